Background: an optimization exercise with open tools, aiming at a short achievable clock period and few clock cycles. Do not read the settings as production practice. At most, simulation tests tie the RTL to the original design; equivalence was not proved. The runs stand in the order in which they began. Some may have run side by side, so a run need not build on the results above it, and the first need not be the original design. Some runs may be left out. An edit can pass the tests and still lose a function that they never use. No functional check of the RTL was part of runs 2, 3 and 5 to 18. No driver is modelled on the clock port, so clocking that relies on it looks cheaper here than on a real chip. Power is estimated from default activity; no workload was simulated.

$ cat flow/config.mk
export PLATFORM = sky130hd
export DESIGN_NAME = Simple_Single_CPU
export DESIGN_NICKNAME = Simple_Single_CPU
export VERILOG_FILES = /design/flow/design.v
export SDC_FILE = /design/flow/constraint.sdc
export NUM_CORES = 8
export LEC_CHECK = 0
export ABC_CLOCK_PERIOD_IN_PS = 5000
export CAP_MARGIN = 20
export CORE_MARGIN = 2
export CORE_UTILIZATION = 25
export PLACE_DENSITY = 0.45
export SETUP_SLACK_MARGIN = 5
export SLEW_MARGIN = 20
$ cat flow/constraint.sdc
create_clock -name core_clock -period 11.0 [get_ports {clk_i}]
set_input_delay 2.2000 -clock core_clock [delete_from_list [all_inputs] [get_ports {clk_i}]]
set_output_delay 2.2000 -clock core_clock [all_outputs]
set_load 0.01 [all_outputs]
$ cat flow/run.sh
#!/bin/bash
# synth_recipe.tcl (not shown) runs the flow's synth.tcl, then flattens the netlist and writes it again
# the make line also repeats each setting of config.mk as NAME=value (left out here)
make -C /OpenROAD-flow-scripts/flow DESIGN_CONFIG=/design/flow/config.mk WORK_HOME=/design/flow/orfs CLKGATE_MAP_FILE= SYNTH_SCRIPT=/design/flow/synth_recipe.tcl finish
$ cat flow/design.v
module ALU
(
    srcA_i,
    srcB_i,
    ALUctrl_i,
    ALUresult_o,
    NZCV_o
);
    input  [32-1:0] srcA_i;       
    input  [32-1:0] srcB_i;       
    input  [ 4-1:0] ALUctrl_i;    
    output [32-1:0] ALUresult_o;  
    output [ 4-1:0] NZCV_o;       
    reg    [33-1:0] result;  
    assign ALUresult_o = result[31:0];  
    assign NZCV_o[3]   = result[31];  
    assign NZCV_o[2]   = ~|result[31:0];  
    assign NZCV_o[1]   = (ALUctrl_i == 4'b0010 || ALUctrl_i == 4'b0110) ? result[32] : 1'b0;  
    assign NZCV_o[0]   = (srcA_i[31] ^ (srcA_i[31] + srcB_i[31])) & (srcB_i[31] ^ (srcA_i[31] + srcB_i[31]));  
    always @(*)
    begin
        case(ALUctrl_i) 
            4'b0000: result = srcA_i & srcB_i;                                    
            4'b0001: result = srcA_i | srcB_i;                                    
            4'b0010: result = srcA_i + srcB_i;                  
            4'b0110: result = srcA_i -{1'b1, srcB_i};                  
            4'b0111: result = ($signed(srcA_i) < $signed(srcB_i)) ? 33'd1:33'd0 ;  
            4'b1100: result = ~(srcA_i | srcB_i);                                    
            4'b1101: result = ~(srcA_i & srcB_i);                                    
            default: result = 33'd0;                               
        endcase
    end
endmodule
module ALU_Conrtoller
(
    funct_i,
    ALUop_i,
    ALUctrl_o
);
    input  [3:0] funct_i;    
    input  [1:0] ALUop_i;    
    output [3:0] ALUctrl_o;  
    reg    [2:0] ALUopcode;  
    assign ALUctrl_o = {1'b0 , ALUopcode};  
    always @(*)
    begin
        case(ALUop_i)  
            2'b00  : ALUopcode = 3'b010;  
            2'b01  : ALUopcode = 3'b110;  
            2'b10  :  
                begin
                    case(funct_i[2:0])
                        3'b000:  ALUopcode = (funct_i[3]) ? 3'b110 : 3'b010;  
                        3'b010:  ALUopcode = 3'b111;  
                        3'b110:  ALUopcode = 3'b001;  
                        3'b111:  ALUopcode = 3'b000;  
                        default: ALUopcode = 3'b000;  
                    endcase
                end
            2'b11  : ALUopcode = 3'b000;        
            default: ALUopcode = 3'b000;  
        endcase
    end
endmodule
module Controller
(
    instr_op_i,
    ALUop_o,
    RegWrite_o,
    MemWrite_o,
    MemtoReg_o,
    MemRead_o,
    ALUSrc_o,
    Branch_o,
    Jal_o,
    Jalr_o
);
    localparam OPC_OP     = 5'b01100;  
    localparam OPC_OP_IMM = 5'b00100;  
    localparam OPC_LOAD   = 5'b00000;  
    localparam OPC_STORE  = 5'b01000;  
    localparam OPC_BRANCH = 5'b11000;  
    localparam OPC_JAL    = 5'b11011;  
    localparam OPC_JALR   = 5'b11001;  
    localparam OPC_LUI    = 5'b01101;  
    localparam OPC_AUIPC  = 5'b00101;  
    localparam F3_ADDSUB = 3'b000;  
    localparam F3_SLT    = 3'b010;  
    localparam F3_SLTU   = 3'b011;  
    localparam F3_XOR    = 3'b100;  
    localparam F3_OR     = 3'b110;  
    localparam F3_AND    = 3'b111;  
    localparam F3_SLL    = 3'b001;  
    localparam F3_SR     = 3'b101;  
    input  wire [7-1:0] instr_op_i;  
    output  reg [2-1:0] ALUop_o;     
    output  reg         RegWrite_o;  
    output  reg         MemWrite_o;  
    output  reg [2-1:0] MemtoReg_o;  
    output  reg         MemRead_o;   
    output  reg         ALUSrc_o;    
    output  reg         Branch_o;    
    output  reg         Jal_o;       
    output  reg         Jalr_o;      
    always @(*)
    begin
        case (instr_op_i[6:2])  
            OPC_LOAD:  
                begin
                    RegWrite_o = 1'b1;
                    ALUSrc_o   = 1'b1;
                    MemWrite_o = 1'b0;
                    MemtoReg_o = 2'b01;
                    MemRead_o  = 1'b1;
                    Branch_o   = 1'b0;
                    Jal_o      = 1'b0;
                    Jalr_o     = 1'b0;
                    ALUop_o    = 2'b00;
                end
            OPC_STORE:  
                begin
                    RegWrite_o = 1'b0;
                    ALUSrc_o   = 1'b1;
                    MemWrite_o = 1'b1;
                    MemtoReg_o = 2'b00;
                    MemRead_o  = 1'b0;
                    Branch_o   = 1'b0;
                    Jal_o      = 1'b0;
                    Jalr_o     = 1'b0;
                    ALUop_o    = 2'b00;
                end
            OPC_BRANCH:  
                begin
                    RegWrite_o = 1'b0;
                    ALUSrc_o   = 1'b0;
                    MemWrite_o = 1'b0;
                    MemtoReg_o = 2'b00;
                    MemRead_o  = 1'b0;
                    Branch_o   = 1'b1;
                    Jal_o      = 1'b0;
                    Jalr_o     = 1'b0;
                    ALUop_o    = 2'b01;
                end
            OPC_OP:  
                begin
                    RegWrite_o = 1'b1;
                    ALUSrc_o   = 1'b0;
                    MemWrite_o = 1'b0;
                    MemtoReg_o = 2'b00;
                    MemRead_o  = 1'b0;
                    Branch_o   = 1'b0;
                    Jal_o      = 1'b0;
                    Jalr_o     = 1'b0;
                    ALUop_o    = 2'b10;
                end
            OPC_OP_IMM:  
                begin
                    RegWrite_o = 1'b1;
                    ALUSrc_o   = 1'b1;
                    MemWrite_o = 1'b0;
                    MemtoReg_o = 2'b00;
                    MemRead_o  = 1'b0;
                    Branch_o   = 1'b0;
                    Jal_o      = 1'b0;
                    Jalr_o     = 1'b0;
                    ALUop_o    = 2'b10;
                end
            OPC_JAL:  
                begin
                    RegWrite_o = 1'b1;
                    ALUSrc_o   = 1'b0;
                    MemWrite_o = 1'b0;
                    MemtoReg_o = 2'b10;
                    MemRead_o  = 1'b0;
                    Branch_o   = 1'b0;
                    Jal_o      = 1'b1;
                    Jalr_o     = 1'b0;
                    ALUop_o    = 2'b00;
                end
            OPC_JALR:  
                begin
                    RegWrite_o = 1'b1;
                    ALUSrc_o   = 1'b0;
                    MemWrite_o = 1'b0;
                    MemtoReg_o = 2'b10;
                    MemRead_o  = 1'b0;
                    Branch_o   = 1'b0;
                    Jal_o      = 1'b0;
                    Jalr_o     = 1'b1;
                    ALUop_o    = 2'b00;
                end
            OPC_AUIPC:  
                begin
                    RegWrite_o = 1'b1;
                    ALUSrc_o   = 1'b0;
                    MemWrite_o = 1'b0;
                    MemtoReg_o = 2'b11;
                    MemRead_o  = 1'b0;
                    Branch_o   = 1'b0;
                    Jal_o      = 1'b0;
                    Jalr_o     = 1'b0;
                    ALUop_o    = 2'b00;
                end
            default:  
                begin
                    RegWrite_o = 1'b0;
                    ALUSrc_o   = 1'b0;
                    MemWrite_o = 1'b0;
                    MemtoReg_o = 2'b00;
                    MemRead_o  = 1'b0;
                    Branch_o   = 1'b0;
                    Jal_o      = 1'b0;
                    Jalr_o     = 1'b0;
                    ALUop_o    = 2'b00;
                end
        endcase
    end
endmodule
module Imm_Gen
(
    instr_data_i,  
    imm_data_o     
);
    localparam OPC_OP_IMM = 5'b00100;  
    localparam OPC_LOAD   = 5'b00000;  
    localparam OPC_STORE  = 5'b01000;  
    localparam OPC_BRANCH = 5'b11000;  
    localparam OPC_JAL    = 5'b11011;  
    localparam OPC_JALR   = 5'b11001;  
    localparam OPC_LUI    = 5'b01101;  
    localparam OPC_AUIPC  = 5'b00101;  
    input      [32-1:0] instr_data_i;  
    output reg [32-1:0] imm_data_o;    
    always @(*)
    begin
        case (instr_data_i[6:2])  
            OPC_LOAD, OPC_OP_IMM, OPC_JALR:  
                imm_data_o = {{20{instr_data_i[31]}}, instr_data_i[31:20]};
            OPC_STORE:  
                imm_data_o = {{20{instr_data_i[31]}}, instr_data_i[31:25], instr_data_i[11:7]};
            OPC_BRANCH:  
                imm_data_o = {{19{instr_data_i[31]}}, instr_data_i[31], instr_data_i[7],
                              instr_data_i[30:25], instr_data_i[11:8], 1'b0};
            OPC_JAL:  
                imm_data_o = {{11{instr_data_i[31]}}, instr_data_i[31], instr_data_i[19:12],
                              instr_data_i[20], instr_data_i[30:21], 1'b0};
            OPC_LUI, OPC_AUIPC:  
                imm_data_o = {instr_data_i[31:12], 12'd0};
            default:  
                imm_data_o = 32'd0;
        endcase
    end
endmodule
module MUX_2to1
(
    select_i,  
    data0_i,   
    data1_i,   
    data_o     
);
    input           select_i;  
    input  [32-1:0] data0_i;   
    input  [32-1:0] data1_i;   
    output [32-1:0] data_o;    
    assign data_o = (select_i) ? data1_i: data0_i;
endmodule
module MUX_4to1
(
    select_i,
    data0_i,
    data1_i,
    data2_i,
    data3_i,
    data_o
);
    input  wire [ 2-1:0] select_i;  
    input  wire [32-1:0] data0_i;   
    input  wire [32-1:0] data1_i;   
    input  wire [32-1:0] data2_i;   
    input  wire [32-1:0] data3_i;   
    output reg  [32-1:0] data_o;    
    always @(*)
    begin
        case (select_i)
            2'b00:   data_o = data0_i;
            2'b01:   data_o = data1_i;
            2'b10:   data_o = data2_i;
            2'b11:   data_o = data3_i;
            default: data_o = 32'd0;  
        endcase 
    end
endmodule
module ProgramCounter
(
    clk_i,   
    rst_n,   
    load_i,  
    count_o  
);
    input  wire          clk_i;    
    input  wire          rst_n;    
    input  wire [32-1:0] load_i;   
    output reg  [32-1:0] count_o;  
    always @(posedge clk_i or negedge rst_n) 
    begin
        if(~rst_n)
            count_o <= 0;
        else
            count_o <= load_i;
    end
endmodule
module Reg_File
(
    clk_i,
    rst_n,
    RegWrite_i,
    rs1_addr_i,
    rs2_addr_i,
    rd_addr_i,
    rd_data_i,
    rs1_data_o,
    rs2_data_o
);
    input           clk_i;       
    input           rst_n;       
    input           RegWrite_i;  
    input  [ 5-1:0] rs1_addr_i;  
    input  [ 5-1:0] rs2_addr_i;  
    input  [ 5-1:0] rd_addr_i;   
    input  [32-1:0] rd_data_i;   
    output [32-1:0] rs1_data_o;  
    output [32-1:0] rs2_data_o;  
    reg signed [31:0] register [0:31];  
    assign rs1_data_o = register[rs1_addr_i];
    assign rs2_data_o = register[rs2_addr_i];
    always @(negedge rst_n or posedge clk_i) 
    begin
        if (~rst_n)  
        begin  
            register[ 0] <= 0; register[ 1] <= 0; register[ 2] <= 0; register[ 3] <= 0;
            register[ 4] <= 0; register[ 5] <= 0; register[ 6] <= 0; register[ 7] <= 0;
            register[ 8] <= 0; register[ 9] <= 0; register[10] <= 0; register[11] <= 0;
            register[12] <= 0; register[13] <= 0; register[14] <= 0; register[15] <= 0;
            register[16] <= 0; register[17] <= 0; register[18] <= 0; register[19] <= 0;
            register[20] <= 0; register[21] <= 0; register[22] <= 0; register[23] <= 0;
            register[24] <= 0; register[25] <= 0; register[26] <= 0; register[27] <= 0;
            register[28] <= 0; register[29] <= 128; register[30] <= 0; register[31] <= 0;
        end
        else
        begin
            if (RegWrite_i)  
            begin
                if(rd_addr_i != 5'd0)  
                    register[rd_addr_i] <= rd_data_i;
            end
            else 
                register[rd_addr_i] <= register[rd_addr_i];
        end
    end
endmodule
module adder
(
    srcA_i,  
    srcB_i,  
    sum_o    
);
    input  [32-1:0] srcA_i;
    input  [32-1:0] srcB_i;
    output [32-1:0] sum_o;
    assign sum_o = srcA_i + srcB_i;
endmodule
module Simple_Single_CPU
(
    clk_i,
    rst_n,
    imem_addr_o,
    imem_rdata_i,
    dmem_addr_o,
    dmem_wdata_o,
    dmem_we_o,
    dmem_re_o,
    dmem_rdata_i
);
    input         clk_i;          
    input         rst_n;          
    output [32-1:0] imem_addr_o;    
    input  [32-1:0] imem_rdata_i;   
    output [32-1:0] dmem_addr_o;    
    output [32-1:0] dmem_wdata_o;   
    output          dmem_we_o;      
    output          dmem_re_o;      
    input  [32-1:0] dmem_rdata_i;   
    wire [32-1:0] PC_next;        
    wire [32-1:0] PC_pres;        
    wire [32-1:0] instr;          
    wire [32-1:0] imm_out;        
    wire [   3:0] funct;          
    wire [   6:0] opcode;         
    wire [ 2-1:0] ALUop;          
    wire          RegWrite;       
    wire          MemWrite;       
    wire [ 2-1:0] MemtoReg;       
    wire          MemRead;        
    wire          ALUSrc;         
    wire          Branch;         
    wire          Jal;            
    wire          Jalr;           
    wire [ 5-1:0] rs1_addr;       
    wire [ 5-1:0] rs2_addr;       
    wire [ 5-1:0] rd_addr;        
    wire [32-1:0] rs1_data;       
    wire [32-1:0] rs2_data;       
    wire [32-1:0] rd_data;        
    wire [32-1:0] ALUsrcA;        
    wire [32-1:0] ALUsrcB;        
    wire [32-1:0] ALUresult;      
    wire [ 4-1:0] NZCV;           
    wire [32-1:0] PC_plusfour;    
    wire [32-1:0] PC_branch;      
    wire [32-1:0] PC_jump;        
    wire [ 4-1:0] ALUctrl;        
    wire [32-1:0] mem_data_wr;    
    wire [32-1:0] mem_data_rd;    
    wire [32-1:0] PC_target;      
    wire          target_sel;     
    ProgramCounter PC
    (
        .clk_i(clk_i),
        .rst_n(rst_n),
        .load_i(PC_next),          
        .count_o(PC_pres)          
    );
    assign imem_addr_o = PC_pres;       
    assign instr       = imem_rdata_i;  
    Imm_Gen ImmGen
    (
        .instr_data_i(instr),    
        .imm_data_o(imm_out)       
    );
    assign opcode = instr[6:0];
    Controller Control
    (
        .instr_op_i(opcode),     
        .ALUop_o(ALUop),        
        .RegWrite_o(RegWrite),     
        .MemWrite_o(MemWrite),     
        .MemtoReg_o(MemtoReg),     
        .MemRead_o(MemRead),      
        .ALUSrc_o(ALUSrc),       
        .Branch_o(Branch),       
        .Jal_o(Jal),          
        .Jalr_o(Jalr)          
    );
    assign rs1_addr = instr[19:15];
    assign rs2_addr = instr[24:20];
    assign rd_addr  = instr[11: 7];
    Reg_File RF
    (
        .clk_i(clk_i),
        .rst_n(rst_n),
        .RegWrite_i(RegWrite),     
        .rs1_addr_i(rs1_addr),     
        .rs2_addr_i(rs2_addr),     
        .rd_addr_i(rd_addr),      
        .rd_data_i(rd_data),      
        .rs1_data_o(rs1_data),     
        .rs2_data_o(rs2_data)      
    );
    MUX_2to1 MUX_ALUSrc
    (
        .data0_i(rs2_data),        
        .data1_i(imm_out),        
        .select_i(ALUSrc),      
        .data_o(ALUsrcB)          
    );
    assign ALUsrcA = rs1_data;
    ALU ALU
    (
        .srcA_i(ALUsrcA),         
        .srcB_i(ALUsrcB),         
        .ALUctrl_i(ALUctrl),      
        .ALUresult_o(ALUresult),    
        .NZCV_o(NZCV)          
    );
    assign funct = {instr[30], instr[14:12]};
    ALU_Conrtoller ALU_Conrtoller
    (
        .funct_i(funct),       
        .ALUop_i(ALUop),       
        .ALUctrl_o(ALUctrl)      
    );
    adder adder_PC_plusfour
    (
        .srcA_i(PC_pres),        
        .srcB_i(32'd4),
        .sum_o(PC_plusfour)          
    );
    assign mem_data_wr = rs2_data;
    assign dmem_addr_o  = ALUresult;     
    assign dmem_wdata_o = mem_data_wr;   
    assign dmem_re_o    = MemRead;       
    assign dmem_we_o    = MemWrite;      
    assign mem_data_rd  = dmem_rdata_i;  
    adder adder_branch_addr
    (
        .srcA_i(PC_pres),        
        .srcB_i(imm_out),        
        .sum_o(PC_branch)          
    );
    MUX_4to1 MUX_Mem_Reg
    (
        .data0_i(ALUresult),       
        .data1_i(mem_data_rd),       
        .data2_i(PC_plusfour),       
        .data3_i(PC_branch),  
        .select_i(MemtoReg),      
        .data_o(rd_data)         
    );
    assign target_sel = (Branch & NZCV[2]) | Jal;
    MUX_2to1 MUX_PC_Source
    (
        .data0_i(PC_plusfour),       
        .data1_i(PC_branch),       
        .select_i(target_sel),      
        .data_o(PC_target)         
    );
    adder adder_jalr_addr
    (
        .srcA_i(rs1_data),        
        .srcB_i(imm_out),        
        .sum_o(PC_jump)          
    );
    MUX_2to1 MUX_PC_Branch
    (
        .data0_i(PC_target),       
        .data1_i(PC_jump),       
        .select_i(Jalr),      
        .data_o(PC_next)         
    );
endmodule
==> results of run 1 <==
## critical path, delay by kind of cell
| kind | cells | cell delay, ns |
|---|---|---|
| AO/OA/AOI/OAI | 8 | 2.10 |
| adder cells (fa/ha/maj) | 1 | 0.23 |
| buffers and inverters | 7 | 0.92 |
| AND/OR/NAND/NOR | 8 | 1.91 |
## path summary, 6_finish.rpt
path | cells past startpoint | start | slack, ns | endpoint
max in group asynchronous | 3 | rst_n | 7.24 | RF.register[26][29]
hold / removal | 0 | RF.register[0][27] | 0.42 | RF.register[0][27]
setup / recovery | 24 | imem_rdata_i[21] | 1.38 | dmem_addr_o[30]
min in group asynchronous | 1 | rst_n | 1.45 | RF.register[28][10]
setup reg to reg | 43 | RF.register[10][1] | 3.54 | PC.count_o[14]
hold reg to reg | 0 | RF.register[0][27] | 0.42 | RF.register[0][27]
## registers in the layout, indices dropped and copies added, names as in the netlist
| signal | cells |
|---|---|
| PC.count_o | 32 |
| RF.register | 1024 |
## report_power, final
group,internal (mW),switching (mW),total [mW]
combinational,3.51,4.29,7.80
sequential,4.64,1.26,5.90
clock,2.52,2.02,4.54
## final cells by class
class,instances,area [um^2],share of cell area
inverters,157,617,0.00628
clock buffers,176,3640,0.0370
multi-input cells,5993,42900,0.437
flip-flops and latches,1056,26400,0.269
diodes,59,148,0.00150
repair buffers,1657,19500,0.198
well taps,3515,4400,0.0447
clock inverters,56,658,0.00670
## placed cells by master, fill, tap and decap left out, types with 45 or more instances in the layout
cell type	netlist	layout
clkbuf_16	0	146
nand2_1	1421	1359
nand2_4	0	46
buf_12	0	286
o21ai_0	1155	492
buf_6	4	351
a221oi_1	302	211
ha_1	159	121
inv_1	156	131
a21oi_1	280	189
a221oi_2	3	86
a22oi_1	840	813
buf_4	3	792
nor3_1	99	54
a21oi_4	0	46
diode_2	0	59
buf_16	0	61
a21oi_2	1	48
nor2_1	330	204
clkdlybuf4s50_1	0	79
nor2_4	0	117
a22o_1	304	304
dfrtp_1	1055	1055
o21ai_2	1	364
buf_8	2	45
o21ai_1	4	285
nand4_1	176	176
nand3_1	121	110
## cells by family (layout without fill, tap and decap cells)
family                   count (synthesis)  after routing  synth area share
AND/OR/NAND/NOR                       2400           2402             0.160
buffers and inverters                  908           2046            0.0531
AO/OA/AOI/OAI                         3310           3319             0.339
adder cells (fa/ha/maj)                163            163            0.0314
flip-flops                            1056           1056             0.401
multiplexers                            32             32           0.00512
other                                    0             59                 0
XOR/XNOR                                77             77            0.0102
## through the flow
| step | hold slack [ns] | power (mW) | instance area, um^2 | util | setup slack (ns) |
|---|---|---|---|---|---|
| floorplan | 0.462 | 8.16 | 68200 | - | 2.69 |
| global placement | 0.402 | 11.0 | 78500 | 0.299 | 0.173 |
| detailed placement | 0.409 | 11.0 | 78500 | 0.299 | 0.139 |
| CTS | 0.424 | 17.2 | 94200 | 0.359 | 1.63 |
| global route | 0.440 | 18.7 | 98100 | 0.374 | 1.42 |
| finish | 0.422 | 18.2 | 98300 | 0.375 | 1.38 |
## per-layer routing
metal | global-route usage | up-vias | share of wire | wire length, um
met2 | 0.535 | 8407 | 0.39 | 215000
met3 | 0.185 | 3057 | 0.15 | 79700
met4 | 0.301 | 30 | 0.10 | 55100
met5 | 0.00693 | - | 0.00075 | 407
met1 | 0.455 | 42114 | 0.36 | 196000
li1 | - | 32205 | - | -
## repair_timing
| action | CTS | global route |
|---|---|---|
| gates cloned | 78 | 16 |
| buffers inserted | 485 | 136 |
| gates resized for setup | 1553 | 733 |
| endpoints found under the setup margin | 1090 | 1089 |
| pin swaps | 350 | 234 |
==> results.ini, run 1 <==
[pwr]
leakage_nw=41.7
peakVddDrop_mv=0.185
power_density_nw_per_um2=186

[placement]
dp.cells=11663
port_buffers=161
gp_congestion=1.04
hpwlAfterDp_um=332000

[finish]
fillCellCount=26267
final_cell_count_no_fill=12669
final_nets=9225
drive_above_1_share=0.323
syn_to_final_growth_pct=49.1

[critical_path]
critPathRequiredTime_ns=8.80
crit_type=input pin to output port
critPathLaunchType=input pin
crit_fanout=5
critPathCaptureType=output port
cp_cell_sequence=buf_12 > buf_12 > or3b_4 > nor2_4 > buf_12 > buf_8 > a22o_1 > a221oi_2 > nand3_2 > nor3_4 > a21oi_2 > o21a_4 > ha_4 > or4b_4 > nor2b_4 > o2111a_2 > nor3_4 > o31a_1 > buf_4 > buf_6 > o211ai_1 > nand3_1 > a32o_2 > buf_6
cpMaxStageDelayCell=or4b_4
crit_top_cell=buf_12
cpPeakStageDelay_ns=0.54
arrival_ns=7.42

[yosys]
synth.area.top_cells=dfrtp_1 (40%), a22oi_1 (9.6%), o21ai_0 (8.8%)
yosysTopAreaCell=dfrtp_1
postSynthCellCount=7946
ys.flop_type=dfrtp_1
yosysTopAreaCellShare=0.400
yosys-top-cells-count=nand2_1 (1421), o21ai_0 (1155), dfrtp_1 (1055)
synth_area_per_cell_um2=8.30
synth-edff-count=0
synth_seq_cells=1056
async_flop_share=1.00
synth.most_common_cell=nand2_1
ys_types=100
syn_area_um2=65900
yosysSeqAreaShare=0.401
yosysWarnings=8

[timing]
clock-skew-final_ns=0.0485
fmax_ghz=0.104
fin_setup_tns_ns=0
hold_viol=0
worst_slew_pin_slew_ns=1.23
rsz0062_at_grt=yes
slew_viol_final=0
period_share=0.875
finalSetupViolations=0
maxSlewHeadroom=0.177
min_period_ns=9.62

[die]
io_pins=164
die_y_um=518
row_count=188
dieArea_um2=268000
start_util=0.251
core_um2=262000
dieWidth_um=518

[drt]
ant_nets=0
drt_iter0_markers=14721
route.detailed.drc=0
num_vias=85813
via_per_inst=6.77
avgRoutedWirePerCell_um=43.1
drt_first_pass_iters=15
drt-total-wl_um=546000

[clock_tree]
clk_latency_ns=0.86
htree_levels=4
path_clk_slew_ns=0.06
cts_buffers=131
cts-root-buf=clkbuf_16
cts.sinks=1056
cts_hold_buf=0
tritoncts=done
cts.path.max_buffers=3

[global_routing]
grt_pass1_wl_um=714000
grt_start_max_net_pins=152
grt_pass1_vias=77364
antenna_found_initial=47
grt.overflow.total=0
track_usage=0.387

[min_path]
min_path_type=flop to flop

[status]
status=finished clean

[run]
drv_cap=0

Testbench counts, summed over its fixed seeds: cycles 30,188.
==> inputs of run 2 (changes only) <==
==> flow/design.v (replaced) <==
module Simple_Single_CPU
(
    input         clk_i,
    input         rst_n,
    output [31:0] imem_addr_o,
    input  [31:0] imem_rdata_i,
    output [31:0] dmem_addr_o,
    output [31:0] dmem_wdata_o,
    output        dmem_we_o,
    output        dmem_re_o,
    input  [31:0] dmem_rdata_i
);
    localparam NB = 4;    
    reg  [31:0] pcF;
    reg         fwE;      
    reg         ldE;      
    reg         rdmE;     
    reg         stE;      
    reg         brE, jalE, jalrE;
    reg         predE;    
    reg         rpE;      
    reg  [NB-1:0] hitE;
    reg  [4:0]  rdE;
    reg  [31:0] A, B, R2, IMM, pcE, pc4E;
    reg         subE, sltE, orE, andE, auiE, lnkE;
    reg         wM, ldM, weM, reM;
    reg  [4:0]  rdM;
    reg  [31:0] resM, sdM;
    reg  [31:0] rf [0:31];
    reg  [31:1] rfv;
    reg  [NB-1:0] bv;
    reg  [31:0] btag [0:NB-1];
    reg  [31:0] btgt [0:NB-1];
    reg  [1:0]  bptr;
    assign imem_addr_o = pcF;
    wire [31:0] I   = imem_rdata_i;
    wire [4:0]  op  = I[6:2];
    wire [4:0]  rd  = I[11:7];
    wire [4:0]  rs1 = I[19:15];
    wire [4:0]  rs2 = I[24:20];
    wire [2:0]  f3  = I[14:12];
    wire dOP   = (op == 5'b01100);
    wire dIMM  = (op == 5'b00100);
    wire dLD   = (op == 5'b00000);
    wire dST   = (op == 5'b01000);
    wire dBR   = (op == 5'b11000);
    wire dJAL  = (op == 5'b11011);
    wire dJALR = (op == 5'b11001);
    wire dAUI  = (op == 5'b00101);
    wire rdnz   = (rd != 5'd0);
    wire dWen   = (dOP | dIMM | dLD | dJAL | dJALR | dAUI) & rdnz;
    wire useRs1 = dOP | dIMM | dLD | dST | dBR | dJALR;
    wire useRs2 = dOP | dST | dBR;
    wire [31:0] immI = {{20{I[31]}}, I[31:20]};
    wire [31:0] immS = {{20{I[31]}}, I[31:25], I[11:7]};
    wire [31:0] immB = {{20{I[31]}}, I[7], I[30:25], I[11:8], 1'b0};
    wire [31:0] immJ = {{12{I[31]}}, I[19:12], I[20], I[30:21], 1'b0};
    wire [31:0] immU = {I[31:12], 12'd0};
    wire arith = dOP | dIMM;
    wire aSub  = arith & (((f3 == 3'b000) & I[30]) | (f3 == 3'b010));
    wire aSlt  = arith & (f3 == 3'b010);
    wire aOr   = arith & (f3 == 3'b110);
    wire aAnd  = arith & ~((f3 == 3'b000) | (f3 == 3'b010) | (f3 == 3'b110));
    wire [31:0] rfe [0:31];
    assign rfe[0] = 32'd0;
    genvar g;
    generate
        for (g = 1; g < 32; g = g + 1) begin : rfeff
            assign rfe[g] = rfv[g] ? rf[g] : ((g == 29) ? 32'd128 : 32'd0);
        end
    endgenerate
    wire [31:0] resE;
    wire [31:0] mval = ldM ? dmem_rdata_i : resM;
    wire fE1 = fwE & (rdE == rs1);
    wire fE2 = fwE & (rdE == rs2);
    wire fM1 = wM & (rdM == rs1);
    wire fM2 = wM & (rdM == rs2);
    wire [31:0] r1v = fE1 ? resE : fM1 ? mval : rfe[rs1];
    wire [31:0] r2v = fE2 ? resE : fM2 ? mval : rfe[rs2];
    wire lduse = ldE & (((rdE == rs1) & useRs1) | ((rdE == rs2) & useRs2));
    wire [NB-1:0] hit;
    reg  [31:0] pTgt;
    integer k;
    generate
        for (g = 0; g < NB; g = g + 1) begin : bl
            assign hit[g] = bv[g] & (btag[g] == pcF);
        end
    endgenerate
    always @(*) begin
        pTgt = 32'd0;
        for (k = 0; k < NB; k = k + 1)
            pTgt = pTgt | (btgt[k] & {32{hit[k]}});
    end
    wire pHit = |hit;
    wire [31:0] pc4F = pcF + 32'd4;
    wire [31:0] sum  = subE ? (A - B) : (A + B);
    wire        slt  = (A[31] ^ B[31]) ? A[31] : sum[31];
    wire [31:0] alu  = sltE ? {31'd0, slt} : orE ? (A | B) : andE ? (A & B) : sum;
    wire [31:0] pcSum = pcE + IMM;
    assign resE = auiE ? pcSum : lnkE ? pc4E : alu;
    wire eq     = (A == R2);
    wire takenE = jalE | jalrE | (brE & eq);
    wire mispE  = rpE | jalrE | (takenE ^ predE);
    wire [31:0] rtgt = rpE ? pcE : jalrE ? sum : takenE ? pcSum : pc4E;
    wire vF = ~mispE & ~lduse;    
    always @(posedge clk_i or negedge rst_n) begin
        if (!rst_n) begin
            pcF   <= 32'd0;
            fwE   <= 1'b0; ldE <= 1'b0; rdmE <= 1'b0; stE <= 1'b0;
            brE   <= 1'b0; jalE <= 1'b0; jalrE <= 1'b0; predE <= 1'b0; rpE <= 1'b0;
            wM    <= 1'b0; weM <= 1'b0; reM <= 1'b0;
            bv    <= {NB{1'b0}};
            bptr  <= 2'd0;
            rfv   <= 31'd0;
        end else begin
            pcF   <= mispE ? rtgt : pHit ? pTgt : pc4F;
            fwE   <= vF & dWen;
            ldE   <= vF & dLD & rdnz;
            rdmE  <= vF & dLD;
            stE   <= vF & dST;
            brE   <= vF & dBR;
            jalE  <= vF & dJAL;
            jalrE <= vF & dJALR;
            predE <= vF & pHit;
            rpE   <= ~mispE & lduse;
            wM    <= fwE;
            weM   <= stE;
            reM   <= rdmE;
            if (mispE & takenE & ~jalrE) begin
                bv[bptr] <= 1'b1;
                bptr     <= bptr + 2'd1;
            end else if (mispE & predE & ~takenE) begin
                bv <= bv & ~hitE;
            end
            if (wM) rfv[rdM] <= 1'b1;
        end
    end
    always @(posedge clk_i) begin
        rdE  <= rd;
        A    <= r1v;
        B    <= (dIMM | dLD | dJALR) ? immI : dST ? immS : r2v;
        R2   <= r2v;
        IMM  <= dBR ? immB : dJAL ? immJ : immU;
        pcE  <= pcF;
        pc4E <= pc4F;
        hitE <= hit;
        subE <= aSub;
        sltE <= aSlt;
        orE  <= aOr;
        andE <= aAnd;
        auiE <= dAUI;
        lnkE <= dJAL | dJALR;
        ldM  <= rdmE;
        rdM  <= rdE;
        resM <= resE;
        sdM  <= R2;
        if (wM) rf[rdM] <= mval;
        if (mispE & takenE & ~jalrE) begin
            btag[bptr] <= pcE;
            btgt[bptr] <= pcSum;
        end
    end
    assign dmem_addr_o  = resM;
    assign dmem_wdata_o = sdM;
    assign dmem_we_o    = weM;
    assign dmem_re_o    = reM;
endmodule
==> results.ini, run 2 <==
[critical_path]
critPathLaunchType=input pin
critPathCaptureType=flop
critPathRequiredTime_ns=11.77
crit_fanout=15
crit_type=input pin to flop
arrival_ns=7.04

[run]
drv_cap=0

[pwr]
power.share.clock=0.331
power.internal_mw=12.5
p_total_mw=19.6
peakVddDrop_mv=0.114
p_sw_frac=0.362
power_density_nw_per_um2=218
p_seq_frac=0.419
leakage_nw=29.9
p_switching_mw=7.08
power.share.combinational=0.250

[clock_tree]
cts_hold_buf=0
clk_latency_ns=0.92
cts_buffers=194
htree_levels=4
path_clk_slew_ns=0.06
tritoncts=done
cts.path.max_buffers=4
cts-root-buf=clkbuf_16
cts.sinks=1599

[drt]
drt_first_pass_iters=8
avgRoutedWirePerCell_um=42.4
route.detailed.drc=0
drt_iter0_markers=13124
num_vias=71373
via_per_inst=6.37
ant_nets=0
drt-total-wl_um=475000

[placement]
place_ws_ns=3.50
port_buffers=161
hpwlAfterDp_um=305000
gp_congestion=0.999
place_area_um2=83100
dp.cells=10803

[timing]
hold_viol=0
fin_setup_tns_ns=0
finalSetupViolations=0
maxSlewHeadroom=0.108
holdWs_ns=0.355
min_period_ns=6.28
fmax_ghz=0.159
worst_slew_pin_slew_ns=1.33
rsz0062_at_grt=yes
layout_setup_ws_ns=4.72
clock-skew-final_ns=0.101
period_share=0.571
slew_viol_final=0

[yosys]
ys.flop_type=edfxtp_1
synth.area.top_cells=edfxtp_1 (49%), dfxtp_1 (7.3%), nand3_1 (7.3%)
postSynthCellCount=6909
synth_seq_cells=1599
synth_area_per_cell_um2=10.9
syn_area_um2=75600
synth.most_common_cell=edfxtp_1
yosysWarnings=1
yosysTopAreaCellShare=0.494
ys_types=100
synth-edff-count=1244
yosysTopAreaCell=edfxtp_1
yosys-top-cells-count=edfxtp_1 (1244), nand3_1 (1096), nand2_1 (573)
yosysSeqAreaShare=0.594
async_flop_share=0.0507

[finish]
finish.instance_area_um2=89700
final_cell_count_no_fill=11209
final_util=0.299
layout_commonest_cell=edfxtp_1
largest_reg_flops=992
drive_above_1_share=0.122
top_register=rf
final_nets=7198
syn_to_final_growth_pct=18.7
mostFrequentLayoutCells=edfxtp_1 (1244), nand3_1 (1093), nand2_1 (562), buf_4 (305), dfxtp_1 (271)
reg_top3=rf x992, btag x128, btgt x124

[global_routing]
grt_pass1_vias=65923
track_usage=0.298
antenna_found_initial=65
top_usage_layer=met2
grt.met3_usage=0.116
use_met2=0.442
use_met1=0.353
grt_start_max_net_pins=70
grt.overflow.total=0
grt_pass1_wl_um=617000

[min_path]
min_path_type=flop to flop

[die]
start_util=0.252
die_y_um=554
core_um2=300000
dieArea_um2=307000
dieWidth_um=554
io_pins=164
row_count=201

[status]
status=finished clean

==> run 2: cell types whose count changed after synthesis, sizes merged, moves of 255 or more <==
cell,before,now
o21ai,1160,179
dfxtp,0,274
dfrtp,1055,81
edfxtp,0,1244
a22o,304,11
clkbuf,677,422
nand3,121,1096
nand2,1421,573
a221oi,305,14
a22oi,840,79
==> run 2: cells by family (layout without fill, tap and decap cells) <==
kind of cell,count (synthesis),in the layout,share of synthesized area
adder cells (fa/ha/maj),88,88,0.0148
buffers and inverters,634,919,0.0332
other,0,57,0
AO/OA/AOI/OAI,1359,1359,0.123
flip-flops,1599,1599,0.594
AND/OR/NAND/NOR,2853,2853,0.189
XOR/XNOR,292,292,0.0340
multiplexers,84,84,0.0117
==> run 2: final timing paths <==
kind                               end              from  depth (start not counted)  slack [ns]
min reg2reg                        weM               stE                          0        0.35
min                                weM               stE                          0        0.35
min in group asynchronous          weM             rst_n                          1        1.32
max in group asynchronous      rfv[16]             rst_n                          2        8.46
max reg2reg                btgt[2][25]            R2[12]                         13        5.21
max                               B[8]  imem_rdata_i[20]                         12        4.72
==> run 2: power groups by stage <==
stage	clock, mW	combinational, mW	sequential (mW)
global route	6.75	4.96	8.22
floorplan	0	2.38	7.82
CTS	6.51	4.68	8.18
detailed placement	0	4.66	8.30
global placement	0	4.64	8.30
finish	6.48	4.88	8.19
==> run 2: worst max-delay path: stages <==
cell             delay, ns
clkdlybuf4s50_1       0.46
buf_4                 0.33
or3b_1                0.70
nor2_4                0.72
buf_4                 0.55
nand3_1               0.15
nand4_1               0.15
nor4_1                0.08
a31oi_2               0.70
o21ai_1               0.19
o21ai_1               0.40
mux2_2                0.27
==> run 2: what timing repair did <==
item | CTS | global route
pin swaps | 0 | 1
resized for setup | 14 | 5
cloned | 0 | 0
setup buffers | 0 | 1
setup endpoints to repair | 180 | 10
==> run 2: routing by layer <==
layer  wire [um]  part of all wire  vias to the layer above
met5         401           0.00084                        -
met4       39200             0.082                       30
met3       63800              0.13                     1995
met2      201000              0.42                     6760
met1      170000              0.36                    35593
li1            -                 -                    26995
==> run 2: area by class of cell <==
type	instances	area, um^2
Antenna cell	57	143
Clock buffer	251	5370
Clock inverter	95	853
Fill cell	30957	211000
Inverter	101	379
Multi-Input combinational cell	4676	29100
Sequential cell	1599	44900
Tap cell	3958	4950
Timing Repair Buffer	472	4010
==> inputs of run 3 (changes only) <==
==> flow/flow/run.sh (new file) <==
#!/bin/bash
# Standard layout, with timing repair aiming well below the 11 ns clock.
set -euo pipefail
bash standard.sh SETUP_SLACK_MARGIN=7.5 finish > standard_make.log 2>&1
==> flow/standard.sh (new file) <==
#!/bin/bash
# synth_recipe.tcl (not shown) runs the flow's synth.tcl, then flattens the netlist and writes it again
# the make line also repeats each setting of config.mk as NAME=value (left out here)
make -C /OpenROAD-flow-scripts/flow DESIGN_CONFIG=/design/flow/config.mk WORK_HOME=/design/flow/orfs CLKGATE_MAP_FILE= SYNTH_SCRIPT=/design/flow/synth_recipe.tcl "${@:-finish}"
removed: flow/run.sh
==> results.ini, run 3 <==
[drt]
drt_first_pass_iters=9
via_per_inst=6.45
drt_iter0_markers=14540
route.detailed.drc=0
drt-total-wl_um=511000
num_vias=77631
avgRoutedWirePerCell_um=42.4
ant_nets=0

[die]
dieWidth_um=554
core_um2=300000
io_pins=164
dieArea_um2=307000
die_y_um=554
row_count=201
start_util=0.252

[critical_path]
crit_fanout=20
cp_cell_sequence=buf_12 > buf_16 > nand3b_1 > buf_4 > buf_4 > nor2_2 > buf_12 > nand3_1 > nand4_1 > or4_4 > nor4_4 > o221ai_2 > o21a_1
critPathLaunchType=input pin
crit_type=input pin to flop
cpMaxStageDelayCell=nor4_4
critPathRequiredTime_ns=11.73
endpoint=A[25]
rr_endpoint=A[28]
r2r_cells=17
crit_start=imem_rdata_i[16]
r2r-start=B[5]
cpPeakStageDelay_ns=0.66
rrSetupSlack_ns=6.77
critPathCaptureType=flop
arrival_ns=5.08

[pwr]
p_sw_frac=0.368
p_seq_frac=0.393
power.internal_mw=13.2
power.share.combinational=0.296
peakVddDrop_mv=0.127
power_density_nw_per_um2=197
p_switching_mw=7.70
power.share.clock=0.311
leakage_nw=36.9

[timing]
rsz0062_at_grt=yes
fin_setup_tns_ns=0
slew_viol_final=0
min_period_ns=4.34
maxSlewHeadroom=0.0961
finalSetupViolations=0
hold_viol=0
fmax_ghz=0.230
clock-skew-final_ns=0.118
worst_slew_pin_slew_ns=1.36
period_share=0.395

[yosys]
ys_types=100
postSynthCellCount=6909
async_flop_share=0.0507
yosysWarnings=1
synth.area.top_cells=edfxtp_1 (49%), dfxtp_1 (7.3%), nand3_1 (7.3%)
synth.most_common_cell=edfxtp_1
yosysSeqAreaShare=0.594
syn_area_um2=75600
yosysTopAreaCellShare=0.494
ys.flop_type=edfxtp_1
synth-edff-count=1244
synth_seq_cells=1599
synth_area_per_cell_um2=10.9
yosys-top-cells-count=edfxtp_1 (1244), nand3_1 (1096), nand2_1 (573)
yosysTopAreaCell=edfxtp_1

[min_path]
min_path_type=flop to flop

[finish]
final_util=0.354
syn_to_final_growth_pct=40.5
final_nets=8016
reg_top3=rf x992, btag x128, btgt x124
mostFrequentLayoutCells=edfxtp_1 (1244), nand3_1 (1013), buf_4 (658), nand2_1 (521), buf_6 (260)
top_register=rf
largest_reg_flops=992
drive_above_1_share=0.324
layout_commonest_cell=edfxtp_1

[status]
status=finished clean

[global_routing]
antenna_found_initial=67
grt_pass1_wl_um=652000
grt_start_max_net_pins=60
track_usage=0.316
grt.overflow.total=0
grt_pass1_vias=69098

[clock_tree]
cts_hold_buf=0
htree_levels=4
tritoncts=done
cts_buffers=189
cts.path.max_buffers=4
cts.sinks=1599
clk_latency_ns=0.96
path_clk_slew_ns=0.06
cts-root-buf=clkbuf_16

[placement]
gp_congestion=0.994
port_buffers=161
hpwlAfterDp_um=298000

[run]
drv_cap=0

run 3: cell count changes in the layout (fill, tap and decap cells not counted), moves of 40 or more:
cell | before | now
buf_4 | 305 | 658
nand3_2 | 3 | 70
clkdlybuf4s50_1 | 159 | 52
buf_6 | 2 | 260
o21ai_0 | 122 | 80
a21oi_1 | 170 | 130
dfxtp_1 | 271 | 175
nand2_1 | 562 | 521
dfxtp_2 | 3 | 69
nor4_1 | 110 | 67
nand3_1 | 1093 | 1013
o22ai_1 | 245 | 204
buf_12 | 3 | 214
run 3: area by class of cell:
| cell class | count | area, um^2 |
|---|---|---|
| timing repair inverter | 8 | 55.1 |
| fill | 29593 | 194000 |
| multi-input combinational | 4680 | 34500 |
| clock buffer | 228 | 5000 |
| timing repair buffer | 1283 | 14700 |
| tap | 3958 | 4950 |
| clock inverter | 114 | 1180 |
| sequential | 1599 | 45200 |
| inverter | 101 | 418 |
| antenna | 72 | 180 |
run 3: metrics by stage:
step / hold WS (ns) / area [um^2] / total power, mW / setup WS [ns] / std cells
2_1_floorplan: 0.331 / 77100 / 10.3 / 6.73 / 6909
3_3_place_gp: 0.356 / 83500 / 13.0 / 3.46 / 10790
3_5_place_dp: 0.354 / 83600 / 13.0 / 3.88 / 10790
4_1_cts: 0.354 / 101000 / 20.3 / 6.83 / 11721
5_1_grt: 0.366 / 106000 / 21.2 / 6.67 / 11978
6_report: 0.354 / 106000 / 20.9 / 6.66 / 12043
run 3: timing repair:
action                                  4_1_cts  5_1_grt
endpoints found under the setup margin      987      695
gates resized for setup                    1868      469
setup buffers                               558      228
pin swaps                                   353      293
cloned                                       31       19
run 3: kinds of logic after synthesis:
family / Yosys count / synth area share
AO/OA/AOI/OAI: 1359 / 0.123
XOR/XNOR: 292 / 0.0340
adder cells (fa/ha/maj): 88 / 0.0148
buffers and inverters: 634 / 0.0332
flip-flops: 1599 / 0.594
AND/OR/NAND/NOR: 2853 / 0.189
multiplexers: 84 / 0.0117
run 3: power groups by stage:
stage               sequential (mW)  clock, mW  combinational (mW)
global placement               8.38          0                4.61
floorplan                      7.82          0                2.45
detailed placement             8.37          0                4.62
finish                         8.22       6.51                6.20
CTS                            8.17       6.51                5.58
global route                   8.20       6.74                6.28
run 3: how the worst min path moves through the flow:
stage | from | to | slack [ns] | cells past startpoint
after CTS | R2[14] | sdM[14] | 0.35 | 0
after global routing | R2[14] | sdM[14] | 0.37 | 0
after floorplan | stE | weM | 0.33 | 0
after detailed placement | R2[14] | sdM[14] | 0.35 | 0
final | R2[14] | sdM[14] | 0.35 | 0
after global placement | R2[11] | sdM[11] | 0.36 | 0
run 3: metal layers:
layer  part of all wire  routed length, um  GRT usage  vias to the layer above
li1                   -                  -          -                    28680
met2               0.40             207000      0.447                     8035
met4               0.10              52900      0.248                       38
met3               0.15              76200      0.149                     2668
met5             0.0022               1140    0.00969                        -
met1               0.34             174000      0.363                    38210
run 3: critical path, delay by kind of cell:
family                 cells  cell delay, ns
AND/OR/NAND/NOR            6            1.74
AO/OA/AOI/OAI              2            0.33
buffers and inverters      5            0.73
==> inputs of run 4 (changes only) <==
==> flow/design.v (replaced) <==
module Simple_Single_CPU
(
    input         clk_i,
    input         rst_n,
    output [31:0] imem_addr_o,
    input  [31:0] imem_rdata_i,
    output [31:0] dmem_addr_o,
    output [31:0] dmem_wdata_o,
    output        dmem_we_o,
    output        dmem_re_o,
    input  [31:0] dmem_rdata_i
);
    reg  [31:0] pcF;
    reg         fwE;      
    reg         fastE;    
    reg         lateE;    
    reg         rdmE;     
    reg         stE;      
    reg         brE;      
    reg         jalrE;    
    reg         auiE;     
    reg         x1E;      
    reg  [4:0]  rdE;
    reg  [31:0] A, B, R2, pcE, tgtE, valE;
    reg         mSum, mOr, mAnd, mVal, slowE, sltE;
    reg         wM, ldM, weM, reM;
    reg         x1M;      
    reg  [4:0]  rdM;
    reg  [31:0] resM, sdM;
    reg  [31:0] baseJ;
    reg  [31:0] rf [0:31];
    reg  [31:1] rfv;
    reg  [31:1] zf;
    assign imem_addr_o = pcF;
    wire [31:0] I   = imem_rdata_i;
    wire [4:0]  op  = I[6:2];
    wire [4:0]  rd  = I[11:7];
    wire [4:0]  rs1 = I[19:15];
    wire [4:0]  rs2 = I[24:20];
    wire [2:0]  f3  = I[14:12];
    wire dOP   = (op == 5'b01100);
    wire dIMM  = (op == 5'b00100);
    wire dLD   = (op == 5'b00000);
    wire dST   = (op == 5'b01000);
    wire dBR   = (op == 5'b11000);
    wire dJAL  = (op == 5'b11011);
    wire dJALR = (op == 5'b11001);
    wire dAUI  = (op == 5'b00101);
    wire rdnz   = (rd != 5'd0);
    wire dWen   = (dOP | dIMM | dLD | dJAL | dJALR | dAUI) & rdnz;
    wire useRs1 = dOP | dIMM | dLD | dST | dBR | dJALR;
    wire useRs2 = dOP | dST | dBR;
    wire useImm = dIMM | dLD | dST | dJALR;
    wire [31:0] immI = {{20{I[31]}}, I[31:20]};
    wire [31:0] immS = {{20{I[31]}}, I[31:25], I[11:7]};
    wire [31:0] immB = {{20{I[31]}}, I[7], I[30:25], I[11:8], 1'b0};
    wire [31:0] immJ = {{12{I[31]}}, I[19:12], I[20], I[30:21], 1'b0};
    wire arith = dOP | dIMM;
    wire aSub  = arith & (f3 == 3'b000) & I[30];
    wire aSlt  = arith & (f3 == 3'b010);
    wire aOr   = arith & (f3 == 3'b110);
    wire aAnd  = arith & ~(f3 == 3'b000) & ~(f3 == 3'b010) & ~(f3 == 3'b110);
    wire aSlow = aSub | aSlt;
    wire dVal  = dAUI | dJAL | dJALR;
    wire [1023:0] rfflat;
    wire [31:0]   zfe;
    assign rfflat[31:0] = 32'd0;
    assign zfe[0] = 1'b1;
    genvar g;
    generate
        for (g = 1; g < 32; g = g + 1) begin : rfeff
            assign rfflat[32*g +: 32] = rfv[g] ? rf[g] : ((g == 29) ? 32'd128 : 32'd0);
            assign zfe[g] = zf[g];
        end
    endgenerate
    wire [31:0] oh1, oh2, rf1, rf2;
    cpu_dec5   u_oh1 (.a(rs1), .y(oh1));
    cpu_dec5   u_oh2 (.a(rs2), .y(oh2));
    cpu_rfread u_rd1 (.regs(rfflat), .oh(oh1), .y(rf1));
    cpu_rfread u_rd2 (.regs(rfflat), .oh(oh2), .y(rf2));
    wire [31:0] resE;
    wire [31:0] mval;
    cpu_mux2 #(32) u_mval (.s(ldM), .a(dmem_rdata_i), .b(resM), .y(mval));
    wire fE1 = fastE & (rdE == rs1);
    wire fE2 = fastE & (rdE == rs2);
    wire fM1 = wM & (rdM == rs1);
    wire fM2 = wM & (rdM == rs2);
    wire [31:0] r1o, r2o, r1v, r2v, b0, Bn;
    cpu_mux2 #(32) u_r1o (.s(fM1), .a(mval), .b(rf1), .y(r1o));
    cpu_mux2 #(32) u_r2o (.s(fM2), .a(mval), .b(rf2), .y(r2o));
    cpu_mux2 #(32) u_r1v (.s(fE1), .a(resE), .b(r1o), .y(r1v));
    cpu_mux2 #(32) u_r2v (.s(fE2), .a(resE), .b(r2o), .y(r2v));
    cpu_mux2 #(32) u_b0  (.s(useImm), .a(dST ? immS : immI), .b(r2o), .y(b0));
    cpu_mux2 #(32) u_bn  (.s(fE2 & ~useImm), .a(resE), .b(b0), .y(Bn));
    wire lduse = lateE & (((rdE == rs1) & useRs1) | ((rdE == rs2) & useRs2));
    wire zr1, zr2;
    cpu_zsel u_zs1 (.oh(oh1), .z(zfe), .y(zr1));
    cpu_zsel u_zs2 (.oh(oh2), .z(zfe), .y(zr2));
    wire kz = ~(fwE & ((rdE == rs1) | (rdE == rs2))) &
              ~(wM & ((rdM == rs1) | (rdM == rs2)));
    wire off4   = (immB == 32'd4);
    wire sameBR = (rs1 == rs2);
    wire brT    = dBR & ~off4 & (sameBR | (kz & zr1 & zr2));     
    wire brN    = dBR & (off4 | (~sameBR & kz & (zr1 ^ zr2)));   
    wire [31:0] pc4F;
    wire [18:0] pcH13p, pcH13m, tB0, tB1;
    wire [10:0] pcH21p, pcH21m, tJ0, tJ1;
    wire [19:0] bjHp, bjHm, tR0, tR1;
    cpu_inc4 u_pc4 (.a(pcF), .y(pc4F));
    cpu_incdec #(19) u_h13 (.a(pcF[31:13]), .p(pcH13p), .m(pcH13m));
    cpu_incdec #(11) u_h21 (.a(pcF[31:21]), .p(pcH21p), .m(pcH21m));
    cpu_incdec #(20) u_bjh (.a(baseJ[31:12]), .p(bjHp), .m(bjHm));
    cpu_hipre #(19) u_pb (.sg(I[31]), .h(pcF[31:13]), .hp(pcH13p), .hm(pcH13m), .y0(tB0), .y1(tB1));
    cpu_hipre #(11) u_pj (.sg(I[31]), .h(pcF[31:21]), .hp(pcH21p), .hm(pcH21m), .y0(tJ0), .y1(tJ1));
    cpu_hipre #(20) u_pr (.sg(I[31]), .h(baseJ[31:12]), .hp(bjHp), .hm(bjHm), .y0(tR0), .y1(tR1));
    wire [12:0] tBl; wire cB;
    wire [20:0] tJl; wire cJ;
    wire [11:0] tRl; wire cR;
    cpu_add #(13) u_tbl (.a(pcF[12:0]), .b(immB[12:0]), .s(tBl), .co(cB));
    cpu_add #(21) u_tjl (.a(pcF[20:0]), .b(immJ[20:0]), .s(tJl), .co(cJ));
    cpu_add #(12) u_trl (.a(baseJ[11:0]), .b(I[31:20]), .s(tRl), .co(cR));
    wire [18:0] tBh;
    wire [10:0] tJh;
    wire [19:0] tRh;
    cpu_mux2 #(19) u_tbh (.s(cB), .a(tB1), .b(tB0), .y(tBh));
    cpu_mux2 #(11) u_tjh (.s(cJ), .a(tJ1), .b(tJ0), .y(tJh));
    cpu_mux2 #(20) u_trh (.s(cR), .a(tR1), .b(tR0), .y(tRh));
    wire [31:0] tB = {tBh, tBl};
    wire [31:0] tJ = {tJh, tJl};
    wire [31:0] tR = {tRh, tRl};
    wire [19:0] auiH; wire auiC;
    cpu_add #(20) u_aui (.a(pcF[31:12]), .b(I[31:12]), .s(auiH), .co(auiC));
    wire [31:0] auiF = {auiH, pcF[11:0]};
    wire jalrF = auiE ? (rs1 == rdE) : ((rs1 == 5'd1) & ~x1E & ~(x1M & ldM));
    wire jmpF  = dJAL | (dJALR & jalrF);
    wire [31:0] sum; wire sumc;
    cpu_add #(32) u_sum (.a(A), .b(B), .s(sum), .co(sumc));
    cpu_ressel u_res (.a(A), .b(B), .sum(sum), .val(valE),
                      .mSum(mSum), .mOr(mOr), .mAnd(mAnd), .mVal(mVal), .y(resE));
    wire [31:0] dif = A - B;
    wire        slt = (A[31] ^ B[31]) ? A[31] : dif[31];
    wire [31:0] resMn = slowE ? (sltE ? {31'd0, slt} : dif) : resE;
    wire eq;
    cpu_eq u_eq (.a(A), .b(R2), .eq(eq));
    wire mispE  = jalrE | (brE & eq);
    wire [31:0] rtgt = jalrE ? sum : tgtE;
    wire go = ~mispE & ~lduse;
    wire [31:0] pcN;
    cpu_pcnext u_pcn (
        .sE(mispE), .sR(go & dJALR & jalrF), .sJ(go & dJAL), .sB(go & brT),
        .s4(go & ~jmpF & ~brT), .sH(~mispE & lduse),
        .e(rtgt), .r(tR), .j(tJ), .b(tB), .p4(pc4F), .h(pcF), .y(pcN));
    wire vF = go;    
    wire        x1w  = wM & x1M;
    wire [31:0] x1M1 = x1w ? mval : rfflat[63:32];
    wire [31:0] x1n  = x1E ? resMn : x1M1;
    always @(posedge clk_i or negedge rst_n) begin
        if (!rst_n) begin
            pcF   <= 32'd0;
            fwE   <= 1'b0; fastE <= 1'b0; lateE <= 1'b0; rdmE <= 1'b0; stE <= 1'b0;
            brE   <= 1'b0; jalrE <= 1'b0; auiE <= 1'b0; x1E <= 1'b0;
            wM    <= 1'b0; weM <= 1'b0; reM <= 1'b0;
            rfv   <= 31'd0;
            zf    <= ~(31'd1 << 28);    
        end else begin
            pcF   <= pcN;
            fwE   <= vF & dWen;
            fastE <= vF & dWen & ~dLD & ~aSlow;
            lateE <= vF & dWen & (dLD | aSlow);
            rdmE  <= vF & dLD;
            stE   <= vF & dST;
            brE   <= vF & dBR & ~brT & ~brN;
            jalrE <= vF & dJALR & ~jalrF;
            auiE  <= vF & dAUI & rdnz;
            x1E   <= vF & dWen & (rd == 5'd1);
            wM    <= fwE;
            weM   <= stE;
            reM   <= rdmE;
            if (wM) begin
                rfv[rdM] <= 1'b1;
                zf[rdM]  <= (mval == 32'd0);
            end
        end
    end
    always @(posedge clk_i) begin
        rdE   <= rd;
        A     <= r1v;
        B     <= Bn;
        R2    <= r2v;
        pcE   <= pcF;
        tgtE  <= tB;
        valE  <= dAUI ? auiF : pc4F;
        mVal  <= dVal;
        mOr   <= aOr;
        mAnd  <= aAnd;
        mSum  <= ~dVal & ~aOr & ~aAnd;
        slowE <= aSlow;
        sltE  <= aSlt;
        baseJ <= (vF & dAUI & rdnz) ? auiF : x1n;
        ldM   <= rdmE;
        x1M   <= x1E;
        rdM   <= rdE;
        resM  <= resMn;
        sdM   <= R2;
        if (wM) rf[rdM] <= mval;
    end
    assign dmem_addr_o  = resM;
    assign dmem_wdata_o = sdM;
    assign dmem_we_o    = weM;
    assign dmem_re_o    = reM;
endmodule
module cpu_add #(parameter W = 32)
(
    input  [W-1:0] a,
    input  [W-1:0] b,
    output [W-1:0] s,
    output         co
);
    localparam L = (W > 16) ? 5 : (W > 8) ? 4 : (W > 4) ? 3 : (W > 2) ? 2 : 1;
    wire [W-1:0] gg [0:L];
    wire [W-1:0] pp [0:L];
    assign gg[0] = a & b;
    assign pp[0] = a ^ b;
    genvar k, i;
    generate
        for (k = 0; k < L; k = k + 1) begin : lvl
            for (i = 0; i < W; i = i + 1) begin : bit_
                if (i >= (1 << k)) begin : comb
                    assign gg[k+1][i] = gg[k][i] | (pp[k][i] & gg[k][i - (1 << k)]);
                    assign pp[k+1][i] = pp[k][i] & pp[k][i - (1 << k)];
                end else begin : pass
                    assign gg[k+1][i] = gg[k][i];
                    assign pp[k+1][i] = pp[k][i];
                end
            end
        end
    endgenerate
    assign s  = pp[0] ^ {gg[L][W-2:0], 1'b0};
    assign co = gg[L][W-1];
endmodule
module cpu_incdec #(parameter W = 20)
(
    input  [W-1:0] a,
    output [W-1:0] p,
    output [W-1:0] m
);
    assign p = a + 1'b1;
    assign m = a - 1'b1;
endmodule
module cpu_inc4
(
    input  [31:0] a,
    output [31:0] y
);
    assign y = a + 32'd4;
endmodule
module cpu_hipre #(parameter W = 20)
(
    input          sg,
    input  [W-1:0] h,
    input  [W-1:0] hp,
    input  [W-1:0] hm,
    output [W-1:0] y0,
    output [W-1:0] y1
);
    assign y0 = sg ? hm : h;
    assign y1 = sg ? h : hp;
endmodule
module cpu_mux2 #(parameter W = 32)
(
    input          s,
    input  [W-1:0] a,
    input  [W-1:0] b,
    output [W-1:0] y
);
    assign y = s ? a : b;
endmodule
module cpu_dec5
(
    input  [4:0]  a,
    output [31:0] y
);
    genvar i;
    generate
        for (i = 0; i < 32; i = i + 1) begin : d
            assign y[i] = (a == i);
        end
    endgenerate
endmodule
module cpu_rfread
(
    input  [1023:0] regs,
    input  [31:0]   oh,
    output [31:0]   y
);
    reg [31:0] acc;
    integer i;
    always @(*) begin
        acc = 32'd0;
        for (i = 0; i < 32; i = i + 1)
            acc = acc | (regs[32*i +: 32] & {32{oh[i]}});
    end
    assign y = acc;
endmodule
module cpu_zsel
(
    input  [31:0] oh,
    input  [31:0] z,
    output        y
);
    assign y = |(oh & z);
endmodule
module cpu_eq
(
    input  [31:0] a,
    input  [31:0] b,
    output        eq
);
    assign eq = (a == b);
endmodule
module cpu_ressel
(
    input  [31:0] a,
    input  [31:0] b,
    input  [31:0] sum,
    input  [31:0] val,
    input         mSum,
    input         mOr,
    input         mAnd,
    input         mVal,
    output [31:0] y
);
    assign y = ({32{mSum}} & sum) | ({32{mOr}} & (a | b)) |
               ({32{mAnd}} & (a & b)) | ({32{mVal}} & val);
endmodule
module cpu_pcnext
(
    input         sE,
    input         sR,
    input         sJ,
    input         sB,
    input         s4,
    input         sH,
    input  [31:0] e,
    input  [31:0] r,
    input  [31:0] j,
    input  [31:0] b,
    input  [31:0] p4,
    input  [31:0] h,
    output [31:0] y
);
    assign y = ({32{sE}} & e) | ({32{sR}} & r) | ({32{sJ}} & j) |
               ({32{sB}} & b) | ({32{s4}} & p4) | ({32{sH}} & h);
endmodule
==> flow/flow/run.sh (replaced) <==
#!/bin/bash
# The standard layout (standard.sh, its synthesis unchanged), with two
# changes to how the layout is optimised:
#  - timing repair aims at a slack well above the 11 ns clock's, so that it keeps
#    shortening the critical paths;
#  - the port buffers are buf_8 cells rather than the resizer's default choice.
# make's full output goes to standard_make.log; each ORFS step also keeps its own
# log under orfs/logs/.
set -euo pipefail
bash standard.sh SETUP_SLACK_MARGIN=7.0 \
    "BUFFER_PORTS_ARGS=-buffer_cell sky130_fd_sc_hd__buf_8" \
    finish > standard_make.log 2>&1
--- a/flow/config.mk
+++ b/flow/config.mk
@@ -12,3 +12,4 @@
 export PLACE_DENSITY = 0.45
 export SETUP_SLACK_MARGIN = 5
 export SLEW_MARGIN = 20
+export SYNTH_HIERARCHICAL = 1
==> results.ini, run 4 <==
[critical_path]
critPathLaunchType=input pin
path_delay_family=simple AND/OR/NAND/NOR gates
critPathCaptureType=flop
path_buf_inv=4
cpPeakStageDelay_ns=0.85
crit_top_cell=mux2_4
cp_cell_sequence=buf_16 > nand2b_4 > buf_12 > nor2_4 > buf_12 > buf_6 > a22oi_2 > nand4_1 > or4_4 > mux2_4 > mux2_4 > mux2_4
arrival_ns=5.45
crit_type=input pin to flop
critPathRequiredTime_ns=11.75
crit_fanout=7
cpMaxStageDelayCell=or4_4

[finish]
top_register=rf
mostFrequentLayoutCells=and2_1 (998), edfxtp_1 (992), a22oi_1 (884), buf_4 (362), nand4_1 (312)
final_nets=7698
largest_reg_flops=992
syn_to_final_growth_pct=30.2
drive_above_1_share=0.307
fillCellCount=30744
final_cell_count_no_fill=11751
layout_commonest_cell=and2_1

[timing]
min_period_ns=4.70
clock-skew-final_ns=0.116
maxSlewHeadroom=0.272
worst_slew_pin_slew_ns=1.09
slew_viol_final=0
period_share=0.428
rsz0062_at_grt=yes
hold_viol=0
finalSetupViolations=0
fmax_ghz=0.213
layout_setup_ws_ns=6.30
fin_setup_tns_ns=0

[yosys]
syn_area_um2=77700
postSynthCellCount=6838
synth_area_per_cell_um2=11.4
yosysWarnings=13

[clock_tree]
clk_latency_ns=0.96
cts_hold_buf=0
cts-root-buf=clkbuf_16
cts.path.max_buffers=4
tritoncts=done
cts_buffers=177
cts.sinks=1372
htree_levels=4
path_clk_slew_ns=0.06

[drt]
ant_nets=0
drt-total-wl_um=413000
via_per_inst=5.65
drt_iter0_markers=9448
avgRoutedWirePerCell_um=35.1
drt_first_pass_iters=7
route.detailed.drc=0
num_vias=66443

[pwr]
leakage_nw=36.0
peakVddDrop_mv=0.132
power_density_nw_per_um2=186

[die]
dieArea_um2=315000
die_y_um=561
core_um2=309000
dieWidth_um=561
start_util=0.251
io_pins=164
row_count=204

[global_routing]
grt_start_max_net_pins=66
track_usage=0.249
grt_pass1_vias=62030
grt_pass1_wl_um=544000
antenna_found_initial=41
grt.overflow.total=0

[placement]
hpwlAfterDp_um=236000
dp.cells=10909
gp_congestion=0.953
place_ws_ns=4.51
port_buffers=161

[status]
status=finished clean

[min_path]
min_path_type=flop to flop

[run]
drv_cap=0

run 4: power by group:
group / total, mW / internal, mW / switching [mW]
sequential: 6.89 / 6.24 / 0.655
combinational: 6.13 / 2.41 / 3.73
clock: 5.77 / 3.32 / 2.45
total: 18.8 / 12.0 / 6.83
run 4: layout make-up:
type                    instances  area [um^2]  share of cell area
well taps                    4120         5150              0.0510
diodes                         20         50.0            0.000495
repair buffers                855        11700               0.116
multi-input cells            4966        40200               0.398
flip-flops and latches       1372        38000               0.376
clock inverters                77          648             0.00641
inverters                     105          414             0.00410
clock buffers                 236         4920              0.0487
run 4: final timing paths:
| kind | start | to | slack, ns | cells after the start |
|---|---|---|---|---|
| worst max-delay path | imem_rdata_i[24] | B[27] | 6.30 | 12 |
| worst min-delay path | stE | weM | 0.35 | 0 |
| worst max register to register | A[0] | baseJ[20] | 7.03 | 13 |
| worst min register to register | stE | weM | 0.35 | 0 |
| max in group asynchronous | rst_n | rfv[3] | 8.36 | 2 |
| min in group asynchronous | rst_n | stE | 1.18 | 1 |
run 4: through the flow:
stage	utilization	hold slack (ns)	power (mW)	area [um^2]
after floorplan	-	0.331	9.98	78300
after global placement	0.275	0.340	12.5	84900
after detailed placement	0.275	0.340	12.5	84900
after CTS	0.318	0.353	18.6	98300
after global routing	0.327	0.361	19.4	101000
final	0.327	0.351	18.8	101000
run 4: metal layers:
metal | global-route usage | share of wire | vias to the layer above
li1 | - | - | 27546
met1 | 0.319 | 0.39 | 33710
met2 | 0.382 | 0.43 | 4181
met3 | 0.0549 | 0.10 | 996
met4 | 0.151 | 0.074 | 10
met5 | 0 | 0.00018 | -
run 4: repair_timing:
action / CTS / global route
resized for setup: 727 / 266
endpoints found under the hold margin: 0 / 0
pin swaps: 251 / 250
cloned: 71 / 11
buffers inserted: 291 / 136
setup endpoints to repair: 233 / 209
Testbench counts for the RTL of run 4, summed over its fixed seeds: cycles 30,932.
==> inputs of run 5 (changes only) <==
--- a/flow/design.v
+++ b/flow/design.v
@@ -11,6 +11,7 @@
     input  [31:0] dmem_rdata_i
 );
     reg  [31:0] pcF;
+    reg  [31:0] pcO;      
     reg         fwE;      
     reg         fastE;    
     reg         lateE;    
@@ -18,6 +19,7 @@
     reg         stE;      
     reg         brE;      
     reg         jalrE;    
+    reg         rpE;      
     reg         auiE;     
     reg         x1E;      
     reg  [4:0]  rdE;
@@ -27,11 +29,13 @@
     reg         x1M;      
     reg  [4:0]  rdM;
     reg  [31:0] resM, sdM;
+    reg  [31:0] resMo;    
     reg  [31:0] baseJ;
+    reg         bjBad;
     reg  [31:0] rf [0:31];
     reg  [31:1] rfv;
     reg  [31:1] zf;
-    assign imem_addr_o = pcF;
+    assign imem_addr_o = pcO;
     wire [31:0] I   = imem_rdata_i;
     wire [4:0]  op  = I[6:2];
     wire [4:0]  rd  = I[11:7];
@@ -73,11 +77,12 @@
             assign zfe[g] = zf[g];
         end
     endgenerate
-    wire [31:0] oh1, oh2, rf1, rf2;
+    wire [31:0] oh1, oh2, ohb, ohz1, ohz2;
     cpu_dec5   u_oh1 (.a(rs1), .y(oh1));
     cpu_dec5   u_oh2 (.a(rs2), .y(oh2));
-    cpu_rfread u_rd1 (.regs(rfflat), .oh(oh1), .y(rf1));
-    cpu_rfread u_rd2 (.regs(rfflat), .oh(oh2), .y(rf2));
+    cpu_dec5   u_ohb (.a(rs2), .y(ohb));
+    cpu_dec5   u_oz1 (.a(rs1), .y(ohz1));
+    cpu_dec5   u_oz2 (.a(rs2), .y(ohz2));
     wire [31:0] resE;
     wire [31:0] mval;
     cpu_mux2 #(32) u_mval (.s(ldM), .a(dmem_rdata_i), .b(resM), .y(mval));
@@ -85,23 +90,36 @@
     wire fE2 = fastE & (rdE == rs2);
     wire fM1 = wM & (rdM == rs1);
     wire fM2 = wM & (rdM == rs2);
-    wire [31:0] r1o, r2o, r1v, r2v, b0, Bn;
-    cpu_mux2 #(32) u_r1o (.s(fM1), .a(mval), .b(rf1), .y(r1o));
-    cpu_mux2 #(32) u_r2o (.s(fM2), .a(mval), .b(rf2), .y(r2o));
-    cpu_mux2 #(32) u_r1v (.s(fE1), .a(resE), .b(r1o), .y(r1v));
-    cpu_mux2 #(32) u_r2v (.s(fE2), .a(resE), .b(r2o), .y(r2v));
-    cpu_mux2 #(32) u_b0  (.s(useImm), .a(dST ? immS : immI), .b(r2o), .y(b0));
-    cpu_mux2 #(32) u_bn  (.s(fE2 & ~useImm), .a(resE), .b(b0), .y(Bn));
+    wire fMl1 = fM1 & ldM, fMr1 = fM1 & ~ldM;
+    wire fMl2 = fM2 & ldM, fMr2 = fM2 & ~ldM;
+    wire fEb  = fE2 & ~useImm;
+    wire fMlb = fMl2 & ~useImm, fMrb = fMr2 & ~useImm;
+    wire [31:0] imB = dST ? immS : immI;
+    wire [31:0] pA, qA, pR, qR, pB, qB;
+    cpu_fwd3 u_fwa (.d0(resE), .s0(fE1), .d1(dmem_rdata_i), .s1(fMl1), .d2(resM), .s2(fMr1), .p(pA), .q(qA));
+    cpu_fwd3 u_fwr (.d0(resE), .s0(fE2), .d1(dmem_rdata_i), .s1(fMl2), .d2(resM), .s2(fMr2), .p(pR), .q(qR));
+    cpu_fwd4 u_fwb (.d0(resE), .s0(fEb), .d1(dmem_rdata_i), .s1(fMlb), .d2(resM), .s2(fMrb),
+                    .d3(imB), .s3(useImm), .p(pB), .q(qB));
+    wire [31:0] r1v, r2v, Bn;
+    cpu_rdport u_opa (.regs(rfflat), .oh(oh1), .fw(fE1 | fM1), .p(pA), .q(qA), .y(r1v));
+    cpu_rdport u_opr (.regs(rfflat), .oh(oh2), .fw(fE2 | fM2), .p(pR), .q(qR), .y(r2v));
+    cpu_rdport u_opb (.regs(rfflat), .oh(ohb), .fw(fEb | fMlb | fMrb | useImm), .p(pB), .q(qB), .y(Bn));
     wire lduse = lateE & (((rdE == rs1) & useRs1) | ((rdE == rs2) & useRs2));
-    wire zr1, zr2;
-    cpu_zsel u_zs1 (.oh(oh1), .z(zfe), .y(zr1));
-    cpu_zsel u_zs2 (.oh(oh2), .z(zfe), .y(zr2));
-    wire kz = ~(fwE & ((rdE == rs1) | (rdE == rs2))) &
-              ~(wM & ((rdM == rs1) | (rdM == rs2)));
+    wire [31:0] ohE, ohM;
+    cpu_dec5 u_ohe (.a(rdE), .y(ohE));
+    cpu_dec5 u_ohm (.a(rdM), .y(ohM));
+    wire [31:0] busy = (ohE & {32{fwE}}) | (ohM & {32{wM}});
+    wire [31:0] zfk  = zfe & ~busy;
+    wire [31:0] nzfk = ~zfe & ~busy;
+    wire zk1, zk2, nk1, nk2;
+    cpu_zselg u_zs1 (.oh(ohz1), .z(zfk), .y(zk1));
+    cpu_zselg u_zs2 (.oh(ohz2), .z(zfk), .y(zk2));
+    cpu_zselg u_nz1 (.oh(ohz1), .z(nzfk), .y(nk1));
+    cpu_zselg u_nz2 (.oh(ohz2), .z(nzfk), .y(nk2));
     wire off4   = (immB == 32'd4);
     wire sameBR = (rs1 == rs2);
-    wire brT    = dBR & ~off4 & (sameBR | (kz & zr1 & zr2));     
-    wire brN    = dBR & (off4 | (~sameBR & kz & (zr1 ^ zr2)));   
+    wire brT    = dBR & ~off4 & (sameBR | (zk1 & zk2));                   
+    wire brN    = dBR & (off4 | (~sameBR & ((zk1 & nk2) | (nk1 & zk2))));  
     wire [31:0] pc4F;
     wire [18:0] pcH13p, pcH13m, tB0, tB1;
     wire [10:0] pcH21p, pcH21m, tJ0, tJ1;
@@ -113,25 +131,19 @@
     cpu_hipre #(19) u_pb (.sg(I[31]), .h(pcF[31:13]), .hp(pcH13p), .hm(pcH13m), .y0(tB0), .y1(tB1));
     cpu_hipre #(11) u_pj (.sg(I[31]), .h(pcF[31:21]), .hp(pcH21p), .hm(pcH21m), .y0(tJ0), .y1(tJ1));
     cpu_hipre #(20) u_pr (.sg(I[31]), .h(baseJ[31:12]), .hp(bjHp), .hm(bjHm), .y0(tR0), .y1(tR1));
-    wire [12:0] tBl; wire cB;
+    wire [12:0] tBl; wire cB, cBn;
     wire [20:0] tJl; wire cJ;
     wire [11:0] tRl; wire cR;
-    cpu_add #(13) u_tbl (.a(pcF[12:0]), .b(immB[12:0]), .s(tBl), .co(cB));
-    cpu_add #(21) u_tjl (.a(pcF[20:0]), .b(immJ[20:0]), .s(tJl), .co(cJ));
-    cpu_add #(12) u_trl (.a(baseJ[11:0]), .b(I[31:20]), .s(tRl), .co(cR));
+    cpu_addg #(13) u_tbl (.a(pcF[12:0]), .b(immB[12:0]), .s(tBl), .co(cB), .con(cBn));
+    cpu_addg #(21) u_tjl (.a(pcF[20:0]), .b(immJ[20:0]), .s(tJl), .co(cJ), .con());
+    cpu_addg #(12) u_trl (.a(baseJ[11:0]), .b(I[31:20]), .s(tRl), .co(cR), .con());
     wire [18:0] tBh;
-    wire [10:0] tJh;
-    wire [19:0] tRh;
     cpu_mux2 #(19) u_tbh (.s(cB), .a(tB1), .b(tB0), .y(tBh));
-    cpu_mux2 #(11) u_tjh (.s(cJ), .a(tJ1), .b(tJ0), .y(tJh));
-    cpu_mux2 #(20) u_trh (.s(cR), .a(tR1), .b(tR0), .y(tRh));
-    wire [31:0] tB = {tBh, tBl};
-    wire [31:0] tJ = {tJh, tJl};
-    wire [31:0] tR = {tRh, tRl};
+    wire [31:0] tB = {tBh, tBl};    
     wire [19:0] auiH; wire auiC;
     cpu_add #(20) u_aui (.a(pcF[31:12]), .b(I[31:12]), .s(auiH), .co(auiC));
     wire [31:0] auiF = {auiH, pcF[11:0]};
-    wire jalrF = auiE ? (rs1 == rdE) : ((rs1 == 5'd1) & ~x1E & ~(x1M & ldM));
+    wire jalrF = auiE ? (rs1 == rdE) : ((rs1 == 5'd1) & ~x1E & ~bjBad);
     wire jmpF  = dJAL | (dJALR & jalrF);
     wire [31:0] sum; wire sumc;
     cpu_add #(32) u_sum (.a(A), .b(B), .s(sum), .co(sumc));
@@ -140,30 +152,43 @@
     wire [31:0] dif = A - B;
     wire        slt = (A[31] ^ B[31]) ? A[31] : dif[31];
     wire [31:0] resMn = slowE ? (sltE ? {31'd0, slt} : dif) : resE;
+    wire [31:0] resMno;
+    cpu_pass #(32) u_rmo (.a(resMn), .y(resMno));
     wire eq;
     cpu_eq u_eq (.a(A), .b(R2), .eq(eq));
-    wire mispE  = jalrE | (brE & eq);
-    wire [31:0] rtgt = jalrE ? sum : tgtE;
-    wire go = ~mispE & ~lduse;
-    wire [31:0] pcN;
-    cpu_pcnext u_pcn (
-        .sE(mispE), .sR(go & dJALR & jalrF), .sJ(go & dJAL), .sB(go & brT),
-        .s4(go & ~jmpF & ~brT), .sH(~mispE & lduse),
-        .e(rtgt), .r(tR), .j(tJ), .b(tB), .p4(pc4F), .h(pcF), .y(pcN));
-    wire vF = go;    
+    wire mispE  = rpE | jalrE | (brE & eq);
+    wire [31:0] rtgt = rpE ? pcE : jalrE ? sum : tgtE;
+    wire nm  = ~mispE;
+    wire eJ  = nm & dJAL;
+    wire eR  = nm & dJALR & jalrF;
+    wire eBs = nm & dBR & ~off4 & sameBR;     
+    wire eBz = nm & dBR & ~off4;              
+    wire e4  = nm & ~jmpF & ~eBs;             
+    wire [31:0] pcN, pcNo;
+    cpu_pcsel u_pcn (
+        .sE(mispE), .e4n(~e4), .eBz(eBz), .eBs(eBs), .zk1(zk1), .zk2(zk2),
+        .cB(cB), .cBn(cBn), .eJ(eJ), .cJ(cJ), .eR(eR), .cR(cR),
+        .e(rtgt), .p4(pc4F),
+        .rl(tRl), .r1(tR1), .r0(tR0), .jl(tJl), .j1(tJ1), .j0(tJ0),
+        .bl(tBl), .b1(tB1), .b0(tB0), .y(pcN));
+    cpu_pass #(32) u_pco (.a(pcN), .y(pcNo));
+    wire vF = ~mispE & ~lduse;    
     wire        x1w  = wM & x1M;
     wire [31:0] x1M1 = x1w ? mval : rfflat[63:32];
-    wire [31:0] x1n  = x1E ? resMn : x1M1;
+    wire [31:0] x1n  = x1E ? valE : x1M1;
     always @(posedge clk_i or negedge rst_n) begin
         if (!rst_n) begin
             pcF   <= 32'd0;
+            pcO   <= 32'd0;
             fwE   <= 1'b0; fastE <= 1'b0; lateE <= 1'b0; rdmE <= 1'b0; stE <= 1'b0;
-            brE   <= 1'b0; jalrE <= 1'b0; auiE <= 1'b0; x1E <= 1'b0;
+            brE   <= 1'b0; jalrE <= 1'b0; rpE <= 1'b0; auiE <= 1'b0; x1E <= 1'b0;
+            bjBad <= 1'b0;
             wM    <= 1'b0; weM <= 1'b0; reM <= 1'b0;
             rfv   <= 31'd0;
             zf    <= ~(31'd1 << 28);    
         end else begin
             pcF   <= pcN;
+            pcO   <= pcNo;
             fwE   <= vF & dWen;
             fastE <= vF & dWen & ~dLD & ~aSlow;
             lateE <= vF & dWen & (dLD | aSlow);
@@ -171,8 +196,10 @@
             stE   <= vF & dST;
             brE   <= vF & dBR & ~brT & ~brN;
             jalrE <= vF & dJALR & ~jalrF;
+            rpE   <= ~mispE & lduse;
             auiE  <= vF & dAUI & rdnz;
             x1E   <= vF & dWen & (rd == 5'd1);
+            bjBad <= x1E & ~mVal;
             wM    <= fwE;
             weM   <= stE;
             reM   <= rdmE;
@@ -201,10 +228,11 @@
         x1M   <= x1E;
         rdM   <= rdE;
         resM  <= resMn;
+        resMo <= resMno;
         sdM   <= R2;
         if (wM) rf[rdM] <= mval;
     end
-    assign dmem_addr_o  = resM;
+    assign dmem_addr_o  = resMo;
     assign dmem_wdata_o = sdM;
     assign dmem_we_o    = weM;
     assign dmem_re_o    = reM;
@@ -287,29 +315,6 @@
         end
     endgenerate
 endmodule
-module cpu_rfread
-(
-    input  [1023:0] regs,
-    input  [31:0]   oh,
-    output [31:0]   y
-);
-    reg [31:0] acc;
-    integer i;
-    always @(*) begin
-        acc = 32'd0;
-        for (i = 0; i < 32; i = i + 1)
-            acc = acc | (regs[32*i +: 32] & {32{oh[i]}});
-    end
-    assign y = acc;
-endmodule
-module cpu_zsel
-(
-    input  [31:0] oh,
-    input  [31:0] z,
-    output        y
-);
-    assign y = |(oh & z);
-endmodule
 module cpu_eq
 (
     input  [31:0] a,
@@ -333,22 +338,271 @@
     assign y = ({32{mSum}} & sum) | ({32{mOr}} & (a | b)) |
                ({32{mAnd}} & (a & b)) | ({32{mVal}} & val);
 endmodule
-module cpu_pcnext
+module cpu_rdport
+(
+    input  [1023:0] regs,
+    input  [31:0]   oh,
+    input           fw,
+    input  [31:0]   p,
+    input  [31:0]   q,
+    output [31:0]   y
+);
+    genvar b, j;
+    generate
+        for (b = 0; b < 32; b = b + 1) begin : bit_
+            wire [15:0] t;
+            wire [3:0]  u;
+            wire [1:0]  v;
+            wire        x;
+            for (j = 0; j < 16; j = j + 1) begin : l1
+                g_aoi22 g (.a(oh[2*j]), .b(regs[32*(2*j) + b]), .c(oh[2*j+1]), .d(regs[32*(2*j+1) + b]), .y(t[j]));
+            end
+            for (j = 0; j < 4; j = j + 1) begin : l2
+                g_nand4 g (.a(t[4*j]), .b(t[4*j+1]), .c(t[4*j+2]), .d(t[4*j+3]), .y(u[j]));
+            end
+            g_nor2  g3a (.a(u[0]), .b(u[1]), .y(v[0]));
+            g_nor2  g3b (.a(u[2]), .b(u[3]), .y(v[1]));
+            g_a21o  g4  (.a(v[0]), .b(v[1]), .c(fw), .y(x));
+            g_nand3 g5  (.a(x), .b(p[b]), .c(q[b]), .y(y[b]));
+        end
+    endgenerate
+endmodule
+module cpu_fwd3
 (
-    input         sE,
-    input         sR,
-    input         sJ,
-    input         sB,
-    input         s4,
-    input         sH,
+    input  [31:0] d0,
+    input         s0,
+    input  [31:0] d1,
+    input         s1,
+    input  [31:0] d2,
+    input         s2,
+    output [31:0] p,
+    output [31:0] q
+);
+    genvar b;
+    generate
+        for (b = 0; b < 32; b = b + 1) begin : bit_
+            g_aoi22 g1 (.a(d0[b]), .b(s0), .c(d1[b]), .d(s1), .y(p[b]));
+            g_nand2 g2 (.a(d2[b]), .b(s2), .y(q[b]));
+        end
+    endgenerate
+endmodule
+module cpu_fwd4
+(
+    input  [31:0] d0,
+    input         s0,
+    input  [31:0] d1,
+    input         s1,
+    input  [31:0] d2,
+    input         s2,
+    input  [31:0] d3,
+    input         s3,
+    output [31:0] p,
+    output [31:0] q
+);
+    genvar b;
+    generate
+        for (b = 0; b < 32; b = b + 1) begin : bit_
+            g_aoi22 g1 (.a(d0[b]), .b(s0), .c(d1[b]), .d(s1), .y(p[b]));
+            g_aoi22 g2 (.a(d2[b]), .b(s2), .c(d3[b]), .d(s3), .y(q[b]));
+        end
+    endgenerate
+endmodule
+module g_aoi22 (input a, input b, input c, input d, output y);
+    assign y = ~((a & b) | (c & d));
+endmodule
+module g_nand4 (input a, input b, input c, input d, output y);
+    assign y = ~(a & b & c & d);
+endmodule
+module g_and2 (input a, input b, output y);
+    assign y = a & b;
+endmodule
+module g_a21o (input a, input b, input c, output y);
+    assign y = (a & b) | c;
+endmodule
+module cpu_addg #(parameter W = 21)
+(
+    input  [W-1:0] a,
+    input  [W-1:0] b,
+    output [W-1:0] s,
+    output         co,
+    output         con
+);
+    localparam L = (W > 16) ? 5 : (W > 8) ? 4 : (W > 4) ? 3 : (W > 2) ? 2 : 1;
+    wire [W-1:0] gg [0:L];
+    wire [W-1:0] tt [0:L];
+    wire [W-1:0] x;
+    genvar k, i;
+    generate
+        for (i = 0; i < W; i = i + 1) begin : l0
+            g_nand2 gn (.a(a[i]), .b(b[i]), .y(gg[0][i]));
+            g_nor2  tn (.a(a[i]), .b(b[i]), .y(tt[0][i]));
+            g_xor2  xx (.a(a[i]), .b(b[i]), .y(x[i]));
+        end
+        for (k = 1; k <= L; k = k + 1) begin : lvl
+            for (i = 0; i < W; i = i + 1) begin : bit_
+                if (i >= (1 << (k - 1))) begin : comb
+                    if (k % 2 == 1) begin : odd
+                        g_oai21 g (.a(tt[k-1][i]), .b(gg[k-1][i - (1 << (k - 1))]), .c(gg[k-1][i]), .y(gg[k][i]));
+                        g_nor2  t (.a(tt[k-1][i]), .b(tt[k-1][i - (1 << (k - 1))]), .y(tt[k][i]));
+                    end else begin : even
+                        g_aoi21 g (.a(tt[k-1][i]), .b(gg[k-1][i - (1 << (k - 1))]), .c(gg[k-1][i]), .y(gg[k][i]));
+                        g_nand2 t (.a(tt[k-1][i]), .b(tt[k-1][i - (1 << (k - 1))]), .y(tt[k][i]));
+                    end
+                end else begin : pass
+                    g_inv g (.a(gg[k-1][i]), .y(gg[k][i]));
+                    g_inv t (.a(tt[k-1][i]), .y(tt[k][i]));
+                end
+            end
+        end
+        assign s[0] = x[0];
+        for (i = 1; i < W; i = i + 1) begin : sm
+            if (L % 2 == 1) begin : t_
+                g_xor2  g (.a(x[i]), .b(gg[L][i-1]), .y(s[i]));
+            end else begin : n_
+                g_xnor2 g (.a(x[i]), .b(gg[L][i-1]), .y(s[i]));
+            end
+        end
+        if (L % 2 == 1) begin : cot
+            assign co = gg[L][W-1];
+            g_inv g (.a(gg[L][W-1]), .y(con));
+        end else begin : cof
+            g_inv g (.a(gg[L][W-1]), .y(co));
+            assign con = gg[L][W-1];
+        end
+    endgenerate
+endmodule
+module g_nand2 (input a, input b, output y);
+    assign y = ~(a & b);
+endmodule
+module g_nor2 (input a, input b, output y);
+    assign y = ~(a | b);
+endmodule
+module g_xor2 (input a, input b, output y);
+    assign y = a ^ b;
+endmodule
+module g_xnor2 (input a, input b, output y);
+    assign y = ~(a ^ b);
+endmodule
+module g_inv (input a, output y);
+    assign y = ~a;
+endmodule
+module g_oai21 (input a, input b, input c, output y);
+    assign y = ~((a | b) & c);
+endmodule
+module g_aoi21 (input a, input b, input c, output y);
+    assign y = ~((a & b) | c);
+endmodule
+module cpu_zselg
+(
+    input  [31:0] oh,
+    input  [31:0] z,
+    output        y
+);
+    wire [15:0] t;
+    wire [3:0]  u;
+    wire [1:0]  v;
+    genvar j;
+    generate
+        for (j = 0; j < 16; j = j + 1) begin : l1
+            g_aoi22 g (.a(oh[2*j]), .b(z[2*j]), .c(oh[2*j+1]), .d(z[2*j+1]), .y(t[j]));
+        end
+        for (j = 0; j < 4; j = j + 1) begin : l2
+            g_nand4 g (.a(t[4*j]), .b(t[4*j+1]), .c(t[4*j+2]), .d(t[4*j+3]), .y(u[j]));
+        end
+    endgenerate
+    g_nor2  g3a (.a(u[0]), .b(u[1]), .y(v[0]));
+    g_nor2  g3b (.a(u[2]), .b(u[3]), .y(v[1]));
+    g_nand2 g4  (.a(v[0]), .b(v[1]), .y(y));
+endmodule
+module cpu_pcsel
+(
+    input         sE,      
+    input         e4n,     
+    input         eBz,     
+    input         eBs,     
+    input         zk1,
+    input         zk2,
+    input         cB,
+    input         cBn,
+    input         eJ,      
+    input         cJ,
+    input         eR,      
+    input         cR,
     input  [31:0] e,
-    input  [31:0] r,
-    input  [31:0] j,
-    input  [31:0] b,
     input  [31:0] p4,
-    input  [31:0] h,
+    input  [11:0] rl,
+    input  [19:0] r1,
+    input  [19:0] r0,
+    input  [20:0] jl,
+    input  [10:0] j1,
+    input  [10:0] j0,
+    input  [12:0] bl,
+    input  [18:0] b1,
+    input  [18:0] b0,
     output [31:0] y
 );
-    assign y = ({32{sE}} & e) | ({32{sR}} & r) | ({32{sJ}} & j) |
-               ({32{sB}} & b) | ({32{s4}} & p4) | ({32{sH}} & h);
+    genvar g, k;
+    generate
+        for (g = 0; g < 4; g = g + 1) begin : grp
+            wire s4, sB, sBi, sBc, sBn, sJc, sJn, sRc, sRn;
+            g_a31oi gs4 (.a(eBz), .b(zk1), .c(zk2), .d(e4n), .y(s4));
+            if (g < 2) begin : lob
+                g_a31o  gsb (.a(eBz), .b(zk1), .c(zk2), .d(eBs), .y(sB));
+            end
+            if (g > 0) begin : hib
+                g_a31oi gsi (.a(eBz), .b(zk1), .c(zk2), .d(eBs), .y(sBi));
+                g_nor2  gbc (.a(sBi), .b(cBn), .y(sBc));
+                g_nor2  gbn (.a(sBi), .b(cB), .y(sBn));
+                g_and2  grc (.a(eR), .b(cR), .y(sRc));
+                g_and2b grn (.an(cR), .b(eR), .y(sRn));
+            end
+            if (g > 1) begin : hij
+                g_and2  gjc (.a(eJ), .b(cJ), .y(sJc));
+                g_and2b gjn (.an(cJ), .b(eJ), .y(sJn));
+            end
+            for (k = 0; k < 8; k = k + 1) begin : bit_
+                localparam integer i = 8 * g + k;
+                wire p, q, r, u;
+                g_aoi22 ga (.a(e[i]), .b(sE), .c(p4[i]), .d(s4), .y(p));
+                if (i < 12) begin : lo
+                    g_aoi22 gb (.a(rl[i]), .b(eR), .c(jl[i]), .d(eJ), .y(q));
+                    g_nand2 gc (.a(bl[i]), .b(sB), .y(r));
+                    g_nand3 gy (.a(p), .b(q), .c(r), .y(y[i]));
+                end else if (i < 13) begin : b12
+                    g_aoi22 gb (.a(r1[i-12]), .b(sRc), .c(r0[i-12]), .d(sRn), .y(q));
+                    g_aoi22 gc (.a(jl[i]), .b(eJ), .c(bl[i]), .d(sB), .y(r));
+                    g_nand3 gy (.a(p), .b(q), .c(r), .y(y[i]));
+                end else if (i < 21) begin : mid
+                    g_aoi22 gb (.a(r1[i-12]), .b(sRc), .c(r0[i-12]), .d(sRn), .y(q));
+                    g_aoi22 gc (.a(b1[i-13]), .b(sBc), .c(b0[i-13]), .d(sBn), .y(r));
+                    g_nand2 gd (.a(jl[i]), .b(eJ), .y(u));
+                    g_nand4 gy (.a(p), .b(q), .c(r), .d(u), .y(y[i]));
+                end else begin : hi
+                    g_aoi22 gb (.a(r1[i-12]), .b(sRc), .c(r0[i-12]), .d(sRn), .y(q));
+                    g_aoi22 gc (.a(b1[i-13]), .b(sBc), .c(b0[i-13]), .d(sBn), .y(r));
+                    g_aoi22 gd (.a(j1[i-21]), .b(sJc), .c(j0[i-21]), .d(sJn), .y(u));
+                    g_nand4 gy (.a(p), .b(q), .c(r), .d(u), .y(y[i]));
+                end
+            end
+        end
+    endgenerate
+endmodule
+module g_nand3 (input a, input b, input c, output y);
+    assign y = ~(a & b & c);
+endmodule
+module cpu_pass #(parameter W = 32)
+(
+    input  [W-1:0] a,
+    output [W-1:0] y
+);
+    assign y = a;
+endmodule
+module g_a31o (input a, input b, input c, input d, output y);
+    assign y = (a & b & c) | d;
+endmodule
+module g_a31oi (input a, input b, input c, input d, output y);
+    assign y = ~((a & b & c) | d);
+endmodule
+module g_and2b (input an, input b, output y);
+    assign y = ~an & b;
 endmodule
==> flow/flow/run.sh (replaced) <==
#!/bin/bash
# The standard layout (standard.sh, its synthesis unchanged), with these
# changes to how the layout is optimised:
#  - timing repair aims at a slack well above the 11 ns clock's, so that it keeps
#    shortening the critical paths;
#  - the port buffers are buf_8 cells rather than the resizer's default choice;
#  - extra timing repair passes after CTS (flow/post_cts.tcl) and after global
#    routing (flow/post_grt.tcl), through ORFS's step hooks.
# make's full output goes to standard_make.log; each ORFS step also keeps its own
# log under orfs/logs/.
set -euo pipefail
F=$(pwd)/flow
bash standard.sh SETUP_SLACK_MARGIN=7.6 \
    "BUFFER_PORTS_ARGS=-buffer_cell sky130_fd_sc_hd__buf_8" \
    POST_CTS_TCL=$F/post_cts.tcl POST_GLOBAL_ROUTE_TCL=$F/post_grt.tcl \
    finish > standard_make.log 2>&1
==> flow/flow/post_cts.tcl (new file) <==
# Run after CTS's own timing repair: one more repair pass from the legalized
# placement, then legalize again.
estimate_parasitics -placement
repair_timing_helper
detailed_placement
check_placement -verbose
estimate_parasitics -placement
report_worst_slack -max
==> flow/flow/post_grt.tcl (new file) <==
# Run after global routing's own repair: more timing repair passes with global
# routing parasitics, each followed by legalization and incremental rerouting of
# the changed nets, as global_route.tcl does after its repair.
for {set pass 0} {$pass < 2} {incr pass} {
  estimate_parasitics -global_routing
  repair_timing_helper
  global_route -start_incremental
  detailed_placement
  global_route -end_incremental
}
estimate_parasitics -global_routing
report_worst_slack -max
write_guides $::env(RESULTS_DIR)/route.guide
--- a/flow/config.mk
+++ b/flow/config.mk
@@ -8,8 +8,8 @@
 export ABC_CLOCK_PERIOD_IN_PS = 5000
 export CAP_MARGIN = 20
 export CORE_MARGIN = 2
-export CORE_UTILIZATION = 25
-export PLACE_DENSITY = 0.45
+export CORE_UTILIZATION = 50
+export PLACE_DENSITY = 0.65
 export SETUP_SLACK_MARGIN = 5
 export SLEW_MARGIN = 20
 export SYNTH_HIERARCHICAL = 1
==> results.ini, run 5 <==
[critical_path]
critPathCaptureType=flop
path_buf_inv=3
cp_cell_sequence=buf_16 > nand3b_1 > buf_4 > nor2_4 > buf_16 > a22oi_2 > nand4_1 > nor2_4 > a21o_1 > nand3_1
arrival_ns=5.19
path_delay_family=simple AND/OR/NAND/NOR gates
cpPeakStageDelay_ns=0.91
crit_type=input pin to flop
crit_fanout=17
critPathRequiredTime_ns=11.78
cpMaxStageDelayCell=nand4_1
critPathLaunchType=input pin

[finish]
top_register=rf
final_nets=9599
drive_above_1_share=0.467
fillCellCount=13728
syn_to_final_growth_pct=31.5
largest_reg_flops=992
layout_commonest_cell=a22oi_2
finish.instance_area_um2=124000
mostFrequentLayoutCells=a22oi_2 (1837), and2_1 (999), edfxtp_1 (992), nand4_1 (454), nand2_1 (396)

[timing]
finalSetupViolations=0
clock-skew-final_ns=0.0431
slew_viol_final=0
holdWs_ns=0.362
period_share=0.401
fmax_ghz=0.226
maxSlewHeadroom=0.150
worst_slew_pin_slew_ns=1.27
fin_setup_tns_ns=0
min_period_ns=4.42
hold_viol=0

[clock_tree]
path_clk_slew_ns=0.06
tritoncts=done
cts.sinks=1470
clk_latency_ns=0.92

[placement]
place_area_um2=102000
gp_congestion=1.04
port_buffers=161
hpwlAfterDp_um=269000

[drt]
num_vias=90583
ant_nets=0
drt_iter0_markers=16283
via_per_inst=7.49
drt-total-wl_um=509000
drt_first_pass_iters=9
avgRoutedWirePerCell_um=42.1
route.detailed.drc=0

[min_path]
min_path_type=flop to flop

[global_routing]
use_met1=0.595
use_met2=0.666
track_usage=0.491
grt_pass1_vias=81143
grt.overflow.total=0
grt_pass1_wl_um=658000
antenna_found_initial=31
top_usage_layer=met2
grt_start_max_net_pins=78
grt.met3_usage=0.244

[pwr]
power.internal_mw=13.1
leakage_nw=41.8
p_sw_frac=0.393
peakVddDrop_mv=0.143
power.share.clock=0.276
p_total_mw=21.5
power.share.combinational=0.355
power_density_nw_per_um2=173
p_switching_mw=8.45
p_seq_frac=0.369

[die]
start_util=0.504
die_y_um=439
core_um2=188000
io_pins=164
dieArea_um2=193000
row_count=159
dieWidth_um=439

[yosys]
synth_area_per_cell_um2=11.3
postSynthCellCount=8384
syn_area_um2=94600
yosysWarnings=12

[status]
status=finished clean

[run]
drv_cap=0

[run 5: cell count changes in the layout (fill, tap and decap cells not counted), sizes merged, moves of 143 or more]
| cell | change |
|---|---|
| a22oi | +673 |
| buf | +216 |
| mux2 | -262 |
| nand2 | +202 |
| nand4 | +143 |
| nor2 | +447 |
| o21ai | +143 |
[run 5: area by class of cell]
cell class / count / area, um^2 / share of cell area
sequential: 1470 / 40400 / 0.324
timing repair buffer: 1067 / 15600 / 0.125
antenna: 25 / 62.6 / 0.000503
tap: 2495 / 3120 / 0.0251
multi-input combinational: 6537 / 59000 / 0.474
clock buffer: 227 / 4790 / 0.0385
inverter: 181 / 692 / 0.00556
clock inverter: 86 / 867 / 0.00697
[run 5: layer usage]
metal,up-vias,share of wire,routed length (um)
met5,-,0.0018,918
met1,44356,0.34,173000
met3,2622,0.17,85300
met2,8883,0.38,195000
met4,28,0.11,54800
li1,34694,-,-
[run 5: final timing paths]
kind	startpoint	to	slack [ns]	cells after the start
max	imem_rdata_i[20]	R2[7]	6.58	10
min	stE	weM	0.36	0
max reg2reg	R2[5]	pcO[29]	7.18	15
min reg2reg	stE	weM	0.36	0
max in group asynchronous	rst_n	rfv[6]	8.21	2
min in group asynchronous	rst_n	pcO[29]	1.29	1
[run 5: power by group through the flow]
stage | sequential [mW] | combinational, mW | clock [mW]
floorplan | 7.34 | 4.16 | 0
global placement | 7.84 | 6.03 | 0
detailed placement | 7.86 | 6.11 | 0
finish | 7.95 | 7.64 | 5.93
[run 5: stage by stage]
stage / utilization / worst slack [ns] / instances
detailed placement: 0.544 / 5.58 / 11013
global placement: 0.544 / 5.61 / 11013
floorplan: - / 6.66 / 8485
finish: 0.663 / 6.58 / 12088
==> inputs of run 6 (changes only) <==
--- a/flow/design.v
+++ b/flow/design.v
@@ -77,12 +77,11 @@
             assign zfe[g] = zf[g];
         end
     endgenerate
-    wire [31:0] oh1, oh2, ohb, ohz1, ohz2;
-    cpu_dec5   u_oh1 (.a(rs1), .y(oh1));
-    cpu_dec5   u_oh2 (.a(rs2), .y(oh2));
-    cpu_dec5   u_ohb (.a(rs2), .y(ohb));
-    cpu_dec5   u_oz1 (.a(rs1), .y(ohz1));
-    cpu_dec5   u_oz2 (.a(rs2), .y(ohz2));
+    wire [31:0] oh1, oh2, ohz1, ohz2;
+    cpu_dec5g  u_oh1 (.a(rs1), .y(oh1));
+    cpu_dec5g  u_oh2 (.a(rs2), .y(oh2));
+    cpu_dec5g  u_oz1 (.a(rs1), .y(ohz1));
+    cpu_dec5g  u_oz2 (.a(rs2), .y(ohz2));
     wire [31:0] resE;
     wire [31:0] mval;
     cpu_mux2 #(32) u_mval (.s(ldM), .a(dmem_rdata_i), .b(resM), .y(mval));
@@ -100,10 +99,13 @@
     cpu_fwd3 u_fwr (.d0(resE), .s0(fE2), .d1(dmem_rdata_i), .s1(fMl2), .d2(resM), .s2(fMr2), .p(pR), .q(qR));
     cpu_fwd4 u_fwb (.d0(resE), .s0(fEb), .d1(dmem_rdata_i), .s1(fMlb), .d2(resM), .s2(fMrb),
                     .d3(imB), .s3(useImm), .p(pB), .q(qB));
+    wire [31:0] v10, v11, v20, v21;
+    cpu_rdtree u_rt1 (.regs(rfflat), .oh(oh1), .v0(v10), .v1(v11));
+    cpu_rdtree u_rt2 (.regs(rfflat), .oh(oh2), .v0(v20), .v1(v21));
     wire [31:0] r1v, r2v, Bn;
-    cpu_rdport u_opa (.regs(rfflat), .oh(oh1), .fw(fE1 | fM1), .p(pA), .q(qA), .y(r1v));
-    cpu_rdport u_opr (.regs(rfflat), .oh(oh2), .fw(fE2 | fM2), .p(pR), .q(qR), .y(r2v));
-    cpu_rdport u_opb (.regs(rfflat), .oh(ohb), .fw(fEb | fMlb | fMrb | useImm), .p(pB), .q(qB), .y(Bn));
+    cpu_opfin u_opa (.v0(v10), .v1(v11), .fw(fE1 | fM1), .p(pA), .q(qA), .y(r1v));
+    cpu_opfin u_opr (.v0(v20), .v1(v21), .fw(fE2 | fM2), .p(pR), .q(qR), .y(r2v));
+    cpu_opfin u_opb (.v0(v20), .v1(v21), .fw(fEb | fMlb | fMrb | useImm), .p(pB), .q(qB), .y(Bn));
     wire lduse = lateE & (((rdE == rs1) & useRs1) | ((rdE == rs2) & useRs2));
     wire [31:0] ohE, ohM;
     cpu_dec5 u_ohe (.a(rdE), .y(ohE));
@@ -158,16 +160,13 @@
     cpu_eq u_eq (.a(A), .b(R2), .eq(eq));
     wire mispE  = rpE | jalrE | (brE & eq);
     wire [31:0] rtgt = rpE ? pcE : jalrE ? sum : tgtE;
-    wire nm  = ~mispE;
-    wire eJ  = nm & dJAL;
-    wire eR  = nm & dJALR & jalrF;
-    wire eBs = nm & dBR & ~off4 & sameBR;     
-    wire eBz = nm & dBR & ~off4;              
-    wire e4  = nm & ~jmpF & ~eBs;             
+    wire dR  = dJALR & jalrF;
+    wire bS  = dBR & sameBR;                  
+    wire j4n = jmpF | bS;                     
     wire [31:0] pcN, pcNo;
     cpu_pcsel u_pcn (
-        .sE(mispE), .e4n(~e4), .eBz(eBz), .eBs(eBs), .zk1(zk1), .zk2(zk2),
-        .cB(cB), .cBn(cBn), .eJ(eJ), .cJ(cJ), .eR(eR), .cR(cR),
+        .sE(mispE), .j4n(j4n), .bZ(dBR), .bS(bS), .zk1(zk1), .zk2(zk2),
+        .cB(cB), .cBn(cBn), .dJ(dJAL), .cJ(cJ), .dR(dR), .cR(cR),
         .e(rtgt), .p4(pc4F),
         .rl(tRl), .r1(tR1), .r0(tR0), .jl(tJl), .j1(tJ1), .j0(tJ0),
         .bl(tBl), .b1(tB1), .b0(tB0), .y(pcN));
@@ -338,32 +337,44 @@
     assign y = ({32{mSum}} & sum) | ({32{mOr}} & (a | b)) |
                ({32{mAnd}} & (a & b)) | ({32{mVal}} & val);
 endmodule
-module cpu_rdport
+module cpu_rdtree
 (
     input  [1023:0] regs,
     input  [31:0]   oh,
-    input           fw,
-    input  [31:0]   p,
-    input  [31:0]   q,
-    output [31:0]   y
+    output [31:0]   v0,
+    output [31:0]   v1
 );
     genvar b, j;
     generate
         for (b = 0; b < 32; b = b + 1) begin : bit_
             wire [15:0] t;
             wire [3:0]  u;
-            wire [1:0]  v;
-            wire        x;
             for (j = 0; j < 16; j = j + 1) begin : l1
                 g_aoi22 g (.a(oh[2*j]), .b(regs[32*(2*j) + b]), .c(oh[2*j+1]), .d(regs[32*(2*j+1) + b]), .y(t[j]));
             end
             for (j = 0; j < 4; j = j + 1) begin : l2
                 g_nand4 g (.a(t[4*j]), .b(t[4*j+1]), .c(t[4*j+2]), .d(t[4*j+3]), .y(u[j]));
             end
-            g_nor2  g3a (.a(u[0]), .b(u[1]), .y(v[0]));
-            g_nor2  g3b (.a(u[2]), .b(u[3]), .y(v[1]));
-            g_a21o  g4  (.a(v[0]), .b(v[1]), .c(fw), .y(x));
-            g_nand3 g5  (.a(x), .b(p[b]), .c(q[b]), .y(y[b]));
+            g_nor2  g3a (.a(u[0]), .b(u[1]), .y(v0[b]));
+            g_nor2  g3b (.a(u[2]), .b(u[3]), .y(v1[b]));
+        end
+    endgenerate
+endmodule
+module cpu_opfin
+(
+    input  [31:0] v0,
+    input  [31:0] v1,
+    input         fw,
+    input  [31:0] p,
+    input  [31:0] q,
+    output [31:0] y
+);
+    genvar b;
+    generate
+        for (b = 0; b < 32; b = b + 1) begin : bit_
+            wire x;
+            g_a21o  g4 (.a(v0[b]), .b(v1[b]), .c(fw), .y(x));
+            g_nand3 g5 (.a(x), .b(p[b]), .c(q[b]), .y(y[b]));
         end
     endgenerate
 endmodule
@@ -492,6 +503,30 @@
 module g_aoi21 (input a, input b, input c, output y);
     assign y = ~((a & b) | c);
 endmodule
+module cpu_dec5g
+(
+    input  [4:0]  a,
+    output [31:0] y
+);
+    wire [4:0] an;
+    wire [3:0] nl;
+    wire [7:0] nh;
+    genvar i;
+    generate
+        for (i = 0; i < 5; i = i + 1) begin : iv
+            g_inv g (.a(a[i]), .y(an[i]));
+        end
+        for (i = 0; i < 4; i = i + 1) begin : lo
+            g_nand2 g (.a(((i / 2) % 2) ? a[1] : an[1]), .b((i % 2) ? a[0] : an[0]), .y(nl[i]));
+        end
+        for (i = 0; i < 8; i = i + 1) begin : hi
+            g_nand3 g (.a(((i / 4) % 2) ? a[4] : an[4]), .b(((i / 2) % 2) ? a[3] : an[3]), .c((i % 2) ? a[2] : an[2]), .y(nh[i]));
+        end
+        for (i = 0; i < 32; i = i + 1) begin : ln
+            g_nor2 g (.a(nl[i % 4]), .b(nh[i / 4]), .y(y[i]));
+        end
+    endgenerate
+endmodule
 module cpu_zselg
 (
     input  [31:0] oh,
@@ -517,16 +552,16 @@
 module cpu_pcsel
 (
     input         sE,      
-    input         e4n,     
-    input         eBz,     
-    input         eBs,     
+    input         j4n,     
+    input         bZ,      
+    input         bS,      
     input         zk1,
     input         zk2,
     input         cB,
     input         cBn,
-    input         eJ,      
+    input         dJ,      
     input         cJ,
-    input         eR,      
+    input         dR,      
     input         cR,
     input  [31:0] e,
     input  [31:0] p4,
@@ -541,41 +576,50 @@
     input  [18:0] b0,
     output [31:0] y
 );
+    wire nm;
+    g_inv gnm (.a(sE), .y(nm));
     genvar g, k;
     generate
         for (g = 0; g < 4; g = g + 1) begin : grp
-            wire s4, sB, sBi, sBc, sBn, sJc, sJn, sRc, sRn;
-            g_a31oi gs4 (.a(eBz), .b(zk1), .c(zk2), .d(e4n), .y(s4));
+            wire s4, sJ, sR, nbS, nbZ, nbSc, nbSn, sB, sBc, sBn, sJc, sJn, sRc, sRn;
+            g_a311oi gs4 (.a(bZ), .b(zk1), .c(zk2), .d(sE), .e(j4n), .y(s4));
+            g_and2   gbs (.a(nm), .b(bS), .y(nbS));
             if (g < 2) begin : lob
-                g_a31o  gsb (.a(eBz), .b(zk1), .c(zk2), .d(eBs), .y(sB));
+                g_a41o  gsb (.a(nm), .b(bZ), .c(zk1), .d(zk2), .e(nbS), .y(sB));
+                g_and2  gsr (.a(nm), .b(dR), .y(sR));
+            end
+            if (g < 3) begin : loj
+                g_and2  gsj (.a(nm), .b(dJ), .y(sJ));
             end
             if (g > 0) begin : hib
-                g_a31oi gsi (.a(eBz), .b(zk1), .c(zk2), .d(eBs), .y(sBi));
-                g_nor2  gbc (.a(sBi), .b(cBn), .y(sBc));
-                g_nor2  gbn (.a(sBi), .b(cB), .y(sBn));
-                g_and2  grc (.a(eR), .b(cR), .y(sRc));
-                g_and2b grn (.an(cR), .b(eR), .y(sRn));
+                g_and2  gbz (.a(nm), .b(bZ), .y(nbZ));
+                g_and3  gsc (.a(nm), .b(bS), .c(cB), .y(nbSc));
+                g_and3b gsn (.an(cB), .b(nm), .c(bS), .y(nbSn));
+                g_a41o  gbc (.a(zk1), .b(zk2), .c(cB), .d(nbZ), .e(nbSc), .y(sBc));
+                g_a41o  gbn (.a(zk1), .b(zk2), .c(cBn), .d(nbZ), .e(nbSn), .y(sBn));
+                g_and3  grc (.a(nm), .b(dR), .c(cR), .y(sRc));
+                g_and3b grn (.an(cR), .b(nm), .c(dR), .y(sRn));
             end
             if (g > 1) begin : hij
-                g_and2  gjc (.a(eJ), .b(cJ), .y(sJc));
-                g_and2b gjn (.an(cJ), .b(eJ), .y(sJn));
+                g_and3  gjc (.a(nm), .b(dJ), .c(cJ), .y(sJc));
+                g_and3b gjn (.an(cJ), .b(nm), .c(dJ), .y(sJn));
             end
             for (k = 0; k < 8; k = k + 1) begin : bit_
                 localparam integer i = 8 * g + k;
                 wire p, q, r, u;
                 g_aoi22 ga (.a(e[i]), .b(sE), .c(p4[i]), .d(s4), .y(p));
                 if (i < 12) begin : lo
-                    g_aoi22 gb (.a(rl[i]), .b(eR), .c(jl[i]), .d(eJ), .y(q));
+                    g_aoi22 gb (.a(rl[i]), .b(sR), .c(jl[i]), .d(sJ), .y(q));
                     g_nand2 gc (.a(bl[i]), .b(sB), .y(r));
                     g_nand3 gy (.a(p), .b(q), .c(r), .y(y[i]));
                 end else if (i < 13) begin : b12
                     g_aoi22 gb (.a(r1[i-12]), .b(sRc), .c(r0[i-12]), .d(sRn), .y(q));
-                    g_aoi22 gc (.a(jl[i]), .b(eJ), .c(bl[i]), .d(sB), .y(r));
+                    g_aoi22 gc (.a(jl[i]), .b(sJ), .c(bl[i]), .d(sB), .y(r));
                     g_nand3 gy (.a(p), .b(q), .c(r), .y(y[i]));
                 end else if (i < 21) begin : mid
                     g_aoi22 gb (.a(r1[i-12]), .b(sRc), .c(r0[i-12]), .d(sRn), .y(q));
                     g_aoi22 gc (.a(b1[i-13]), .b(sBc), .c(b0[i-13]), .d(sBn), .y(r));
-                    g_nand2 gd (.a(jl[i]), .b(eJ), .y(u));
+                    g_nand2 gd (.a(jl[i]), .b(sJ), .y(u));
                     g_nand4 gy (.a(p), .b(q), .c(r), .d(u), .y(y[i]));
                 end else begin : hi
                     g_aoi22 gb (.a(r1[i-12]), .b(sRc), .c(r0[i-12]), .d(sRn), .y(q));
@@ -587,6 +631,18 @@
         end
     endgenerate
 endmodule
+module g_a311oi (input a, input b, input c, input d, input e, output y);
+    assign y = ~((a & b & c) | d | e);
+endmodule
+module g_a41o (input a, input b, input c, input d, input e, output y);
+    assign y = (a & b & c & d) | e;
+endmodule
+module g_and3 (input a, input b, input c, output y);
+    assign y = a & b & c;
+endmodule
+module g_and3b (input an, input b, input c, output y);
+    assign y = ~an & b & c;
+endmodule
 module g_nand3 (input a, input b, input c, output y);
     assign y = ~(a & b & c);
 endmodule
==> flow/flow/run.sh (replaced) <==
#!/bin/bash
# The standard layout (standard.sh, its synthesis unchanged), with these
# changes to how the layout is optimised:
#  - timing repair aims at a slack well above the 11 ns clock's, so that it keeps
#    shortening the critical paths;
#  - the port buffers are buf_8 cells rather than the resizer's default choice;
#  - an extra timing repair pass after CTS (flow/post_cts.tcl), through ORFS's
#    step hook.
# make's full output goes to standard_make.log; each ORFS step also keeps its own
# log under orfs/logs/.
set -euo pipefail
F=$(pwd)/flow
bash standard.sh SETUP_SLACK_MARGIN=7.6 \
    "BUFFER_PORTS_ARGS=-buffer_cell sky130_fd_sc_hd__buf_8" \
    POST_CTS_TCL=$F/post_cts.tcl \
    finish > standard_make.log 2>&1
--- a/flow/config.mk
+++ b/flow/config.mk
@@ -8,8 +8,8 @@
 export ABC_CLOCK_PERIOD_IN_PS = 5000
 export CAP_MARGIN = 20
 export CORE_MARGIN = 2
-export CORE_UTILIZATION = 50
-export PLACE_DENSITY = 0.65
+export CORE_UTILIZATION = 35
+export PLACE_DENSITY = 0.5
 export SETUP_SLACK_MARGIN = 5
 export SLEW_MARGIN = 20
 export SYNTH_HIERARCHICAL = 1
removed: flow/flow/post_grt.tcl
==> results.ini, run 6 <==
[timing]
fin_setup_tns_ns=0
clock-skew-final_ns=0.0396
min_period_ns=3.96
period_share=0.360
maxSlewHeadroom=0.239
slew_viol_final=0
hold_viol=0
layout_setup_ws_ns=7.04
finalSetupViolations=0
fmax_ghz=0.253
rsz0062_at_grt=yes
worst_slew_pin_slew_ns=1.14

[yosys]
postSynthCellCount=7601
yosysWarnings=12
synth_area_per_cell_um2=11.5
syn_area_um2=87400

[critical_path]
crit_fanout=6
arrival_ns=4.70
critPathLaunchType=input pin
cpMaxStageDelayCell=nand4_1
crit_type=input pin to flop
cp_cell_sequence=buf_16 > buf_12 > buf_8 > nand3_4 > buf_12 > nor2_4 > buf_12 > a22oi_2 > nand4_1 > nor2_4 > a21o_1 > nand3_1
critPathCaptureType=flop
path_buf_inv=5
crit_top_cell=buf_12
cpPeakStageDelay_ns=0.65
critPathRequiredTime_ns=11.74
path_delay_family=simple AND/OR/NAND/NOR gates

[placement]
hpwlAfterDp_um=243000
port_buffers=161
gp_congestion=0.935
place_ws_ns=5.26

[drt]
ant_nets=0
drt_first_pass_iters=8
num_vias=72752
drt_iter0_markers=8019
drt-total-wl_um=428000
avgRoutedWirePerCell_um=35.9
route.detailed.drc=0
via_per_inst=6.11

[pwr]
p_total_mw=20.3
leakage_nw=38.9
peakVddDrop_mv=0.126
power_density_nw_per_um2=180

[clock_tree]
cts.sinks=1470
tritoncts=done
path_clk_slew_ns=0.06
clk_latency_ns=0.88

[die]
dieArea_um2=254000
row_count=183
io_pins=164
core_um2=248000
start_util=0.352
dieWidth_um=504
die_y_um=504

[global_routing]
grt_pass1_vias=69750
antenna_found_initial=36
track_usage=0.328
grt_start_max_net_pins=75
grt_pass1_wl_um=576000
grt.overflow.total=0

[finish]
largest_reg_flops=992
top_register=rf
fillCellCount=22542
drive_above_1_share=0.408
final_nets=8594
syn_to_final_growth_pct=29.1
layout_commonest_cell=a22oi_2
mostFrequentLayoutCells=a22oi_2 (1322), and2_1 (1006), edfxtp_1 (992), nand2_1 (351), nor2_1 (325)

[min_path]
min_path_type=flop to flop

[status]
status=finished clean

[run]
drv_cap=0

run 6: final timing paths:
check	from	endpoint	slack (ns)	cells after the start
hold reg to reg	stE	weM	0.35	0
setup / recovery	imem_rdata_i[17]	A[13]	7.04	12
min in group asynchronous	rst_n	pcF[16]	1.32	1
max in group asynchronous	rst_n	rfv[16]	8.55	2
hold / removal	stE	weM	0.35	0
setup reg to reg	R2[5]	pcO[18]	7.28	10
run 6: final cells by class:
type	count	area (um^2)	share of cell area
Inverter	213	885	0.00784
Tap cell	3330	4170	0.0369
Clock inverter	91	796	0.00706
Clock buffer	233	4820	0.0428
Timing Repair Buffer	856	12400	0.110
Multi-Input combinational cell	5704	49300	0.437
Antenna cell	16	40.0	0.000355
Sequential cell	1470	40300	0.357
run 6: metal layers:
layer / wire length, um / global-route usage / vias to the layer above
met4: 28900 / 0.194 / 12
met2: 190000 / 0.509 / 4085
met5: 81 / 0 / -
li1: - / - / 30692
met3: 41400 / 0.0809 / 1023
met1: 167000 / 0.413 / 36940
run 6: through the flow:
step,std cells,utilization,hold WS [ns],area [um^2]
finish,11913,0.454,0.353,113000
global route,11899,0.454,0.358,113000
detailed placement,11042,0.384,0.343,95400
global placement,11042,0.384,0.340,95400
floorplan,7670,-,0.331,88900
run 6: power breakdown:
part / switching [mW] / internal [mW] / total, mW
logic: 4.27 / 2.61 / 6.88
registers: 0.821 / 6.79 / 7.62
clock network: 2.52 / 3.32 / 5.84
total: 7.62 / 12.7 / 20.3
==> inputs of run 7 (changes only) <==
--- a/flow/design.v
+++ b/flow/design.v
@@ -78,8 +78,8 @@
         end
     endgenerate
     wire [31:0] oh1, oh2, ohz1, ohz2;
-    cpu_dec5g  u_oh1 (.a(rs1), .y(oh1));
-    cpu_dec5g  u_oh2 (.a(rs2), .y(oh2));
+    cpu_dec5   u_oh1 (.a(rs1), .y(oh1));
+    cpu_dec5   u_oh2 (.a(rs2), .y(oh2));
     cpu_dec5g  u_oz1 (.a(rs1), .y(ohz1));
     cpu_dec5g  u_oz2 (.a(rs2), .y(ohz2));
     wire [31:0] resE;
@@ -113,9 +113,11 @@
     wire [31:0] busy = (ohE & {32{fwE}}) | (ohM & {32{wM}});
     wire [31:0] zfk  = zfe & ~busy;
     wire [31:0] nzfk = ~zfe & ~busy;
-    wire zk1, zk2, nk1, nk2;
+    wire zk1, zk2, zk1b, zk2b, nk1, nk2;
     cpu_zselg u_zs1 (.oh(ohz1), .z(zfk), .y(zk1));
     cpu_zselg u_zs2 (.oh(ohz2), .z(zfk), .y(zk2));
+    cpu_zselg u_zs3 (.oh(ohz1), .z(zfk), .y(zk1b));
+    cpu_zselg u_zs4 (.oh(ohz2), .z(zfk), .y(zk2b));
     cpu_zselg u_nz1 (.oh(ohz1), .z(nzfk), .y(nk1));
     cpu_zselg u_nz2 (.oh(ohz2), .z(nzfk), .y(nk2));
     wire off4   = (immB == 32'd4);
@@ -165,7 +167,7 @@
     wire j4n = jmpF | bS;                     
     wire [31:0] pcN, pcNo;
     cpu_pcsel u_pcn (
-        .sE(mispE), .j4n(j4n), .bZ(dBR), .bS(bS), .zk1(zk1), .zk2(zk2),
+        .sE(mispE), .j4n(j4n), .bZ(dBR), .bS(bS), .zk1(zk1), .zk2(zk2), .zk1b(zk1b), .zk2b(zk2b),
         .cB(cB), .cBn(cBn), .dJ(dJAL), .cJ(cJ), .dR(dR), .cR(cR),
         .e(rtgt), .p4(pc4F),
         .rl(tRl), .r1(tR1), .r0(tR0), .jl(tJl), .j1(tJ1), .j0(tJ0),
@@ -555,8 +557,10 @@
     input         j4n,     
     input         bZ,      
     input         bS,      
-    input         zk1,
+    input         zk1,     
     input         zk2,
+    input         zk1b,    
+    input         zk2b,
     input         cB,
     input         cBn,
     input         dJ,      
@@ -582,10 +586,12 @@
     generate
         for (g = 0; g < 4; g = g + 1) begin : grp
             wire s4, sJ, sR, nbS, nbZ, nbSc, nbSn, sB, sBc, sBn, sJc, sJn, sRc, sRn;
-            g_a311oi gs4 (.a(bZ), .b(zk1), .c(zk2), .d(sE), .e(j4n), .y(s4));
+            wire z1 = (g < 2) ? zk1 : zk1b;
+            wire z2 = (g < 2) ? zk2 : zk2b;
+            g_a311oi gs4 (.a(bZ), .b(z1), .c(z2), .d(sE), .e(j4n), .y(s4));
             g_and2   gbs (.a(nm), .b(bS), .y(nbS));
             if (g < 2) begin : lob
-                g_a41o  gsb (.a(nm), .b(bZ), .c(zk1), .d(zk2), .e(nbS), .y(sB));
+                g_a41o  gsb (.a(nm), .b(bZ), .c(z1), .d(z2), .e(nbS), .y(sB));
                 g_and2  gsr (.a(nm), .b(dR), .y(sR));
             end
             if (g < 3) begin : loj
@@ -595,8 +601,8 @@
                 g_and2  gbz (.a(nm), .b(bZ), .y(nbZ));
                 g_and3  gsc (.a(nm), .b(bS), .c(cB), .y(nbSc));
                 g_and3b gsn (.an(cB), .b(nm), .c(bS), .y(nbSn));
-                g_a41o  gbc (.a(zk1), .b(zk2), .c(cB), .d(nbZ), .e(nbSc), .y(sBc));
-                g_a41o  gbn (.a(zk1), .b(zk2), .c(cBn), .d(nbZ), .e(nbSn), .y(sBn));
+                g_a41o  gbc (.a(z1), .b(z2), .c(cB), .d(nbZ), .e(nbSc), .y(sBc));
+                g_a41o  gbn (.a(z1), .b(z2), .c(cBn), .d(nbZ), .e(nbSn), .y(sBn));
                 g_and3  grc (.a(nm), .b(dR), .c(cR), .y(sRc));
                 g_and3b grn (.an(cR), .b(nm), .c(dR), .y(sRn));
             end
==> flow/flow/post_cts.tcl (replaced) <==
# Run after CTS's own timing repair.
# 1. Weak gates that drive long nets: a single-strength cell whose net spans more
#    than 50 um (half-perimeter of its pins' cells) becomes the strength-4 (else 2)
#    cell of the same function, so that later extraction finds no slow, long,
#    weakly driven wire that the repair, working from estimates, left alone.
# 2. One more timing repair pass, then legalize.
set block [ord::get_db_block]
set db [ord::get_db]
set thr [expr {50 * [$block getDbUnitsPerMicron]}]
set n 0
foreach net [$block getNets] {
  if {[$net getSigType] ne "SIGNAL"} { continue }
  set drv ""
  set xs {}
  set ys {}
  foreach it [$net getITerms] {
    set b [[$it getInst] getBBox]
    lappend xs [$b xMin]
    lappend ys [$b yMin]
    if {[$it isOutputSignal]} { set drv [$it getInst] }
  }
  if {$drv eq "" || [llength $xs] < 2} { continue }
  set hp [expr {[tcl::mathfunc::max {*}$xs] - [tcl::mathfunc::min {*}$xs] + [tcl::mathfunc::max {*}$ys] - [tcl::mathfunc::min {*}$ys]}]
  if {$hp < $thr} { continue }
  set m [[$drv getMaster] getName]
  if {![regexp {^(sky130_fd_sc_hd__(nand|nor|a2|o2|a3|o3|a4|o4|inv|xor|xnor|and|or|mux)[a-z0-9]*)_[01]$} $m -> base]} { continue }
  foreach s {4 2} {
    set nm [$db findMaster ${base}_$s]
    if {$nm ne ""} {
      $drv swapMaster $nm
      incr n
      break
    }
  }
}
puts "post_cts: upsized $n weak drivers of long nets"
detailed_placement
estimate_parasitics -placement
report_worst_slack -max
repair_timing_helper
detailed_placement
check_placement -verbose
estimate_parasitics -placement
report_worst_slack -max
==> results.ini, run 7 <==
[critical_path]
crit_type=input pin to flop
r2r-start=R2[17]
critPathCaptureType=flop
arrival_ns=4.41
crit_fanout=8
r2r_cells=11
critPathRequiredTime_ns=11.73
crit_start=imem_rdata_i[19]
critPathLaunchType=input pin

[timing]
finalSetupViolations=0
fmax_ghz=0.272
rsz0062_at_grt=yes
fin_setup_tns_ns=0
slew_viol_final=0
clock-skew-final_ns=0.0556
holdWs_ns=0.348
hold_viol=0
period_share=0.334
worst_slew_pin_slew_ns=1.20
min_period_ns=3.68
maxSlewHeadroom=0.201

[pwr]
peakVddDrop_mv=0.155
leakage_nw=40.1
power_density_nw_per_um2=177
p_total_mw=20.9

[global_routing]
track_usage=0.319
antenna_found_initial=17
grt_pass1_vias=69393
grt.overflow.total=0
grt_pass1_wl_um=571000
grt_start_max_net_pins=68

[drt]
route.detailed.drc=0
highest_layer=met5
drt_iter0_markers=7891
wl_met1_um=171000
ant_nets=0
num_vias=72971
drt-total-wl_um=427000
drt_first_pass_iters=6
wl_met3_um=37300
via_per_inst=6.13
wl_met2_um=186000
avgRoutedWirePerCell_um=35.9

[finish]
mostFrequentLayoutCells=a22oi_2 (1359), edfxtp_1 (992), and2_1 (980), nand2_1 (321), buf_4 (302)
fillCellCount=22237
layout_commonest_cell=a22oi_2
drive_above_1_share=0.460
largest_reg_flops=992
top_register=rf
syn_to_final_growth_pct=34.0
final_nets=8571

[clock_tree]
cts.sinks=1470
path_clk_slew_ns=0.06
tritoncts=done
clk_latency_ns=0.89

[yosys]
syn_area_um2=87900
postSynthCellCount=7643
synth_area_per_cell_um2=11.5
yosysWarnings=12

[status]
status=finished clean

[placement]
gp_congestion=0.970
hpwlAfterDp_um=249000
port_buffers=161

[die]
start_util=0.353
dieWidth_um=505
row_count=183
core_um2=249000
dieArea_um2=255000
die_y_um=505
io_pins=164

[min_path]
min_path_type=flop to flop
min_path_cells=0
hold_start=stE

[run]
drv_cap=0

run 7: where the power goes:
part | internal, mW | switching, mW
registers | 6.79 | 0.954
logic | 2.83 | 4.46
clock network | 3.31 | 2.56
total | 12.9 | 7.97
run 7: per-layer routing:
layer,vias up,global-route usage
met5,-,0
met4,4,0.206
met3,902,0.0617
met2,3846,0.480
met1,37429,0.418
li1,30790,-
run 7: cell type report:
type | count | area, um^2 | share of cell area
inverter | 203 | 838 | 0.00712
multi-input combinational | 5750 | 55400 | 0.470
clock buffer | 251 | 4890 | 0.0415
clock inverter | 68 | 821 | 0.00697
antenna | 24 | 60.1 | 0.000510
sequential | 1470 | 40300 | 0.342
tap | 3330 | 4170 | 0.0354
timing repair buffer | 797 | 11300 | 0.0961
timing repair inverter | 2 | 13.8 | 0.000117
run 7: critical path, cell delays in order:
cell and delay (ns):
buf_16 0.15, clkinvlp_4 0.19, buf_6 0.17, nand3_4 0.11
nor2_2 0.08, a22oi_2 0.17, nand4_1 0.20, nor2_4 0.21
nand2_8 0.13, a41o_4 0.33, a22oi_2 0.24, nand4_1 0.14
run 7: metrics by stage:
step	worst slack [ns]	instances	utilization	area, um^2
after floorplan	6.55	7712	-	89300
after global placement	5.42	11084	0.384	95700
after detailed placement	5.36	11084	0.384	95700
after global routing	7.31	11873	0.472	118000
final	7.32	11895	0.473	118000
run 7: final timing paths:
path / end / slack (ns)
min: weM / 0.35
min reg2reg: weM / 0.35
min in group asynchronous: pcF[24] / 1.30
max: pcO[26] / 7.32
max in group asynchronous: rfv[13] / 7.91
max reg2reg: pcO[26] / 7.35
==> inputs of run 8 (changes only) <==
--- a/flow/design.v
+++ b/flow/design.v
@@ -19,7 +19,6 @@
     reg         stE;      
     reg         brE;      
     reg         jalrE;    
-    reg         rpE;      
     reg         auiE;     
     reg         x1E;      
     reg  [4:0]  rdE;
@@ -77,9 +76,11 @@
             assign zfe[g] = zf[g];
         end
     endgenerate
-    wire [31:0] oh1, oh2, ohz1, ohz2;
+    wire [31:0] oh1, oh2, oh1h, oh2h, ohz1, ohz2;
     cpu_dec5   u_oh1 (.a(rs1), .y(oh1));
     cpu_dec5   u_oh2 (.a(rs2), .y(oh2));
+    cpu_dec5   u_oh3 (.a(rs1), .y(oh1h));
+    cpu_dec5   u_oh4 (.a(rs2), .y(oh2h));
     cpu_dec5g  u_oz1 (.a(rs1), .y(ohz1));
     cpu_dec5g  u_oz2 (.a(rs2), .y(ohz2));
     wire [31:0] resE;
@@ -100,8 +101,8 @@
     cpu_fwd4 u_fwb (.d0(resE), .s0(fEb), .d1(dmem_rdata_i), .s1(fMlb), .d2(resM), .s2(fMrb),
                     .d3(imB), .s3(useImm), .p(pB), .q(qB));
     wire [31:0] v10, v11, v20, v21;
-    cpu_rdtree u_rt1 (.regs(rfflat), .oh(oh1), .v0(v10), .v1(v11));
-    cpu_rdtree u_rt2 (.regs(rfflat), .oh(oh2), .v0(v20), .v1(v21));
+    cpu_rdtree u_rt1 (.regs(rfflat), .ohl(oh1), .ohh(oh1h), .v0(v10), .v1(v11));
+    cpu_rdtree u_rt2 (.regs(rfflat), .ohl(oh2), .ohh(oh2h), .v0(v20), .v1(v21));
     wire [31:0] r1v, r2v, Bn;
     cpu_opfin u_opa (.v0(v10), .v1(v11), .fw(fE1 | fM1), .p(pA), .q(qA), .y(r1v));
     cpu_opfin u_opr (.v0(v20), .v1(v21), .fw(fE2 | fM2), .p(pR), .q(qR), .y(r2v));
@@ -160,16 +161,21 @@
     cpu_pass #(32) u_rmo (.a(resMn), .y(resMno));
     wire eq;
     cpu_eq u_eq (.a(A), .b(R2), .eq(eq));
-    wire mispE  = rpE | jalrE | (brE & eq);
-    wire [31:0] rtgt = rpE ? pcE : jalrE ? sum : tgtE;
-    wire dR  = dJALR & jalrF;
-    wire bS  = dBR & sameBR;                  
-    wire j4n = jmpF | bS;                     
+    wire mispE  = jalrE | (brE & eq);
+    wire [31:0] rtgt = jalrE ? sum : tgtE;
+    wire nh  = ~lduse;
+    wire dR  = dJALR & jalrF & nh;
+    wire dJ  = dJAL & nh;
+    wire bZ  = dBR & nh;
+    wire bS  = bZ & sameBR;                   
+    wire j4n = (jmpF | bS) & nh;              
+    wire [31:0] p4h;
+    cpu_mux2 #(32) u_p4h (.s(lduse), .a(pcF), .b(pc4F), .y(p4h));
     wire [31:0] pcN, pcNo;
     cpu_pcsel u_pcn (
-        .sE(mispE), .j4n(j4n), .bZ(dBR), .bS(bS), .zk1(zk1), .zk2(zk2), .zk1b(zk1b), .zk2b(zk2b),
-        .cB(cB), .cBn(cBn), .dJ(dJAL), .cJ(cJ), .dR(dR), .cR(cR),
-        .e(rtgt), .p4(pc4F),
+        .sE(mispE), .j4n(j4n), .bZ(bZ), .bS(bS), .zk1(zk1), .zk2(zk2), .zk1b(zk1b), .zk2b(zk2b),
+        .cB(cB), .cBn(cBn), .dJ(dJ), .cJ(cJ), .dR(dR), .cR(cR),
+        .e(rtgt), .p4(p4h),
         .rl(tRl), .r1(tR1), .r0(tR0), .jl(tJl), .j1(tJ1), .j0(tJ0),
         .bl(tBl), .b1(tB1), .b0(tB0), .y(pcN));
     cpu_pass #(32) u_pco (.a(pcN), .y(pcNo));
@@ -182,7 +188,7 @@
             pcF   <= 32'd0;
             pcO   <= 32'd0;
             fwE   <= 1'b0; fastE <= 1'b0; lateE <= 1'b0; rdmE <= 1'b0; stE <= 1'b0;
-            brE   <= 1'b0; jalrE <= 1'b0; rpE <= 1'b0; auiE <= 1'b0; x1E <= 1'b0;
+            brE   <= 1'b0; jalrE <= 1'b0; auiE <= 1'b0; x1E <= 1'b0;
             bjBad <= 1'b0;
             wM    <= 1'b0; weM <= 1'b0; reM <= 1'b0;
             rfv   <= 31'd0;
@@ -197,7 +203,6 @@
             stE   <= vF & dST;
             brE   <= vF & dBR & ~brT & ~brN;
             jalrE <= vF & dJALR & ~jalrF;
-            rpE   <= ~mispE & lduse;
             auiE  <= vF & dAUI & rdnz;
             x1E   <= vF & dWen & (rd == 5'd1);
             bjBad <= x1E & ~mVal;
@@ -342,7 +347,8 @@
 module cpu_rdtree
 (
     input  [1023:0] regs,
-    input  [31:0]   oh,
+    input  [31:0]   ohl,
+    input  [31:0]   ohh,
     output [31:0]   v0,
     output [31:0]   v1
 );
@@ -351,6 +357,7 @@
         for (b = 0; b < 32; b = b + 1) begin : bit_
             wire [15:0] t;
             wire [3:0]  u;
+            wire [31:0] oh = (b < 16) ? ohl : ohh;
             for (j = 0; j < 16; j = j + 1) begin : l1
                 g_aoi22 g (.a(oh[2*j]), .b(regs[32*(2*j) + b]), .c(oh[2*j+1]), .d(regs[32*(2*j+1) + b]), .y(t[j]));
             end
==> results.ini, run 8 <==
[die]
core_um2=249000
start_util=0.353
io_pins=164
dieArea_um2=255000
dieWidth_um=505
die_y_um=505
row_count=183

[drt]
ant_nets=0
drt_iter0_markers=8636
avgRoutedWirePerCell_um=35.0
num_vias=73602
drt-total-wl_um=421000
via_per_inst=6.11
route.detailed.drc=0
drt_first_pass_iters=6

[run]
drv_cap=0

[finish]
drive_above_1_share=0.473
layout_commonest_cell=a22oi_2
mostFrequentLayoutCells=a22oi_2 (1361), edfxtp_1 (992), and2_1 (978), nand2_1 (374), buf_4 (354)
syn_to_final_growth_pct=33.9
largest_reg_flops=992
final_nets=8719
top_register=rf

[timing]
slew_viol_final=0
rsz0062_at_grt=yes
period_share=0.343
worst_slew_pin_slew_ns=1.16
min_period_ns=3.78
clock-skew-final_ns=0.0627
finalSetupViolations=0
fin_setup_tns_ns=0
hold_viol=0
maxSlewHeadroom=0.229
fmax_ghz=0.265

[critical_path]
crit_top_cell=buf_12
r2r_cells=13
arrival_ns=4.45
rr_endpoint=zf[4]
r2r-start=rdM[4]
critPathLaunchType=input pin
critPathCaptureType=flop
path_delay_family=buffers and inverters
crit_fanout=8
path_buf_inv=5
rrSetupSlack_ns=7.25
crit_type=input pin to flop
critPathRequiredTime_ns=11.67
cpMaxStageDelayCell=and2_4
cp_cell_sequence=buf_16 > xnor2_4 > nand3_4 > nor4_4 > o21ai_2 > inv_2 > buf_12 > nor2_4 > and2_4 > o21bai_4 > buf_12 > a311oi_4 > buf_12 > a22oi_2 > nand4_4
cpPeakStageDelay_ns=0.26

[clock_tree]
tritoncts=done
cts.sinks=1437
path_clk_slew_ns=0.06
clk_latency_ns=0.86

[global_routing]
antenna_found_initial=51
grt.overflow.total=0
top_usage_layer=met2
grt.met3_usage=0.0648
grt_pass1_vias=70900
grt_pass1_wl_um=567000
use_met2=0.472
use_met1=0.416
grt_start_max_net_pins=77
track_usage=0.315

[yosys]
postSynthCellCount=7753
synth_area_per_cell_um2=11.3
yosysWarnings=12
syn_area_um2=87800

[placement]
port_buffers=161
hpwlAfterDp_um=257000
gp_congestion=0.951

[min_path]
min_path_type=flop to flop
min_path_cells=0
hold_start=stE
min_to=weM

[pwr]
p_total_mw=21.0
leakage_nw=39.8
power_density_nw_per_um2=179
peakVddDrop_mv=0.127

[status]
status=finished clean

==> run 8: worst max path at each step <==
stage,startpoint,to,slack [ns],depth (start not counted)
after detailed placement,imem_rdata_i[15],pcF[29],4.80,13
after global placement,imem_rdata_i[16],pcF[24],4.78,13
after global routing,rdM[1],zf[4],7.11,20
final,imem_rdata_i[17],pcF[29],7.22,15
after floorplan,imem_rdata_i[4],B[0],6.59,7
==> run 8: final cells by class <==
class | count | area, um^2
fill | 22332 | 131000
sequential | 1437 | 39600
clock inverter | 91 | 913
inverter | 191 | 759
antenna | 20 | 50.0
tap | 3330 | 4170
timing repair inverter | 1 | 6.26
multi-input combinational | 5902 | 56300
timing repair buffer | 841 | 11000
clock buffer | 226 | 4700
==> run 8: metal layers <==
metal,wire length (um),vias up
met5,55,-
met4,31400,8
met3,36000,920
met2,181000,3679
met1,173000,37815
li1,-,31180
==> run 8: report_power, final <==
group          switching [mW]  total [mW]  leakage [nW]  internal [mW]
Clock                    2.50        5.79          2.75           3.29
Combinational            4.81        7.81          23.7           3.00
Sequential              0.766        7.40          13.3           6.63
==> run 8: through the flow <==
step                cells  cell area (um^2)  hold WS, ns  setup WS, ns  utilization
floorplan            7822             89200        0.331          6.59            -
global placement    11208             95900        0.337          4.78        0.386
detailed placement  11209             96000        0.346          4.80        0.386
global route        12022            117000        0.360          7.11        0.472
finish              12039            117000        0.352          7.22        0.472
==> run 8: worst register-to-register path, delay by kind of cell (launching register included) <==
family / cells / cell delay [ns]
and+or+nand+nor: 9 / 2.53
DFF: 1 / 0.34
muxes: 1 / 0.31
adders and majority gates: 1 / 0.27
buffers and inverters: 2 / 0.25
==> inputs of run 9 (changes only) <==
--- a/flow/design.v
+++ b/flow/design.v
@@ -22,6 +22,8 @@
     reg         auiE;     
     reg         x1E;      
     reg  [4:0]  rdE;
+    reg  [4:0]  predR;
+    reg         predV;
     reg  [31:0] A, B, R2, pcE, tgtE, valE;
     reg         mSum, mOr, mAnd, mVal, slowE, sltE;
     reg         wM, ldM, weM, reM;
@@ -76,11 +78,9 @@
             assign zfe[g] = zf[g];
         end
     endgenerate
-    wire [31:0] oh1, oh2, oh1h, oh2h, ohz1, ohz2;
+    wire [31:0] oh1, oh2, ohz1, ohz2;
     cpu_dec5   u_oh1 (.a(rs1), .y(oh1));
     cpu_dec5   u_oh2 (.a(rs2), .y(oh2));
-    cpu_dec5   u_oh3 (.a(rs1), .y(oh1h));
-    cpu_dec5   u_oh4 (.a(rs2), .y(oh2h));
     cpu_dec5g  u_oz1 (.a(rs1), .y(ohz1));
     cpu_dec5g  u_oz2 (.a(rs2), .y(ohz2));
     wire [31:0] resE;
@@ -101,8 +101,8 @@
     cpu_fwd4 u_fwb (.d0(resE), .s0(fEb), .d1(dmem_rdata_i), .s1(fMlb), .d2(resM), .s2(fMrb),
                     .d3(imB), .s3(useImm), .p(pB), .q(qB));
     wire [31:0] v10, v11, v20, v21;
-    cpu_rdtree u_rt1 (.regs(rfflat), .ohl(oh1), .ohh(oh1h), .v0(v10), .v1(v11));
-    cpu_rdtree u_rt2 (.regs(rfflat), .ohl(oh2), .ohh(oh2h), .v0(v20), .v1(v21));
+    cpu_rdtree u_rt1 (.regs(rfflat), .oh(oh1), .v0(v10), .v1(v11));
+    cpu_rdtree u_rt2 (.regs(rfflat), .oh(oh2), .v0(v20), .v1(v21));
     wire [31:0] r1v, r2v, Bn;
     cpu_opfin u_opa (.v0(v10), .v1(v11), .fw(fE1 | fM1), .p(pA), .q(qA), .y(r1v));
     cpu_opfin u_opr (.v0(v20), .v1(v21), .fw(fE2 | fM2), .p(pR), .q(qR), .y(r2v));
@@ -123,7 +123,14 @@
     cpu_zselg u_nz2 (.oh(ohz2), .z(nzfk), .y(nk2));
     wire off4   = (immB == 32'd4);
     wire sameBR = (rs1 == rs2);
-    wire brT    = dBR & ~off4 & (sameBR | (zk1 & zk2));                   
+    wire [31:0] kP  = rfflat[32*predR +: 32];
+    wire [31:0] gP  = (A & B) | ((A ^ B) & ~kP);    
+    wire [31:0] cP  = {gP[30:0], 1'b0};
+    wire        eqP = ((A ^ B ^ kP) == cP[31:0]);
+    wire        lpT = dBR & fastE & mSum & (rdE == rs1) & predV & (predR == rs2) &
+                      ~(wM & (rdM == predR)) & eqP;
+    wire bSame  = sameBR | lpT;             
+    wire brT    = dBR & ~off4 & (bSame | (zk1 & zk2));                    
     wire brN    = dBR & (off4 | (~sameBR & ((zk1 & nk2) | (nk1 & zk2))));  
     wire [31:0] pc4F;
     wire [18:0] pcH13p, pcH13m, tB0, tB1;
@@ -167,7 +174,7 @@
     wire dR  = dJALR & jalrF & nh;
     wire dJ  = dJAL & nh;
     wire bZ  = dBR & nh;
-    wire bS  = bZ & sameBR;                   
+    wire bS  = bZ & bSame;                    
     wire j4n = (jmpF | bS) & nh;              
     wire [31:0] p4h;
     cpu_mux2 #(32) u_p4h (.s(lduse), .a(pcF), .b(pc4F), .y(p4h));
@@ -189,6 +196,7 @@
             pcO   <= 32'd0;
             fwE   <= 1'b0; fastE <= 1'b0; lateE <= 1'b0; rdmE <= 1'b0; stE <= 1'b0;
             brE   <= 1'b0; jalrE <= 1'b0; auiE <= 1'b0; x1E <= 1'b0;
+            predV <= 1'b0;
             bjBad <= 1'b0;
             wM    <= 1'b0; weM <= 1'b0; reM <= 1'b0;
             rfv   <= 31'd0;
@@ -202,6 +210,7 @@
             rdmE  <= vF & dLD;
             stE   <= vF & dST;
             brE   <= vF & dBR & ~brT & ~brN;
+            if (vF & dBR & fwE & (rdE == rs1)) predV <= 1'b1;
             jalrE <= vF & dJALR & ~jalrF;
             auiE  <= vF & dAUI & rdnz;
             x1E   <= vF & dWen & (rd == 5'd1);
@@ -230,6 +239,7 @@
         slowE <= aSlow;
         sltE  <= aSlt;
         baseJ <= (vF & dAUI & rdnz) ? auiF : x1n;
+        if (vF & dBR & fwE & (rdE == rs1)) predR <= rs2;
         ldM   <= rdmE;
         x1M   <= x1E;
         rdM   <= rdE;
@@ -347,8 +357,7 @@
 module cpu_rdtree
 (
     input  [1023:0] regs,
-    input  [31:0]   ohl,
-    input  [31:0]   ohh,
+    input  [31:0]   oh,
     output [31:0]   v0,
     output [31:0]   v1
 );
@@ -357,7 +366,6 @@
         for (b = 0; b < 32; b = b + 1) begin : bit_
             wire [15:0] t;
             wire [3:0]  u;
-            wire [31:0] oh = (b < 16) ? ohl : ohh;
             for (j = 0; j < 16; j = j + 1) begin : l1
                 g_aoi22 g (.a(oh[2*j]), .b(regs[32*(2*j) + b]), .c(oh[2*j+1]), .d(regs[32*(2*j+1) + b]), .y(t[j]));
             end
==> results.ini, run 9 <==
[pwr]
p_total_mw=22.2
power.share.clock=0.280
p_sw_frac=0.389
power_density_nw_per_um2=175
p_switching_mw=8.66
leakage_nw=43.5
p_seq_frac=0.337
power.share.combinational=0.383
power.internal_mw=13.6
peakVddDrop_mv=0.140

[finish]
mostFrequentLayoutCells=a22oi_2 (1358), edfxtp_1 (997), and2_1 (938), nor2_1 (387), nand2_1 (345)
final_cell_count_no_fill=12910
final_util=0.460
drive_above_1_share=0.469
largest_reg_flops=992
layout_commonest_cell=a22oi_2
top_register=rf
final_nets=9240
syn_to_final_growth_pct=31.1

[timing]
min_period_ns=5.45
finalSetupViolations=0
hold_viol=0
worst_slew_pin_slew_ns=1.12
slew_viol_final=0
maxSlewHeadroom=0.256
holdWs_ns=0.366
fin_setup_tns_ns=0
rsz0062_at_grt=yes
period_share=0.496
fmax_ghz=0.183
clock-skew-final_ns=0.168

[global_routing]
grt_pass1_wl_um=695000
grt.overflow.total=0
grt_start_max_net_pins=79
track_usage=0.360
antenna_found_initial=44
grt_pass1_vias=79518

[placement]
dp.cells=12110
hpwlAfterDp_um=321000
port_buffers=161
gp_congestion=0.974

[die]
dieArea_um2=281000
row_count=193
die_y_um=530
start_util=0.351
io_pins=164
dieWidth_um=530
core_um2=276000

[critical_path]
critPathRequiredTime_ns=11.70
path_buf_inv=6
crit_fanout=15
critPathCaptureType=flop
path_delay_family=multiplexers
crit_type=flop to flop
arrival_ns=6.15
rrSetupSlack_ns=5.55
cpMaxStageDelayCell=mux4_2
critPathLaunchType=flop
cpPeakStageDelay_ns=0.54
crit_top_cell=buf_12
cp_cell_sequence=buf_4 > buf_12 > inv_16 > buf_16 > mux4_2 > mux2i_2 > mux4_2 > fa_1 > xor2_4 > nand4_1 > nor4_2 > nand2_2 > a311oi_4 > a31oi_4 > o21ai_4 > buf_12 > a311oi_4 > buf_12 > a22oi_2 > nand4_1

[drt]
drt_first_pass_iters=8
num_vias=84245
route.detailed.drc=0
avgRoutedWirePerCell_um=40.4
drt_iter0_markers=12065
ant_nets=0
via_per_inst=6.53
drt-total-wl_um=521000

[run]
drv_cap=0

[clock_tree]
path_clk_slew_ns=0.06
tritoncts=done
clk_latency_ns=0.98
cts.sinks=1443

[yosys]
syn_area_um2=96800
postSynthCellCount=8349
synth_area_per_cell_um2=11.6
yosysWarnings=12

[min_path]
min_path_type=flop to flop

[status]
status=finished clean

run 9: cell count changes in the layout (fill, tap and decap cells not counted), moves of 40 or more:
cell,before,now
mux4_2,0,242
mux2i_1,3,113
nor2_2,144,34
nor2_1,302,387
mux2_4,102,159
and2_1,978,938
run 9: worst reg2reg max path, stage by stage (launching register included):
cell      delay [ns]
edfxtp_1        0.38
buf_4           0.16
buf_12          0.15
inv_16          0.24
buf_16          0.25
mux4_2          0.57
mux2i_2         0.34
mux4_2          0.44
fa_1            0.53
xor2_4          0.20
nand4_1         0.13
nor4_2          0.31
nand2_2         0.22
a311oi_4        0.29
a31oi_4         0.18
o21ai_4         0.21
buf_12          0.15
a311oi_4        0.06
buf_12          0.18
a22oi_2         0.14
nand4_1         0.17
run 9: through the flow:
| step | instance area, um^2 | worst slack [ns] |
|---|---|---|
| floorplan | 98400 | 6.40 |
| global placement | 105000 | 3.68 |
| detailed placement | 105000 | 3.88 |
| global route | 127000 | 5.54 |
| finish | 127000 | 5.55 |
run 9: worst paths after layout:
| path | startpoint | endpoint | cells after the start |
|---|---|---|---|
| max | predR[0] | pcF[19] | 20 |
| min | rdmE | ldM | 0 |
| max reg2reg | predR[0] | pcF[19] | 20 |
| min reg2reg | rdmE | ldM | 0 |
| max in group asynchronous | rst_n | rfv[24] | 2 |
| min in group asynchronous | rst_n | pcO[28] | 1 |
run 9: cell type report:
cell class,count,area [um^2]
fill,24887,149000
antenna,25,62.6
clock inverter,91,893
clock buffer,238,5120
multi-input combinational,6359,64300
timing repair inverter,4,45.0
inverter,235,982
tap,3705,4640
sequential,1443,39900
timing repair buffer,810,11100
run 9: layer usage:
| layer | share of wire | GRT usage | up-vias |
|---|---|---|---|
| li1 | - | - | 33679 |
| met1 | 0.37 | 0.442 | 43024 |
| met2 | 0.43 | 0.545 | 5916 |
| met3 | 0.12 | 0.119 | 1606 |
| met4 | 0.074 | 0.220 | 20 |
| met5 | 0.00048 | 0 | - |
run 9: power groups by stage:
stage | clock [mW] | sequential [mW] | combinational, mW
floorplan | 0 | 7.17 | 4.37
global route | 6.48 | 7.52 | 8.78
finish | 6.23 | 7.49 | 8.52
global placement | 0 | 7.47 | 6.96
detailed placement | 0 | 7.47 | 7.01
==> inputs of run 10 (changes only) <==
--- a/flow/design.v
+++ b/flow/design.v
@@ -24,6 +24,7 @@
     reg  [4:0]  rdE;
     reg  [4:0]  predR;
     reg         predV;
+    reg  [31:0] kP;
     reg  [31:0] A, B, R2, pcE, tgtE, valE;
     reg         mSum, mOr, mAnd, mVal, slowE, sltE;
     reg         wM, ldM, weM, reM;
@@ -123,12 +124,10 @@
     cpu_zselg u_nz2 (.oh(ohz2), .z(nzfk), .y(nk2));
     wire off4   = (immB == 32'd4);
     wire sameBR = (rs1 == rs2);
-    wire [31:0] kP  = rfflat[32*predR +: 32];
-    wire [31:0] gP  = (A & B) | ((A ^ B) & ~kP);    
-    wire [31:0] cP  = {gP[30:0], 1'b0};
-    wire        eqP = ((A ^ B ^ kP) == cP[31:0]);
-    wire        lpT = dBR & fastE & mSum & (rdE == rs1) & predV & (predR == rs2) &
-                      ~(wM & (rdM == predR)) & eqP;
+    wire eqP;
+    cpu_sumeq u_seq (.a(A), .b(B), .k(kP), .eq(eqP));
+    wire lpOK = fastE & mSum & predV & eqP & ~(wM & (rdM == predR));    
+    wire lpT  = dBR & lpOK & (rdE == rs1) & (predR == rs2);
     wire bSame  = sameBR | lpT;             
     wire brT    = dBR & ~off4 & (bSame | (zk1 & zk2));                    
     wire brN    = dBR & (off4 | (~sameBR & ((zk1 & nk2) | (nk1 & zk2))));  
@@ -210,7 +209,7 @@
             rdmE  <= vF & dLD;
             stE   <= vF & dST;
             brE   <= vF & dBR & ~brT & ~brN;
-            if (vF & dBR & fwE & (rdE == rs1)) predV <= 1'b1;
+            if (vF & dBR & fwE & (rdE == rs1)) predV <= (rdE != rs2);
             jalrE <= vF & dJALR & ~jalrF;
             auiE  <= vF & dAUI & rdnz;
             x1E   <= vF & dWen & (rd == 5'd1);
@@ -239,7 +238,12 @@
         slowE <= aSlow;
         sltE  <= aSlt;
         baseJ <= (vF & dAUI & rdnz) ? auiF : x1n;
-        if (vF & dBR & fwE & (rdE == rs1)) predR <= rs2;
+        if (vF & dBR & fwE & (rdE == rs1)) begin
+            predR <= rs2;
+            kP    <= r2v;             
+        end else if (wM & (rdM == predR)) begin
+            kP    <= mval;
+        end
         ldM   <= rdmE;
         x1M   <= x1E;
         rdM   <= rdE;
@@ -667,6 +671,16 @@
 module g_nand3 (input a, input b, input c, output y);
     assign y = ~(a & b & c);
 endmodule
+module cpu_sumeq
+(
+    input  [31:0] a,
+    input  [31:0] b,
+    input  [31:0] k,
+    output        eq
+);
+    wire [31:0] g = (a & b) | ((a ^ b) & ~k);
+    assign eq = ((a ^ b ^ k) == {g[30:0], 1'b0});
+endmodule
 module cpu_pass #(parameter W = 32)
 (
     input  [W-1:0] a,
==> results.ini, run 10 <==
[status]
status=finished clean

[global_routing]
top_usage_layer=met2
grt.met3_usage=0.0934
use_met2=0.492
grt_pass1_vias=72974
grt.overflow.total=0
antenna_found_initial=34
grt_start_max_net_pins=75
grt_pass1_wl_um=602000
track_usage=0.330
use_met1=0.424

[finish]
final_util=0.474
mostFrequentLayoutCells=a22oi_2 (1350), edfxtp_1 (1029), and2_1 (973), nand2_1 (351), buf_4 (289)
syn_to_final_growth_pct=35.0
final_cell_count_no_fill=12149
largest_reg_flops=992
finish.instance_area_um2=121000
layout_commonest_cell=a22oi_2
top_register=rf
drive_above_1_share=0.471
fillCellCount=22537
final_nets=8802

[drt]
drt_iter0_markers=9235
route.detailed.drc=0
ant_nets=0
drt_first_pass_iters=6
num_vias=75823
avgRoutedWirePerCell_um=36.8
via_per_inst=6.24
drt-total-wl_um=447000

[yosys]
syn_area_um2=89900
postSynthCellCount=7830
synth_area_per_cell_um2=11.5
yosysWarnings=12

[timing]
holdWs_ns=0.346
hold_viol=0
maxSlewHeadroom=0.247
min_period_ns=4.07
slew_viol_final=0
finalSetupViolations=0
fmax_ghz=0.246
rsz0062_at_grt=yes
period_share=0.370
layout_setup_ws_ns=6.93
clock-skew-final_ns=0.0645
worst_slew_pin_slew_ns=1.13
fin_setup_tns_ns=0

[pwr]
p_total_mw=21.7
power_density_nw_per_um2=179
leakage_nw=41.5
peakVddDrop_mv=0.184

[die]
row_count=186
start_util=0.351
io_pins=164
dieArea_um2=261000
core_um2=256000
die_y_um=511
dieWidth_um=511

[critical_path]
critPathRequiredTime_ns=11.60
critPathCaptureType=flop
r2r-start=kP[4]
rrSetupSlack_ns=7.00
arrival_ns=4.67
path_buf_inv=6
r2r_cells=17
crit_type=input pin to flop
critPathLaunchType=input pin
cpMaxStageDelayCell=nor2_4
cp_cell_sequence=buf_16 > buf_12 > nand3b_1 > buf_6 > nor2_4 > buf_12 > buf_16 > buf_4 > a22oi_2 > nand4_1 > nor2_4 > a21o_1 > nand3_2 > mux2_4
path_delay_family=buffers and inverters
path_depth=14
endpoint=kP[31]
crit_fanout=8
cpPeakStageDelay_ns=0.28
crit_start=imem_rdata_i[21]
rr_endpoint=pcO[7]

[clock_tree]
tritoncts=done
cts.sinks=1475
clk_latency_ns=0.90
path_clk_slew_ns=0.05

[min_path]
min_path_type=flop to flop
min_path_cells=0

[placement]
place_area_um2=97800
gp_congestion=0.959
place_ws_ns=4.86
dp.cells=11299
hpwlAfterDp_um=260000
port_buffers=161

[run]
drv_cap=0

[run 10: report_power, final]
group | total [mW] | internal, mW | switching [mW]
sequential | 7.75 | 6.82 | 0.922
clock | 6.20 | 3.59 | 2.61
combinational | 7.79 | 3.06 | 4.74
[run 10: area by class of cell]
type	instances	area, um^2	share of cell area
repair buffers	822	12100	0.0996
clock inverters	101	1240	0.0102
clock buffers	227	4820	0.0397
multi-input cells	5899	57200	0.471
inverters	223	872	0.00719
well taps	3384	4230	0.0349
flip-flops and latches	1475	40800	0.337
diodes	17	42.5	0.000351
repair inverters	1	7.51	0.0000619
[run 10: routing by layer]
layer,part of all wire,vias up,wire (um)
met3,0.10,1123,45000
li1,-,31395,-
met2,0.43,4219,191000
met4,0.072,18,32200
met5,0.00023,-,101
met1,0.40,39068,178000
[run 10: how the worst min path moves through the flow]
stage | from | endpoint
6_report | stE | weM
5_1_grt | stE | weM
3_5_place_dp | stE | weM
3_3_place_gp | stE | weM
2_1_floorplan | stE | weM
[run 10: worst reg2reg max path: stages, from the launching register on]
cell and delay, ns:
edfxtp_1 0.39, inv_2 0.07, fa_2 0.47, xnor2_4 0.22
nor4_4 0.37, nand4_1 0.23, nor4_4 0.40, nand3_1 0.17
nor3_2 0.16, nand3_2 0.12, o21ai_4 0.23, and2_4 0.20
or3_4 0.20, buf_12 0.12, a311oi_4 0.04, buf_12 0.17
a22oi_2 0.18, nand3_2 0.16
==> inputs of run 11 (changes only) <==
--- a/flow/design.v
+++ b/flow/design.v
@@ -25,6 +25,7 @@
     reg  [4:0]  predR;
     reg         predV;
     reg  [31:0] kP;
+    reg         kLoad;    
     reg  [31:0] A, B, R2, pcE, tgtE, valE;
     reg         mSum, mOr, mAnd, mVal, slowE, sltE;
     reg         wM, ldM, weM, reM;
@@ -127,7 +128,8 @@
     wire eqP;
     cpu_sumeq u_seq (.a(A), .b(B), .k(kP), .eq(eqP));
     wire lpOK = fastE & mSum & predV & eqP & ~(wM & (rdM == predR));    
-    wire lpT  = dBR & lpOK & (rdE == rs1) & (predR == rs2);
+    wire lpT;
+    cpu_lpt u_lpt (.ok(lpOK), .c1(rdE == rs1), .c2(predR == rs2), .y(lpT));
     wire bSame  = sameBR | lpT;             
     wire brT    = dBR & ~off4 & (bSame | (zk1 & zk2));                    
     wire brN    = dBR & (off4 | (~sameBR & ((zk1 & nk2) | (nk1 & zk2))));  
@@ -196,6 +198,7 @@
             fwE   <= 1'b0; fastE <= 1'b0; lateE <= 1'b0; rdmE <= 1'b0; stE <= 1'b0;
             brE   <= 1'b0; jalrE <= 1'b0; auiE <= 1'b0; x1E <= 1'b0;
             predV <= 1'b0;
+            kLoad <= 1'b0;
             bjBad <= 1'b0;
             wM    <= 1'b0; weM <= 1'b0; reM <= 1'b0;
             rfv   <= 31'd0;
@@ -209,7 +212,9 @@
             rdmE  <= vF & dLD;
             stE   <= vF & dST;
             brE   <= vF & dBR & ~brT & ~brN;
-            if (vF & dBR & fwE & (rdE == rs1)) predV <= (rdE != rs2);
+            kLoad <= vF & dBR & fwE & (rdE == rs1) & (rdE != rs2);
+            if (vF & dBR & fwE & (rdE == rs1)) predV <= 1'b0;
+            else if (kLoad) predV <= 1'b1;
             jalrE <= vF & dJALR & ~jalrF;
             auiE  <= vF & dAUI & rdnz;
             x1E   <= vF & dWen & (rd == 5'd1);
@@ -238,12 +243,9 @@
         slowE <= aSlow;
         sltE  <= aSlt;
         baseJ <= (vF & dAUI & rdnz) ? auiF : x1n;
-        if (vF & dBR & fwE & (rdE == rs1)) begin
-            predR <= rs2;
-            kP    <= r2v;             
-        end else if (wM & (rdM == predR)) begin
-            kP    <= mval;
-        end
+        if (vF & dBR & fwE & (rdE == rs1)) predR <= rs2;
+        if (kLoad) kP <= R2;
+        else if (wM & (rdM == predR)) kP <= mval;
         ldM   <= rdmE;
         x1M   <= x1E;
         rdM   <= rdE;
@@ -678,8 +680,45 @@
     input  [31:0] k,
     output        eq
 );
-    wire [31:0] g = (a & b) | ((a ^ b) & ~k);
-    assign eq = ((a ^ b ^ k) == {g[30:0], 1'b0});
+    wire [31:0] x, s, g, e;
+    wire [7:0]  t;
+    wire [3:0]  u;
+    wire        en;
+    genvar i;
+    generate
+        for (i = 0; i < 32; i = i + 1) begin : bit_
+            wire kn;
+            g_xor2  gx (.a(a[i]), .b(b[i]), .y(x[i]));
+            g_xor2  gs (.a(x[i]), .b(k[i]), .y(s[i]));           
+            g_inv   gk (.a(k[i]), .y(kn));
+            g_mux2  gg (.s(x[i]), .a(kn), .b(a[i]), .y(g[i]));   
+            if (i == 0) begin : b0
+                g_inv  ge (.a(s[i]), .y(e[i]));
+            end else begin : bn
+                g_xnor2 ge (.a(s[i]), .b(g[i-1]), .y(e[i]));
+            end
+        end
+        for (i = 0; i < 8; i = i + 1) begin : l2
+            g_nand4 g (.a(e[4*i]), .b(e[4*i+1]), .c(e[4*i+2]), .d(e[4*i+3]), .y(t[i]));
+        end
+        for (i = 0; i < 4; i = i + 1) begin : l3
+            g_nor2 g (.a(t[2*i]), .b(t[2*i+1]), .y(u[i]));
+        end
+    endgenerate
+    g_nand4 g4 (.a(u[0]), .b(u[1]), .c(u[2]), .d(u[3]), .y(en));
+    g_inv   g5 (.a(en), .y(eq));
+endmodule
+module cpu_lpt
+(
+    input  ok,
+    input  c1,
+    input  c2,
+    output y
+);
+    assign y = ok & c1 & c2;
+endmodule
+module g_mux2 (input s, input a, input b, output y);
+    assign y = s ? a : b;
 endmodule
 module cpu_pass #(parameter W = 32)
 (
==> results.ini, run 11 <==
[global_routing]
antenna_found_initial=41
grt_pass1_vias=72447
grt_pass1_wl_um=588000
grt.overflow.total=0
grt_start_max_net_pins=79
track_usage=0.318

[pwr]
power_density_nw_per_um2=179
p_total_mw=21.7
leakage_nw=41.5
peakVddDrop_mv=0.163

[timing]
worst_slew_pin_slew_ns=1.20
finalSetupViolations=0
fmax_ghz=0.258
maxSlewHeadroom=0.199
slew_viol_final=0
hold_viol=0
fin_setup_tns_ns=0
min_period_ns=3.88
period_share=0.352
layout_setup_ws_ns=7.12
clock-skew-final_ns=0.0868
rsz0062_at_grt=yes

[clock_tree]
path_clk_slew_ns=0.06
cts.sinks=1476
clk_latency_ns=0.89
tritoncts=done

[die]
io_pins=164
core_um2=257000
start_util=0.352
die_y_um=513
dieArea_um2=263000
row_count=186
dieWidth_um=513

[drt]
via_per_inst=6.13
num_vias=74952
route.detailed.drc=0
drt_iter0_markers=8605
ant_nets=0
drt-total-wl_um=432000
drt_first_pass_iters=5
avgRoutedWirePerCell_um=35.3

[critical_path]
cp_cell_sequence=buf_16 > xor2_4 > nor3_4 > nor4b_4 > o21a_2 > buf_12 > nand2b_4 > clkinvlp_4 > buf_12 > buf_6 > buf_6 > a311oi_4 > buf_6 > a22oi_2 > nand4_1
crit_top_cell=buf_6
cpMaxStageDelayCell=a311oi_4
r2r_cells=12
crit_fanout=6
critPathLaunchType=input pin
critPathRequiredTime_ns=11.75
critPathCaptureType=flop
arrival_ns=4.63
crit_type=input pin to flop
cpPeakStageDelay_ns=0.31

[placement]
hpwlAfterDp_um=259000
dp.cells=11396
place_ws_ns=5.07
place_area_um2=98300
port_buffers=161
gp_congestion=0.962

[finish]
syn_to_final_growth_pct=34.4
layout_commonest_cell=a22oi_2
largest_reg_flops=992
final_nets=8845
fillCellCount=22684
final_cell_count_no_fill=12227
finish.instance_area_um2=122000
top_register=rf
drive_above_1_share=0.467
mostFrequentLayoutCells=a22oi_2 (1356), edfxtp_1 (1029), and2_1 (974), nand2_1 (382), buf_4 (300)

[yosys]
yosysWarnings=12
postSynthCellCount=7923
syn_area_um2=90600
synth_area_per_cell_um2=11.4

[min_path]
min_path_type=flop to flop
min_path_cells=0

[run]
drv_cap=0

[status]
status=finished clean

-- run 11: worst paths after layout --
path / slack [ns] / startpoint / to
worst max-delay path: 7.12 / imem_rdata_i[19] / pcO[16]
worst min-delay path: 0.35 / stE / weM
worst max register to register: 7.32 / R2[6] / pcO[17]
worst min register to register: 0.35 / stE / weM
max in group asynchronous: 8.12 / rst_n / rfv[15]
min in group asynchronous: 1.31 / rst_n / pcO[27]
-- run 11: power breakdown --
group          switching, mW  total, mW  leakage (nW)  internal (mW)
sequential             0.946       7.77          13.7           6.82
combinational           4.75       7.91          24.9           3.16
clock                   2.59       6.06          2.88           3.47
total                   8.28       21.7          41.5           13.5
-- run 11: layout make-up --
type	count	area, um^2	share of cell area
inverters	231	901	0.00740
clock buffers	252	5000	0.0410
flip-flops and latches	1476	40900	0.336
well taps	3384	4230	0.0348
diodes	19	47.5	0.000391
repair buffers	795	11300	0.0925
clock inverters	80	955	0.00784
repair inverters	1	7.51	0.0000617
multi-input cells	5989	58400	0.480
-- run 11: per-stage QoR --
stage / hold slack (ns) / utilization
floorplan: 0.331 / -
global placement: 0.340 / 0.382
detailed placement: 0.336 / 0.382
global route: 0.369 / 0.473
finish: 0.347 / 0.473
-- run 11: critical path, delay by kind of cell --
| kind | cells | cell delay (ns) |
|---|---|---|
| XOR/XNOR | 1 | 0.16 |
| AND/OR/NAND/NOR | 4 | 0.78 |
| buffers and inverters | 7 | 0.89 |
| AO/OA/AOI/OAI | 3 | 0.56 |
-- run 11: metal layers --
metal / track usage / routed length (um) / vias up
met3: 0.0732 / 40200 / 939
met1: 0.418 / 175000 / 38448
met2: 0.479 / 187000 / 3875
li1: - / - / 31668
met4: 0.181 / 28900 / 22
met5: 0 / 137 / -
==> inputs of run 12 (changes only) <==
--- a/flow/design.v
+++ b/flow/design.v
@@ -22,6 +22,8 @@
     reg         auiE;     
     reg         x1E;      
     reg  [4:0]  rdE;
+    reg  [31:0] predPC;
+    reg  [4:0]  predS;
     reg  [4:0]  predR;
     reg         predV;
     reg  [31:0] kP;
@@ -127,10 +129,9 @@
     wire sameBR = (rs1 == rs2);
     wire eqP;
     cpu_sumeq u_seq (.a(A), .b(B), .k(kP), .eq(eqP));
-    wire lpOK = fastE & mSum & predV & eqP & ~(wM & (rdM == predR));    
-    wire lpT;
-    cpu_lpt u_lpt (.ok(lpOK), .c1(rdE == rs1), .c2(predR == rs2), .y(lpT));
-    wire bSame  = sameBR | lpT;             
+    wire lpT = predV & (pcF == predPC) & fastE & mSum & (rdE == predS) & eqP &
+               ~(wM & (rdM == predR));
+    wire bSame  = sameBR | (dBR & lpT);     
     wire brT    = dBR & ~off4 & (bSame | (zk1 & zk2));                    
     wire brN    = dBR & (off4 | (~sameBR & ((zk1 & nk2) | (nk1 & zk2))));  
     wire [31:0] pc4F;
@@ -243,7 +244,11 @@
         slowE <= aSlow;
         sltE  <= aSlt;
         baseJ <= (vF & dAUI & rdnz) ? auiF : x1n;
-        if (vF & dBR & fwE & (rdE == rs1)) predR <= rs2;
+        if (vF & dBR & fwE & (rdE == rs1)) begin
+            predR  <= rs2;
+            predS  <= rs1;
+            predPC <= pcF;
+        end
         if (kLoad) kP <= R2;
         else if (wM & (rdM == predR)) kP <= mval;
         ldM   <= rdmE;
@@ -708,15 +713,6 @@
     g_nand4 g4 (.a(u[0]), .b(u[1]), .c(u[2]), .d(u[3]), .y(en));
     g_inv   g5 (.a(en), .y(eq));
 endmodule
-module cpu_lpt
-(
-    input  ok,
-    input  c1,
-    input  c2,
-    output y
-);
-    assign y = ok & c1 & c2;
-endmodule
 module g_mux2 (input s, input a, input b, output y);
     assign y = s ? a : b;
 endmodule
==> results.ini, run 12 <==
[timing]
min_period_ns=3.98
maxSlewHeadroom=0.227
slew_viol_final=0
rsz0062_at_grt=yes
period_share=0.362
worst_slew_pin_slew_ns=1.16
clock-skew-final_ns=0.109
fmax_ghz=0.251
fin_setup_tns_ns=0
hold_viol=0
holdWs_ns=0.358
finalSetupViolations=0

[critical_path]
crit_type=flop to flop
r2r_cells=17
critPathCaptureType=flop
critPathRequiredTime_ns=11.71
critPathLaunchType=flop
rrSetupSlack_ns=7.02
endpoint=pcO[30]
r2r-start=A[29]
rr_endpoint=pcO[30]
arrival_ns=4.70
crit_start=A[29]
crit_fanout=6

[finish]
drive_above_1_share=0.481
fillCellCount=23089
final_nets=9090
largest_reg_flops=992
final_util=0.478
top_register=rf
mostFrequentLayoutCells=a22oi_2 (1357), edfxtp_1 (1066), and2_1 (979), buf_4 (385), nand2_1 (337)
layout_commonest_cell=a22oi_2
syn_to_final_growth_pct=36.2

[drt]
drt-total-wl_um=453000
avgRoutedWirePerCell_um=36.0
drt_first_pass_iters=6
route.detailed.drc=0
num_vias=78092
ant_nets=0
drt_iter0_markers=9508
via_per_inst=6.20

[min_path]
min_path_type=flop to flop

[yosys]
postSynthCellCount=7998
yosysWarnings=12
synth_area_per_cell_um2=11.5
syn_area_um2=91900

[global_routing]
grt.overflow.total=0
antenna_found_initial=41
grt_start_max_net_pins=75
track_usage=0.322
grt_pass1_vias=74498
grt_pass1_wl_um=602000

[die]
start_util=0.351
io_pins=164
core_um2=262000
dieArea_um2=267000
die_y_um=516
row_count=188
dieWidth_um=516

[pwr]
leakage_nw=43.0
power_density_nw_per_um2=181
peakVddDrop_mv=0.150

[clock_tree]
cts.sinks=1513
path_clk_slew_ns=0.06
clk_latency_ns=0.94
tritoncts=done

[placement]
hpwlAfterDp_um=263000
gp_congestion=0.947
port_buffers=161

[status]
status=finished clean

[run]
drv_cap=0

-- run 12: changes by cell type in the layout (fill, tap and decap cells not counted), moves of 17 or more --
cell	change
o21ai_2	+18
clkbuf_16	+19
nand2_1	-45
buf_4	+85
clkinv_2	+17
nand2b_1	-29
edfxtp_1	+37
nand4_4	-26
a221oi_1	+25
a221oi_4	-28
nand4_1	+29
buf_12	+38
buf_6	+17
-- run 12: cell type report --
type | instances | area (um^2) | area share
Clock inverter | 84 | 926 | 0.00740
Sequential cell | 1513 | 42100 | 0.336
Timing Repair inverter | 6 | 45.0 | 0.000360
Tap cell | 3515 | 4400 | 0.0352
Multi-Input combinational cell | 6025 | 58200 | 0.465
Antenna cell | 20 | 50.0 | 0.000400
Inverter | 234 | 926 | 0.00740
Timing Repair Buffer | 948 | 13200 | 0.105
Clock buffer | 257 | 5280 | 0.0422
-- run 12: critical path, cell delays in order, from the launching register on --
cell	delay [ns]
dfxtp_4	0.38
xor2_4	0.17
mux2_4	0.33
xnor2_2	0.18
nand4_1	0.20
nor2_4	0.29
nand4_4	0.18
inv_4	0.12
nand4_4	0.10
or4_4	0.53
nor4_4	0.21
a31oi_4	0.10
o22ai_4	0.23
buf_12	0.16
a311oi_4	0.06
buf_12	0.18
a22oi_2	0.23
nand4_4	0.14
-- run 12: report_power, final --
part | switching (mW) | internal (mW)
Sequential | 0.721 | 7.02
Combinational | 5.26 | 3.26
Clock | 2.65 | 3.76
-- run 12: how the worst min path moves through the flow --
stage | endpoint | startpoint | depth (start not counted) | slack [ns]
floorplan | weM | stE | 0 | 0.33
detailed placement | weM | stE | 0 | 0.35
global placement | weM | stE | 0 | 0.35
finish | weM | stE | 0 | 0.36
global route | weM | stE | 0 | 0.37
-- run 12: per-layer routing --
metal | up-vias | global-route usage | routed length [um]
li1 | 32308 | - | -
met4 | 26 | 0.192 | 32500
met1 | 39903 | 0.422 | 180000
met2 | 4553 | 0.480 | 194000
met5 | - | 0 | 244
met3 | 1302 | 0.0774 | 46800
-- run 12: through the flow --
step           cell area, um^2  total power, mW  cells  worst slack [ns]
2_1_floorplan            93200             11.9   8067              6.66
3_3_place_gp            100000             14.6  11630              5.14
3_5_place_dp            100000             14.6  11630              5.13
5_1_grt                 125000             23.3  12586              6.94
6_report                125000             22.7  12602              7.02
==> inputs of run 13 (changes only) <==
--- a/flow/design.v
+++ b/flow/design.v
@@ -129,8 +129,10 @@
     wire sameBR = (rs1 == rs2);
     wire eqP;
     cpu_sumeq u_seq (.a(A), .b(B), .k(kP), .eq(eqP));
-    wire lpT = predV & (pcF == predPC) & fastE & mSum & (rdE == predS) & eqP &
-               ~(wM & (rdM == predR));
+    wire lpPre = predV & (pcF == predPC) & fastE & mSum & (rdE == predS) &
+                 ~(wM & (rdM == predR));
+    wire lpT;
+    g_and2 u_lpt (.a(lpPre), .b(eqP), .y(lpT));
     wire bSame  = sameBR | (dBR & lpT);     
     wire brT    = dBR & ~off4 & (bSame | (zk1 & zk2));                    
     wire brN    = dBR & (off4 | (~sameBR & ((zk1 & nk2) | (nk1 & zk2))));  
@@ -172,12 +174,9 @@
     cpu_eq u_eq (.a(A), .b(R2), .eq(eq));
     wire mispE  = jalrE | (brE & eq);
     wire [31:0] rtgt = jalrE ? sum : tgtE;
-    wire nh  = ~lduse;
-    wire dR  = dJALR & jalrF & nh;
-    wire dJ  = dJAL & nh;
-    wire bZ  = dBR & nh;
-    wire bS  = bZ & bSame;                    
-    wire j4n = (jmpF | bS) & nh;              
+    wire dR, dJ, bZ, bS, j4n;
+    cpu_fsel u_fsel (.dJAL(dJAL), .dJALR(dJALR), .jalrF(jalrF), .dBR(dBR), .sameBR(sameBR),
+                     .lpT(lpT), .lduse(lduse), .dJ(dJ), .dR(dR), .bZ(bZ), .bS(bS), .j4n(j4n));
     wire [31:0] p4h;
     cpu_mux2 #(32) u_p4h (.s(lduse), .a(pcF), .b(pc4F), .y(p4h));
     wire [31:0] pcN, pcNo;
@@ -713,6 +712,27 @@
     g_nand4 g4 (.a(u[0]), .b(u[1]), .c(u[2]), .d(u[3]), .y(en));
     g_inv   g5 (.a(en), .y(eq));
 endmodule
+module cpu_fsel
+(
+    input  dJAL,
+    input  dJALR,
+    input  jalrF,
+    input  dBR,
+    input  sameBR,
+    input  lpT,
+    input  lduse,
+    output dJ,
+    output dR,
+    output bZ,
+    output bS,
+    output j4n
+);
+    assign dJ  = dJAL & ~lduse;
+    assign dR  = dJALR & jalrF & ~lduse;
+    assign bZ  = dBR & ~lduse;
+    assign bS  = dBR & (sameBR | lpT) & ~lduse;                     
+    assign j4n = (dJAL | (dJALR & jalrF) | (dBR & (sameBR | lpT))) & ~lduse;
+endmodule
 module g_mux2 (input s, input a, input b, output y);
     assign y = s ? a : b;
 endmodule
==> results.ini, run 13 <==
[critical_path]
rrSetupSlack_ns=7.20
r2r_cells=12
arrival_ns=4.52
critPathLaunchType=input pin
endpoint=pcO[24]
crit_type=input pin to flop
crit_start=imem_rdata_i[20]
crit_fanout=11
critPathRequiredTime_ns=11.67
critPathCaptureType=flop
r2r-start=R2[6]
rr_endpoint=pcO[24]

[placement]
port_buffers=161
place_ws_ns=5.27
hpwlAfterDp_um=261000
gp_congestion=0.952

[timing]
fin_setup_tns_ns=0
fmax_ghz=0.259
finalSetupViolations=0
rsz0062_at_grt=yes
layout_setup_ws_ns=7.14
slew_viol_final=0
clock-skew-final_ns=0.120
min_period_ns=3.86
period_share=0.351
maxSlewHeadroom=0.210
hold_viol=0
holdWs_ns=0.348
worst_slew_pin_slew_ns=1.18

[pwr]
power.share.combinational=0.368
p_sw_frac=0.378
power.share.clock=0.283
p_switching_mw=8.30
peakVddDrop_mv=0.148
power_density_nw_per_um2=179
power.internal_mw=13.6
p_total_mw=21.9
p_seq_frac=0.349
leakage_nw=41.6

[global_routing]
antenna_found_initial=27
grt_pass1_vias=72423
grt.overflow.total=0
grt_start_max_net_pins=75
track_usage=0.320
grt_pass1_wl_um=593000

[finish]
mostFrequentLayoutCells=a22oi_2 (1355), edfxtp_1 (1066), and2_1 (975), nand2_1 (370), nor2_1 (301)
largest_reg_flops=992
drive_above_1_share=0.455
top_register=rf
syn_to_final_growth_pct=33.3
final_nets=8911
layout_commonest_cell=a22oi_2

[drt]
num_vias=75987
via_per_inst=6.11
avgRoutedWirePerCell_um=35.8
drt_iter0_markers=8604
drt_first_pass_iters=6
route.detailed.drc=0
ant_nets=0
drt-total-wl_um=445000

[yosys]
syn_area_um2=91900
postSynthCellCount=7994
synth_area_per_cell_um2=11.5
yosysWarnings=12

[die]
row_count=188
start_util=0.351
dieWidth_um=516
io_pins=164
dieArea_um2=267000
core_um2=262000
die_y_um=516

[status]
status=finished clean

[clock_tree]
path_clk_slew_ns=0.06
tritoncts=done
clk_latency_ns=0.93
cts.sinks=1513

[min_path]
min_path_type=flop to flop

[run]
drv_cap=0

## run 13: changes by cell type in the layout (fill, tap and decap cells not counted), sizes merged, moves of 7 or more
| cell | change |
|---|---|
| clkbuf | -28 |
| o31ai | +7 |
| diode | +14 |
| buf | -171 |
| xnor2 | +34 |
| xor2 | -28 |
| clkinv | +14 |
| nand2 | +13 |
## run 13: power by group through the flow
stage / Combinational (mW) / Clock [mW] / Sequential (mW)
after floorplan: 4.22 / 0 / 7.52
after global placement: 6.67 / 0 / 7.66
after detailed placement: 6.72 / 0 / 7.67
after global routing: 8.39 / 6.49 / 7.69
final: 8.08 / 6.20 / 7.67
## run 13: area by class of cell
class / instances / area, um^2
Timing Repair Buffer: 776 / 11400
Clock buffer: 233 / 5060
Timing Repair inverter: 1 / 7.51
Multi-Input combinational cell: 6025 / 57700
Sequential cell: 1513 / 41900
Inverter: 234 / 946
Antenna cell: 34 / 85.1
Tap cell: 3515 / 4400
Clock inverter: 103 / 920
Fill cell: 23173 / 139000
## run 13: per-stage QoR
step / util / area [um^2] / cells
2_1_floorplan: - / 93400 / 8063
3_3_place_gp: 0.382 / 100000 / 11625
3_5_place_dp: 0.382 / 100000 / 11626
5_1_grt: 0.467 / 122000 / 12407
6_report: 0.468 / 122000 / 12434
## run 13: metal layers
layer / GRT usage / vias up / share of wire
met2: 0.479 / 4098 / 0.43
met5: 0.00775 / - / 0.0014
met4: 0.180 / 10 / 0.067
met1: 0.415 / 38952 / 0.40
li1: - / 31945 / -
met3: 0.0860 / 982 / 0.098
## run 13: worst min path at each step
stage / end / slack [ns] / start / depth (start not counted)
after global routing: weM / 0.35 / stE / 0
after global placement: weM / 0.34 / stE / 0
final: weM / 0.35 / stE / 0
after floorplan: weM / 0.33 / stE / 0
after detailed placement: weM / 0.34 / stE / 0
## run 13: critical path, stage by stage
cell and delay (ns):
buf_16 0.15, xnor2_1 0.15, nand2_1 0.11, nor4b_2 0.32, o21ai_2 0.12, inv_2 0.09, buf_12 0.10, nand2b_4 0.13
clkinvlp_4 0.10, buf_12 0.15, and2_4 0.14, a41o_4 0.33, a22oi_2 0.25, nand4_4 0.14
==> inputs of run 14 (changes only) <==
--- a/flow/config.mk
+++ b/flow/config.mk
@@ -8,8 +8,8 @@
 export ABC_CLOCK_PERIOD_IN_PS = 5000
 export CAP_MARGIN = 20
 export CORE_MARGIN = 2
-export CORE_UTILIZATION = 35
-export PLACE_DENSITY = 0.5
+export CORE_UTILIZATION = 28
+export PLACE_DENSITY = 0.45
 export SETUP_SLACK_MARGIN = 5
 export SLEW_MARGIN = 20
 export SYNTH_HIERARCHICAL = 1
==> results.ini, run 14 <==
[status]
status=finished clean

[finish]
finish.instance_area_um2=124000
largest_reg_flops=992
fillCellCount=31349
drive_above_1_share=0.452
layout_commonest_cell=a22oi_2
final_nets=8948
syn_to_final_growth_pct=34.5
top_register=rf
mostFrequentLayoutCells=a22oi_2 (1353), edfxtp_1 (1066), and2_1 (974), nand2_1 (369), buf_4 (307)

[die]
dieWidth_um=577
core_um2=327000
row_count=210
io_pins=164
dieArea_um2=333000
die_y_um=577
start_util=0.281

[critical_path]
r2r_cells=12
crit_fanout=8
critPathCaptureType=flop
path_delay_family=simple AND/OR/NAND/NOR gates
cpMaxStageDelayCell=a41o_4
rrSetupSlack_ns=7.15
crit_type=input pin to flop
crit_top_cell=buf_12
critPathLaunchType=input pin
cpPeakStageDelay_ns=0.33
rr_endpoint=pcF[27]
arrival_ns=4.62
r2r-start=R2[6]
path_buf_inv=5
cp_cell_sequence=buf_16 > xor2_2 > nor3_2 > nor4b_4 > o21ai_2 > inv_2 > buf_12 > nand2b_4 > clkinvlp_4 > buf_12 > and2_4 > a41o_4 > a22oi_2 > nand4_4
critPathRequiredTime_ns=11.71

[drt]
route.detailed.drc=0
drt-total-wl_um=477000
avgRoutedWirePerCell_um=35.8
num_vias=76980
drt_first_pass_iters=8
ant_nets=0
drt_iter0_markers=9374
via_per_inst=5.79

[global_routing]
grt_pass1_vias=73500
grt_pass1_wl_um=624000
antenna_found_initial=65
track_usage=0.271
grt.overflow.total=0
grt_start_max_net_pins=76

[pwr]
power_density_nw_per_um2=181
p_total_mw=22.3
power.share.combinational=0.373
power.share.clock=0.281
peakVddDrop_mv=0.163
p_switching_mw=8.57
leakage_nw=41.7
power.internal_mw=13.7
p_seq_frac=0.346
p_sw_frac=0.384

[timing]
holdWs_ns=0.367
clock-skew-final_ns=0.126
min_period_ns=3.91
slew_viol_final=0
maxSlewHeadroom=0.217
finalSetupViolations=0
worst_slew_pin_slew_ns=1.17
hold_viol=0
fmax_ghz=0.255
fin_setup_tns_ns=0
period_share=0.356
rsz0062_at_grt=yes

[min_path]
hold_start=stE
min_path_cells=0
min_path_type=flop to flop
min_to=weM

[placement]
hpwlAfterDp_um=271000
port_buffers=161
place_area_um2=101000
gp_congestion=0.945

[clock_tree]
path_clk_slew_ns=0.06
tritoncts=done
clk_latency_ns=0.96
cts.sinks=1513

[yosys]
syn_area_um2=91900
yosysWarnings=12
postSynthCellCount=7994
synth_area_per_cell_um2=11.5

[run]
drv_cap=0

run 14: changes by cell type in the layout (fill, tap and decap cells not counted), sizes merged:
cell / before / now
buf: 755 / 780
bufbuf: 16 / 6
bufinv: 14 / 11
clkbuf: 238 / 283
clkinv: 71 / 54
clkinvlp: 24 / 9
inv: 229 / 234
mux2: 341 / 352
run 14: stage by stage:
| step | utilization | instances | worst slack (ns) |
|---|---|---|---|
| finish | 0.378 | 13306 | 7.09 |
| detailed placement | 0.309 | 12463 | 5.30 |
| floorplan | - | 8063 | 6.55 |
| global placement | 0.309 | 12462 | 5.32 |
| global route | 0.378 | 13274 | 7.02 |
run 14: power groups by stage:
stage	Combinational, mW	Sequential (mW)	Clock [mW]
floorplan	4.22	7.52	0
global placement	6.76	7.67	0
detailed placement	6.80	7.67	0
global route	8.65	7.73	6.55
finish	8.33	7.72	6.26
run 14: worst max-delay path by stage:
| stage | endpoint | slack (ns) | depth (start not counted) | from |
|---|---|---|---|---|
| 6_report | pcF[27] | 7.09 | 14 | imem_rdata_i[18] |
| 5_1_grt | pcF[20] | 7.02 | 14 | imem_rdata_i[18] |
| 2_1_floorplan | pcO[16] | 6.55 | 13 | imem_rdata_i[3] |
| 3_5_place_dp | pcO[13] | 5.30 | 13 | imem_rdata_i[19] |
| 3_3_place_gp | pcF[30] | 5.32 | 12 | imem_rdata_i[19] |
run 14: routing by layer:
| metal | vias up | wire length, um | GRT usage |
|---|---|---|---|
| li1 | 32037 | - | - |
| met3 | 1160 | 41500 | 0.0647 |
| met4 | 22 | 35400 | 0.174 |
| met1 | 39525 | 195000 | 0.348 |
| met2 | 4236 | 205000 | 0.407 |
| met5 | - | 567 | 0 |
run 14: cell type report:
cell class / count / area [um^2] / area share
diodes: 34 / 85.1 / 0.000689
clock buffers: 270 / 5310 / 0.0430
clock inverters: 73 / 709 / 0.00574
inverters: 234 / 928 / 0.00751
multi-input cells: 6036 / 57500 / 0.466
flip-flops and latches: 1513 / 42000 / 0.340
well taps: 4346 / 5440 / 0.0440
repair buffers: 799 / 11600 / 0.0939
repair inverters: 1 / 7.51 / 0.0000608
==> inputs of run 15 (changes only) <==
--- a/flow/design.v
+++ b/flow/design.v
@@ -22,12 +22,6 @@
     reg         auiE;     
     reg         x1E;      
     reg  [4:0]  rdE;
-    reg  [31:0] predPC;
-    reg  [4:0]  predS;
-    reg  [4:0]  predR;
-    reg         predV;
-    reg  [31:0] kP;
-    reg         kLoad;    
     reg  [31:0] A, B, R2, pcE, tgtE, valE;
     reg         mSum, mOr, mAnd, mVal, slowE, sltE;
     reg         wM, ldM, weM, reM;
@@ -119,22 +113,15 @@
     wire [31:0] zfk  = zfe & ~busy;
     wire [31:0] nzfk = ~zfe & ~busy;
     wire zk1, zk2, zk1b, zk2b, nk1, nk2;
-    cpu_zselg u_zs1 (.oh(ohz1), .z(zfk), .y(zk1));
-    cpu_zselg u_zs2 (.oh(ohz2), .z(zfk), .y(zk2));
-    cpu_zselg u_zs3 (.oh(ohz1), .z(zfk), .y(zk1b));
-    cpu_zselg u_zs4 (.oh(ohz2), .z(zfk), .y(zk2b));
+    cpu_zselm u_zs1 (.a(rs1), .z(zfk), .y(zk1));
+    cpu_zselm u_zs2 (.a(rs2), .z(zfk), .y(zk2));
+    cpu_zselm u_zs3 (.a(rs1), .z(zfk), .y(zk1b));
+    cpu_zselm u_zs4 (.a(rs2), .z(zfk), .y(zk2b));
     cpu_zselg u_nz1 (.oh(ohz1), .z(nzfk), .y(nk1));
     cpu_zselg u_nz2 (.oh(ohz2), .z(nzfk), .y(nk2));
     wire off4   = (immB == 32'd4);
     wire sameBR = (rs1 == rs2);
-    wire eqP;
-    cpu_sumeq u_seq (.a(A), .b(B), .k(kP), .eq(eqP));
-    wire lpPre = predV & (pcF == predPC) & fastE & mSum & (rdE == predS) &
-                 ~(wM & (rdM == predR));
-    wire lpT;
-    g_and2 u_lpt (.a(lpPre), .b(eqP), .y(lpT));
-    wire bSame  = sameBR | (dBR & lpT);     
-    wire brT    = dBR & ~off4 & (bSame | (zk1 & zk2));                    
+    wire brT    = dBR & ~off4 & (sameBR | (zk1 & zk2));                   
     wire brN    = dBR & (off4 | (~sameBR & ((zk1 & nk2) | (nk1 & zk2))));  
     wire [31:0] pc4F;
     wire [18:0] pcH13p, pcH13m, tB0, tB1;
@@ -174,9 +161,12 @@
     cpu_eq u_eq (.a(A), .b(R2), .eq(eq));
     wire mispE  = jalrE | (brE & eq);
     wire [31:0] rtgt = jalrE ? sum : tgtE;
-    wire dR, dJ, bZ, bS, j4n;
-    cpu_fsel u_fsel (.dJAL(dJAL), .dJALR(dJALR), .jalrF(jalrF), .dBR(dBR), .sameBR(sameBR),
-                     .lpT(lpT), .lduse(lduse), .dJ(dJ), .dR(dR), .bZ(bZ), .bS(bS), .j4n(j4n));
+    wire nh  = ~lduse;
+    wire dR  = dJALR & jalrF & nh;
+    wire dJ  = dJAL & nh;
+    wire bZ  = dBR & nh;
+    wire bS  = bZ & sameBR;                   
+    wire j4n = (jmpF | bS) & nh;              
     wire [31:0] p4h;
     cpu_mux2 #(32) u_p4h (.s(lduse), .a(pcF), .b(pc4F), .y(p4h));
     wire [31:0] pcN, pcNo;
@@ -197,8 +187,6 @@
             pcO   <= 32'd0;
             fwE   <= 1'b0; fastE <= 1'b0; lateE <= 1'b0; rdmE <= 1'b0; stE <= 1'b0;
             brE   <= 1'b0; jalrE <= 1'b0; auiE <= 1'b0; x1E <= 1'b0;
-            predV <= 1'b0;
-            kLoad <= 1'b0;
             bjBad <= 1'b0;
             wM    <= 1'b0; weM <= 1'b0; reM <= 1'b0;
             rfv   <= 31'd0;
@@ -212,9 +200,6 @@
             rdmE  <= vF & dLD;
             stE   <= vF & dST;
             brE   <= vF & dBR & ~brT & ~brN;
-            kLoad <= vF & dBR & fwE & (rdE == rs1) & (rdE != rs2);
-            if (vF & dBR & fwE & (rdE == rs1)) predV <= 1'b0;
-            else if (kLoad) predV <= 1'b1;
             jalrE <= vF & dJALR & ~jalrF;
             auiE  <= vF & dAUI & rdnz;
             x1E   <= vF & dWen & (rd == 5'd1);
@@ -243,13 +228,6 @@
         slowE <= aSlow;
         sltE  <= aSlt;
         baseJ <= (vF & dAUI & rdnz) ? auiF : x1n;
-        if (vF & dBR & fwE & (rdE == rs1)) begin
-            predR  <= rs2;
-            predS  <= rs1;
-            predPC <= pcF;
-        end
-        if (kLoad) kP <= R2;
-        else if (wM & (rdM == predR)) kP <= mval;
         ldM   <= rdmE;
         x1M   <= x1E;
         rdM   <= rdE;
@@ -554,6 +532,31 @@
         end
     endgenerate
 endmodule
+module cpu_zselm
+(
+    input  [4:0]  a,
+    input  [31:0] z,
+    output        y
+);
+    wire [7:0] m1;
+    wire [1:0] m2;
+    genvar i;
+    generate
+        for (i = 0; i < 8; i = i + 1) begin : l1
+            g_mux4 g (.s1(a[1]), .s0(a[0]), .d3(z[4*i+3]), .d2(z[4*i+2]), .d1(z[4*i+1]), .d0(z[4*i]), .y(m1[i]));
+        end
+        for (i = 0; i < 2; i = i + 1) begin : l2
+            g_mux4 g (.s1(a[3]), .s0(a[2]), .d3(m1[4*i+3]), .d2(m1[4*i+2]), .d1(m1[4*i+1]), .d0(m1[4*i]), .y(m2[i]));
+        end
+    endgenerate
+    g_mux2 g3 (.s(a[4]), .a(m2[1]), .b(m2[0]), .y(y));
+endmodule
+module g_mux4 (input s1, input s0, input d3, input d2, input d1, input d0, output y);
+    assign y = s1 ? (s0 ? d3 : d2) : (s0 ? d1 : d0);
+endmodule
+module g_mux2 (input s, input a, input b, output y);
+    assign y = s ? a : b;
+endmodule
 module cpu_zselg
 (
     input  [31:0] oh,
@@ -677,65 +680,6 @@
 module g_nand3 (input a, input b, input c, output y);
     assign y = ~(a & b & c);
 endmodule
-module cpu_sumeq
-(
-    input  [31:0] a,
-    input  [31:0] b,
-    input  [31:0] k,
-    output        eq
-);
-    wire [31:0] x, s, g, e;
-    wire [7:0]  t;
-    wire [3:0]  u;
-    wire        en;
-    genvar i;
-    generate
-        for (i = 0; i < 32; i = i + 1) begin : bit_
-            wire kn;
-            g_xor2  gx (.a(a[i]), .b(b[i]), .y(x[i]));
-            g_xor2  gs (.a(x[i]), .b(k[i]), .y(s[i]));           
-            g_inv   gk (.a(k[i]), .y(kn));
-            g_mux2  gg (.s(x[i]), .a(kn), .b(a[i]), .y(g[i]));   
-            if (i == 0) begin : b0
-                g_inv  ge (.a(s[i]), .y(e[i]));
-            end else begin : bn
-                g_xnor2 ge (.a(s[i]), .b(g[i-1]), .y(e[i]));
-            end
-        end
-        for (i = 0; i < 8; i = i + 1) begin : l2
-            g_nand4 g (.a(e[4*i]), .b(e[4*i+1]), .c(e[4*i+2]), .d(e[4*i+3]), .y(t[i]));
-        end
-        for (i = 0; i < 4; i = i + 1) begin : l3
-            g_nor2 g (.a(t[2*i]), .b(t[2*i+1]), .y(u[i]));
-        end
-    endgenerate
-    g_nand4 g4 (.a(u[0]), .b(u[1]), .c(u[2]), .d(u[3]), .y(en));
-    g_inv   g5 (.a(en), .y(eq));
-endmodule
-module cpu_fsel
-(
-    input  dJAL,
-    input  dJALR,
-    input  jalrF,
-    input  dBR,
-    input  sameBR,
-    input  lpT,
-    input  lduse,
-    output dJ,
-    output dR,
-    output bZ,
-    output bS,
-    output j4n
-);
-    assign dJ  = dJAL & ~lduse;
-    assign dR  = dJALR & jalrF & ~lduse;
-    assign bZ  = dBR & ~lduse;
-    assign bS  = dBR & (sameBR | lpT) & ~lduse;                     
-    assign j4n = (dJAL | (dJALR & jalrF) | (dBR & (sameBR | lpT))) & ~lduse;
-endmodule
-module g_mux2 (input s, input a, input b, output y);
-    assign y = s ? a : b;
-endmodule
 module cpu_pass #(parameter W = 32)
 (
     input  [W-1:0] a,
--- a/flow/config.mk
+++ b/flow/config.mk
@@ -8,8 +8,8 @@
 export ABC_CLOCK_PERIOD_IN_PS = 5000
 export CAP_MARGIN = 20
 export CORE_MARGIN = 2
-export CORE_UTILIZATION = 28
-export PLACE_DENSITY = 0.45
+export CORE_UTILIZATION = 35
+export PLACE_DENSITY = 0.5
 export SETUP_SLACK_MARGIN = 5
 export SLEW_MARGIN = 20
 export SYNTH_HIERARCHICAL = 1
==> results.ini, run 15 <==
[global_routing]
grt.overflow.total=0
grt_start_max_net_pins=76
antenna_found_initial=26
grt_pass1_wl_um=565000
grt_pass1_vias=69871
track_usage=0.320

[drt]
drt_iter0_markers=9399
route.detailed.drc=0
num_vias=73346
ant_nets=0
drt-total-wl_um=425000
drt_first_pass_iters=6
avgRoutedWirePerCell_um=36.2
via_per_inst=6.25

[critical_path]
r2r-start=rdE[0]
r2r_cells=10
crit_start=imem_rdata_i[20]
critPathLaunchType=input pin
arrival_ns=4.66
endpoint=pcO[25]
rr_endpoint=pcO[25]
critPathRequiredTime_ns=11.79
crit_fanout=8
rrSetupSlack_ns=7.17
crit_type=input pin to flop
critPathCaptureType=flop

[clock_tree]
tritoncts=done
path_clk_slew_ns=0.06
clk_latency_ns=0.91
cts.sinks=1437

[finish]
final_cell_count_no_fill=11739
largest_reg_flops=992
mostFrequentLayoutCells=a22oi_2 (1292), edfxtp_1 (992), and2_1 (991), nand2_1 (377), nor2_1 (309)
final_nets=8424
drive_above_1_share=0.445
top_register=rf
register_area_um2=39600
multi_input_area_um2=55100
finish.instance_area_um2=115000
fillCellCount=22248
syn_to_final_growth_pct=31.5
layout_commonest_cell=a22oi_2

[die]
start_util=0.352
io_pins=164
dieWidth_um=504
die_y_um=504
core_um2=248000
row_count=183
dieArea_um2=254000

[timing]
rsz0062_at_grt=yes
fin_setup_tns_ns=0
finalSetupViolations=0
slew_viol_final=0
period_share=0.352
min_period_ns=3.87
maxSlewHeadroom=0.186
layout_setup_ws_ns=7.13
clock-skew-final_ns=0.0817
worst_slew_pin_slew_ns=1.22
hold_viol=0
fmax_ghz=0.258

[yosys]
syn_area_um2=87300
synth_area_per_cell_um2=11.5
yosysWarnings=12
postSynthCellCount=7611

[pwr]
leakage_nw=38.7
peakVddDrop_mv=0.149
power_density_nw_per_um2=179

[placement]
hpwlAfterDp_um=244000
place_ws_ns=5.44
dp.cells=11046
place_area_um2=95200
gp_congestion=0.925
port_buffers=161

[run]
drv_cap=0

[status]
status=finished clean

[min_path]
min_path_type=flop to flop

-- run 15: report_power, final --
group	internal [mW]	switching (mW)	leakage [nW]	total, mW
clock network	3.09	2.49	2.61	5.59
registers	6.63	0.858	13.3	7.48
logic	2.92	4.53	22.8	7.45
-- run 15: layout make-up --
| type | instances | share of cell area |
|---|---|---|
| flip-flops and latches | 1437 | 0.345 |
| clock buffers | 218 | 0.0397 |
| repair inverters | 1 | 0.0000654 |
| diodes | 16 | 0.000349 |
| clock inverters | 93 | 0.00743 |
| repair buffers | 695 | 0.0846 |
| inverters | 191 | 0.00652 |
| multi-input cells | 5758 | 0.480 |
| well taps | 3330 | 0.0363 |
-- run 15: worst max-delay path, stage by stage --
cell and delay, ns:
buf_16 0.12, mux4_2 0.52, mux4_2 0.55, mux2_4 0.41, a311oi_4 0.38, buf_12 0.19, a22oi_2 0.07, nand4_1 0.20
-- run 15: worst min path at each step --
stage	startpoint	end	slack, ns	cells after the start
after global routing	stE	weM	0.37	0
final	stE	weM	0.35	0
after detailed placement	stE	weM	0.35	0
after global placement	stE	weM	0.34	0
after floorplan	stE	weM	0.33	0
-- run 15: metal layers --
| layer | global-route usage | up-vias | wire length, um |
|---|---|---|---|
| met2 | 0.465 | 4445 | 179000 |
| met3 | 0.0799 | 981 | 46100 |
| met1 | 0.424 | 37509 | 169000 |
| li1 | - | 30405 | - |
| met5 | 0 | - | 281 |
| met4 | 0.200 | 6 | 30400 |
-- run 15: through the flow --
stage,util,power (mW),hold WS [ns]
global placement,0.383,13.6,0.340
detailed placement,0.383,13.6,0.345
global route,0.462,21.1,0.366
finish,0.462,20.5,0.352
floorplan,-,11.1,0.331
==> inputs of run 16 (changes only) <==
--- a/flow/design.v
+++ b/flow/design.v
@@ -12,6 +12,7 @@
 );
     reg  [31:0] pcF;
     reg  [31:0] pcO;      
+    reg  [31:0] pcC;      
     reg         fwE;      
     reg         fastE;    
     reg         lateE;    
@@ -22,6 +23,12 @@
     reg         auiE;     
     reg         x1E;      
     reg  [4:0]  rdE;
+    reg  [31:0] predPC;
+    reg  [4:0]  predS;
+    reg  [4:0]  predR;
+    reg         predV;
+    reg  [31:0] kP;
+    reg         kLoad;    
     reg  [31:0] A, B, R2, pcE, tgtE, valE;
     reg         mSum, mOr, mAnd, mVal, slowE, sltE;
     reg         wM, ldM, weM, reM;
@@ -113,15 +120,22 @@
     wire [31:0] zfk  = zfe & ~busy;
     wire [31:0] nzfk = ~zfe & ~busy;
     wire zk1, zk2, zk1b, zk2b, nk1, nk2;
-    cpu_zselm u_zs1 (.a(rs1), .z(zfk), .y(zk1));
-    cpu_zselm u_zs2 (.a(rs2), .z(zfk), .y(zk2));
-    cpu_zselm u_zs3 (.a(rs1), .z(zfk), .y(zk1b));
-    cpu_zselm u_zs4 (.a(rs2), .z(zfk), .y(zk2b));
+    cpu_zselg u_zs1 (.oh(ohz1), .z(zfk), .y(zk1));
+    cpu_zselg u_zs2 (.oh(ohz2), .z(zfk), .y(zk2));
+    cpu_zselg u_zs3 (.oh(ohz1), .z(zfk), .y(zk1b));
+    cpu_zselg u_zs4 (.oh(ohz2), .z(zfk), .y(zk2b));
     cpu_zselg u_nz1 (.oh(ohz1), .z(nzfk), .y(nk1));
     cpu_zselg u_nz2 (.oh(ohz2), .z(nzfk), .y(nk2));
     wire off4   = (immB == 32'd4);
     wire sameBR = (rs1 == rs2);
-    wire brT    = dBR & ~off4 & (sameBR | (zk1 & zk2));                   
+    wire eqP;
+    cpu_sumeq u_seq (.a(A), .b(B), .k(kP), .eq(eqP));
+    wire lpPre = predV & (pcC == predPC) & fastE & mSum & (rdE == predS) &
+                 ~(wM & (rdM == predR));
+    wire lpT;
+    g_and2 u_lpt (.a(lpPre), .b(eqP), .y(lpT));
+    wire bSame  = sameBR | (dBR & lpT);     
+    wire brT    = dBR & ~off4 & (bSame | (zk1 & zk2));                    
     wire brN    = dBR & (off4 | (~sameBR & ((zk1 & nk2) | (nk1 & zk2))));  
     wire [31:0] pc4F;
     wire [18:0] pcH13p, pcH13m, tB0, tB1;
@@ -161,12 +175,9 @@
     cpu_eq u_eq (.a(A), .b(R2), .eq(eq));
     wire mispE  = jalrE | (brE & eq);
     wire [31:0] rtgt = jalrE ? sum : tgtE;
-    wire nh  = ~lduse;
-    wire dR  = dJALR & jalrF & nh;
-    wire dJ  = dJAL & nh;
-    wire bZ  = dBR & nh;
-    wire bS  = bZ & sameBR;                   
-    wire j4n = (jmpF | bS) & nh;              
+    wire dR, dJ, bZ, bS, j4n;
+    cpu_fsel u_fsel (.dJAL(dJAL), .dJALR(dJALR), .jalrF(jalrF), .dBR(dBR), .sameBR(sameBR),
+                     .lpT(lpT), .lduse(lduse), .dJ(dJ), .dR(dR), .bZ(bZ), .bS(bS), .j4n(j4n));
     wire [31:0] p4h;
     cpu_mux2 #(32) u_p4h (.s(lduse), .a(pcF), .b(pc4F), .y(p4h));
     wire [31:0] pcN, pcNo;
@@ -177,6 +188,8 @@
         .rl(tRl), .r1(tR1), .r0(tR0), .jl(tJl), .j1(tJ1), .j0(tJ0),
         .bl(tBl), .b1(tB1), .b0(tB0), .y(pcN));
     cpu_pass #(32) u_pco (.a(pcN), .y(pcNo));
+    wire [31:0] pcNc;
+    cpu_pass #(32) u_pcc (.a(pcN), .y(pcNc));
     wire vF = ~mispE & ~lduse;    
     wire        x1w  = wM & x1M;
     wire [31:0] x1M1 = x1w ? mval : rfflat[63:32];
@@ -185,8 +198,11 @@
         if (!rst_n) begin
             pcF   <= 32'd0;
             pcO   <= 32'd0;
+            pcC   <= 32'd0;
             fwE   <= 1'b0; fastE <= 1'b0; lateE <= 1'b0; rdmE <= 1'b0; stE <= 1'b0;
             brE   <= 1'b0; jalrE <= 1'b0; auiE <= 1'b0; x1E <= 1'b0;
+            predV <= 1'b0;
+            kLoad <= 1'b0;
             bjBad <= 1'b0;
             wM    <= 1'b0; weM <= 1'b0; reM <= 1'b0;
             rfv   <= 31'd0;
@@ -194,12 +210,16 @@
         end else begin
             pcF   <= pcN;
             pcO   <= pcNo;
+            pcC   <= pcNc;
             fwE   <= vF & dWen;
             fastE <= vF & dWen & ~dLD & ~aSlow;
             lateE <= vF & dWen & (dLD | aSlow);
             rdmE  <= vF & dLD;
             stE   <= vF & dST;
             brE   <= vF & dBR & ~brT & ~brN;
+            kLoad <= vF & dBR & fwE & (rdE == rs1) & (rdE != rs2);
+            if (vF & dBR & fwE & (rdE == rs1)) predV <= 1'b0;
+            else if (kLoad) predV <= 1'b1;
             jalrE <= vF & dJALR & ~jalrF;
             auiE  <= vF & dAUI & rdnz;
             x1E   <= vF & dWen & (rd == 5'd1);
@@ -228,6 +248,13 @@
         slowE <= aSlow;
         sltE  <= aSlt;
         baseJ <= (vF & dAUI & rdnz) ? auiF : x1n;
+        if (vF & dBR & fwE & (rdE == rs1)) begin
+            predR  <= rs2;
+            predS  <= rs1;
+            predPC <= pcC;
+        end
+        if (kLoad) kP <= R2;
+        else if (wM & (rdM == predR)) kP <= mval;
         ldM   <= rdmE;
         x1M   <= x1E;
         rdM   <= rdE;
@@ -532,31 +559,6 @@
         end
     endgenerate
 endmodule
-module cpu_zselm
-(
-    input  [4:0]  a,
-    input  [31:0] z,
-    output        y
-);
-    wire [7:0] m1;
-    wire [1:0] m2;
-    genvar i;
-    generate
-        for (i = 0; i < 8; i = i + 1) begin : l1
-            g_mux4 g (.s1(a[1]), .s0(a[0]), .d3(z[4*i+3]), .d2(z[4*i+2]), .d1(z[4*i+1]), .d0(z[4*i]), .y(m1[i]));
-        end
-        for (i = 0; i < 2; i = i + 1) begin : l2
-            g_mux4 g (.s1(a[3]), .s0(a[2]), .d3(m1[4*i+3]), .d2(m1[4*i+2]), .d1(m1[4*i+1]), .d0(m1[4*i]), .y(m2[i]));
-        end
-    endgenerate
-    g_mux2 g3 (.s(a[4]), .a(m2[1]), .b(m2[0]), .y(y));
-endmodule
-module g_mux4 (input s1, input s0, input d3, input d2, input d1, input d0, output y);
-    assign y = s1 ? (s0 ? d3 : d2) : (s0 ? d1 : d0);
-endmodule
-module g_mux2 (input s, input a, input b, output y);
-    assign y = s ? a : b;
-endmodule
 module cpu_zselg
 (
     input  [31:0] oh,
@@ -680,6 +682,65 @@
 module g_nand3 (input a, input b, input c, output y);
     assign y = ~(a & b & c);
 endmodule
+module cpu_sumeq
+(
+    input  [31:0] a,
+    input  [31:0] b,
+    input  [31:0] k,
+    output        eq
+);
+    wire [31:0] x, s, g, e;
+    wire [7:0]  t;
+    wire [3:0]  u;
+    wire        en;
+    genvar i;
+    generate
+        for (i = 0; i < 32; i = i + 1) begin : bit_
+            wire kn;
+            g_xor2  gx (.a(a[i]), .b(b[i]), .y(x[i]));
+            g_xor2  gs (.a(x[i]), .b(k[i]), .y(s[i]));           
+            g_inv   gk (.a(k[i]), .y(kn));
+            g_mux2  gg (.s(x[i]), .a(kn), .b(a[i]), .y(g[i]));   
+            if (i == 0) begin : b0
+                g_inv  ge (.a(s[i]), .y(e[i]));
+            end else begin : bn
+                g_xnor2 ge (.a(s[i]), .b(g[i-1]), .y(e[i]));
+            end
+        end
+        for (i = 0; i < 8; i = i + 1) begin : l2
+            g_nand4 g (.a(e[4*i]), .b(e[4*i+1]), .c(e[4*i+2]), .d(e[4*i+3]), .y(t[i]));
+        end
+        for (i = 0; i < 4; i = i + 1) begin : l3
+            g_nor2 g (.a(t[2*i]), .b(t[2*i+1]), .y(u[i]));
+        end
+    endgenerate
+    g_nand4 g4 (.a(u[0]), .b(u[1]), .c(u[2]), .d(u[3]), .y(en));
+    g_inv   g5 (.a(en), .y(eq));
+endmodule
+module cpu_fsel
+(
+    input  dJAL,
+    input  dJALR,
+    input  jalrF,
+    input  dBR,
+    input  sameBR,
+    input  lpT,
+    input  lduse,
+    output dJ,
+    output dR,
+    output bZ,
+    output bS,
+    output j4n
+);
+    assign dJ  = dJAL & ~lduse;
+    assign dR  = dJALR & jalrF & ~lduse;
+    assign bZ  = dBR & ~lduse;
+    assign bS  = dBR & (sameBR | lpT) & ~lduse;                     
+    assign j4n = (dJAL | (dJALR & jalrF) | (dBR & (sameBR | lpT))) & ~lduse;
+endmodule
+module g_mux2 (input s, input a, input b, output y);
+    assign y = s ? a : b;
+endmodule
 module cpu_pass #(parameter W = 32)
 (
     input  [W-1:0] a,
==> results.ini, run 16 <==
[clock_tree]
tritoncts=done
path_clk_slew_ns=0.06
clk_latency_ns=0.93
cts.sinks=1545

[placement]
port_buffers=161
hpwlAfterDp_um=267000
place_ws_ns=5.12
gp_congestion=0.952

[finish]
layout_commonest_cell=a22oi_2
top_register=rf
drive_above_1_share=0.469
largest_reg_flops=992
mostFrequentLayoutCells=a22oi_2 (1358), edfxtp_1 (1066), and2_1 (972), nand2_1 (372), buf_4 (296)
fillCellCount=23524
final_nets=9018
syn_to_final_growth_pct=33.9

[die]
core_um2=265000
dieArea_um2=270000
dieWidth_um=519
die_y_um=519
row_count=189
start_util=0.351
io_pins=164

[timing]
rsz0062_at_grt=yes
maxSlewHeadroom=0.194
layout_setup_ws_ns=7.11
finalSetupViolations=0
clock-skew-final_ns=0.109
period_share=0.354
min_period_ns=3.89
fin_setup_tns_ns=0
fmax_ghz=0.257
slew_viol_final=0
worst_slew_pin_slew_ns=1.21
hold_viol=0

[drt]
drt-total-wl_um=437000
via_per_inst=6.07
route.detailed.drc=0
avgRoutedWirePerCell_um=34.8
drt_iter0_markers=7872
num_vias=76261
ant_nets=0
drt_first_pass_iters=6

[run]
drv_cap=0

[yosys]
syn_area_um2=93000
synth_area_per_cell_um2=11.5
yosysWarnings=12
postSynthCellCount=8061

[min_path]
min_path_type=flop to flop

[global_routing]
grt_pass1_vias=73964
antenna_found_initial=42
grt_pass1_wl_um=593000
grt_start_max_net_pins=75
track_usage=0.311
grt.overflow.total=0

[critical_path]
arrival_ns=4.67
critPathCaptureType=flop
critPathLaunchType=input pin
crit_type=input pin to flop
critPathRequiredTime_ns=11.78
crit_fanout=7

[pwr]
power_density_nw_per_um2=179
leakage_nw=42.6
peakVddDrop_mv=0.167

[status]
status=finished clean

-- run 16: per-layer routing --
metal,vias to the layer above,GRT usage,share of wire
met5,-,0.00404,0.00034
met4,16,0.180,0.070
met3,1081,0.0757,0.093
met2,3830,0.468,0.43
met1,39133,0.405,0.40
li1,32201,-,-
-- run 16: critical path, cell delays in order --
cell        delay [ns]
buf_16            0.12
xor2_2            0.15
nor3_2            0.26
nor4b_4           0.24
o21ai_2           0.10
inv_2             0.09
buf_12            0.11
nand2b_4          0.14
clkinvlp_4        0.19
buf_6             0.18
a311oi_4          0.31
buf_12            0.17
buf_12            0.10
a22oi_2           0.04
nand4_1           0.14
buf_6             0.13
-- run 16: worst paths after layout --
check                           to  slack [ns]              from  depth (start not counted)
min in group asynchronous  pcO[18]        1.31             rst_n                          1
setup reg to reg           pcO[31]        7.23             A[31]                         16
max in group asynchronous   rfv[4]        8.09             rst_n                          2
setup / recovery           pcC[13]        7.11  imem_rdata_i[17]                         16
hold reg to reg                weM        0.36               stE                          0
hold / removal                 weM        0.36               stE                          0
-- run 16: power by group --
part	total [mW]	switching (mW)	internal, mW	leakage, nW
clock network	6.37	2.69	3.67	3.00
registers	8.03	0.882	7.15	14.5
logic	7.88	4.78	3.10	25.1
-- run 16: through the flow --
stage / power [mW] / utilization / hold WS (ns) / instances / area [um^2]
5_1_grt: 22.9 / 0.470 / 0.360 / 12535 / 124000
3_3_place_gp: 14.6 / 0.382 / 0.348 / 11673 / 101000
3_5_place_dp: 14.6 / 0.382 / 0.347 / 11673 / 101000
2_1_floorplan: 12.0 / - / 0.331 / 8130 / 94600
6_report: 22.3 / 0.470 / 0.361 / 12559 / 124000
-- run 16: layout make-up --
type	count	area (um^2)	share of cell area
diodes	28	70.1	0.000563
clock buffers	243	5090	0.0409
clock inverters	102	1030	0.00831
inverters	234	923	0.00742
multi-input cells	6016	58000	0.466
flip-flops and latches	1545	42800	0.343
well taps	3533	4420	0.0355
repair buffers	857	12200	0.0977
repair inverters	1	7.51	0.0000603
==> inputs of run 17 (changes only) <==
--- a/flow/design.v
+++ b/flow/design.v
@@ -12,7 +12,6 @@
 );
     reg  [31:0] pcF;
     reg  [31:0] pcO;      
-    reg  [31:0] pcC;      
     reg         fwE;      
     reg         fastE;    
     reg         lateE;    
@@ -23,12 +22,6 @@
     reg         auiE;     
     reg         x1E;      
     reg  [4:0]  rdE;
-    reg  [31:0] predPC;
-    reg  [4:0]  predS;
-    reg  [4:0]  predR;
-    reg         predV;
-    reg  [31:0] kP;
-    reg         kLoad;    
     reg  [31:0] A, B, R2, pcE, tgtE, valE;
     reg         mSum, mOr, mAnd, mVal, slowE, sltE;
     reg         wM, ldM, weM, reM;
@@ -84,8 +77,8 @@
         end
     endgenerate
     wire [31:0] oh1, oh2, ohz1, ohz2;
-    cpu_dec5   u_oh1 (.a(rs1), .y(oh1));
-    cpu_dec5   u_oh2 (.a(rs2), .y(oh2));
+    cpu_dec5g  u_oh1 (.a(rs1), .y(oh1));
+    cpu_dec5g  u_oh2 (.a(rs2), .y(oh2));
     cpu_dec5g  u_oz1 (.a(rs1), .y(ohz1));
     cpu_dec5g  u_oz2 (.a(rs2), .y(ohz2));
     wire [31:0] resE;
@@ -128,14 +121,7 @@
     cpu_zselg u_nz2 (.oh(ohz2), .z(nzfk), .y(nk2));
     wire off4   = (immB == 32'd4);
     wire sameBR = (rs1 == rs2);
-    wire eqP;
-    cpu_sumeq u_seq (.a(A), .b(B), .k(kP), .eq(eqP));
-    wire lpPre = predV & (pcC == predPC) & fastE & mSum & (rdE == predS) &
-                 ~(wM & (rdM == predR));
-    wire lpT;
-    g_and2 u_lpt (.a(lpPre), .b(eqP), .y(lpT));
-    wire bSame  = sameBR | (dBR & lpT);     
-    wire brT    = dBR & ~off4 & (bSame | (zk1 & zk2));                    
+    wire brT    = dBR & ~off4 & (sameBR | (zk1 & zk2));                   
     wire brN    = dBR & (off4 | (~sameBR & ((zk1 & nk2) | (nk1 & zk2))));  
     wire [31:0] pc4F;
     wire [18:0] pcH13p, pcH13m, tB0, tB1;
@@ -177,7 +163,7 @@
     wire [31:0] rtgt = jalrE ? sum : tgtE;
     wire dR, dJ, bZ, bS, j4n;
     cpu_fsel u_fsel (.dJAL(dJAL), .dJALR(dJALR), .jalrF(jalrF), .dBR(dBR), .sameBR(sameBR),
-                     .lpT(lpT), .lduse(lduse), .dJ(dJ), .dR(dR), .bZ(bZ), .bS(bS), .j4n(j4n));
+                     .lduse(lduse), .dJ(dJ), .dR(dR), .bZ(bZ), .bS(bS), .j4n(j4n));
     wire [31:0] p4h;
     cpu_mux2 #(32) u_p4h (.s(lduse), .a(pcF), .b(pc4F), .y(p4h));
     wire [31:0] pcN, pcNo;
@@ -188,8 +174,6 @@
         .rl(tRl), .r1(tR1), .r0(tR0), .jl(tJl), .j1(tJ1), .j0(tJ0),
         .bl(tBl), .b1(tB1), .b0(tB0), .y(pcN));
     cpu_pass #(32) u_pco (.a(pcN), .y(pcNo));
-    wire [31:0] pcNc;
-    cpu_pass #(32) u_pcc (.a(pcN), .y(pcNc));
     wire vF = ~mispE & ~lduse;    
     wire        x1w  = wM & x1M;
     wire [31:0] x1M1 = x1w ? mval : rfflat[63:32];
@@ -198,11 +182,8 @@
         if (!rst_n) begin
             pcF   <= 32'd0;
             pcO   <= 32'd0;
-            pcC   <= 32'd0;
             fwE   <= 1'b0; fastE <= 1'b0; lateE <= 1'b0; rdmE <= 1'b0; stE <= 1'b0;
             brE   <= 1'b0; jalrE <= 1'b0; auiE <= 1'b0; x1E <= 1'b0;
-            predV <= 1'b0;
-            kLoad <= 1'b0;
             bjBad <= 1'b0;
             wM    <= 1'b0; weM <= 1'b0; reM <= 1'b0;
             rfv   <= 31'd0;
@@ -210,16 +191,12 @@
         end else begin
             pcF   <= pcN;
             pcO   <= pcNo;
-            pcC   <= pcNc;
             fwE   <= vF & dWen;
             fastE <= vF & dWen & ~dLD & ~aSlow;
             lateE <= vF & dWen & (dLD | aSlow);
             rdmE  <= vF & dLD;
             stE   <= vF & dST;
             brE   <= vF & dBR & ~brT & ~brN;
-            kLoad <= vF & dBR & fwE & (rdE == rs1) & (rdE != rs2);
-            if (vF & dBR & fwE & (rdE == rs1)) predV <= 1'b0;
-            else if (kLoad) predV <= 1'b1;
             jalrE <= vF & dJALR & ~jalrF;
             auiE  <= vF & dAUI & rdnz;
             x1E   <= vF & dWen & (rd == 5'd1);
@@ -248,13 +225,6 @@
         slowE <= aSlow;
         sltE  <= aSlt;
         baseJ <= (vF & dAUI & rdnz) ? auiF : x1n;
-        if (vF & dBR & fwE & (rdE == rs1)) begin
-            predR  <= rs2;
-            predS  <= rs1;
-            predPC <= pcC;
-        end
-        if (kLoad) kP <= R2;
-        else if (wM & (rdM == predR)) kP <= mval;
         ldM   <= rdmE;
         x1M   <= x1E;
         rdM   <= rdE;
@@ -682,41 +652,6 @@
 module g_nand3 (input a, input b, input c, output y);
     assign y = ~(a & b & c);
 endmodule
-module cpu_sumeq
-(
-    input  [31:0] a,
-    input  [31:0] b,
-    input  [31:0] k,
-    output        eq
-);
-    wire [31:0] x, s, g, e;
-    wire [7:0]  t;
-    wire [3:0]  u;
-    wire        en;
-    genvar i;
-    generate
-        for (i = 0; i < 32; i = i + 1) begin : bit_
-            wire kn;
-            g_xor2  gx (.a(a[i]), .b(b[i]), .y(x[i]));
-            g_xor2  gs (.a(x[i]), .b(k[i]), .y(s[i]));           
-            g_inv   gk (.a(k[i]), .y(kn));
-            g_mux2  gg (.s(x[i]), .a(kn), .b(a[i]), .y(g[i]));   
-            if (i == 0) begin : b0
-                g_inv  ge (.a(s[i]), .y(e[i]));
-            end else begin : bn
-                g_xnor2 ge (.a(s[i]), .b(g[i-1]), .y(e[i]));
-            end
-        end
-        for (i = 0; i < 8; i = i + 1) begin : l2
-            g_nand4 g (.a(e[4*i]), .b(e[4*i+1]), .c(e[4*i+2]), .d(e[4*i+3]), .y(t[i]));
-        end
-        for (i = 0; i < 4; i = i + 1) begin : l3
-            g_nor2 g (.a(t[2*i]), .b(t[2*i+1]), .y(u[i]));
-        end
-    endgenerate
-    g_nand4 g4 (.a(u[0]), .b(u[1]), .c(u[2]), .d(u[3]), .y(en));
-    g_inv   g5 (.a(en), .y(eq));
-endmodule
 module cpu_fsel
 (
     input  dJAL,
@@ -724,7 +659,6 @@
     input  jalrF,
     input  dBR,
     input  sameBR,
-    input  lpT,
     input  lduse,
     output dJ,
     output dR,
@@ -735,11 +669,8 @@
     assign dJ  = dJAL & ~lduse;
     assign dR  = dJALR & jalrF & ~lduse;
     assign bZ  = dBR & ~lduse;
-    assign bS  = dBR & (sameBR | lpT) & ~lduse;                     
-    assign j4n = (dJAL | (dJALR & jalrF) | (dBR & (sameBR | lpT))) & ~lduse;
-endmodule
-module g_mux2 (input s, input a, input b, output y);
-    assign y = s ? a : b;
+    assign bS  = dBR & sameBR & ~lduse;                  
+    assign j4n = (dJAL | (dJALR & jalrF) | (dBR & sameBR)) & ~lduse;
 endmodule
 module cpu_pass #(parameter W = 32)
 (
==> results.ini, run 17 <==
[placement]
gp_congestion=0.958
dp.cells=11029
port_buffers=161
hpwlAfterDp_um=241000
place_area_um2=95400

[finish]
largest_reg_flops=992
fillCellCount=22058
finish.instance_area_um2=118000
top_register=rf
layout_commonest_cell=a22oi_2
mostFrequentLayoutCells=a22oi_2 (1356), edfxtp_1 (992), and2_1 (988), nand2_1 (300), buf_4 (262)
final_util=0.474
final_nets=8500
drive_above_1_share=0.470
final_cell_count_no_fill=11804
syn_to_final_growth_pct=34.6

[drt]
drt_iter0_markers=8377
drt-total-wl_um=420000
avgRoutedWirePerCell_um=35.6
num_vias=72602
route.detailed.drc=0
via_per_inst=6.15
drt_first_pass_iters=6
ant_nets=0

[critical_path]
critPathCaptureType=flop
critPathLaunchType=flop
crit_top_cell=nand4_1
cp_cell_sequence=xor2_1 > nor4_1 > nand4_1 > nor2_4 > a21o_4 > clkinvlp_4 > and2_1 > a41o_4 > a22oi_2 > nand4_1 > buf_4
cpMaxStageDelayCell=dfxtp_1
critPathRequiredTime_ns=11.73
path_delay_family=simple AND/OR/NAND/NOR gates
arrival_ns=4.53
path_buf_inv=2
crit_fanout=14
cpPeakStageDelay_ns=0.59
crit_type=flop to flop

[global_routing]
grt_pass1_wl_um=565000
antenna_found_initial=38
grt_start_max_net_pins=82
grt_pass1_vias=69915
grt.overflow.total=0
track_usage=0.315

[die]
dieArea_um2=254000
core_um2=248000
dieWidth_um=504
row_count=183
start_util=0.352
io_pins=164
die_y_um=504

[timing]
clock-skew-final_ns=0.0903
min_period_ns=3.80
hold_viol=0
maxSlewHeadroom=0.280
worst_slew_pin_slew_ns=1.08
fmax_ghz=0.263
finalSetupViolations=0
rsz0062_at_grt=yes
slew_viol_final=0
fin_setup_tns_ns=0
period_share=0.346

[status]
status=finished clean

[pwr]
p_seq_frac=0.366
power.share.combinational=0.356
power.internal_mw=12.7
power.share.clock=0.278
p_switching_mw=7.86
p_sw_frac=0.383
leakage_nw=39.9
power_density_nw_per_um2=175
peakVddDrop_mv=0.173

[clock_tree]
clk_latency_ns=0.89
path_clk_slew_ns=0.06
tritoncts=done
cts.sinks=1437

[run]
drv_cap=0

[yosys]
syn_area_um2=87400
yosysWarnings=12
postSynthCellCount=7595
synth_area_per_cell_um2=11.5

[min_path]
min_path_type=flop to flop

==> run 17: layer usage <==
layer  vias to the layer above  global-route usage  share of wire
met5                         -             0.00338        0.00095
met4                        20               0.207          0.079
met3                      1053              0.0699          0.089
met2                      3873               0.483           0.44
met1                     37028               0.397           0.39
li1                      30628                   -              -
==> run 17: worst reg2reg max path: cells and delay by family, from the launching register on <==
kind / cells / cell delay, ns
compound gates: 3 / 0.92
flops: 1 / 0.59
simple gates: 5 / 1.50
buf+inv: 2 / 0.54
xor+xnor: 1 / 0.13
==> run 17: power by group through the flow <==
| stage | Combinational, mW | Clock [mW] | Sequential, mW |
|---|---|---|---|
| 5_1_grt | 7.62 | 5.97 | 7.55 |
| 2_1_floorplan | 3.94 | 0 | 7.13 |
| 3_3_place_gp | 5.97 | 0 | 7.54 |
| 3_5_place_dp | 6.00 | 0 | 7.54 |
| 6_report | 7.31 | 5.70 | 7.52 |
==> run 17: path summary, 6_finish.rpt <==
kind	cells after the start	slack, ns	start	endpoint
setup / recovery	11	7.20	A[15]	pcF[24]
hold / removal	1	0.34	mVal	bjBad
setup reg to reg	11	7.20	A[15]	pcF[24]
hold reg to reg	1	0.34	mVal	bjBad
max in group asynchronous	2	8.14	rst_n	rfv[25]
min in group asynchronous	1	1.26	rst_n	pcO[28]
==> run 17: per-stage QoR <==
step / setup WS, ns / hold slack [ns] / power (mW)
after global placement: 4.78 / 0.342 / 13.5
final: 7.20 / 0.343 / 20.5
after detailed placement: 5.36 / 0.346 / 13.5
after global routing: 7.18 / 0.352 / 21.1
after floorplan: 6.67 / 0.331 / 11.1
==> run 17: cell type report <==
class	instances	area [um^2]	area share
antenna	10	25.0	0.000213
clock buffer	230	4780	0.0406
clock inverter	80	791	0.00672
inverter	214	901	0.00766
multi-input combinational	5726	55900	0.475
sequential	1437	39600	0.337
tap	3330	4170	0.0354
timing repair buffer	775	11500	0.0977
timing repair inverter	2	13.8	0.000117
==> inputs of run 18 (changes only) <==
--- a/flow/config.mk
+++ b/flow/config.mk
@@ -8,8 +8,8 @@
 export ABC_CLOCK_PERIOD_IN_PS = 5000
 export CAP_MARGIN = 20
 export CORE_MARGIN = 2
-export CORE_UTILIZATION = 35
-export PLACE_DENSITY = 0.5
+export CORE_UTILIZATION = 28
+export PLACE_DENSITY = 0.45
 export SETUP_SLACK_MARGIN = 5
 export SLEW_MARGIN = 20
 export SYNTH_HIERARCHICAL = 1
==> results.ini, run 18 <==
[pwr]
leakage_nw=40.6
p_seq_frac=0.353
peakVddDrop_mv=0.137
power.internal_mw=13.1
power_density_nw_per_um2=177
p_switching_mw=8.22
power.share.combinational=0.361
p_sw_frac=0.385
power.share.clock=0.286

[global_routing]
track_usage=0.271
grt.overflow.total=0
grt_pass1_wl_um=599000
antenna_found_initial=31
grt_start_max_net_pins=99
grt_pass1_vias=71056

[run]
drv_cap=0

[finish]
fillCellCount=29401
layout_commonest_cell=a22oi_2
top_register=rf
syn_to_final_growth_pct=37.8
final_util=0.387
final_nets=8576
mostFrequentLayoutCells=a22oi_2 (1360), edfxtp_1 (992), and2_1 (980), nand2_1 (295), buf_4 (293)
drive_above_1_share=0.483
final_cell_count_no_fill=12715
largest_reg_flops=992

[critical_path]
crit_type=input pin to flop
critPathCaptureType=flop
critPathLaunchType=input pin
crit_fanout=8
cpMaxStageDelayCell=a41o_4
cpPeakStageDelay_ns=0.27
arrival_ns=4.47
critPathRequiredTime_ns=11.69
cp_cell_sequence=buf_16 > clkinvlp_4 > nand3_4 > nor2_4 > a22oi_2 > nand4_1 > nor2_4 > nand2_8 > buf_4 > a41o_4 > a22oi_2 > nand4_1

[drt]
ant_nets=0
drt_iter0_markers=7749
via_per_inst=5.74
route.detailed.drc=0
drt-total-wl_um=443000
num_vias=72929
avgRoutedWirePerCell_um=34.9
drt_first_pass_iters=5

[timing]
min_period_ns=3.78
fin_setup_tns_ns=0
worst_slew_pin_slew_ns=1.18
rsz0062_at_grt=yes
clock-skew-final_ns=0.0724
finalSetupViolations=0
maxSlewHeadroom=0.214
period_share=0.344
fmax_ghz=0.264
hold_viol=0
slew_viol_final=0

[yosys]
synth_area_per_cell_um2=11.5
yosysWarnings=12
postSynthCellCount=7595
syn_area_um2=87400

[die]
dieWidth_um=563
start_util=0.281
dieArea_um2=317000
row_count=205
io_pins=164
core_um2=311000
die_y_um=563

[placement]
gp_congestion=0.926
dp.cells=11847
hpwlAfterDp_um=257000
port_buffers=161

[clock_tree]
cts.sinks=1437
tritoncts=done
clk_latency_ns=0.91
path_clk_slew_ns=0.06

[status]
status=finished clean

[min_path]
min_path_type=flop to flop

## run 18: cell types whose count changed in the layout (fill, tap and decap cells not counted), moves of 9 or more
cell | before | now
ha_4 | 23 | 34
nor2_1 | 256 | 245
dfxtp_2 | 70 | 88
buf_16 | 78 | 97
buf_6 | 82 | 92
dfxtp_1 | 215 | 205
nand3_1 | 166 | 181
nor2_2 | 62 | 75
nand3_4 | 46 | 36
mux2_8 | 3 | 18
ha_1 | 68 | 59
diode_2 | 10 | 21
buf_4 | 262 | 293
## run 18: critical path: cells and delay by family
family	cells	cell delay, ns
buffers and inverters	3	0.50
AOI/OAI and AO/OA	3	0.65
and+or+nand+nor	6	1.06
## run 18: worst paths after layout
kind                                  startpoint  endpoint  slack, ns  cells past startpoint
min in group asynchronous                  rst_n   pcO[27]       1.21                      1
worst max-delay path            imem_rdata_i[22]   pcO[25]       7.22                     12
max in group asynchronous                  rst_n   rfv[19]       8.69                      2
worst min register to register               stE       weM       0.35                      0
worst max register to register             R2[1]   pcO[18]       7.43                     11
worst min-delay path                         stE       weM       0.35                      0
## run 18: per-stage QoR
stage / setup WS, ns / hold slack, ns / cell area, um^2 / total power [mW]
floorplan: 6.67 / 0.331 / 88900 / 11.1
global placement: 5.13 / 0.339 / 96500 / 13.7
detailed placement: 5.14 / 0.336 / 96500 / 13.7
global route: 7.22 / 0.367 / 120000 / 21.9
finish: 7.22 / 0.347 / 120000 / 21.3
## run 18: metal layers
metal / routed length (um) / track usage / vias up
met5: 58 / 0 / -
met3: 34300 / 0.0540 / 907
li1: - / - / 30836
met4: 30000 / 0.156 / 8
met2: 200000 / 0.427 / 3310
met1: 179000 / 0.344 / 37868
## run 18: final cells by class
cell class | count | area, um^2 | area share
antenna | 21 | 52.6 | 0.000436
clock buffer | 248 | 5060 | 0.0420
clock inverter | 88 | 852 | 0.00707
inverter | 214 | 905 | 0.00751
multi-input combinational | 5735 | 56600 | 0.470
sequential | 1437 | 39600 | 0.329
tap | 4140 | 5180 | 0.0430
timing repair buffer | 830 | 12200 | 0.101
timing repair inverter | 2 | 13.8 | 0.000114
## run 18: power groups by stage
stage	clock network [mW]	logic, mW	registers (mW)
after global placement	0	6.16	7.52
after global routing	6.39	8.01	7.55
after floorplan	0	3.94	7.13
after detailed placement	0	6.20	7.52
final	6.11	7.69	7.53
==> inputs of run 19 (changes only) <==
--- a/flow/design.v
+++ b/flow/design.v
@@ -77,8 +77,8 @@
         end
     endgenerate
     wire [31:0] oh1, oh2, ohz1, ohz2;
-    cpu_dec5g  u_oh1 (.a(rs1), .y(oh1));
-    cpu_dec5g  u_oh2 (.a(rs2), .y(oh2));
+    cpu_dec5   u_oh1 (.a(rs1), .y(oh1));
+    cpu_dec5   u_oh2 (.a(rs2), .y(oh2));
     cpu_dec5g  u_oz1 (.a(rs1), .y(ohz1));
     cpu_dec5g  u_oz2 (.a(rs2), .y(ohz2));
     wire [31:0] resE;
@@ -88,8 +88,8 @@
     wire fE2 = fastE & (rdE == rs2);
     wire fM1 = wM & (rdM == rs1);
     wire fM2 = wM & (rdM == rs2);
-    wire fMl1 = fM1 & ldM, fMr1 = fM1 & ~ldM;
-    wire fMl2 = fM2 & ldM, fMr2 = fM2 & ~ldM;
+    wire fMl1 = fM1 & ldM & ~fE1, fMr1 = fM1 & ~ldM & ~fE1;
+    wire fMl2 = fM2 & ldM & ~fE2, fMr2 = fM2 & ~ldM & ~fE2;
     wire fEb  = fE2 & ~useImm;
     wire fMlb = fMl2 & ~useImm, fMrb = fMr2 & ~useImm;
     wire [31:0] imB = dST ? immS : immI;
@@ -161,9 +161,12 @@
     cpu_eq u_eq (.a(A), .b(R2), .eq(eq));
     wire mispE  = jalrE | (brE & eq);
     wire [31:0] rtgt = jalrE ? sum : tgtE;
-    wire dR, dJ, bZ, bS, j4n;
-    cpu_fsel u_fsel (.dJAL(dJAL), .dJALR(dJALR), .jalrF(jalrF), .dBR(dBR), .sameBR(sameBR),
-                     .lduse(lduse), .dJ(dJ), .dR(dR), .bZ(bZ), .bS(bS), .j4n(j4n));
+    wire nh  = ~lduse;
+    wire dR  = dJALR & jalrF & nh;
+    wire dJ  = dJAL & nh;
+    wire bZ  = dBR & nh;
+    wire bS  = bZ & sameBR;                   
+    wire j4n = (jmpF | bS) & nh;              
     wire [31:0] p4h;
     cpu_mux2 #(32) u_p4h (.s(lduse), .a(pcF), .b(pc4F), .y(p4h));
     wire [31:0] pcN, pcNo;
@@ -652,26 +655,6 @@
 module g_nand3 (input a, input b, input c, output y);
     assign y = ~(a & b & c);
 endmodule
-module cpu_fsel
-(
-    input  dJAL,
-    input  dJALR,
-    input  jalrF,
-    input  dBR,
-    input  sameBR,
-    input  lduse,
-    output dJ,
-    output dR,
-    output bZ,
-    output bS,
-    output j4n
-);
-    assign dJ  = dJAL & ~lduse;
-    assign dR  = dJALR & jalrF & ~lduse;
-    assign bZ  = dBR & ~lduse;
-    assign bS  = dBR & sameBR & ~lduse;                  
-    assign j4n = (dJAL | (dJALR & jalrF) | (dBR & sameBR)) & ~lduse;
-endmodule
 module cpu_pass #(parameter W = 32)
 (
     input  [W-1:0] a,
--- a/flow/config.mk
+++ b/flow/config.mk
@@ -8,8 +8,8 @@
 export ABC_CLOCK_PERIOD_IN_PS = 5000
 export CAP_MARGIN = 20
 export CORE_MARGIN = 2
-export CORE_UTILIZATION = 28
-export PLACE_DENSITY = 0.45
+export CORE_UTILIZATION = 35
+export PLACE_DENSITY = 0.5
 export SETUP_SLACK_MARGIN = 5
 export SLEW_MARGIN = 20
 export SYNTH_HIERARCHICAL = 1
==> results.ini, run 19 <==
[pwr]
power.share.clock=0.285
p_seq_frac=0.353
p_sw_frac=0.380
p_switching_mw=7.97
power_density_nw_per_um2=177
power.internal_mw=13.0
leakage_nw=40.2
power.share.combinational=0.363
peakVddDrop_mv=0.139

[global_routing]
grt_pass1_vias=70718
antenna_found_initial=25
grt.overflow.total=0
grt_pass1_wl_um=582000
grt_start_max_net_pins=75
track_usage=0.331

[finish]
multi_input_area_um2=54800
largest_reg_flops=992
final_nets=8639
fillCellCount=21980
layout_commonest_cell=a22oi_2
finish.instance_area_um2=118000
register_area_um2=39600
mostFrequentLayoutCells=a22oi_2 (1356), edfxtp_1 (992), and2_1 (978), nand2_1 (373), buf_4 (293)
syn_to_final_growth_pct=35.7
final_cell_count_no_fill=11965
drive_above_1_share=0.464
top_register=rf

[die]
io_pins=164
dieWidth_um=503
die_y_um=503
dieArea_um2=253000
row_count=183
start_util=0.351
core_um2=248000

[critical_path]
critPathRequiredTime_ns=11.75
r2r-start=A[25]
critPathCaptureType=flop
rrSetupSlack_ns=7.36
crit_type=input pin to flop
r2r_cells=12
crit_fanout=7
rr_endpoint=pcF[17]
arrival_ns=4.46
critPathLaunchType=input pin

[timing]
maxSlewHeadroom=0.303
hold_viol=0
fmax_ghz=0.270
layout_setup_ws_ns=7.29
fin_setup_tns_ns=0
rsz0062_at_grt=yes
period_share=0.337
min_period_ns=3.71
clock-skew-final_ns=0.0745
finalSetupViolations=0
worst_slew_pin_slew_ns=1.05
slew_viol_final=0

[drt]
drt-total-wl_um=433000
drt_first_pass_iters=6
drt_iter0_markers=8576
num_vias=74160
ant_nets=0
avgRoutedWirePerCell_um=36.2
route.detailed.drc=0
via_per_inst=6.20

[min_path]
min_path_type=flop to flop
hold_start=stE
min_path_cells=0
min_to=weM

[yosys]
yosysWarnings=12
syn_area_um2=87200
postSynthCellCount=7640
synth_area_per_cell_um2=11.4

[placement]
port_buffers=161
place_area_um2=95300
place_ws_ns=5.32
hpwlAfterDp_um=249000
gp_congestion=0.934
dp.cells=11100

[clock_tree]
tritoncts=done
clk_latency_ns=0.88
path_clk_slew_ns=0.06
cts.sinks=1437

[status]
status=finished clean

[run]
drv_cap=0

run 19: power groups by stage:
stage               Combinational, mW  Sequential, mW  Clock (mW)
finish                           7.61            7.39        5.96
detailed placement               6.35            7.39           0
global placement                 6.30            7.38           0
global route                     7.89            7.42        6.23
floorplan                        4.02            7.15           0
run 19: final cells by class:
| cell class | instances | area share |
|---|---|---|
| multi-input cells | 5791 | 0.463 |
| flip-flops and latches | 1437 | 0.335 |
| repair buffers | 866 | 0.110 |
| clock buffers | 260 | 0.0427 |
| well taps | 3330 | 0.0352 |
| clock inverters | 62 | 0.00679 |
| inverters | 195 | 0.00666 |
| diodes | 22 | 0.000465 |
| repair inverters | 2 | 0.000116 |
run 19: worst max-delay path, stage by stage:
cell and delay, ns:
buf_16 0.13, buf_12 0.15, or3b_4 0.26, buf_12 0.13, nor2_4 0.06, buf_6 0.13
buf_16 0.14, buf_12 0.16, a22oi_2 0.21, nand4_4 0.22, nor2_4 0.32, a21o_1 0.21
nand3_1 0.08
run 19: routing by layer:
layer / routed length (um) / global-route usage / share of wire
met5: 97 / 0 / 0.00022
met4: 32600 / 0.205 / 0.075
met3: 46000 / 0.0892 / 0.11
met2: 183000 / 0.485 / 0.42
met1: 172000 / 0.432 / 0.40
run 19: worst max-delay path by stage:
stage,to,cells past startpoint,start,slack [ns]
2_1_floorplan,B[0],6,imem_rdata_i[5],6.67
3_3_place_gp,zf[10],9,dmem_rdata_i[9],5.44
5_1_grt,pcF[18],14,imem_rdata_i[17],7.28
6_report,A[29],13,imem_rdata_i[18],7.29
3_5_place_dp,zf[6],9,dmem_rdata_i[9],5.32
run 19: per-stage QoR:
stage | util | total power, mW | hold WS, ns
after floorplan | - | 11.2 | 0.331
after global placement | 0.384 | 13.7 | 0.340
after detailed placement | 0.384 | 13.7 | 0.349
after global routing | 0.477 | 21.5 | 0.390
final | 0.477 | 21.0 | 0.378
Testbench counts for the RTL of run 19, summed over its fixed seeds: cycles 30,932.

-- static timing again, ports no longer ideal --
The flow's constraints put no driver on any port. The routed layouts listed below were extracted and timed again, unchanged, in two steps.
Step 1: set_driving_cell puts a clkbuf_16 on clk_i and a buf_2 on each other input, an assumption about the parent block.
Step 2, shift: input delay + t, output delay - t, t = (earliest + latest rising clock arrival at the registers) / 2. This alone moves slack from input paths to output paths.
Three values: no drivers, after step 1, after step 2; two values: the first two.
| run | t (ns) | setup WS [ns] | worst setup path after step 2 | slew at the worst register clock pin (ns) |
|---|---|---|---|---|
| run 1 | 0.953 | 1.380 / 1.266 / 0.906 | input to register | 0.08 / 0.08 |
| run 2 | 0.983 | 4.721 / 4.810 / 3.827 | input to register | 0.07 / 0.07 |
| run 3 | 1.008 | 6.659 / 6.649 / 5.641 | input to register | 0.07 / 0.07 |
| run 4 | 0.984 | 6.297 / 6.069 / 5.085 | input to register | 0.07 / 0.07 |
| run 5 | 0.987 | 6.584 / 6.384 / 5.397 | input to register | 0.07 / 0.07 |
| run 6 | 0.950 | 7.042 / 6.843 / 5.893 | input to register | 0.07 / 0.07 |
| run 7 | 0.956 | 7.321 / 7.009 / 6.053 | input to register | 0.07 / 0.07 |
| run 8 | 0.923 | 7.224 / 6.982 / 6.059 | input to register | 0.07 / 0.07 |
| run 9 | 0.986 | 5.548 / 5.548 / 5.548 | register to register | 0.07 / 0.07 |
| run 10 | 0.976 | 6.929 / 6.761 / 5.786 | input to register | 0.07 / 0.07 |
| run 11 | 0.943 | 7.124 / 6.983 / 6.040 | input to register | 0.07 / 0.07 |
| run 12 | 0.973 | 7.017 / 6.934 / 5.961 | input to register | 0.07 / 0.07 |
| run 13 | 0.966 | 7.144 / 7.057 / 6.091 | input to register | 0.07 / 0.07 |
| run 14 | 0.996 | 7.086 / 6.918 / 5.923 | input to register | 0.07 / 0.07 |
| run 15 | 0.952 | 7.130 / 6.751 / 5.799 | input to register | 0.07 / 0.07 |
| run 16 | 0.980 | 7.110 / 7.023 / 6.043 | input to register | 0.07 / 0.07 |
| run 17 | 0.937 | 7.198 / 7.063 / 6.126 | input to register | 0.07 / 0.07 |
| run 18 | 0.969 | 7.218 / 7.018 / 6.049 | input to register | 0.07 / 0.07 |
| run 19 | 0.940 | 7.294 / 7.056 / 6.116 | input to register | 0.07 / 0.07 |
After both steps setup and hold are still met in every run listed. For run 15, which loses most, drivers alone change the setup slack by -0.379 ns; drivers and shift together by -1.331 ns.
